Source: an optimization exercise on an open RTL-to-GDS flow (aim: small area). Production flows keep margins and buffers that such runs may drop. RTL that was checked went through simulation tests only; none was proved equivalent to the original. The runs stand in the order in which they began. Some may have run side by side, so a run need not build on the results above it, and the first need not be the original design. The series may have gaps, and a smaller design here may also do less where the tests do not look. Function not checked in runs 3 to 7: the RTL went through the layout flow alone. Power figures rest on the tool's default switching activity, not on a simulated workload.

<file path="flow/design.v">
module gshare
	#(  parameter GH_WIDTH = 8,
		parameter PC_WIDTH = 32,
		parameter INDEX_W  = 8 
	)
	(
	input clk,ares,sync_reset,
	input [PC_WIDTH-1:0] instr_data,
	input instr_valid,
	input [INDEX_W-1:0] pred_result_idx,
	input pred_result_data,
	input pred_result_valid,
	output [INDEX_W+1-1:0] pred_data,
	output pred_valid
);
	localparam GHIST_W = GH_WIDTH < INDEX_W ? INDEX_W : GH_WIDTH;
	localparam INIT_PRED = 2'b10;  
	reg [1:0] pred_state_table [(1<<INDEX_W)-1:0] ;
	reg [1:0] pred_state_next ;
	reg [GHIST_W-1:0] ghist;
	wire [INDEX_W-1:0] idx ;
	wire [1:0] pred_state; 
	wire [1:0] current_pred;
	reg [1:0] pred_state_table_state_next;
	integer i;
	assign idx = instr_data[INDEX_W-1:0]^ghist[INDEX_W-1:0];
	assign pred_state = pred_state_table [idx];
	assign pred_data = {idx,pred_state[1]};
	assign pred_valid = instr_valid;
	assign current_pred = pred_state_table[pred_result_idx];
	always@* begin
		case({pred_result_data,current_pred})
			3'b0_00 : pred_state_table_state_next = 2'b00;
			3'b0_01 : pred_state_table_state_next = 2'b00;
			3'b0_10 : pred_state_table_state_next = 2'b01;
			3'b0_11 : pred_state_table_state_next = 2'b10;
			3'b1_00 : pred_state_table_state_next = 2'b01;
			3'b1_01 : pred_state_table_state_next = 2'b10;
			3'b1_10 : pred_state_table_state_next = 2'b11;
			3'b1_11 : pred_state_table_state_next = 2'b11;
		endcase
	end
	always@(posedge clk or posedge ares) begin
		if (ares) begin
			for (i=0; i< (1<<INDEX_W) ; i=i+1) pred_state_table[i] <= INIT_PRED;
		end
		else if (sync_reset) begin
			for (i=0; i< (1<<INDEX_W) ; i=i+1) pred_state_table[i] <= INIT_PRED;
		end
		else begin
			if (pred_result_valid) begin
				pred_state_table[pred_result_idx] <= pred_state_table_state_next; 
			end
			end
	end
	always@(posedge clk or posedge ares) begin
		if (ares) ghist <= 'd0;
		else if (sync_reset) ghist <= 'd0;
		else if (pred_result_valid) ghist <= {ghist[GHIST_W-2:0],pred_result_data};
	end
endmodule
</file>
<file path="flow/run.sh">
#!/bin/bash
# synth_recipe.tcl (not shown) runs the flow's synth.tcl, then flattens the netlist and writes it again
# the make line also repeats each setting of config.mk as NAME=value (left out here)
make -C /OpenROAD-flow-scripts/flow DESIGN_CONFIG=/design/flow/config.mk WORK_HOME=/design/flow/orfs CLKGATE_MAP_FILE= SYNTH_SCRIPT=/design/flow/synth_recipe.tcl finish
</file>
<file path="flow/config.mk">
export PLATFORM = sky130hd
export DESIGN_NAME = gshare
export DESIGN_NICKNAME = gshare
export VERILOG_FILES = /design/flow/design.v
export SDC_FILE = /design/flow/constraint.sdc
export NUM_CORES = 4
export LEC_CHECK = 0
export CAP_MARGIN = 20
export CORE_MARGIN = 2
export CORE_UTILIZATION = 30
export PLACE_DENSITY = 0.4
export SLEW_MARGIN = 20
</file>
<file path="flow/constraint.sdc">
create_clock -name core_clock -period 9.0 [get_ports {clk}]
set_input_delay 1.8000 -clock core_clock [delete_from_list [all_inputs] [get_ports {clk}]]
set_output_delay 1.8000 -clock core_clock [all_outputs]
set_load 0.01 [all_outputs]
</file>
==> summary.txt, run 1 <==
Synth Instances = 3787
PD cells = 170 nW/µm²
WP buf/inv = 6
worst path required time = 7.20 ns
Critical Path Slowest Stage Cell = a2111oi_0
cells on worst reg2reg path = 9
worst hold path startpoint = pred_state_table[174][1]
initial antenna violation count = 8
switching power = 0.00217 W
hold path cells = 2
Lkg Pwr = 12.2 nW
combinational share of power = 18.4%
Hold Vio Cnt, Final = 0
synthesized area = 33500 µm²
Hold EP = pred_state_table[174][1]
Syn Nets = 3833
Nets = 3691
Post-synth EDFFs = 0
WL final = 193000 µm
Detailed Routing Iterations Pass 1 = 6
CP arrival = 6.69 ns
TritonCTS clock tree = built
post-synthesis sequential area ratio = 39.8%
CP Capture Type = output pin
clock slew at reported path FFs = 0.05 ns
GRT Total Usage = 32.7%
final setup fails = 0
via count = 34.6k
crit share post-route = 94.4%
detailed placement HPWL = 128000 µm
status = finished clean
CTS Hold Bufs = 0
antenna viol nets, final = 0
relative slew slack = 23.8%
RSZ-0062 raised after global routing = no
initial core utilization = 30.3%
Resize count post-CTS = 0
Die W = 338 µm
most frequent CP cell = buf_4
sw frac = 33.5%
GR Overflow Total = 0
Hold Crit Class = reg -> reg
slowest cell delay on critical path = 0.83 ns
Synth async-reset ratio = 100%
critical path peak fanout = 18
max frequency = 0.118 GHz
vias in the first global route = 32.5k
Final Cell Area = 38100 µm²
P_int = 0.00431 W
first-pass GRT wire length = 271000 µm
total I/O pin count = 56
Seq pwr share = 36.4%
row count = 122
H-tree lvl count = 3
total CTS buffers = 69
Final Wtd Congestion = 0.972
maxcap violations = 0
final core occ = 34.4%
worst skew pair latency = 0.67 ns
crit-path cells = clkdlybuf4s50_1 > xnor2_2 > buf_4 > clkinv_1 > buf_4 > nor4_2 > buf_4 > a22oi_1 > a31oi_1 > a2111oi_0 > nand4_1 > or4_1 > mux2_2 > clkdlybuf4s50_1
final setup TNS = 0 ns
clock skew = 0.0342 ns
P&R area growth vs syn = 13.8%
Setup Buffers After CTS = 0
layout cells sized above 1 = 24.0%
# DRC = 0
Die Ht = 338 µm
DR WL/cell = 37.3 µm
top_reg_cell synth = dfrtp_1
CTS root buf = clkbuf_16
largest net degree at the start of global routing = 177
Syn Area/Cell = 8.84 µm²
Max Slew Vio Count = 0
floorplan core area = 111000 µm²
#FFs+latches synth = 520
Initial DRC Count = 4901
number of vias per cell = 6.67
Setup crit start kind = input port
Die Area = 114000 µm²
reg-to-reg endpoint = pred_state_table[176][1]
Distinct cells, synth = 81
cell area after placement = 35800 µm²
Clock Path Buffers = 3
Final min period = 8.49 ns
clk sink count = 520
Worst-Margin Slew = 1.14 ns
Worst VDD drop = 169 µV
Port Buffers = 29
Setup CP Type = in -> out
fillers = 11.3k
clock power share = 45.2%
Synth Warn # = 2
internal reg-to-reg setup slack = 4.42 ns
Reg-to-Reg Start = pred_state_table[183][0]
critical path's top delay family = buffers and inverters
## metal layers
layer  share of wire (%)  vias to the layer above  global-route usage (%)
met4                 4.5                        8                    13.5
li1                    -                    14200                       -
met2                  42                     2166                    46.4
met3                  10                      428                    8.48
met5               0.027                        -                       0
met1                  43                    17800                    46.6
## power groups by stage
stage / Combinational, W / Sequential, W / Clock [W]
after global routing: 0.00122 / 0.00236 / 0.00305
after CTS: 0.00116 / 0.00236 / 0.00297
after floorplan: 0.000730 / 0.00239 / 0
after detailed placement: 0.00116 / 0.00240 / 0
final: 0.00119 / 0.00236 / 0.00293
after global placement: 0.00117 / 0.00240 / 0
## metrics by stage
step           setup slack (ns)  std cells  power (W)  hold slack [ns]
6_report                  0.507       5190    0.00648            0.560
3_5_place_dp              0.887       5062    0.00356            0.552
2_1_floorplan             0.345       3787    0.00312            0.508
3_3_place_gp              0.799       5060    0.00356            0.544
5_1_grt                   0.449       5185    0.00663            0.578
4_1_cts                   0.868       5185    0.00649            0.556
## synth_stat cells, drive strengths merged, types with 14 or more instances
library cell  count  share of area [%]
a21oi           294                4.4
a221oi           25               0.67
a222oi           15               0.45
a22o             32               0.84
a22oi           184                4.1
a311oi          262                 11
a31oi            29               0.54
a32oi            22               0.58
and2             30               0.56
and3             16               0.30
buf             189                3.1
clkbuf          259                3.0
dfrtp           264                 20
dfstp           256                 20
mux2             23               0.77
mux2i            19               0.57
nand2           370                4.1
nand3           166                2.5
nand4            55                1.0
nor2            573                6.4
nor2b            18               0.34
nor3             27               0.40
nor3b            14               0.31
nor4             63                1.2
o211ai           16               0.36
o21ai            53               0.80
o22ai            47               0.88
o31ai           261                5.9
## layout by cell type (no fill, tap or decap), types with 47 or more instances in the layout
cell type | netlist | routed
a22oi_1 | 183 | 183
nand3_1 | 166 | 166
a311oi_2 | 208 | 208
buf_4 | 37 | 195
nand2_1 | 370 | 368
a21oi_1 | 294 | 294
o31ai_1 | 261 | 261
o21ai_0 | 52 | 52
o22ai_1 | 47 | 47
nand4_1 | 55 | 55
a311oi_1 | 54 | 54
nor2_1 | 573 | 570
dfstp_2 | 256 | 256
clkbuf_16 | 0 | 72
dfrtp_1 | 264 | 264
## worst register-to-register path, cell delays in order, from the launching register on
cell and delay (ns):
dfrtp_1 0.40, a22oi_1 0.23, o21ai_0 0.31, a2111oi_1 0.96, nand3_1 0.27, nor4_4 0.36
a31oi_1 0.27, a221oi_4 0.84, buf_4 0.63, o31ai_1 0.21
## final cells by class
class                           count  area [µm²]  share of cell area, %
Inverter                           15        60.1                  0.158
Tap cell                         1488        1860                   4.88
Sequential cell                   520       13300                   35.0
Clock inverter                     23         299                  0.785
Antenna cell                        5        12.5                 0.0328
Clock buffer                      100        2010                   5.27
Multi-Input combinational cell   2804       18500                   48.6
Timing Repair Buffer              235        2010                   5.27
## state kept, by name, summed over array words and instances (netlist names)
signal / count
ghist: 8
pred_state_table: 512
## kinds of logic (layout without fill, tap and decap cells)
group                    Yosys count  after routing  share of synthesized area, %
AO/OA/AOI/OAI                   1316           1316                          32.2
XOR/XNOR                           9              9                         0.235
adder cells (fa/ha/maj)            2              2                        0.0598
buffers and inverters            463            373                          6.35
flip-flops                       520            520                          39.8
multiplexers                      42             42                          1.34
other                              0              5                             0
AND/OR/NAND/NOR                 1435           1435                          20.0
## worst max-delay path by stage
| stage | startpoint | to | slack, ns | cells after the start |
|---|---|---|---|---|
| after floorplan | ares | ghist[0] | 0.34 | 1 |
| after CTS | instr_data[7] | pred_data[0] | 0.87 | 14 |
| after global placement | instr_data[6] | pred_data[0] | 0.80 | 12 |
| after global routing | instr_data[6] | pred_data[0] | 0.45 | 12 |
| final | instr_data[7] | pred_data[0] | 0.51 | 14 |
| after detailed placement | instr_data[7] | pred_data[0] | 0.89 | 14 |
==> inputs of run 2 (changes only) <==
==> flow/design.v (replaced) <==
module gshare
	#(  parameter GH_WIDTH = 8,
		parameter PC_WIDTH = 32,
		parameter INDEX_W  = 8
	)
	(
	input clk,ares,sync_reset,
	input [PC_WIDTH-1:0] instr_data,
	input instr_valid,
	input [INDEX_W-1:0] pred_result_idx,
	input pred_result_data,
	input pred_result_valid,
	output [INDEX_W+1-1:0] pred_data,
	output pred_valid
);
	localparam N = 1<<INDEX_W;
	reg [N-1:0] dir_n;
	reg [N-1:0] str;
	reg [INDEX_W-1:0] ghist;
	wire [INDEX_W-1:0] idx = instr_data[INDEX_W-1:0] ^ ghist;
	assign pred_data = {idx, ~dir_n[idx]};
	assign pred_valid = instr_valid;
	wire cur_dir = ~dir_n[pred_result_idx];
	wire cur_str = str[pred_result_idx];
	wire new_dir_n = sync_reset ? 1'b0 : ~(cur_str ? cur_dir : pred_result_data);
	wire new_str   = sync_reset ? 1'b0 : (cur_dir == pred_result_data);
	wire [N-1:0] we = {N{sync_reset}} | ({{(N-1){1'b0}}, pred_result_valid} << pred_result_idx);
	integer i;
	always @(posedge clk or posedge ares) begin
		if (ares) begin
			dir_n <= {N{1'b0}};
			str <= {N{1'b0}};
		end else begin
			for (i = 0; i < N; i = i + 1)
				if (we[i]) begin
					dir_n[i] <= new_dir_n;
					str[i] <= new_str;
				end
		end
	end
	always @(posedge clk or posedge ares) begin
		if (ares) ghist <= {INDEX_W{1'b0}};
		else if (sync_reset) ghist <= {INDEX_W{1'b0}};
		else if (pred_result_valid) ghist <= {ghist[INDEX_W-2:0], pred_result_data};
	end
endmodule
--- a/flow/config.mk
+++ b/flow/config.mk
@@ -9,4 +9,5 @@
 export CORE_MARGIN = 2
-export CORE_UTILIZATION = 30
-export PLACE_DENSITY = 0.4
+export CORE_UTILIZATION = 50
+export CTS_BUF_LIST = sky130_fd_sc_hd__clkbuf_4 sky130_fd_sc_hd__clkbuf_8
+export PLACE_DENSITY = 0.6
 export SLEW_MARGIN = 20
==> summary.txt, run 2 <==
Syn Area/Cell = 10.7 µm² (+21%)
relative slew slack = 17.2% (-6.6 points)
Detailed Routing Iterations Pass 1 = 5 (-1)
Worst-Margin Slew = 1.24 ns (+0.0946 ns)
vias in the first global route = 21.8k (-33%)
Die Ht = 239 µm (-29%)
RSZ-0062 raised after global routing = no
Final min period = 7.72 ns (-0.769 ns)
Setup CP Type = in -> out
Synth area leader = dfrtp_1
main combinational cell family by area after synthesis = multiplexers
largest net degree at the start of global routing = 194 (+9.6%)
Largest regs = dir_n x256, str x256, ghist x8
clock slew at reported path FFs = 0.05 ns (about the same)
Worst VDD drop = 103 µV (-39%)
top_reg_cell synth = dfrtp_1
Syn Nets = 2631 (-31%)
Die Area = 57300 µm² (-50%)
PD cells = 172 nW/µm² (+1.2%)
# DRC = 0 (unchanged)
Synth Warn # = 1 (-1)
Hold Crit Class = reg -> reg
post-synthesis sequential area ratio = 47.0% (+7.2 points)
Post-Synth Simple-Gate Area = 13.9% (-6.1 points)
Distinct cells, synth = 49 (-40%)
total I/O pin count = 56 (unchanged)
layout cells sized above 1 = 16.1% (-7.9 points)
final setup fails = 0 (unchanged)
mux cell area share after synthesis = 17.8% (+16 points)
Post-Synth XOR/XNOR Area = 0.285% (+0.049 points)
number of vias per cell = 6.57 (-1.4%)
Lkg Pwr = 11.5 nW (-5.9%)
worst path required time = 7.20 ns (about the same)
Critical Path Slowest Stage Cell = xor2_4
DR WL/cell = 26.7 µm (-28%)
WL final = 88900 µm (-54%)
Setup Buffers After CTS = 0 (unchanged)
Max Slew Vio Count = 0 (unchanged)
WP buf/inv = 3 (-3)
Synth Instances = 2585 (-32%)
Synth async-reset ratio = 100% (unchanged)
most frequent CP cell = mux4_2
commonest non-fill, non-tap cell in the layout = nor2_1
row count = 86 (-30%)
GRT Total Usage = 31.7% (-1.0 points)
critical path peak fanout = 14 (-4)
synthesized area = 27700 µm² (-17%)
CTS root buf = clkbuf_8
first-pass GRT wire length = 136000 µm (-50%)
synth cell count leaders = 798 x nor2_1, 520 x dfrtp_1, 509 x a211oi_1, 183 x mux4_2, 110 x clkbuf_1
post-synth top area share = 47.0% (+27 points)
Post-synth EDFFs = 0 (unchanged)
H-tree lvl count = 3 (unchanged)
CP Capture Type = output pin
TritonCTS clock tree = built
CP arrival = 5.92 ns (-0.77 ns)
Resize count post-CTS = 0 (unchanged)
count leader, synth = nor2_1
max frequency = 0.129 GHz (+10%)
total CTS buffers = 91 (+32%)
GR Overflow Total = 0 (unchanged)
Port Buffers = 29 (unchanged)
status = finished clean
post-synthesis compound-gate area fraction = 16.4% (-16 points)
antenna viol nets, final = 0 (unchanged)
most frequent cells in the layout = 796 x nor2_1, 520 x dfrtp_1, 509 x a211oi_1
P&R area growth vs syn = 8.89%
Initial DRC Count = 2295 (-53%)
CTS Hold Bufs = 0 (unchanged)
Post-Synth Adder-Cell Area = 0% (-0.060 points)
Die W = 239 µm (-29%)
Final Wtd Congestion = 0.919 (-5.5%)
crit share post-route = 85.8% (-8.5 points)
floorplan core area = 54900 µm² (-50%)
slowest cell delay on critical path = 0.76 ns (-0.07 ns)
Clock Path Buffers = 3 (unchanged)
maxcap violations = 0 (unchanged)
Hold Vio Cnt, Final = 0 (unchanged)
Tot Pwr = 0.00519 W (-20%)
#FFs+latches synth = 520 (unchanged)
initial antenna violation count = 1 (-7)
DP Worst Slack = 1.28 ns (+0.395 ns)
final worst setup slack = 1.28 ns (+0.769 ns)
crit-path cells = clkdlybuf4s50_1 > xor2_4 > buf_12 > mux4_2 > mux4_2 > a22o_1 > a221oi_1 > mux4_2 > clkdlybuf4s50_1
clk sink count = 520 (unchanged)
final setup TNS = 0 ns (unchanged)
Nets = 2595 (-30%)
initial core utilization = 50.5% (+20 points)
via count = 21.9k (-37%)
critical path's top delay family = multiplexers
detailed placement HPWL = 57500 µm (-55%)
Setup crit start kind = input port
top cells by area, synth = dfrtp_1 47%, mux4_2 15%, a211oi_1 14%
worst skew pair latency = 0.71 ns (+0.04 ns)
clock skew = 0.0405 ns (+0.00632 ns)
## run 2: changes by cell type after synthesis, moves of 159 or more
cell / change
dfrtp_1: +256
nor2_1: +225
a211oi_1: +500
dfstp_2: -256
a22oi_1: -159
a311oi_2: -208
a21oi_1: -284
mux4_2: +183
o31ai_1: -260
nand2_1: -285
## run 2: metal layers
layer	share of wire, %	GRT usage (%)
met2	46	48.3
met4	4.9	14.8
met5	0	0
met1	41	43.6
met3	8.5	6.77
## run 2: area by class of cell
type | count | area (µm²)
diodes | 2 | 5.00
clock buffers | 148 | 1820
clock inverters | 17 | 109
fillers | 4748 | 24700
inverters | 8 | 33.8
multi-input cells | 1849 | 13500
flip-flops and latches | 520 | 13000
well taps | 704 | 881
repair buffers | 79 | 816
## run 2: power by group
group | internal [W] | switching [W] | leakage, nW
combinational | 0.000130 | 0.000419 | 3.18
sequential | 0.00234 | 0.00000442 | 7.26
clock | 0.00128 | 0.00102 | 1.02
## run 2: path summary, 6_finish.rpt
path                          startpoint            to  slack [ns]  depth (start not counted)
setup / recovery           instr_data[0]  pred_data[0]        1.28                          9
hold / removal                   str[95]       str[95]        0.56                          2
setup reg to reg                str[235]     dir_n[34]        4.76                          9
hold reg to reg                  str[95]       str[95]        0.56                          2
max in group asynchronous           ares       str[36]        5.45                          4
min in group asynchronous           ares     dir_n[26]        1.60                          2
## run 2: worst register-to-register path, stage by stage, from the launching register on
cell and delay, ns:
dfrtp_1 0.38, mux4_2 0.51, a32o_1 0.36, a311oi_1 0.43, a31oi_1 0.14, or4_1 0.52, a32oi_1 0.42, mux2i_4 0.39
buf_12 0.54, a211oi_1 0.36
## run 2: cells by family after synthesis
logic type | after synthesis
compound gates | 604
xor+xnor | 9
buf+inv | 216
flops | 520
mux | 262
simple gates | 974
## run 2: stage by stage
step	hold WS, ns	area, µm²	util, %	cells
floorplan	0.507	27700	-	2585
global placement	0.532	28200	51.4	3159
detailed placement	0.554	28200	51.4	3159
CTS	0.562	30100	54.9	3324
global route	0.577	30100	54.9	3327
finish	0.558	30100	54.9	3327
==> inputs of run 3 (changes only) <==
--- a/flow/design.v
+++ b/flow/design.v
@@ -22,7 +22,6 @@
 	assign pred_valid = instr_valid;
+	wire [N-1:0] sel = {{(N-1){1'b0}}, pred_result_valid} << pred_result_idx;
 	wire cur_dir = ~dir_n[pred_result_idx];
-	wire cur_str = str[pred_result_idx];
-	wire new_dir_n = sync_reset ? 1'b0 : ~(cur_str ? cur_dir : pred_result_data);
-	wire new_str   = sync_reset ? 1'b0 : (cur_dir == pred_result_data);
-	wire [N-1:0] we = {N{sync_reset}} | ({{(N-1){1'b0}}, pred_result_valid} << pred_result_idx);
+	wire new_str = ~sync_reset & (cur_dir == pred_result_data);
+	wire new_dir_n = ~sync_reset & ~pred_result_data;
 	integer i;
@@ -33,7 +32,6 @@
 		end else begin
-			for (i = 0; i < N; i = i + 1)
-				if (we[i]) begin
-					dir_n[i] <= new_dir_n;
-					str[i] <= new_str;
-				end
+			for (i = 0; i < N; i = i + 1) begin
+				if (sel[i] | sync_reset) str[i] <= new_str;
+				if ((sel[i] & ~str[i]) | sync_reset) dir_n[i] <= new_dir_n;
+			end
 		end
==> flow/flow/run.sh (new file) <==
#!/bin/bash
set -euo pipefail
W=$(pwd)
# synthesis script: synth_recipe.tcl, sourcing a copy of ORFS synth.tcl whose
# abc call uses our script
sed "s#log_cmd abc {\*}\$abc_args#log_cmd abc -script $W/flow/abc.script {*}[lrange \$abc_args 2 end]#" \
  "$FLOW_HOME/scripts/synth.tcl" > "$W/area_synth_main.tcl"
grep -q "flow/abc.script" "$W/area_synth_main.tcl"
sed "s#\$::env(SCRIPTS_DIR)/synth.tcl#$W/area_synth_main.tcl#" "$W/synth_recipe.tcl" > "$W/area_synth.tcl"
grep -q "area_synth_main.tcl" "$W/area_synth.tcl"
sed "s#SYNTH_SCRIPT=[^ ]*#SYNTH_SCRIPT=$W/area_synth.tcl#" "$W/standard.sh" > "$W/area_standard.sh"
grep -q "area_synth.tcl" "$W/area_standard.sh"
bash "$W/area_standard.sh" finish > "$W/flow_make.log" 2>&1
==> flow/flow/abc.script (new file) <==
strash
&get -n
&st
&synch2
&nf -a -R 1000
&st
&synch2
&nf -a -R 1000
&put
==> flow/standard.sh (new file) <==
#!/bin/bash
# synth_recipe.tcl (not shown) runs the flow's synth.tcl, then flattens the netlist and writes it again
# the make line also repeats each setting of config.mk as NAME=value (left out here)
make -C /OpenROAD-flow-scripts/flow DESIGN_CONFIG=/design/flow/config.mk WORK_HOME=/design/flow/orfs CLKGATE_MAP_FILE= SYNTH_SCRIPT=/design/flow/synth_recipe.tcl "${@:-finish}"
removed: flow/run.sh
==> summary.txt, run 3 <==
Port Buffers = 29 (unchanged)
Setup CP Type = in -> out
Die Area = 53100 µm² (-7.3%)
CTS root buf = clkbuf_8
first-pass GRT wire length = 121000 µm (-11%)
#FFs+latches synth = 520 (unchanged)
Final Cell Area = 29300 µm² (-2.9%)
largest net degree at the start of global routing = 168 (-13%)
Die W = 230 µm (-3.7%)
most frequent cells in the layout = 520 x dfrtp_1, 510 x o21ai_0, 263 x nand2_1
worst skew pair latency = 0.70 ns (about the same)
PD cells = 171 nW/µm² (-0.71%)
synth cell count leaders = 520 x dfrtp_1, 510 x o21ai_0, 263 x nand2_1, 261 x a21oi_1, 256 x nand3b_1
Final min period = 7.89 ns (+0.162 ns)
Synth area leader = dfrtp_1
Largest regs = dir_n x256, str x256, ghist x8
Clock Path Buffers = 3 (unchanged)
crit share post-route = 87.6% (+1.8 points)
top cells by area, synth = dfrtp_1 51%, mux4_2 13%, o21ai_0 10%
synthesized area = 25600 µm² (-7.4%)
critical path peak fanout = 14 (unchanged)
final setup TNS = 0 ns (unchanged)
max frequency = 0.127 GHz (-2.1%)
Post-synth EDFFs = 0 (unchanged)
Final Wtd Congestion = 0.807 (-12%)
row count = 82 (-4.7%)
Setup crit end = pred_data[0]
Max Slew Vio Count = 0 (unchanged)
Nets = 2572 (-0.89%)
H-tree lvl count = 3 (unchanged)
clock skew = 0.0369 ns (-0.00358 ns)
Setup Buffers After CTS = 0 (unchanged)
relative slew slack = 22.7% (+5.6 points)
internal reg-to-reg setup slack = 4.70 ns (-0.06 ns)
P_int = 0.00377 W (+0.49%)
CP Capture Type = output pin
worst path required time = 7.20 ns (about the same)
layout cells sized above 1 = 14.4% (-1.7 points)
detailed placement HPWL = 44000 µm (-23%)
Tot Pwr = 0.00500 W (-3.6%)
GRT Total Usage = 29.3% (-2.3 points)
final setup fails = 0 (unchanged)
status = finished clean
RSZ-0062 raised after global routing = no
WL final = 76400 µm (-14%)
maxcap violations = 0 (unchanged)
Synth Warn # = 1 (unchanged)
Setup crit start kind = input port
Crit. Startpoint = instr_data[0]
P&R area growth vs syn = 14.1%
TritonCTS clock tree = built
final core occ = 58.1% (+3.2 points)
vias in the first global route = 21.4k (-2.0%)
Lkg Pwr = 11.3 nW (-1.6%)
Die Ht = 230 µm (-3.7%)
count leader, synth = dfrtp_1
commonest non-fill, non-tap cell in the layout = dfrtp_1
reg-to-reg endpoint = str[165]
Distinct cells, synth = 25 (-49%)
Syn Nets = 2412 (-8.3%)
via count = 21.4k (-2.2%)
initial core utilization = 50.9% (+0.46 points)
Initial DRC Count = 1852 (-19%)
initial antenna violation count = 1 (unchanged)
Reg-to-Reg Start = dir_n[237]
Hold Vio Cnt, Final = 0 (unchanged)
CP arrival = 6.09 ns (+0.17 ns)
Worst-Margin Slew = 1.16 ns (-0.0816 ns)
hold path cells = 2 (unchanged)
Detailed Routing Iterations Pass 1 = 6 (+1)
Worst VDD drop = 112 µV (+8.4%)
fillers = 4272 (-10%)
cell area after placement = 27300 µm² (-3.2%)
cells on worst reg2reg path = 11 (+2)
clock slew at reported path FFs = 0.05 ns (about the same)
Seq pwr share = 46.9% (+1.7 points)
floorplan core area = 50400 µm² (-8.2%)
total CTS buffers = 90 (-1.1%)
number of vias per cell = 6.54 (-0.46%)
total I/O pin count = 56 (unchanged)
DR WL/cell = 23.4 µm (-12%)
switching power = 0.00123 W (-14%)
top_reg_cell synth = dfrtp_1
post-synth top area share = 50.7% (+3.7 points)
post-synthesis sequential area ratio = 50.7% (+3.7 points)
GR Overflow Total = 0 (unchanged)
clock power share = 46.3% (+2.1 points)
antenna viol nets, final = 0 (unchanged)
Synth Instances = 2366 (-8.5%)
# DRC = 0 (unchanged)
Hold Crit Class = reg -> reg
Resize count post-CTS = 0 (unchanged)
Syn Area/Cell = 10.8 µm² (+1.2%)
CTS Hold Bufs = 0 (unchanged)
sw frac = 24.7% (-3.1 points)
clk sink count = 520 (unchanged)
Synth async-reset ratio = 100% (unchanged)
combinational share of power = 6.9% (-3.7 points)
run 3: through the flow:
| stage | setup slack [ns] | hold WS (ns) | cells |
|---|---|---|---|
| final | 1.11 | 0.526 | 3269 |
| after global routing | 0.922 | 0.553 | 3269 |
| after global placement | 1.09 | 0.497 | 3105 |
| after floorplan | 0.0444 | 0.482 | 2366 |
| after CTS | 1.09 | 0.525 | 3267 |
| after detailed placement | 1.09 | 0.510 | 3105 |
run 3: cell families (layout without fill, tap and decap cells):
group                     after synthesis  count (layout)  synth area share, %
DFF                                   520             520                 50.7
AOI/OAI and AO/OA                     812             812                 16.3
other                                   0               1                    0
buffers and inverters                   5             235               0.0878
xor gates and xnor gates                9               9                0.307
and+or+nand+nor                       862             862                 19.2
muxes                                 158             158                 13.4
run 3: layout make-up:
cell class,count,area [µm²],area share [%]
diodes,1,2.50,0.00855
flip-flops and latches,520,13000,44.5
inverters,4,31.3,0.107
well taps,672,841,2.87
clock inverters,5,27.5,0.0940
clock buffers,157,1930,6.59
multi-input cells,1841,12800,43.6
repair buffers,69,664,2.27
run 3: worst min-delay path by stage:
stage               slack [ns]       end      from
global placement          0.50  str[255]  str[255]
global route              0.55    str[5]    str[5]
finish                    0.53  str[253]  str[253]
floorplan                 0.48  str[253]  str[253]
CTS                       0.53  str[253]  str[253]
detailed placement        0.51  str[253]  str[253]
run 3: metal layers:
layer  global-route usage, %  up-vias  part of all wire (%)
met4                    11.3        0                   3.7
li1                        -     9466                     -
met2                    47.5      745                    48
met5                       0        -                     0
met1                    39.3    11000                    42
met3                    5.79      178                   6.7
run 3: power groups by stage:
| stage | combinational (W) | clock [W] | sequential (W) |
|---|---|---|---|
| 6_report | 0.000343 | 0.00232 | 0.00235 |
| 5_1_grt | 0.000367 | 0.00247 | 0.00234 |
| 4_1_cts | 0.000346 | 0.00236 | 0.00235 |
| 3_5_place_dp | 0.000346 | 0 | 0.00239 |
| 3_3_place_gp | 0.000343 | 0 | 0.00239 |
| 2_1_floorplan | 0.000157 | 0 | 0.00239 |
run 3: critical path: stages:
cell and delay, ns:
clkdlybuf4s50_1 0.57, xor2_4 0.56, buf_4 0.41, mux4_2 0.54
mux4_2 0.52, mux4_2 0.52, mux2_1 0.30, o21ai_0 0.23
clkdlybuf4s50_1 0.61
==> inputs of run 4 (changes only) <==
==> flow/design.v (replaced) <==
module gshare
	#(  parameter GH_WIDTH = 8,
		parameter PC_WIDTH = 32,
		parameter INDEX_W  = 8
	)
	(
	input clk,ares,sync_reset,
	input [PC_WIDTH-1:0] instr_data,
	input instr_valid,
	input [INDEX_W-1:0] pred_result_idx,
	input pred_result_data,
	input pred_result_valid,
	output [INDEX_W+1-1:0] pred_data,
	output pred_valid
);
	localparam N = 256;
	reg [N-1:0] dir_n;
	reg [N-1:0] str;
	reg [7:0] ghist;
	wire [7:0] idx = instr_data[7:0] ^ ghist;
	wire [7:0] lo_sel = 8'd1 << idx[2:0];
	wire [31:0] grp;
	genvar g, k;
	generate for (g = 0; g < 32; g = g + 1) begin : prd
		assign grp[g] = |(lo_sel & dir_n[g*8 +: 8]);
	end endgenerate
	assign pred_data = {idx, ~grp[idx[7:3]]};
	assign pred_valid = instr_valid;
	wire [15:0] row = {15'd0, pred_result_valid} << pred_result_idx[7:4];
	wire [15:0] col = 16'd1 << pred_result_idx[3:0];
	wire [15:0] row_s = row | {16{sync_reset}};
	wire [15:0] col_s = col | {16{sync_reset}};
	wire [N-1:0] we;
	generate for (g = 0; g < 16; g = g + 1) begin : r
		for (k = 0; k < 16; k = k + 1) begin : c
			assign we[g*16+k] = row_s[g] & col_s[k];
		end
	end endgenerate
	wire cur_dir = |(we & ~dir_n);
	wire new_str = ~sync_reset & (cur_dir ~^ pred_result_data);
	wire new_dir_n = ~sync_reset & ~pred_result_data;
	integer i;
	always @(posedge clk or posedge ares) begin
		if (ares) begin
			dir_n <= {N{1'b0}};
			str <= {N{1'b0}};
		end else begin
			for (i = 0; i < N; i = i + 1) begin
				if (we[i]) str[i] <= new_str;
				if (we[i] & ~(str[i] & ~sync_reset)) dir_n[i] <= new_dir_n;
			end
		end
	end
	always @(posedge clk or posedge ares) begin
		if (ares) ghist <= 8'd0;
		else if (sync_reset) ghist <= 8'd0;
		else if (pred_result_valid) ghist <= {ghist[6:0], pred_result_data};
	end
endmodule
--- a/flow/config.mk
+++ b/flow/config.mk
@@ -10,3 +10,5 @@
 export CORE_UTILIZATION = 50
-export CTS_BUF_LIST = sky130_fd_sc_hd__clkbuf_4 sky130_fd_sc_hd__clkbuf_8
+export CTS_BUF_LIST = sky130_fd_sc_hd__clkbuf_8
+export CTS_CLUSTER_DIAMETER = 60
+export CTS_CLUSTER_SIZE = 14
 export PLACE_DENSITY = 0.6
==> summary.txt, run 4 <==
clk sink count = 520 (unchanged)
final setup TNS = 0 ns (unchanged)
CTS root buf = clkbuf_8
Hold Crit Class = reg -> reg
CP arrival = 6.55 ns (+0.46 ns)
post-synthesis sequential area ratio = 53.3% (+2.5 points)
Port Buffers = 29 (unchanged)
WL final = 85700 µm (+12%)
RSZ-0062 raised after global routing = no
post-synth top area share = 53.3% (+2.5 points)
GR Overflow Total = 0 (unchanged)
n_diodes = 0 (-1)
total CTS buffers = 46 (-49%)
DR WL/cell = 25.3 µm (+8.1%)
worst skew pair latency = 0.68 ns (-0.02 ns)
Final Wtd Congestion = 0.925 (+15%)
vias in the first global route = 21.0k (-1.5%)
Resize count post-CTS = 0 (unchanged)
count leader, synth = nand2_1
fillers = 4400 (+3.0%)
#FFs+latches synth = 520 (unchanged)
Synth Warn # = 1 (unchanged)
P&R area growth vs syn = 11.4%
Post-synth EDFFs = 0 (unchanged)
Setup Buffers After CTS = 0 (unchanged)
clock slew at reported path FFs = 0.10 ns (+0.05 ns)
TritonCTS clock tree = built
final core occ = 56.1% (-2.0 points)
initial core utilization = 50.3% (-0.58 points)
status = finished clean
Hold Vio Cnt, Final = 0 (unchanged)
maxcap violations = 0 (unchanged)
PD cells = 196 nW/µm² (+15%)
Detailed Routing Iterations Pass 1 = 8 (+2)
detailed placement HPWL = 53600 µm (+22%)
Die Area = 50700 µm² (-4.6%)
Final min period = 8.35 ns (+0.467 ns)
Die W = 225 µm (-2.3%)
Synth async-reset ratio = 100% (unchanged)
Final Cell Area = 27200 µm² (-7.0%)
Worst-Margin Slew = 1.20 ns (+0.0437 ns)
Distinct cells, synth = 37 (+48%)
clock skew = 0.0322 ns (-0.00466 ns)
Synth Instances = 2604 (+10%)
Clock Path Buffers = 3 (unchanged)
Setup CP Type = in -> out
worst path required time = 7.20 ns (about the same)
top cells by area, synth = dfrtp_1 53%, o21ai_0 11%, nand2_1 8.6%
relative slew slack = 20.0% (-2.7 points)
total I/O pin count = 56 (unchanged)
row count = 81 (-1.2%)
Worst VDD drop = 134 µV (+20%)
Lkg Pwr = 11.4 nW (+1.4%)
cell area after placement = 26300 µm² (-3.6%)
Syn Area/Cell = 9.38 µm² (-13%)
H-tree lvl count = 2 (-1)
top_reg_cell synth = dfrtp_1
floorplan core area = 48500 µm² (-3.6%)
Largest regs = dir_n x256, str x256, ghist x8
synth cell count leaders = 559 x nand2_1, 555 x o21ai_0, 520 x dfrtp_1, 224 x o31ai_1, 222 x nor2b_1
Setup crit start kind = input port
max frequency = 0.120 GHz (-5.6%)
largest net degree at the start of global routing = 164 (-2.4%)
crit share post-route = 92.8% (+5.2 points)
storage element area = 13000 µm² (unchanged)
commonest non-fill, non-tap cell in the layout = nand2_1
CTS Hold Bufs = 0 (unchanged)
Initial DRC Count = 2883 (+56%)
first-pass GRT wire length = 130000 µm (+7.9%)
critical path peak fanout = 17 (+3)
layout cells sized above 1 = 5.77% (-8.6 points)
most frequent cells in the layout = 559 x nand2_1, 555 x o21ai_0, 520 x dfrtp_1
Die Ht = 225 µm (-2.3%)
GRT Total Usage = 34.1% (+4.8 points)
initial antenna violation count = 0 (-1)
# DRC = 0 (unchanged)
synthesized area = 24400 µm² (-4.7%)
antenna viol nets, final = 0 (unchanged)
Syn Nets = 2650 (+9.9%)
Synth area leader = dfrtp_1
Nets = 2798 (+8.8%)
Multi-input gate area = 11500 µm² (-9.7%)
via count = 22.3k (+4.1%)
Max Slew Vio Count = 0 (unchanged)
CP Capture Type = output pin
number of vias per cell = 6.56 (+0.25%)
final setup fails = 0 (unchanged)
-- run 4: layer usage --
| metal | up-vias | wire, µm | part of all wire, % | global-route usage, % |
|---|---|---|---|---|
| met1 | 10900 | 37800 | 44 | 50.8 |
| met3 | 189 | 8350 | 9.7 | 7.05 |
| met4 | 0 | 3070 | 3.6 | 12.3 |
| met2 | 1080 | 36500 | 43 | 49.2 |
| li1 | 10100 | - | - | - |
| met5 | - | 0 | 0 | 0 |
-- run 4: cell families (layout without fill, tap and decap cells) --
logic type	after synthesis	in the layout	share of synthesized area (%)
xor+xnor	9	9	0.323
flops	520	520	53.3
buf+inv	7	175	0.123
mux	11	11	0.604
simple gates	914	914	17.0
compound gates	1143	1143	28.7
-- run 4: area by class of cell --
class | count | area share [%]
clock buffers | 55 | 2.78
clock inverters | 13 | 0.529
inverters | 6 | 0.143
multi-input cells | 2077 | 42.4
flip-flops and latches | 520 | 47.8
well taps | 622 | 2.86
repair buffers | 101 | 3.51
-- run 4: worst paths after layout --
check | slack, ns | start | cells after the start | endpoint
worst max-delay path | 0.65 | instr_data[1] | 11 | pred_data[0]
max in group asynchronous | 5.76 | ares | 3 | str[248]
min in group asynchronous | 1.74 | ares | 2 | str[130]
worst min-delay path | 0.46 | str[242] | 1 | dir_n[242]
worst min register to register | 0.46 | str[242] | 1 | dir_n[242]
worst max register to register | 4.88 | dir_n[87] | 10 | str[27]
-- run 4: critical path: stages --
cell             delay (ns)
clkdlybuf4s50_1        0.42
xnor2_1                0.84
clkinv_1               0.61
nor2_4                 0.51
buf_12                 0.24
a221oi_1               0.09
a31oi_1                0.33
a21oi_1                0.15
mux4_2                 0.48
mux4_2                 0.53
clkdlybuf4s50_1        0.52
-- run 4: metrics by stage --
| step | worst slack (ns) | hold slack [ns] | total power (W) | instances |
|---|---|---|---|---|
| after global routing | 0.582 | 0.470 | 0.00558 | 3394 |
| after floorplan | 0.506 | 0.445 | 0.00343 | 2604 |
| after global placement | 0.839 | 0.450 | 0.00382 | 3326 |
| final | 0.646 | 0.458 | 0.00534 | 3394 |
| after CTS | 0.754 | 0.453 | 0.00534 | 3394 |
| after detailed placement | 0.789 | 0.457 | 0.00387 | 3326 |
-- run 4: where the power goes --
group          internal (W)  total [W]  switching (W)
Clock              0.000638    0.00148       0.000841
Combinational      0.000329   0.000946       0.000617
Sequential          0.00263    0.00291       0.000286
==> inputs of run 5 (changes only) <==
--- a/flow/config.mk
+++ b/flow/config.mk
@@ -10,5 +10,5 @@
 export CORE_UTILIZATION = 50
-export CTS_BUF_LIST = sky130_fd_sc_hd__clkbuf_8
-export CTS_CLUSTER_DIAMETER = 60
-export CTS_CLUSTER_SIZE = 14
+export CTS_BUF_LIST = sky130_fd_sc_hd__clkbuf_16
+export CTS_CLUSTER_DIAMETER = 80
+export CTS_CLUSTER_SIZE = 28
 export PLACE_DENSITY = 0.6
==> summary.txt, run 5 <==
number of vias per cell = 6.60 (+0.69%)
P&R area growth vs syn = 12.2%
Syn Area/Cell = 9.38 µm² (unchanged)
Synth area leader = dfrtp_1
maxcap violations = 0 (unchanged)
TritonCTS clock tree = built
crit share post-route = 92.8% (about the same)
Setup crit start kind = input port
Post-synth EDFFs = 0 (unchanged)
final setup fails = 0 (unchanged)
count leader, synth = nand2_1
initial antenna violation count = 1 (+1)
floorplan core area = 48500 µm² (unchanged)
total CTS buffers = 30 (-35%)
clock slew at reported path FFs = 0.10 ns (about the same)
synthesized area = 24400 µm² (unchanged)
largest net degree at the start of global routing = 164 (unchanged)
n_diodes = 0 (unchanged)
GR Overflow Total = 0 (unchanged)
row count = 81 (unchanged)
CTS root buf = clkbuf_16
total I/O pin count = 56 (unchanged)
synth cell count leaders = 559 x nand2_1, 555 x o21ai_0, 520 x dfrtp_1, 224 x o31ai_1, 222 x nor2b_1
critical path peak fanout = 19 (+2)
worst skew pair latency = 0.64 ns (-0.04 ns)
Final Wtd Congestion = 0.925 (unchanged)
status = finished clean
GRT Total Usage = 33.7% (-0.46 points)
CTS Hold Bufs = 0 (unchanged)
RSZ-0062 raised after global routing = no
clk sink count = 520 (unchanged)
Nets = 2782 (-0.57%)
Synth Instances = 2604 (unchanged)
Worst VDD drop = 141 µV (+5.0%)
Largest regs = dir_n x256, str x256, ghist x8
layout cells sized above 1 = 5.44% (-0.33 points)
Synth Warn # = 1 (unchanged)
Clock Path Buffers = 3 (unchanged)
top_reg_cell synth = dfrtp_1
# DRC = 0 (unchanged)
clock skew = 0.0352 ns (+0.00291 ns)
Hold Crit Class = reg -> reg
Die W = 225 µm (unchanged)
final setup TNS = 0 ns (unchanged)
Synth async-reset ratio = 100% (unchanged)
DR WL/cell = 25.1 µm (-0.48%)
Initial DRC Count = 2659 (-7.8%)
Die Ht = 225 µm (unchanged)
Detailed Routing Iterations Pass 1 = 6 (-2)
worst path required time = 7.20 ns (about the same)
commonest non-fill, non-tap cell in the layout = nand2_1
hold slack = 0.470 ns (+0.0114 ns)
Lkg Pwr = 11.5 nW (+0.56%)
initial core utilization = 50.3% (unchanged)
first-pass GRT wire length = 130000 µm (-0.43%)
Die Area = 50700 µm² (unchanged)
CP Capture Type = output pin
antenna viol nets, final = 0 (unchanged)
most frequent cells in the layout = 559 x nand2_1, 555 x o21ai_0, 520 x dfrtp_1
Syn Nets = 2650 (unchanged)
relative slew slack = 19.8% (-0.23 points)
post-synth top area share = 53.3% (unchanged)
Hold Vio Cnt, Final = 0 (unchanged)
WL final = 85000 µm (-0.89%)
Worst-Margin Slew = 1.20 ns (+0.00340 ns)
Setup Buffers After CTS = 0 (unchanged)
DP Worst Slack = 0.789 ns (unchanged)
Port Buffers = 29 (unchanged)
max frequency = 0.120 GHz (about the same)
H-tree lvl count = 1 (-1)
#FFs+latches synth = 520 (unchanged)
Setup CP Type = in -> out
top cells by area, synth = dfrtp_1 53%, o21ai_0 11%, nand2_1 8.6%
Distinct cells, synth = 37 (unchanged)
Final min period = 8.35 ns (-0.000479 ns)
detailed placement HPWL = 53600 µm (unchanged)
Resize count post-CTS = 0 (unchanged)
via count = 22.3k (+0.28%)
Max Slew Vio Count = 0 (unchanged)
final worst setup slack = 0.647 ns (+0.000479 ns)
post-synthesis sequential area ratio = 53.3% (unchanged)
PD cells = 202 nW/µm² (+3.2%)
CP arrival = 6.55 ns (about the same)
vias in the first global route = 20.9k (-0.62%)
-- run 5: cell counts after synthesis --
No cell type changed its count.
-- run 5: metrics by stage --
stage	power [W]	util [%]	instances	area (µm²)
2_1_floorplan	0.00343	-	2604	24400
3_3_place_gp	0.00382	54.2	3326	26300
3_5_place_dp	0.00387	54.2	3326	26300
4_1_cts	0.00554	56.5	3380	27400
5_1_grt	0.00578	56.5	3380	27400
6_report	0.00555	56.5	3380	27400
-- run 5: where the power goes --
part	leakage, nW	switching, W	internal [W]
clock	0.545	0.000948	0.000746
combinational	4.13	0.000617	0.000329
sequential	6.82	0.000285	0.00263
-- run 5: kinds of logic after synthesis --
kind of cell	count (synthesis)	share of synthesized area, %
AOI/OAI and AO/OA	1143	28.7
xor gates and xnor gates	9	0.323
buffers and inverters	7	0.123
DFF	520	53.3
muxes	11	0.604
and+or+nand+nor	914	17.0
-- run 5: worst paths after layout --
check | from | end | slack [ns] | depth (start not counted)
max in group asynchronous | ares | dir_n[121] | 5.74 | 3
min in group asynchronous | ares | str[130] | 1.78 | 2
hold / removal | str[242] | dir_n[242] | 0.47 | 1
hold reg to reg | str[242] | dir_n[242] | 0.47 | 1
setup reg to reg | dir_n[87] | str[182] | 4.86 | 10
setup / recovery | instr_data[1] | pred_data[0] | 0.65 | 12
-- run 5: final cells by class --
cell class                      instances  area, µm²
Sequential cell                       520      13000
Timing Repair Buffer                  101        956
Inverter                                6       38.8
Clock inverter                         23        339
Multi-Input combinational cell       2077      11500
Tap cell                              622        778
Fill cell                            4371      21100
Clock buffer                           31        776
-- run 5: per-layer routing --
metal / part of all wire [%] / up-vias / track usage, % / wire, µm
li1: - / 10100 / - / -
met1: 45 / 11000 / 51.6 / 38400
met2: 43 / 1011 / 48.9 / 36300
met3: 8.8 / 189 / 5.07 / 7470
met4: 3.3 / 2 / 11.2 / 2820
met5: 0.020 / - / 0 / 17
-- run 5: worst max-delay path: stages --
cell and delay (ns):
clkdlybuf4s50_1 0.42, xnor2_1 0.84, clkinv_1 0.61, nor2_4 0.50
buf_12 0.25, a22o_1 0.17, a221oi_1 0.05, nand3_1 0.20
a21oi_1 0.13, mux4_2 0.49, mux4_2 0.54, clkdlybuf4s50_1 0.52
==> inputs of run 6 (changes only) <==
--- a/flow/design.v
+++ b/flow/design.v
@@ -39,4 +39,5 @@
 	wire cur_dir = |(we & ~dir_n);
+	wire cur_str = |(we & str);
 	wire new_str = ~sync_reset & (cur_dir ~^ pred_result_data);
-	wire new_dir_n = ~sync_reset & ~pred_result_data;
+	wire new_dir_n = ~sync_reset & ~(cur_str ? cur_dir : pred_result_data);
 	integer i;
@@ -48,4 +49,6 @@
 			for (i = 0; i < N; i = i + 1) begin
-				if (we[i]) str[i] <= new_str;
-				if (we[i] & ~(str[i] & ~sync_reset)) dir_n[i] <= new_dir_n;
+				if (we[i]) begin
+					str[i] <= new_str;
+					dir_n[i] <= new_dir_n;
+				end
 			end
--- a/flow/config.mk
+++ b/flow/config.mk
@@ -10,5 +10,5 @@
 export CORE_UTILIZATION = 50
-export CTS_BUF_LIST = sky130_fd_sc_hd__clkbuf_16
-export CTS_CLUSTER_DIAMETER = 80
-export CTS_CLUSTER_SIZE = 28
+export CTS_BUF_LIST = sky130_fd_sc_hd__clkbuf_8
+export CTS_CLUSTER_DIAMETER = 60
+export CTS_CLUSTER_SIZE = 16
 export PLACE_DENSITY = 0.6
==> summary.txt, run 6 <==
synthesized area = 24000 µm² (-1.7%)
CP Capture Type = output pin
CTS root buf = clkbuf_8
Tot Pwr = 0.00489 W (-12%)
final worst setup slack = 1.15 ns (+0.499 ns)
Hold EP = str[123]
Reg-to-Reg Start = dir_n[91]
hold slack = 0.484 ns (+0.0147 ns)
Synth area leader = dfrtp_1
top_reg_cell synth = dfrtp_1
Worst VDD drop = 122 µV (-14%)
Setup CP Type = in -> out
Final Wtd Congestion = 1.01 (+9.1%)
GRT Total Usage = 39.2% (+5.5 points)
RSZ-0062 raised after global routing = no
Syn Nets = 2567 (-3.1%)
row count = 80 (-1.2%)
Die W = 223 µm (-0.83%)
synth cell count leaders = 777 x nand2_1, 520 x dfrtp_1, 298 x o21ai_0, 261 x o31ai_1, 165 x a22oi_1
Syn Area/Cell = 9.53 µm² (+1.6%)
WL met2 = 42500 µm (+17%)
Seq pwr share = 51.9% (-0.6 points)
crit share post-route = 87.3% (-5.5 points)
Clock Path Buffers = 3 (unchanged)
total I/O pin count = 56 (unchanged)
number of vias per cell = 6.91 (+4.6%)
top cells by area, synth = dfrtp_1 54%, nand2_1 12%, o31ai_1 8.2%
Setup crit start kind = input port
# DRC = 0 (unchanged)
reg-to-reg endpoint = dir_n[182]
maxcap violations = 0 (unchanged)
P&R area growth vs syn = 12.5%
Final min period = 7.85 ns (-0.499 ns)
Port Buffers = 29 (unchanged)
Post-synth EDFFs = 0 (unchanged)
storage element area = 13000 µm² (unchanged)
final setup fails = 0 (unchanged)
first-pass GRT wire length = 145000 µm (+11%)
Distinct cells, synth = 38 (+2.7%)
clk sink count = 520 (unchanged)
floorplan core area = 47500 µm² (-2.1%)
Die Area = 49800 µm² (-1.7%)
Met3 Wirelength = 8760 µm (+17%)
count leader, synth = nand2_1
Hold Vio Cnt, Final = 0 (unchanged)
relative slew slack = 19.8% (about the same)
PD cells = 181 nW/µm² (-11%)
CTS Hold Bufs = 0 (unchanged)
Detailed Routing Iterations Pass 1 = 6 (unchanged)
Max Slew Vio Count = 0 (unchanged)
hold path cells = 2 (+1)
Synth Warn # = 1 (unchanged)
post-synthesis sequential area ratio = 54.2% (+0.91 points)
largest net degree at the start of global routing = 173 (+5.5%)
most frequent cells in the layout = 777 x nand2_1, 520 x dfrtp_1, 298 x o21ai_0
max frequency = 0.127 GHz (+6.4%)
DR WL/cell = 29.2 µm (+16%)
detailed placement HPWL = 62100 µm (+16%)
clock power share = 31.6% (+1.1 points)
Hold Crit Class = reg -> reg
internal reg-to-reg setup slack = 3.91 ns (-0.95 ns)
worst hold path startpoint = str[123]
antenna viol nets, final = 0 (unchanged)
total CTS buffers = 45 (+50%)
Multi-input gate area = 11200 µm² (-3.0%)
worst path required time = 7.20 ns (about the same)
Lkg Pwr = 11.4 nW (-0.81%)
metal1 wirelength = 38800 µm (+1.1%)
worst skew pair latency = 0.70 ns (+0.06 ns)
P_int = 0.00334 W (-9.8%)
H-tree lvl count = 2 (+1)
post-synth top area share = 54.2% (+0.91 points)
#FFs+latches synth = 520 (unchanged)
Setup Buffers After CTS = 0 (unchanged)
DP Worst Slack = 1.27 ns (+0.482 ns)
Initial DRC Count = 3099 (+17%)
Largest regs = dir_n x256, str x256, ghist x8
Die Ht = 223 µm (-0.83%)
cells on worst reg2reg path = 12 (+2)
Synth async-reset ratio = 100% (unchanged)
clock skew = 0.0336 ns (-0.00159 ns)
WL final = 97000 µm (+14%)
Top Layer Used = met5
clock slew at reported path FFs = 0.09 ns (about the same)
initial core utilization = 50.5% (+0.19 points)
status = finished clean
Synth Instances = 2521 (-3.2%)
final setup TNS = 0 ns (unchanged)
vias in the first global route = 21.8k (+4.3%)
Nets = 2731 (-1.8%)
switching power = 0.00155 W (-16%)
commonest non-fill, non-tap cell in the layout = nand2_1
Resize count post-CTS = 0 (unchanged)
GR Overflow Total = 0 (unchanged)
initial antenna violation count = 1 (unchanged)
TritonCTS clock tree = built
CP arrival = 6.05 ns (-0.50 ns)
critical path peak fanout = 24 (+5)
combinational share of power = 16.5% (-0.5 points)
Worst-Margin Slew = 1.20 ns (+0.0000941 ns)
layout cells sized above 1 = 7.08% (+1.6 points)
via count = 23.0k (+3.0%)
sw frac = 31.7% (-1.6 points)
n_diodes = 0 (unchanged)
fillers = 4291 (-1.8%)
-- run 6: cell types whose count changed after synthesis, moves of 12 or more --
cell / delta
nor3_1: -32
a22oi_1: +95
nor2b_1: -216
a21oi_1: -21
nand2_1: +218
nand4_1: +12
o31ai_1: +37
nand3_1: +19
o22ai_1: +20
o21ai_0: -257
-- run 6: kinds of logic after synthesis --
logic type / count (synthesis) / synth area share [%]
AOI/OAI and AO/OA: 1057 / 29.5
DFF: 520 / 54.2
xor gates and xnor gates: 9 / 0.328
and+or+nand+nor: 917 / 15.2
muxes: 13 / 0.698
buffers and inverters: 5 / 0.0937
-- run 6: how the worst max path moves through the flow --
| stage | end | slack [ns] | startpoint | cells past startpoint |
|---|---|---|---|---|
| floorplan | str[0] | 1.09 | pred_result_idx[0] | 11 |
| global placement | dir_n[249] | 1.36 | pred_result_idx[2] | 16 |
| detailed placement | dir_n[192] | 1.27 | pred_result_idx[3] | 16 |
| CTS | pred_data[0] | 1.36 | instr_data[2] | 12 |
| global route | pred_data[0] | 1.12 | instr_data[2] | 12 |
| finish | pred_data[0] | 1.15 | instr_data[2] | 12 |
-- run 6: final cells by class --
| cell class | instances | share of cell area, % |
|---|---|---|
| Inverter | 4 | 0.116 |
| Multi-Input combinational cell | 1996 | 41.4 |
| Clock buffer | 51 | 2.60 |
| Timing Repair Buffer | 118 | 3.98 |
| Clock inverter | 23 | 0.930 |
| Sequential cell | 520 | 48.1 |
| Tap cell | 615 | 2.85 |
-- run 6: critical path, stage by stage --
cell and delay (ns):
clkdlybuf4s50_1 0.48, xor2_1 0.31, nand2_1 0.22, nor2_4 0.84, buf_4 0.38, a22oi_1 0.11
nand4_1 0.18, o21ai_0 0.20, mux4_2 0.54, o211ai_1 0.18, o21ai_0 0.23, clkdlybuf4s50_1 0.55
-- run 6: per-stage QoR --
step,cell area (µm²),utilization [%],std cells
5_1_grt,27000,56.9,3327
4_1_cts,27000,56.8,3327
3_3_place_gp,26100,54.8,3253
6_report,27000,56.9,3327
2_1_floorplan,24000,-,2521
3_5_place_dp,26100,54.8,3253
-- run 6: layer usage --
layer / up-vias / global-route usage, %
met5: - / 0
met4: 2 / 24.6
met3: 329 / 7.01
met2: 1320 / 59.1
met1: 11300 / 52.8
li1: 10100 / -
-- run 6: power groups by stage --
stage	clock network, W	registers [W]	logic (W)
after floorplan	0	0.00256	0.000435
after global placement	0	0.00258	0.000773
after detailed placement	0	0.00258	0.000786
after CTS	0.00155	0.00253	0.000786
after global routing	0.00164	0.00255	0.000859
final	0.00154	0.00254	0.000808
==> inputs of run 7 (changes only) <==
--- a/flow/flow/run.sh
+++ b/flow/flow/run.sh
@@ -12,2 +12,3 @@
 grep -q "area_synth.tcl" "$W/area_standard.sh"
+export BUFFER_PORTS_ARGS="-buffer_cell sky130_fd_sc_hd__buf_1"
 bash "$W/area_standard.sh" finish > "$W/flow_make.log" 2>&1
--- a/flow/config.mk
+++ b/flow/config.mk
@@ -7,3 +7,3 @@
 export LEC_CHECK = 0
-export CAP_MARGIN = 20
+export CAP_MARGIN = 10
 export CORE_MARGIN = 2
@@ -14,2 +14,2 @@
 export PLACE_DENSITY = 0.6
-export SLEW_MARGIN = 20
+export SLEW_MARGIN = 10
==> summary.txt, run 7 <==
final setup TNS = 0 ns (unchanged)
synth cell count leaders = 777 x nand2_1, 520 x dfrtp_1, 298 x o21ai_0, 261 x o31ai_1, 165 x a22oi_1
largest net degree at the start of global routing = 173 (unchanged)
worst path required time = 7.20 ns (about the same)
Synth Instances = 2521 (unchanged)
clock power share = 32.6% (+1.0 points)
Critical Path Slowest Stage Cell = xnor2_1
H-tree lvl count = 2 (unchanged)
critical path peak fanout = 21 (-13%)
CP Capture Type = output pin
initial core utilization = 50.5% (unchanged)
DR WL/cell = 29.0 µm (-0.58%)
Tot Pwr = 0.00495 W (+1.3%)
detailed placement HPWL = 61400 µm (-1.0%)
Port Buffers = 29 (unchanged)
most frequent cells in the layout = 777 x nand2_1, 520 x dfrtp_1, 298 x o21ai_0
row count = 80 (unchanged)
PD cells = 185 nW/µm² (+2.0%)
floorplan core area = 47500 µm² (unchanged)
WL final = 96400 µm (-0.61%)
post-synthesis sequential area ratio = 54.2% (unchanged)
total CTS buffers = 47 (+4.4%)
Setup Buffers After CTS = 0 (unchanged)
initial antenna violation count = 2 (+1)
WP buf/inv = 4 (+1)
CTS root buf = clkbuf_8
Hold Crit Class = reg -> reg
#FFs+latches synth = 520 (unchanged)
Die Area = 49800 µm² (unchanged)
Die Ht = 223 µm (unchanged)
# DRC = 0 (unchanged)
top_reg_cell synth = dfrtp_1
number of vias per cell = 6.87 (-0.53%)
Detailed Routing Iterations Pass 1 = 6 (unchanged)
top cells by area, synth = dfrtp_1 54%, nand2_1 12%, o31ai_1 8.2%
synthesized area = 24000 µm² (unchanged)
crit share post-route = 85.3% (-2.0 points)
Clock Path Buffers = 3 (unchanged)
Final min period = 7.68 ns (-0.176 ns)
Synth async-reset ratio = 100% (unchanged)
clock skew = 0.0228 ns (-0.0107 ns)
Resize count post-CTS = 0 (unchanged)
crit-path cells = buf_1 > xnor2_1 > clkinv_1 > nor2_4 > buf_4 > a22o_1 > a221oi_1 > nand4_1 > o21ai_0 > mux4_2 > o211ai_1 > o21ai_0 > buf_1
layout cells sized above 1 = 6.90% (-0.18 points)
worst skew pair latency = 0.69 ns (about the same)
Seq pwr share = 51.3% (-0.6 points)
max frequency = 0.130 GHz (+2.3%)
clock slew at reported path FFs = 0.08 ns (about the same)
post-synth top area share = 54.2% (unchanged)
CP arrival = 5.88 ns (-0.17 ns)
Nets = 2725 (-0.22%)
Hold Vio Cnt, Final = 0 (unchanged)
count leader, synth = nand2_1
total I/O pin count = 56 (unchanged)
critical path's top delay family = buffers and inverters
sw frac = 31.8% (+0.054 points)
Setup CP Type = in -> out
Lkg Pwr = 11.3 nW (-1.1%)
TritonCTS clock tree = built
RSZ-0062 raised after global routing = no
Distinct cells, synth = 38 (unchanged)
Initial DRC Count = 2967 (-4.3%)
antenna viol nets, final = 0 (unchanged)
slowest cell delay on critical path = 0.74 ns (-0.10 ns)
CTS Hold Bufs = 0 (unchanged)
first-pass GRT wire length = 143000 µm (-1.4%)
status = finished clean
Post-synth EDFFs = 0 (unchanged)
GRT Total Usage = 38.7% (-0.50 points)
Non-Filler Instances = 3326 (-0.030%)
Synth Warn # = 1 (unchanged)
switching power = 0.00157 W (+1.4%)
via count = 22.9k (-0.56%)
Synth area leader = dfrtp_1
final setup fails = 0 (unchanged)
Max Slew Vio Count = 0 (unchanged)
dpl cells = 3245 (-0.25%)
relative slew slack = 14.0% (-5.8 points)
combinational share of power = 16.1% (-0.4 points)
Syn Area/Cell = 9.53 µm² (unchanged)
maxcap violations = 0 (unchanged)
Largest regs = dir_n x256, str x256, ghist x8
Setup crit start kind = input port
fillers = 4292 (+0.023%)
P_int = 0.00338 W (+1.2%)
P&R area growth vs syn = 11.7%
Worst VDD drop = 132 µV (+8.0%)
Final Wtd Congestion = 1.02 (+0.53%)
Syn Nets = 2567 (unchanged)
vias in the first global route = 21.9k (+0.46%)
Die W = 223 µm (unchanged)
GR Overflow Total = 0 (unchanged)
commonest non-fill, non-tap cell in the layout = nand2_1
Worst-Margin Slew = 1.27 ns (+0.0706 ns)
clk sink count = 520 (unchanged)
run 7: cell count changes in the layout (fill, tap and decap cells not counted), moves of 3 or more:
cell	previous run	this run
clkinv_4	3	6
buf_1	0	28
clkdlybuf4s50_1	28	0
clkinvlp_4	2	9
buf_4	80	73
clkinv_2	6	2
run 7: cell families after synthesis:
logic type / count (synthesis) / synth area share, %
compound gates: 1057 / 29.5
flops: 520 / 54.2
simple gates: 917 / 15.2
buf+inv: 5 / 0.0937
mux: 13 / 0.698
xor+xnor: 9 / 0.328
run 7: worst paths after layout:
check | start | to | slack (ns) | cells after the start
max | instr_data[0] | pred_data[0] | 1.32 | 13
min | str[57] | str[57] | 0.48 | 2
max reg2reg | dir_n[89] | dir_n[217] | 4.02 | 11
min reg2reg | str[57] | str[57] | 0.48 | 2
max in group asynchronous | ares | dir_n[152] | 6.31 | 3
min in group asynchronous | ares | str[254] | 1.23 | 2
run 7: through the flow:
stage	setup WS [ns]	area (µm²)	hold slack, ns	utilization [%]
3_5_place_dp	1.39	25800	0.459	54.2
2_1_floorplan	1.09	24000	0.440	-
3_3_place_gp	1.44	25800	0.453	54.2
6_report	1.32	26800	0.482	56.4
4_1_cts	1.35	26800	0.482	56.4
5_1_grt	1.15	26800	0.501	56.4
run 7: metal layers:
layer | vias up | share of wire, % | track usage [%]
li1 | 10100 | - | -
met1 | 11100 | 38 | 50.5
met2 | 1310 | 44 | 58.9
met3 | 361 | 9.4 | 7.92
met4 | 2 | 7.7 | 25.6
met5 | - | 0.019 | 0
run 7: final cells by class:
cell class / count / area (µm²) / share of cell area, %
sequential: 520 / 13000 / 48.5
antenna: 1 / 2.50 / 0.00933
multi-input combinational: 1996 / 11200 / 41.6
timing repair buffer: 110 / 821 / 3.06
tap: 615 / 769 / 2.87
inverter: 4 / 31.3 / 0.117
clock inverter: 31 / 365 / 1.36
clock buffer: 49 / 674 / 2.51
run 7: worst register-to-register path: stages, from the launching register on:
cell and delay [ns]:
dfrtp_1 0.41, o22ai_1 0.12, o41ai_1 0.74, o221ai_1 0.36, nor4_1 0.64, o2111ai_1 0.28, nor3_1 0.39, nand4_1 0.42
mux2i_1 0.37, nand2b_4 0.37, buf_4 0.50, o21ai_0 0.30
run 7: power groups by stage:
stage	clock [W]	combinational [W]	sequential (W)
detailed placement	0	0.000778	0.00258
finish	0.00161	0.000799	0.00254
global placement	0	0.000765	0.00258
CTS	0.00163	0.000779	0.00253
floorplan	0	0.000435	0.00256
global route	0.00170	0.000849	0.00255
==> inputs of run 8 (changes only) <==
==> flow/design.v (replaced) <==
module gshare
	#(  parameter GH_WIDTH = 8,
		parameter PC_WIDTH = 32,
		parameter INDEX_W  = 8
	)
	(
	input clk,ares,sync_reset,
	input [PC_WIDTH-1:0] instr_data,
	input instr_valid,
	input [INDEX_W-1:0] pred_result_idx,
	input pred_result_data,
	input pred_result_valid,
	output [INDEX_W+1-1:0] pred_data,
	output pred_valid
);
	localparam N = 256;
	reg [N-1:0] dir_n;      
	reg [N-1:0] str;        
	reg [7:0] ghist;
	reg clr_pend;           
	reg wb_valid;           
	reg [7:0] wb_idx;
	reg wb_dir, wb_str;
	genvar g, k;
	wire [7:0] idx = instr_data[7:0] ^ ghist;
	wire [7:0] lo_sel = 8'd1 << idx[2:0];
	wire [31:0] grp;
	generate for (g = 0; g < 32; g = g + 1) begin : prd
		assign grp[g] = |(lo_sel & dir_n[g*8 +: 8]);
	end endgenerate
	wire tbl_dir_n = grp[idx[7:3]];
	wire p_hit = wb_valid & (wb_idx == idx);
	assign pred_data = {idx, p_hit ? wb_dir : (clr_pend | ~tbl_dir_n)};
	assign pred_valid = instr_valid;
	wire [15:0] u_row = 16'd1 << pred_result_idx[7:4];
	wire [15:0] u_col = 16'd1 << pred_result_idx[3:0];
	wire [15:0] row_dir, row_str;
	generate for (g = 0; g < 16; g = g + 1) begin : rd
		assign row_dir[g] = |(u_col & ~dir_n[g*16 +: 16]);
		assign row_str[g] = |(u_col & str[g*16 +: 16]);
	end endgenerate
	wire u_hit = wb_valid & (wb_idx == pred_result_idx);
	wire cur_dir = u_hit ? wb_dir : (clr_pend | (|(u_row & row_dir)));
	wire cur_str = u_hit ? wb_str : (~clr_pend & (|(u_row & row_str)));
	wire new_dir = cur_str ? cur_dir : pred_result_data;
	wire new_str = cur_dir ~^ pred_result_data;
	wire clear = clr_pend | sync_reset;
	wire [15:0] w_row = ({15'd0, wb_valid} << wb_idx[7:4]) | {16{clear}};
	wire [15:0] w_col = (16'd1 << wb_idx[3:0]) | {16{clear}};
	wire w_dir_n = ~clear & ~wb_dir;
	wire w_str = ~clear & wb_str;
	wire [N-1:0] we_n;    
	generate for (g = 0; g < 16; g = g + 1) begin : r
		for (k = 0; k < 16; k = k + 1) begin : c
			assign we_n[g*16+k] = ~(w_row[g] & w_col[k]);
		end
	end endgenerate
	wire [N-1:0] dir_n_d = ~(({N{~w_dir_n}} | we_n) & ~(dir_n & we_n));
	wire [N-1:0] str_d = ~(({N{~w_str}} | we_n) & ~(str & we_n));
	always @(posedge clk) begin
		dir_n <= dir_n_d;
		str <= str_d;
	end
	always @(posedge clk or posedge ares) begin
		if (ares) begin
			clr_pend <= 1'b1;
			wb_valid <= 1'b0;
		end else begin
			clr_pend <= 1'b0;
			wb_valid <= pred_result_valid & ~sync_reset;
		end
	end
	always @(posedge clk) begin
		wb_idx <= pred_result_idx;
		wb_dir <= new_dir;
		wb_str <= new_str;
	end
	always @(posedge clk or posedge ares) begin
		if (ares) ghist <= 8'd0;
		else if (sync_reset) ghist <= 8'd0;
		else if (pred_result_valid) ghist <= {ghist[6:0], pred_result_data};
	end
endmodule
==> flow/run.sh (new file) <==
#!/bin/bash
# synth_recipe.tcl (not shown) runs the flow's synth.tcl, then flattens the netlist and writes it again
# the make line also repeats each setting of config.mk as NAME=value (left out here)
make -C /OpenROAD-flow-scripts/flow DESIGN_CONFIG=/design/flow/config.mk WORK_HOME=/design/flow/orfs CLKGATE_MAP_FILE= SYNTH_SCRIPT=/design/flow/synth_recipe.tcl finish
removed: flow/flow/run.sh
removed: flow/flow/abc.script
removed: flow/standard.sh
==> summary.txt, run 8 <==
clock skew = 0.0319 ns (+0.00905 ns)
CTS Hold Bufs = 0 (unchanged)
Die Ht = 223 µm (about the same)
Setup CP Type = in -> out
Non-Filler Instances = 2507 (-25%)
top_reg_cell synth = edfxtp_1
worst skew pair latency = 0.70 ns (about the same)
P_int = 0.00375 W (+11%)
SO Faults = slew limit
total CTS buffers = 44 (-6.4%)
dpl cells = 2438 (-25%)
antenna viol nets, final = 0 (unchanged)
combinational share of power = 14.3% (-1.8 points)
P&R area growth vs syn = 8.51%
post-synth top area share = 63.9% (+9.7 points)
Max Slew Vio Count = 87 (+87)
switching power = 0.00152 W (-3.2%)
top cells by area, synth = edfxtp_1 64%, nor2_1 5.3%, o22ai_1 3.1%
# DRC = 0 (unchanged)
floorplan core area = 47600 µm² (+0.21%)
Distinct cells, synth = 90 (+140%)
via count = 18.7k (-18%)
clock slew at reported path FFs = 0.10 ns (+0.02 ns)
Lkg Pwr = 9.12 nW (-19%)
Syn Area/Cell = 13.0 µm² (+36%)
GR Overflow Total = 0 (unchanged)
Synth async-reset ratio = 1.88% (-98 points)
clk sink count = 532 (+2.3%)
final worst setup slack = 0.997 ns (-0.325 ns)
detailed placement HPWL = 63900 µm (+4.1%)
most frequent CP cell = clkdlybuf4s50_1
worst path required time = 7.20 ns (about the same)
PD cells = 202 nW/µm² (+9.4%)
vias in the first global route = 17.9k (-18%)
H-tree lvl count = 2 (unchanged)
sw frac = 28.9% (-2.9 points)
layout cells sized above 1 = 12.9% (+6.0 points)
WL final = 101000 µm (+4.5%)
Port Buffers = 29 (unchanged)
cell area after placement = 25300 µm² (-2.0%)
relative slew slack = -8.83% (-23 points)
post-synthesis sequential area ratio = 65.8% (+12 points)
Hold Crit Class = reg -> reg
Worst-Margin Slew = 1.63 ns (+0.358 ns)
Critical Path Slowest Stage Cell = nor2_1
GRT Total Usage = 40.3% (+1.5 points)
number of vias per cell = 7.46 (+8.6%)
DP Worst Slack = 1.28 ns (-0.103 ns)
final setup fails = 0 (unchanged)
Setup crit start kind = input port
initial antenna violation count = 4 (+2)
initial core utilization = 50.5% (about the same)
synthesized area = 24100 µm² (+0.14%)
crit share post-route = 88.9% (+3.6 points)
Tot Pwr = 0.00527 W (+6.4%)
synth cell count leaders = 512 x edfxtp_1, 338 x nor2_1, 118 x o22ai_1, 71 x nand2_1, 70 x clkbuf_1
final setup TNS = 0 ns (unchanged)
Synth Warn # = 1 (unchanged)
first-pass GRT wire length = 138000 µm (-3.1%)
Clock Path Buffers = 3 (unchanged)
maxcap violations = 0 (unchanged)
Syn Nets = 1903 (-26%)
commonest non-fill, non-tap cell in the layout = edfxtp_1
Final min period = 8.00 ns (+0.325 ns)
clock power share = 26.2% (-6.4 points)
count leader, synth = edfxtp_1
#FFs+latches synth = 532 (+2.3%)
CTS root buf = clkbuf_8
max frequency = 0.125 GHz (-4.1%)
crit-path cells = clkdlybuf4s50_1 > xnor2_4 > clkinv_2 > buf_12 > nor2_1 > o2bb2ai_1 > nand2_1 > a41oi_1 > a211o_1 > nor4bb_1 > nor3_1 > clkdlybuf4s50_1
Worst VDD drop = 143 µV (+8.4%)
Hold Vio Cnt, Final = 0 (unchanged)
Synth area leader = edfxtp_1
DR WL/cell = 40.2 µm (+39%)
Initial DRC Count = 3404 (+15%)
CP arrival = 6.20 ns (+0.32 ns)
Post-synth EDFFs = 512 (+512)
critical path peak fanout = 66 (+210%)
internal reg-to-reg setup slack = 5.67 ns (+1.65 ns)
TritonCTS clock tree = built
Setup Buffers After CTS = 0 (unchanged)
CP Capture Type = output pin
Detailed Routing Iterations Pass 1 = 7 (+1)
status = failed layout checks
Nets = 1915 (-30%)
most frequent cells in the layout = 512 x edfxtp_1, 335 x nor2_1, 118 x o22ai_1
Die W = 223 µm (about the same)
total I/O pin count = 56 (unchanged)
Die Area = 49900 µm² (+0.14%)
Final Wtd Congestion = 1.06 (+4.0%)
Resize count post-CTS = 0 (unchanged)
Seq pwr share = 59.5% (+8.2 points)
Final Cell Area = 26100 µm² (-2.7%)
row count = 80 (unchanged)
slowest cell delay on critical path = 0.95 ns (+0.21 ns)
RSZ-0062 raised after global routing = no
largest net degree at the start of global routing = 257 (+49%)
Synth Instances = 1857 (-26%)
==> run 8: area by class of cell <==
type / count / area, µm²
Inverter: 13 / 52.6
Tap cell: 615 / 769
Fill cell: 4021 / 21500
Sequential cell: 532 / 15800
Clock inverter: 21 / 173
Antenna cell: 1 / 2.50
Multi-Input combinational cell: 1166 / 7710
Clock buffer: 47 / 647
Timing Repair Buffer: 112 / 926
==> run 8: through the flow <==
| step | util (%) | hold WS, ns |
|---|---|---|
| floorplan | - | 0.507 |
| detailed placement | 53.1 | 0.577 |
| global placement | 53.1 | 0.565 |
| CTS | 54.8 | 0.600 |
| global route | 54.8 | 0.648 |
| finish | 54.8 | 0.587 |
==> run 8: cell families after synthesis <==
logic type | synth area share [%]
mux | 4.64
other cells | 0.0156
buf+inv | 3.24
xor+xnor | 1.05
flops | 65.8
compound gates | 14.1
simple gates | 11.1
==> run 8: metal layers <==
layer / part of all wire (%) / global-route usage (%) / up-vias
met5: 0.026 / 0 / -
met1: 36 / 54.2 / 9255
li1: - / - / 7338
met3: 14 / 12.2 / 429
met4: 7.2 / 22.2 / 4
met2: 42 / 58.6 / 1670
==> run 8: critical path: cells and delay by family <==
family	cells	cell delay (ns)
compound gates	3	0.73
buf+inv	4	1.47
xor+xnor	1	0.61
simple gates	4	1.46
==> run 8: final timing paths <==
kind	to	cells after the start	startpoint
worst max-delay path	pred_data[0]	12	instr_data[1]
worst min-delay path	ghist[7]	2	ghist[7]
worst max register to register	wb_dir	8	flop
worst min register to register	ghist[7]	2	ghist[7]
max in group asynchronous	clr_pend	2	ares
min in group asynchronous	ghist[0]	2	ares
==> run 8: power by group through the flow <==
stage	Sequential, W	Combinational (W)	Clock, W
after floorplan	0.00313	0.000427	0
after global placement	0.00318	0.000713	0
after detailed placement	0.00318	0.000719	0
after CTS	0.00313	0.000721	0.00138
after global routing	0.00315	0.000773	0.00146
final	0.00313	0.000754	0.00138
==> inputs of run 9 (changes only) <==
--- a/flow/design.v
+++ b/flow/design.v
@@ -57,7 +57,9 @@
 	end endgenerate
-	wire [N-1:0] dir_n_d = ~(({N{~w_dir_n}} | we_n) & ~(dir_n & we_n));
-	wire [N-1:0] str_d = ~(({N{~w_str}} | we_n) & ~(str & we_n));
+	integer i;
 	always @(posedge clk) begin
-		dir_n <= dir_n_d;
-		str <= str_d;
+		for (i = 0; i < N; i = i + 1)
+			if (~we_n[i]) begin
+				dir_n[i] <= w_dir_n;
+				str[i] <= w_str;
+			end
 	end
==> flow/flow/run.sh (new file) <==
#!/bin/bash
set -euo pipefail
W=$(pwd)
# synthesis script: synth_recipe.tcl, sourcing a copy of ORFS synth.tcl whose
# abc call uses our script
sed "s#log_cmd abc {\*}\$abc_args#log_cmd abc -script $W/flow/abc.script {*}[lrange \$abc_args 2 end]#" \
  "$FLOW_HOME/scripts/synth.tcl" > "$W/area_synth_main.tcl"
grep -q "flow/abc.script" "$W/area_synth_main.tcl"
sed "s#\$::env(SCRIPTS_DIR)/synth.tcl#$W/area_synth_main.tcl#" "$W/synth_recipe.tcl" > "$W/area_synth.tcl"
grep -q "area_synth_main.tcl" "$W/area_synth.tcl"
sed "s#SYNTH_SCRIPT=[^ ]*#SYNTH_SCRIPT=$W/area_synth.tcl#" "$W/standard.sh" > "$W/area_standard.sh"
grep -q "area_synth.tcl" "$W/area_standard.sh"
export BUFFER_PORTS_ARGS="-buffer_cell sky130_fd_sc_hd__buf_1"
bash "$W/area_standard.sh" finish > "$W/flow_make.log" 2>&1
==> flow/flow/abc.script (new file) <==
strash
&get -n
&st
&synch2
&nf -a -R 1000
&st
&synch2
&nf -a -R 1000
&put
==> flow/standard.sh (new file) <==
#!/bin/bash
# synth_recipe.tcl (not shown) runs the flow's synth.tcl, then flattens the netlist and writes it again
# the make line also repeats each setting of config.mk as NAME=value (left out here)
make -C /OpenROAD-flow-scripts/flow DESIGN_CONFIG=/design/flow/config.mk WORK_HOME=/design/flow/orfs CLKGATE_MAP_FILE= SYNTH_SCRIPT=/design/flow/synth_recipe.tcl "${@:-finish}"
--- a/flow/config.mk
+++ b/flow/config.mk
@@ -7,3 +7,3 @@
 export LEC_CHECK = 0
-export CAP_MARGIN = 10
+export CAP_MARGIN = 20
 export CORE_MARGIN = 2
@@ -14,2 +14,2 @@
 export PLACE_DENSITY = 0.6
-export SLEW_MARGIN = 10
+export SLEW_MARGIN = 20
removed: flow/run.sh
==> summary.txt, run 9 <==
H-tree lvl count = 2 (unchanged)
critical path peak fanout = 15 (-77%)
WL final = 82900 µm (-18%)
worst path required time = 7.20 ns (about the same)
GRT Total Usage = 36.8% (-3.5 points)
Detailed Routing Iterations Pass 1 = 6 (-1)
Setup CP Type = in -> out
relative slew slack = 25.9% (+35 points)
CTS Hold Bufs = 0 (unchanged)
Setup crit start kind = input port
final worst setup slack = 1.30 ns (+0.302 ns)
Lkg Pwr = 8.34 nW (-8.5%)
Multi-input gate area = 6270 µm² (-19%)
post-synth top area share = 70.2% (+6.3 points)
clock slew at reported path FFs = 0.09 ns (about the same)
Synth Warn # = 1 (unchanged)
largest net degree at the start of global routing = 110 (-57%)
layout cells sized above 1 = 10.3% (-2.6 points)
status = finished clean
Hold Crit Class = reg -> reg
clock power share = 27.0% (+0.8 points)
slowest cell delay on critical path = 0.96 ns (about the same)
detailed placement HPWL = 50100 µm (-22%)
vias in the first global route = 15.8k (-12%)
Initial DRC Count = 2873 (-16%)
total CTS buffers = 43 (-2.3%)
Synth Instances = 1578 (-15%)
most frequent cells in the layout = 512 x edfxtp_1, 309 x nor2_1, 122 x o22ai_1
total I/O pin count = 56 (unchanged)
PD cells = 208 nW/µm² (+2.9%)
first-pass GRT wire length = 114000 µm (-17%)
Clock Path Buffers = 3 (unchanged)
Critical Path Slowest Stage Cell = o311ai_0
Setup Buffers After CTS = 0 (unchanged)
Tot Pwr = 0.00506 W (-3.9%)
Distinct cells, synth = 42 (-53%)
Synth async-reset ratio = 1.88% (unchanged)
Die Area = 45500 µm² (-8.8%)
Synth area leader = edfxtp_1
Max Slew Vio Count = 0 (-100%)
Die W = 213 µm (-4.5%)
#FFs+latches synth = 532 (unchanged)
cell area after placement = 23600 µm² (-6.8%)
Post-synth EDFFs = 512 (unchanged)
CP Capture Type = output pin
Nets = 1776 (-7.3%)
number of vias per cell = 7.19 (-3.5%)
crit share post-route = 85.6% (-3.4 points)
final setup TNS = 0 ns (unchanged)
Worst VDD drop = 96.2 µV (-33%)
Port Buffers = 29 (unchanged)
DP Worst Slack = 1.56 ns (+0.276 ns)
Hold Vio Cnt, Final = 0 (unchanged)
synthesized area = 21900 µm² (-9.0%)
top cells by area, synth = edfxtp_1 70%, nor2_1 5.6%, a22oi_1 3.8%
worst skew pair latency = 0.67 ns (-0.03 ns)
count leader, synth = edfxtp_1
Die Ht = 213 µm (-4.5%)
Non-Filler Instances = 2337 (-6.8%)
row count = 76 (-5.0%)
Largest regs = dir_n x256, str x256
CTS root buf = clkbuf_8
P_int = 0.00370 W (-1.1%)
Final Cell Area = 24400 µm² (-6.6%)
Seq pwr share = 61.6% (+2.1 points)
floorplan core area = 43200 µm² (-9.4%)
maxcap violations = 0 (unchanged)
most frequent CP cell = buf_1
commonest non-fill, non-tap cell in the layout = edfxtp_1
DR WL/cell = 35.5 µm (-12%)
fillers = 3616 (-10%)
CP arrival = 5.90 ns (-0.30 ns)
Syn Nets = 1624 (-15%)
clock skew = 0.0333 ns (+0.00147 ns)
synth cell count leaders = 512 x edfxtp_1, 327 x nor2_1, 122 x o22ai_1, 111 x a22oi_1, 73 x a22o_1
crit-path cells = buf_1 > xnor2_1 > clkinv_1 > nor2_4 > a22o_1 > a221oi_1 > nand4_1 > o21ai_0 > o311ai_0 > o211ai_1 > a211oi_1 > a21oi_1 > buf_1
initial antenna violation count = 4 (unchanged)
switching power = 0.00136 W (-11%)
# DRC = 0 (unchanged)
final setup fails = 0 (unchanged)
Final Wtd Congestion = 0.986 (-6.6%)
RSZ-0062 raised after global routing = no
TritonCTS clock tree = built
initial core utilization = 50.7% (+0.23 points)
Resize count post-CTS = 0 (unchanged)
P&R area growth vs syn = 11.3%
dpl cells = 2270 (-6.9%)
top_reg_cell synth = edfxtp_1
GR Overflow Total = 0 (unchanged)
antenna viol nets, final = 0 (unchanged)
Final min period = 7.70 ns (-0.302 ns)
clk sink count = 532 (unchanged)
combinational share of power = 11.3% (-3.0 points)
Syn Area/Cell = 13.9 µm² (+7.1%)
storage element area = 15800 µm² (unchanged)
max frequency = 0.130 GHz (+3.9%)
via count = 16.8k (-10%)
post-synthesis sequential area ratio = 72.3% (+6.5 points)
sw frac = 26.9% (-2.1 points)
Worst-Margin Slew = 1.11 ns (-0.525 ns)
-- run 9: changes by cell type in the layout (fill, tap and decap cells not counted), moves of 13 or more --
cell / before / now
a22oi_1: 66 / 111
mux2_2: 33 / 0
mux2i_1: 44 / 8
nor2_1: 335 / 309
a221oi_1: 40 / 60
buf_1: 0 / 29
a222oi_1: 16 / 0
nand4_1: 10 / 36
a22o_1: 15 / 73
nand2_1: 71 / 48
nand3_1: 30 / 45
a32oi_1: 13 / 0
clkdlybuf4s50_1: 25 / 0
-- run 9: metrics by stage --
stage / hold slack, ns / utilization, %
finish: 0.587 / 56.5
global route: 0.625 / 56.4
CTS: 0.588 / 56.4
detailed placement: 0.566 / 54.6
global placement: 0.536 / 54.6
floorplan: 0.506 / -
-- run 9: final cells by class --
type / count / share of cell area (%)
well taps: 585 / 3.00
inverters: 6 / 0.0924
multi-input cells: 1039 / 25.7
clock buffers: 45 / 2.54
repair buffers: 108 / 2.88
flip-flops and latches: 532 / 64.9
diodes: 3 / 0.0308
clock inverters: 19 / 0.780
-- run 9: kinds of logic (layout without fill, tap and decap cells) --
| logic type | Yosys count | count (layout) | share of synthesized area [%] |
|---|---|---|---|
| muxes | 9 | 9 | 0.417 |
| and+or+nand+nor | 521 | 521 | 10.2 |
| buffers and inverters | 7 | 178 | 0.137 |
| DFF | 532 | 532 | 72.3 |
| other | 1 | 4 | 0.0171 |
| AOI/OAI and AO/OA | 483 | 483 | 15.9 |
| xor gates and xnor gates | 25 | 25 | 1.00 |
-- run 9: power groups by stage --
| stage | Clock [W] | Combinational, W | Sequential (W) |
|---|---|---|---|
| floorplan | 0 | 0.000301 | 0.00313 |
| global placement | 0 | 0.000539 | 0.00317 |
| detailed placement | 0 | 0.000548 | 0.00317 |
| CTS | 0.00138 | 0.000549 | 0.00312 |
| global route | 0.00146 | 0.000597 | 0.00314 |
| finish | 0.00137 | 0.000574 | 0.00312 |
-- run 9: worst paths after layout --
kind / from / to / slack [ns] / cells after the start
min in group asynchronous: ares / wb_valid / 1.04 / 2
setup / recovery: instr_data[1] / pred_data[0] / 1.30 / 13
setup reg to reg: str[50] / wb_dir / 5.53 / 10
hold reg to reg: ghist[2] / ghist[2] / 0.59 / 2
hold / removal: ghist[2] / ghist[2] / 0.59 / 2
max in group asynchronous: ares / clr_pend / 7.69 / 2
-- run 9: worst max-delay path: cells and delay by family --
kind	cells	cell delay, ns
buffers and inverters	3	0.71
xor gates and xnor gates	1	0.65
and+or+nand+nor	2	0.76
AOI/OAI and AO/OA	7	1.97
-- run 9: per-layer routing --
metal,up-vias,global-route usage [%],part of all wire [%],wire length (µm)
li1,6773,-,-,-
met1,8269,50.5,37,30500
met2,1427,51.0,41,33800
met3,338,12.9,16,13000
met4,6,20.6,6.9,5710
met5,-,0,0.048,40
==> inputs of run 10 (changes only) <==
--- a/flow/config.mk
+++ b/flow/config.mk
@@ -10,5 +10,5 @@
 export CORE_UTILIZATION = 50
-export CTS_BUF_LIST = sky130_fd_sc_hd__clkbuf_8
-export CTS_CLUSTER_DIAMETER = 60
-export CTS_CLUSTER_SIZE = 16
+export CTS_BUF_LIST = sky130_fd_sc_hd__clkbuf_4
+export CTS_CLUSTER_DIAMETER = 40
+export CTS_CLUSTER_SIZE = 8
 export PLACE_DENSITY = 0.6
==> summary.txt, run 10 <==
Setup CP Type = in -> out
Synth Warn # = 1 (unchanged)
Non-Filler Instances = 2395 (+2.5%)
Hold Crit Class = reg -> reg
Post-Synth Simple-Gate Area = 10.2% (unchanged)
critical path peak fanout = 15 (unchanged)
WL final = 83500 µm (+0.65%)
Crit. Startpoint = instr_data[1]
GR Overflow Total = 0 (unchanged)
worst hold path startpoint = ghist[7]
CP Capture Type = output pin
CTS root buf = clkbuf_4
Die Area = 45500 µm² (unchanged)
Final Wtd Congestion = 0.986 (unchanged)
P&R area growth vs syn = 11.8%
antenna viol nets, final = 0 (unchanged)
H-tree lvl count = 3 (+1)
max frequency = 0.130 GHz (+0.19%)
worst path required time = 7.20 ns (about the same)
top_reg_cell synth = edfxtp_1
clk sink count = 532 (unchanged)
Post-synth EDFFs = 512 (unchanged)
total CTS buffers = 84 (+95%)
layout cells sized above 1 = 13.4% (+3.1 points)
mux cell area share after synthesis = 0.417% (unchanged)
total I/O pin count = 56 (unchanged)
Port Buffers = 29 (unchanged)
crit-path cells = buf_1 > xnor2_1 > clkinv_1 > nor2_4 > a22o_1 > a221oi_1 > nand4_1 > o21ai_0 > o311ai_0 > o211ai_1 > a211oi_1 > a21oi_1 > buf_1
via count = 17.1k (+1.5%)
most frequent cells in the layout = 512 x edfxtp_1, 309 x nor2_1, 122 x o22ai_1
Setup Buffers After CTS = 0 (unchanged)
Max Slew Vio Count = 0 (unchanged)
final core occ = 56.7% (+0.26 points)
PD cells = 209 nW/µm² (+0.80%)
Clock Path Buffers = 3 (unchanged)
Worst VDD drop = 90.0 µV (-6.4%)
Top Layer Used = met5
worst skew pair latency = 0.81 ns (+0.14 ns)
Initial DRC Count = 3181 (+11%)
top cells by area, synth = edfxtp_1 70%, nor2_1 5.6%, a22oi_1 3.8%
synthesized area = 21900 µm² (unchanged)
synth cell count leaders = 512 x edfxtp_1, 327 x nor2_1, 122 x o22ai_1, 111 x a22oi_1, 73 x a22o_1
slowest cell delay on critical path = 0.93 ns (-0.03 ns)
Setup crit start kind = input port
status = finished clean
Post-Synth Adder-Cell Area = 0% (unchanged)
CTS Hold Bufs = 0 (unchanged)
Worst-Margin Slew = 1.12 ns (+0.0154 ns)
Final min period = 7.69 ns (-0.0146 ns)
Reg-to-Reg Start = str[50]
#FFs+latches synth = 532 (unchanged)
final setup fails = 0 (unchanged)
WL met2 = 33900 µm (+0.42%)
crit share post-route = 85.4% (-0.16 points)
Hold Vio Cnt, Final = 0 (unchanged)
Met3 Wirelength = 12900 µm (-0.32%)
number of vias per cell = 7.12 (-0.99%)
Die W = 213 µm (unchanged)
main combinational cell family by area after synthesis = compound AO/OA/AOI/OAI gates
metal1 wirelength = 31000 µm (+1.6%)
GRT Total Usage = 37.1% (+0.26 points)
row count = 76 (unchanged)
hold slack = 0.582 ns (-0.00472 ns)
initial core utilization = 50.7% (unchanged)
detailed placement HPWL = 50100 µm (unchanged)
Largest regs = dir_n x256, str x256
fillers = 3655 (+1.1%)
# DRC = 0 (unchanged)
relative slew slack = 25.1% (-0.79 points)
storage element area = 15800 µm² (unchanged)
TritonCTS clock tree = built
first-pass GRT wire length = 115000 µm (+0.72%)
Synth async-reset ratio = 1.88% (unchanged)
Critical Path Slowest Stage Cell = o311ai_0
Synth area leader = edfxtp_1
Die Ht = 213 µm (unchanged)
Synth Instances = 1578 (unchanged)
Resize count post-CTS = 0 (unchanged)
post-synth top area share = 70.2% (unchanged)
Detailed Routing Iterations Pass 1 = 6 (unchanged)
Nets = 1817 (+2.3%)
Lkg Pwr = 8.46 nW (+1.5%)
Multi-input gate area = 6270 µm² (unchanged)
Distinct cells, synth = 42 (unchanged)
clock slew at reported path FFs = 0.08 ns (about the same)
post-synthesis sequential area ratio = 72.3% (unchanged)
DR WL/cell = 34.9 µm (-1.8%)
clock skew = 0.0498 ns (+0.0165 ns)
CP arrival = 5.89 ns (about the same)
count leader, synth = edfxtp_1
initial antenna violation count = 4 (unchanged)
most frequent CP cell = buf_1
maxcap violations = 0 (unchanged)
Syn Area/Cell = 13.9 µm² (unchanged)
Post-Synth XOR/XNOR Area = 1.00% (unchanged)
Syn Nets = 1624 (unchanged)
vias in the first global route = 16.2k (+2.6%)
post-synthesis compound-gate area fraction = 15.9% (unchanged)
RSZ-0062 raised after global routing = no
largest net degree at the start of global routing = 110 (unchanged)
floorplan core area = 43200 µm² (unchanged)
dpl cells = 2270 (unchanged)
commonest non-fill, non-tap cell in the layout = edfxtp_1
==> run 10: cell count changes in the layout (fill, tap and decap cells not counted), sizes merged <==
cell / before / now
inv: 9 / 0
bufinv: 3 / 1
clkbuf: 45 / 108
clkinvlp: 3 / 2
clkinv: 10 / 17
==> run 10: cells by family (layout without fill, tap and decap cells) <==
kind of cell / after synthesis / after routing
other cells: 1 / 4
flops: 532 / 532
mux: 9 / 9
buf+inv: 7 / 236
xor+xnor: 25 / 25
compound gates: 483 / 483
simple gates: 521 / 521
==> run 10: layout make-up <==
type	instances	area share, %
clock inverters	14	0.455
repair buffers	108	2.87
diodes	3	0.0307
multi-input cells	1039	25.6
clock buffers	108	3.31
flip-flops and latches	532	64.6
well taps	585	2.99
inverters	6	0.0920
==> run 10: layer usage <==
layer,track usage [%],vias to the layer above
met3,12.7,329
li1,-,6908
met1,50.7,8308
met5,0.779,-
met4,23.1,6
met2,50.7,1509
==> run 10: power breakdown <==
| part | leakage [nW] | internal (W) | total [W] | switching [W] |
|---|---|---|---|---|
| Combinational | 2.35 | 0.000146 | 0.000575 | 0.000429 |
| Clock | 0.548 | 0.000586 | 0.00143 | 0.000847 |
| Sequential | 5.56 | 0.00300 | 0.00312 | 0.000120 |
==> run 10: per-stage QoR <==
step | cell area [µm²] | setup slack [ns] | TNS (ns) | power, W
2_1_floorplan | 21900 | -0.920 | -470.86 | 0.00343
3_3_place_gp | 23600 | 1.55 | 0 | 0.00371
3_5_place_dp | 23600 | 1.56 | 0 | 0.00372
4_1_cts | 24500 | 1.55 | 0 | 0.00511
5_1_grt | 24500 | 1.25 | 0 | 0.00528
6_report | 24500 | 1.31 | 0 | 0.00513
==> run 10: worst max-delay path, delay by kind of cell <==
| kind | cells | cell delay [ns] |
|---|---|---|
| AO/OA/AOI/OAI | 7 | 1.97 |
| XOR/XNOR | 1 | 0.65 |
| buffers and inverters | 3 | 0.70 |
| AND/OR/NAND/NOR | 2 | 0.76 |
==> run 10: worst paths after layout <==
check                                to  slack [ns]  cells past startpoint
setup / recovery           pred_data[0]        1.31                     13
min in group asynchronous      ghist[4]        0.89                      2
max in group asynchronous      clr_pend        7.83                      2
hold reg to reg                ghist[7]        0.58                      2
setup reg to reg                 wb_dir        5.62                     10
hold / removal                 ghist[7]        0.58                      2
==> inputs of run 11 (changes only) <==
==> flow/design.v (replaced) <==
module gshare
	#(  parameter GH_WIDTH = 8,
		parameter PC_WIDTH = 32,
		parameter INDEX_W  = 8
	)
	(
	input clk,ares,sync_reset,
	input [PC_WIDTH-1:0] instr_data,
	input instr_valid,
	input [INDEX_W-1:0] pred_result_idx,
	input pred_result_data,
	input pred_result_valid,
	output [INDEX_W+1-1:0] pred_data,
	output pred_valid
);
	localparam N = 256;
	reg [N-1:0] dir_n;      
	reg [N-1:0] str;        
	reg [7:0] ghist;
	reg clr_pend;           
	reg wb_valid;           
	reg [7:0] wb_idx;
	reg wb_taken;
	genvar g, k;
	wire clear = clr_pend | sync_reset;
	wire [15:0] b_row = 16'd1 << wb_idx[7:4];
	wire [15:0] b_col = 16'd1 << wb_idx[3:0];
	wire [15:0] row_dir, row_str;
	generate for (g = 0; g < 16; g = g + 1) begin : rd
		assign row_dir[g] = |(b_col & ~dir_n[g*16 +: 16]);
		assign row_str[g] = |(b_col & str[g*16 +: 16]);
	end endgenerate
	wire cur_dir = |(b_row & row_dir);
	wire cur_str = |(b_row & row_str);
	wire new_dir = cur_str ? cur_dir : wb_taken;
	wire new_str = cur_dir ~^ wb_taken;
	wire [7:0] idx = instr_data[7:0] ^ ghist;
	wire [7:0] lo_sel = 8'd1 << idx[2:0];
	wire [31:0] grp;
	generate for (g = 0; g < 32; g = g + 1) begin : prd
		assign grp[g] = |(lo_sel & dir_n[g*8 +: 8]);
	end endgenerate
	wire tbl_dir_n = grp[idx[7:3]];
	wire p_hit = wb_valid & (wb_idx == idx);
	assign pred_data = {idx, p_hit ? new_dir : (clr_pend | ~tbl_dir_n)};
	assign pred_valid = instr_valid;
	wire [15:0] w_row = (b_row & {16{wb_valid}}) | {16{clear}};
	wire [15:0] w_col = b_col | {16{clear}};
	wire w_dir_n = ~clear & ~new_dir;
	wire w_str = ~clear & new_str;
	integer i;
	always @(posedge clk) begin
		for (i = 0; i < N; i = i + 1)
			if (w_row[i/16] & w_col[i%16]) begin
				dir_n[i] <= w_dir_n;
				str[i] <= w_str;
			end
	end
	always @(posedge clk or posedge ares) begin
		if (ares) begin
			clr_pend <= 1'b1;
			wb_valid <= 1'b0;
		end else begin
			clr_pend <= 1'b0;
			wb_valid <= pred_result_valid & ~sync_reset;
		end
	end
	always @(posedge clk) begin
		wb_idx <= pred_result_idx;
		wb_taken <= pred_result_data;
	end
	always @(posedge clk or posedge ares) begin
		if (ares) ghist <= 8'd0;
		else if (sync_reset) ghist <= 8'd0;
		else if (pred_result_valid) ghist <= {ghist[6:0], pred_result_data};
	end
endmodule
--- a/flow/config.mk
+++ b/flow/config.mk
@@ -10,5 +10,5 @@
 export CORE_UTILIZATION = 50
-export CTS_BUF_LIST = sky130_fd_sc_hd__clkbuf_4
-export CTS_CLUSTER_DIAMETER = 40
-export CTS_CLUSTER_SIZE = 8
+export CTS_BUF_LIST = sky130_fd_sc_hd__clkbuf_8
+export CTS_CLUSTER_DIAMETER = 60
+export CTS_CLUSTER_SIZE = 16
 export PLACE_DENSITY = 0.6
==> summary.txt, run 11 <==
floorplan core area = 44200 µm² (+2.4%)
Hold Vio Cnt, Final = 0 (unchanged)
largest net degree at the start of global routing = 257 (+130%)
n_diodes = 0 (-3)
DR WL/cell = 33.4 µm (-4.2%)
antenna viol nets, final = 0 (unchanged)
row count = 77 (+1.3%)
critical path's top delay family = simple AND/OR/NAND/NOR gates
initial antenna violation count = 0 (-4)
Syn Area/Cell = 13.5 µm² (-2.7%)
number of vias per cell = 6.93 (-2.8%)
Max Slew Vio Count = 0 (unchanged)
dpl cells = 2342 (+3.2%)
top cells by area, synth = edfxtp_1 69%, nor2_1 5.4%, mux2i_1 4.4%
WL final = 80900 µm (-3.1%)
clock slew at reported path FFs = 0.09 ns (about the same)
TritonCTS clock tree = built
relative slew slack = 18.0% (-7.1 points)
P&R area growth vs syn = 11.0%
CTS Hold Bufs = 0 (unchanged)
Crit. Startpoint = instr_data[2]
Resize count post-CTS = 0 (unchanged)
Port Buffers = 29 (unchanged)
fillers = 3733 (+2.1%)
Clock Path Buffers = 3 (unchanged)
CP arrival = 5.74 ns (-0.15 ns)
Final min period = 7.54 ns (-0.147 ns)
Synth area leader = edfxtp_1
Setup crit start kind = input port
GRT Total Usage = 34.6% (-2.4 points)
PD cells = 213 nW/µm² (+1.8%)
Hold Crit Class = reg -> reg
worst hold path startpoint = ghist[6]
Distinct cells, synth = 38 (-9.5%)
via count = 16.8k (-1.7%)
status = finished clean
Die W = 216 µm (+1.2%)
Reg-to-Reg Start = wb_idx[1]
H-tree lvl count = 2 (-1)
# DRC = 0 (unchanged)
Syn Nets = 1706 (+5.0%)
Largest regs = dir_n x256, str x256
Setup CP Type = in -> out
#FFs+latches synth = 531 (-0.19%)
critical path peak fanout = 14 (-1)
Nets = 1843 (+1.4%)
crit share post-route = 83.8% (-1.6 points)
Worst-Margin Slew = 1.23 ns (+0.104 ns)
crit-path cells = buf_1 > xor2_1 > nand2b_1 > buf_4 > a21oi_1 > nor4_1 > nor4_1 > o21ai_0 > mux2i_1 > a21oi_1 > nor2_1 > a21oi_1 > buf_1
CTS root buf = clkbuf_8
maxcap violations = 0 (unchanged)
Die Area = 46600 µm² (+2.3%)
Initial DRC Count = 2821 (-11%)
synth cell count leaders = 512 x edfxtp_1, 324 x nor2_1, 158 x nand2_1, 105 x o22ai_1, 99 x mux2i_1
total I/O pin count = 56 (unchanged)
Die Ht = 216 µm (+1.2%)
Synth Instances = 1660 (+5.2%)
total CTS buffers = 45 (-46%)
top_reg_cell synth = edfxtp_1
Detailed Routing Iterations Pass 1 = 6 (unchanged)
post-synth top area share = 68.6% (-1.6 points)
most frequent CP cell = a21oi_1
Setup Buffers After CTS = 0 (unchanged)
worst path required time = 7.20 ns (about the same)
first-pass GRT wire length = 114000 µm (-1.2%)
Post-synth EDFFs = 512 (unchanged)
worst skew pair latency = 0.69 ns (-0.12 ns)
clock skew = 0.0429 ns (-0.00693 ns)
final setup TNS = 0 ns (unchanged)
Synth Warn # = 1 (unchanged)
layout cells sized above 1 = 9.40% (-4.0 points)
synthesized area = 22400 µm² (+2.4%)
max frequency = 0.133 GHz (+1.9%)
final setup fails = 0 (unchanged)
initial core utilization = 50.7% (about the same)
commonest non-fill, non-tap cell in the layout = edfxtp_1
Final Wtd Congestion = 0.920 (-6.6%)
vias in the first global route = 16.0k (-1.0%)
Synth async-reset ratio = 1.88% (+0.0035 points)
Worst VDD drop = 136 µV (+51%)
WP buf/inv = 3 (unchanged)
Critical Path Slowest Stage Cell = nand2b_1
Non-Filler Instances = 2422 (+1.1%)
Lkg Pwr = 8.81 nW (+4.0%)
count leader, synth = edfxtp_1
most frequent cells in the layout = 512 x edfxtp_1, 297 x nor2_1, 156 x nand2_1
clk sink count = 531 (-0.19%)
CP Capture Type = output pin
detailed placement HPWL = 48500 µm (-3.2%)
hold slack = 0.596 ns (+0.0140 ns)
slowest cell delay on critical path = 0.87 ns (-0.06 ns)
GR Overflow Total = 0 (unchanged)
RSZ-0062 raised after global routing = no
post-synthesis sequential area ratio = 70.5% (-1.8 points)
-- run 11: cell types whose count changed after synthesis, moves of 17 or more --
| cell | change |
|---|---|
| a31oi_1 | -20 |
| o22ai_1 | -17 |
| nor4_1 | +32 |
| nand2_1 | +110 |
| a21oi_1 | +31 |
| nand3_1 | -39 |
| a22oi_1 | -68 |
| mux2i_1 | +91 |
-- run 11: through the flow --
stage | power [W] | instance area, µm² | setup WS, ns | util, %
after CTS | 0.00529 | 24900 | 1.69 | 56.3
after global placement | 0.00387 | 24000 | 1.73 | 54.2
after detailed placement | 0.00389 | 24000 | 1.71 | 54.2
final | 0.00531 | 24900 | 1.46 | 56.3
after global routing | 0.00546 | 24900 | 1.34 | 56.3
after floorplan | 0.00359 | 22400 | -1.58 | -
-- run 11: area by class of cell --
type / instances / area, µm² / share of cell area (%)
Tap cell: 592 / 741 / 2.98
Inverter: 5 / 23.8 / 0.0955
Clock inverter: 30 / 234 / 0.940
Sequential cell: 531 / 15800 / 63.5
Multi-Input combinational cell: 1123 / 6790 / 27.3
Clock buffer: 50 / 688 / 2.76
Timing Repair Buffer: 91 / 603 / 2.42
-- run 11: cell families after synthesis --
kind of cell / synth area share (%)
compound gates: 12.0
simple gates: 11.5
mux: 5.22
flops: 70.5
xor+xnor: 0.664
other cells: 0.0167
buf+inv: 0.117
-- run 11: path summary, 6_finish.rpt --
path / to / slack (ns) / depth (start not counted)
min: ghist[6] / 0.60 / 2
min in group asynchronous: ghist[5] / 1.02 / 2
max: pred_data[0] / 1.46 / 13
min reg2reg: ghist[6] / 0.60 / 2
max reg2reg: str[40] / 4.12 / 12
max in group asynchronous: clr_pend / 7.71 / 2
-- run 11: worst min-delay path, stage by stage (launching register included) --
cell and delay (ns):
dfrtp_1 0.39, mux2i_1 0.09, nor2_1 0.08
-- run 11: metal layers --
| metal | up-vias | wire length, µm | global-route usage (%) |
|---|---|---|---|
| met1 | 8360 | 30800 | 48.5 |
| li1 | 6906 | - | - |
| met4 | 0 | 4260 | 16.0 |
| met2 | 1263 | 35600 | 51.5 |
| met3 | 247 | 10200 | 8.27 |
| met5 | - | 0 | 0 |
-- run 11: where the power goes --
part           internal, W  switching, W
registers          0.00306      0.000138
clock network     0.000590      0.000857
logic             0.000183      0.000483
==> inputs of run 12 (changes only) <==
--- a/flow/config.mk
+++ b/flow/config.mk
@@ -7,5 +7,5 @@
 export LEC_CHECK = 0
-export CAP_MARGIN = 20
+export CAP_MARGIN = 10
 export CORE_MARGIN = 2
-export CORE_UTILIZATION = 50
+export CORE_UTILIZATION = 65
 export CTS_BUF_LIST = sky130_fd_sc_hd__clkbuf_8
@@ -13,3 +13,3 @@
 export CTS_CLUSTER_SIZE = 16
-export PLACE_DENSITY = 0.6
-export SLEW_MARGIN = 20
+export PLACE_DENSITY = 0.75
+export SLEW_MARGIN = 10
==> summary.txt, run 12 <==
status = finished clean
Setup crit end = pred_data[0]
maxcap violations = 0 (unchanged)
top_reg_cell synth = edfxtp_1
clock power share = 24.2% (-3.1 points)
Lkg Pwr = 8.76 nW (-0.48%)
Multi-input gate area = 6780 µm² (-0.20%)
Initial DRC Count = 3181 (+13%)
Worst VDD drop = 194 µV (+43%)
CTS root buf = clkbuf_8
most frequent cells in the layout = 512 x edfxtp_1, 297 x nor2_1, 158 x nand2_1
Hold Crit Class = reg -> reg
Port Buffers = 29 (unchanged)
number of vias per cell = 7.48 (+8.0%)
Crit. Startpoint = instr_data[1]
initial antenna violation count = 2 (+2)
commonest non-fill, non-tap cell in the layout = edfxtp_1
clk sink count = 531 (unchanged)
Synth async-reset ratio = 1.88% (unchanged)
DP Worst Slack = 1.82 ns (+0.112 ns)
synthesized area = 22400 µm² (unchanged)
switching power = 0.00138 W (-6.7%)
internal reg-to-reg setup slack = 2.76 ns (-1.36 ns)
relative slew slack = 5.35% (-13 points)
Synth area leader = edfxtp_1
TritonCTS clock tree = built
Resize count post-CTS = 0 (unchanged)
Critical Path Slowest Stage Cell = nor4_1
#FFs+latches synth = 531 (unchanged)
Setup CP Type = in -> out
Synth Warn # = 1 (unchanged)
WP buf/inv = 3 (unchanged)
worst path required time = 7.20 ns (about the same)
CP arrival = 5.67 ns (-0.07 ns)
clock slew at reported path FFs = 0.09 ns (about the same)
initial core utilization = 65.4% (+15 points)
final setup fails = 0 (unchanged)
Clock Path Buffers = 3 (unchanged)
Die Area = 36000 µm² (-23%)
sw frac = 27.2% (-0.66 points)
hold slack = 0.585 ns (-0.0108 ns)
Reg-to-Reg Start = wb_idx[0]
Setup Buffers After CTS = 0 (unchanged)
GRT Total Usage = 42.0% (+7.4 points)
Syn Nets = 1706 (unchanged)
Final min period = 7.47 ns (-0.0650 ns)
cells on worst reg2reg path = 13 (+1)
P&R area growth vs syn = 9.21%
first-pass GRT wire length = 106000 µm (-6.4%)
total I/O pin count = 56 (unchanged)
Synth Instances = 1660 (unchanged)
P_int = 0.00369 W (-3.6%)
detailed placement HPWL = 45000 µm (-7.2%)
reg-to-reg endpoint = str[27]
Crit path depth = 13 (unchanged)
Post-synth EDFFs = 512 (unchanged)
fillers = 2433 (-35%)
clock skew = 0.0406 ns (-0.00223 ns)
worst skew pair latency = 0.64 ns (-0.05 ns)
Die W = 190 µm (-12%)
Tot Pwr = 0.00507 W (-4.5%)
Syn Area/Cell = 13.5 µm² (unchanged)
antenna viol nets, final = 0 (unchanged)
total CTS buffers = 39 (-13%)
Seq pwr share = 62.8% (+2.6 points)
H-tree lvl count = 2 (unchanged)
Largest regs = dir_n x256, str x256
Setup crit start kind = input port
CTS Hold Bufs = 0 (unchanged)
layout cells sized above 1 = 8.12% (-1.3 points)
max frequency = 0.134 GHz (+0.87%)
floorplan core area = 34300 µm² (-22%)
DR WL/cell = 33.0 µm (-1.2%)
CP Capture Type = output pin
GR Overflow Total = 0 (unchanged)
combinational share of power = 13.0% (+0.4 points)
Nets = 1838 (-0.27%)
via count = 17.0k (+1.6%)
RSZ-0062 raised after global routing = no
critical path peak fanout = 13 (-1)
Die Ht = 190 µm (-12%)
largest net degree at the start of global routing = 149 (-42%)
Final Wtd Congestion = 0.981 (+6.6%)
Distinct cells, synth = 38 (unchanged)
# DRC = 0 (unchanged)
synth cell count leaders = 512 x edfxtp_1, 324 x nor2_1, 158 x nand2_1, 105 x o22ai_1, 99 x mux2i_1
storage element area = 15800 µm² (about the same)
Hold Vio Cnt, Final = 0 (unchanged)
WL final = 75200 µm (-7.0%)
critical path's top delay family = simple AND/OR/NAND/NOR gates
vias in the first global route = 16.4k (+2.2%)
Detailed Routing Iterations Pass 1 = 7 (+1)
PD cells = 207 nW/µm² (-2.9%)
Worst-Margin Slew = 1.42 ns (+0.189 ns)
slowest cell delay on critical path = 0.68 ns (-0.19 ns)
crit share post-route = 83.1% (-0.72 points)
post-synthesis sequential area ratio = 70.5% (unchanged)
count leader, synth = edfxtp_1
post-synth top area share = 68.6% (unchanged)
final worst setup slack = 1.53 ns (+0.0650 ns)
Max Slew Vio Count = 0 (unchanged)
crit-path cells = buf_1 > xor2_1 > nand2b_1 > buf_4 > o22ai_1 > nor4_1 > o41ai_1 > o21ai_0 > mux2i_1 > a21oi_1 > nor2_1 > a21oi_1 > buf_1
top cells by area, synth = edfxtp_1 69%, nor2_1 5.4%, mux2i_1 4.4%
row count = 68 (-12%)
## run 12: changes by cell type in the layout (fill, tap and decap cells not counted), sizes merged
cell      previous run  this run
diode                0         2
buf                 91        92
clkinv              10         5
inv                 19        29
clkbuf              50        41
clkinvlp             4         0
bufinv               2         1
## run 12: cells by family after synthesis
family          after synthesis  synth area share (%)
simple gates                610                  11.5
other cells                   1                0.0167
flops                       531                  70.5
xor+xnor                     17                 0.664
buf+inv                       6                 0.117
compound gates              380                  12.0
mux                         115                  5.22
## run 12: stage by stage
stage / setup TNS [ns] / instances / area, µm² / util (%)
2_1_floorplan: -1.58 / 1660 / 22400 / -
3_3_place_gp: 0 / 2205 / 23700 / 69.3
3_5_place_dp: 0 / 2206 / 23800 / 69.3
4_1_cts: 0 / 2277 / 24500 / 71.4
5_1_grt: 0 / 2277 / 24500 / 71.4
6_report: 0 / 2279 / 24500 / 71.4
## run 12: area by class of cell
type                            instances  share of cell area [%]
Antenna cell                            2                  0.0204
Clock buffer                           41                    2.30
Clock inverter                         30                   0.572
Inverter                                5                  0.0971
Multi-Input combinational cell       1123                    27.7
Sequential cell                       531                    64.6
Tap cell                              455                    2.32
Timing Repair Buffer                   92                    2.44
## run 12: worst min-delay path by stage
stage                     slack [ns]       end      from  depth (start not counted)
after floorplan                 0.51  ghist[7]  ghist[7]                          2
after global placement          0.54  ghist[7]  ghist[7]                          2
after detailed placement        0.58  ghist[7]  ghist[7]                          2
after CTS                       0.60  ghist[7]  ghist[7]                          2
after global routing            0.62  ghist[7]  ghist[7]                          2
final                           0.59  ghist[7]  ghist[7]                          2
## run 12: power groups by stage
| stage | combinational, W | clock (W) | sequential (W) |
|---|---|---|---|
| after floorplan | 0.000389 | 0 | 0.00320 |
| after global placement | 0.000611 | 0 | 0.00322 |
| after detailed placement | 0.000628 | 0 | 0.00323 |
| after CTS | 0.000630 | 0.00121 | 0.00318 |
| after global routing | 0.000684 | 0.00130 | 0.00320 |
| final | 0.000659 | 0.00123 | 0.00318 |
## run 12: per-layer routing
metal	vias to the layer above	share of wire, %	GRT usage, %
li1	6905	-	-
met1	8124	33	56.8
met2	1610	43	61.7
met3	403	16	12.0
met4	0	7.2	24.3
met5	-	0	0
## run 12: worst register-to-register path, cell delays in order (launching register included)
cell     delay (ns)
dfxtp_2        0.93
buf_4          0.50
nor2b_1        0.19
nand2_1        1.06
o22ai_1        0.25
nor2_1         0.22
nand4_1        0.20
a22oi_1        0.33
nand4_1        0.25
nor2_1         0.26
xnor2_1        0.15
nor2_4         0.11
buf_4          0.66
buf_4          0.78
==> inputs of run 13 (changes only) <==
==> flow/flow/abc.script (replaced) <==
strash
&get -n
&st
&dch -f
&nf -a -R 1000
&put
strash
&get -n
&st
&dch -f
&nf -a -R 1000
&put
strash
&get -n
&st
&dch -f
&nf -a -R 1000
&put
==> summary.txt, run 13 <==
P_int = 0.00367 W (-0.57%)
Hold EP = ghist[7]
fillers = 2145 (-12%)
cells on worst reg2reg path = 15 (+2)
CTS root buf = clkbuf_8
layout cells sized above 1 = 10.7% (+2.6 points)
Non-Filler Instances = 2051 (-10%)
synthesized area = 21200 µm² (-5.6%)
#FFs+latches synth = 531 (unchanged)
WL final = 76800 µm (+2.1%)
Clock Path Buffers = 3 (unchanged)
Max Slew Vio Count = 0 (unchanged)
Resize count post-CTS = 0 (unchanged)
internal reg-to-reg setup slack = 2.67 ns (-0.09 ns)
main combinational cell family by area after synthesis = compound AO/OA/AOI/OAI gates
Hold Vio Cnt, Final = 0 (unchanged)
hold slack = 0.552 ns (-0.0335 ns)
CTS Hold Bufs = 0 (unchanged)
post-synth top area share = 72.6% (+4.1 points)
max frequency = 0.128 GHz (-4.0%)
Die W = 184 µm (-2.8%)
PD cells = 214 nW/µm² (+3.3%)
Die Area = 34000 µm² (-5.5%)
crit-path cells = buf_1 > xnor2_1 > buf_4 > clkinv_1 > nor2_4 > buf_4 > a222oi_1 > nand3_1 > nand2_1 > a31oi_1 > a311oi_1 > a311o_1 > a311oi_1 > o21ai_0 > buf_1
clock slew at reported path FFs = 0.09 ns (about the same)
Final min period = 7.79 ns (+0.312 ns)
P&R area growth vs syn = 10.3%
critical path peak fanout = 21 (+8)
top_reg_cell synth = edfxtp_1
initial core utilization = 65.5% (+0.15 points)
total CTS buffers = 40 (+2.6%)
antenna viol nets, final = 0 (unchanged)
via count = 16.9k (-1.1%)
Post-Synth XOR/XNOR Area = 0.538% (-0.13 points)
post-synthesis compound-gate area fraction = 15.0% (+3.1 points)
worst skew pair latency = 0.60 ns (-0.04 ns)
Initial DRC Count = 4427 (+39%)
GR Overflow Total = 0 (unchanged)
switching power = 0.00132 W (-4.2%)
Detailed Routing Iterations Pass 1 = 14 (+7)
Largest regs = dir_n x256, str x256
Seq pwr share = 63.9% (+1.1 points)
number of vias per cell = 8.22 (+9.9%)
sw frac = 26.4% (-0.73 points)
Post-Synth Adder-Cell Area = 0% (unchanged)
DR WL/cell = 37.4 µm (+13%)
slowest cell delay on critical path = 0.86 ns (+0.18 ns)
CP arrival = 5.99 ns (+0.32 ns)
Final Wtd Congestion = 1.01 (+2.8%)
Synth area leader = edfxtp_1
Post-synth EDFFs = 512 (unchanged)
first-pass GRT wire length = 108000 µm (+1.2%)
Nets = 1632 (-11%)
Worst VDD drop = 146 µV (-25%)
initial antenna violation count = 5 (+3)
CP Capture Type = output pin
hold path cells = 1 (-1)
crit share post-route = 86.5% (+3.5 points)
floorplan core area = 32300 µm² (-5.8%)
Synth Instances = 1439 (-13%)
Reg-to-Reg Start = wb_idx[1]
Setup crit start kind = input port
Lkg Pwr = 8.04 nW (-8.3%)
reg-to-reg endpoint = str[23]
Port Buffers = 29 (unchanged)
synth cell count leaders = 512 x edfxtp_1, 311 x nor2_1, 121 x a222oi_1, 117 x o22ai_1, 50 x nand2_1
mux cell area share after synthesis = 0.0532% (-5.2 points)
final setup fails = 0 (unchanged)
Final Cell Area = 23300 µm² (-4.7%)
clock skew = 0.0180 ns (-0.0227 ns)
TritonCTS clock tree = built
vias in the first global route = 16.2k (-1.4%)
Synth Warn # = 1 (unchanged)
Setup Buffers After CTS = 0 (unchanged)
RSZ-0062 raised after global routing = no
# DRC = 0 (unchanged)
dpl cells = 1986 (-10%)
most frequent cells in the layout = 512 x edfxtp_1, 276 x nor2_1, 121 x a222oi_1
Worst-Margin Slew = 1.32 ns (-0.0961 ns)
final core occ = 72.3% (+0.87 points)
row count = 66 (-2.9%)
Post-Synth Simple-Gate Area = 9.51% (-2.0 points)
cell area after placement = 22600 µm² (-4.8%)
count leader, synth = edfxtp_1
maxcap violations = 0 (unchanged)
Distinct cells, synth = 39 (+2.6%)
worst hold path startpoint = ghist[7]
commonest non-fill, non-tap cell in the layout = edfxtp_1
largest net degree at the start of global routing = 165 (+11%)
status = finished clean
Die Ht = 184 µm (-2.8%)
Synth async-reset ratio = 1.88% (unchanged)
relative slew slack = 11.9% (+6.5 points)
H-tree lvl count = 2 (unchanged)
total I/O pin count = 56 (unchanged)
Critical Path Slowest Stage Cell = nor2_4
Hold Crit Class = reg -> reg
combinational share of power = 11.1% (-1.9 points)
Setup CP Type = in -> out
final setup TNS = 0 ns (unchanged)
post-synthesis sequential area ratio = 74.7% (+4.2 points)
clk sink count = 531 (unchanged)
GRT Total Usage = 45.6% (+3.6 points)
detailed placement HPWL = 45000 µm (about the same)
Syn Nets = 1485 (-13%)
top cells by area, synth = edfxtp_1 73%, a222oi_1 5.7%, nor2_1 5.5%
clock power share = 25.0% (+0.8 points)
Syn Area/Cell = 14.7 µm² (+8.9%)
worst path required time = 7.20 ns (about the same)
## run 13: changes by cell type after synthesis, moves of 16 or more
cell and delta:
a22oi_1 -22, a221oi_1 -18, a31oi_1 +16, a21oi_1 -54, nand2_1 -108, mux2i_1 -99, a22o_1 -44, nand3_1 +37
a222oi_1 +121
## run 13: layer usage
layer | up-vias | share of wire [%] | track usage, %
li1 | 6403 | - | -
met5 | - | 0.029 | 1.04
met2 | 1943 | 41 | 62.8
met1 | 7932 | 31 | 57.9
met3 | 580 | 20 | 22.7
met4 | 4 | 8.4 | 27.6
## run 13: stage by stage
step | setup WS (ns) | power (W)
floorplan | 1.53 | 0.00348
global placement | 1.94 | 0.00372
finish | 1.21 | 0.00499
CTS | 1.83 | 0.00493
global route | 1.28 | 0.00509
detailed placement | 1.87 | 0.00375
## run 13: how the worst max path moves through the flow
stage                        startpoint  cells past startpoint  slack (ns)      endpoint
after floorplan               wb_idx[0]                     11        1.53      dir_n[0]
after global placement    instr_data[2]                     15        1.94  pred_data[0]
after detailed placement  instr_data[2]                     15        1.87  pred_data[0]
after CTS                 instr_data[2]                     15        1.83  pred_data[0]
after global routing          wb_idx[1]                     14        1.28  pred_data[0]
final                     instr_data[2]                     15        1.21  pred_data[0]
## run 13: cells by family after synthesis
group,Yosys count
flops,531
xor+xnor,13
buf+inv,8
compound gates,407
other cells,1
simple gates,478
mux,1
## run 13: power groups by stage
stage / clock (W) / sequential, W / combinational (W)
floorplan: 0 / 0.00319 / 0.000295
global placement: 0 / 0.00322 / 0.000500
detailed placement: 0 / 0.00323 / 0.000516
CTS: 0.00123 / 0.00318 / 0.000517
global route: 0.00132 / 0.00321 / 0.000570
finish: 0.00125 / 0.00319 / 0.000554
## run 13: cell type report
type	instances	area, µm²	share of cell area [%]
Clock inverter	19	138	0.590
Sequential cell	531	15800	67.7
Tap cell	442	553	2.37
Inverter	7	26.3	0.113
Antenna cell	5	12.5	0.0536
Timing Repair Buffer	106	712	3.05
Clock buffer	41	564	2.42
Multi-Input combinational cell	900	5530	23.7
## run 13: critical path, delay by kind of cell
kind / cells / cell delay, ns
AOI/OAI and AO/OA: 6 / 1.81
xor gates and xnor gates: 1 / 0.14
buffers and inverters: 5 / 1.17
and+or+nand+nor: 3 / 1.05
==> inputs of run 14 (changes only) <==
--- a/flow/config.mk
+++ b/flow/config.mk
@@ -7,5 +7,5 @@
 export LEC_CHECK = 0
-export CAP_MARGIN = 10
+export CAP_MARGIN = 5
 export CORE_MARGIN = 2
-export CORE_UTILIZATION = 65
+export CORE_UTILIZATION = 72
 export CTS_BUF_LIST = sky130_fd_sc_hd__clkbuf_8
@@ -13,3 +13,3 @@
 export CTS_CLUSTER_SIZE = 16
-export PLACE_DENSITY = 0.75
-export SLEW_MARGIN = 10
+export PLACE_DENSITY = 0.82
+export SLEW_MARGIN = 5
==> summary.txt, run 14 <==
hold path cells = 1 (unchanged)
top cells by area, synth = edfxtp_1 73%, a222oi_1 5.7%, nor2_1 5.5%
top_reg_cell synth = edfxtp_1
detailed placement HPWL = 45000 µm (-0.14%)
total I/O pin count = 56 (unchanged)
count leader, synth = edfxtp_1
Setup Buffers After CTS = 0 (unchanged)
Die Ht = 175 µm (-4.9%)
initial core utilization = 73.3% (+7.8 points)
Initial DRC Count = 5942 (+34%)
Port Buffers = 29 (unchanged)
fillers = 1582 (-26%)
# DRC = 0 (unchanged)
P&R area growth vs syn = 9.72%
crit share post-route = 85.4% (-1.1 points)
max frequency = 0.130 GHz (+1.3%)
CTS root buf = clkbuf_8
worst skew pair latency = 0.63 ns (+0.03 ns)
post-synth top area share = 72.6% (unchanged)
Synth Instances = 1439 (unchanged)
Final Cell Area = 23200 µm² (-0.51%)
Largest regs = dir_n x256, str x256
Hold Vio Cnt, Final = 0 (unchanged)
Syn Area/Cell = 14.7 µm² (unchanged)
via count = 17.1k (+1.2%)
Nets = 1635 (+0.18%)
Reg-to-Reg Start = wb_idx[1]
initial antenna violation count = 3 (-2)
Die Area = 30800 µm² (-9.5%)
relative slew slack = 13.3% (+1.4 points)
number of vias per cell = 8.60 (+4.6%)
Hold Crit Class = reg -> reg
Final Wtd Congestion = 1.02 (+1.5%)
Syn Nets = 1485 (unchanged)
status = finished clean
Max Slew Vio Count = 0 (unchanged)
CP Capture Type = output pin
maxcap violations = 0 (unchanged)
Detailed Routing Iterations Pass 1 = 13 (-1)
Final min period = 7.69 ns (-0.0974 ns)
final setup TNS = 0 ns (unchanged)
Worst-Margin Slew = 1.30 ns (-0.0199 ns)
worst hold path startpoint = ghist[7]
Post-synth EDFFs = 512 (unchanged)
total CTS buffers = 39 (-2.5%)
vias in the first global route = 16.6k (+2.7%)
PD cells = 213 nW/µm² (-0.43%)
WL final = 75700 µm (-1.4%)
floorplan core area = 28900 µm² (-11%)
RSZ-0062 raised after global routing = no
Setup CP Type = reg -> out
worst path required time = 7.20 ns (about the same)
H-tree lvl count = 2 (unchanged)
Clock Path Buffers = 3 (unchanged)
#FFs+latches synth = 531 (unchanged)
layout cells sized above 1 = 10.8% (+0.027 points)
CTS Hold Bufs = 0 (unchanged)
most frequent cells in the layout = 512 x edfxtp_1, 276 x nor2_1, 121 x a222oi_1
Synth async-reset ratio = 1.88% (unchanged)
final setup fails = 0 (unchanged)
largest net degree at the start of global routing = 167 (+1.2%)
Lkg Pwr = 8.00 nW (-0.42%)
row count = 62 (-6.1%)
first-pass GRT wire length = 107000 µm (-0.59%)
GR Overflow Total = 0 (unchanged)
critical path peak fanout = 16 (-24%)
clock slew at reported path FFs = 0.11 ns (+0.02 ns)
DR WL/cell = 38.1 µm (+1.9%)
CP arrival = 5.89 ns (-0.10 ns)
Die W = 175 µm (-4.9%)
post-synthesis sequential area ratio = 74.7% (unchanged)
Resize count post-CTS = 0 (unchanged)
Synth Warn # = 1 (unchanged)
clk sink count = 531 (unchanged)
cell area after placement = 22600 µm² (-0.25%)
clock skew = 0.0487 ns (+0.0308 ns)
Worst VDD drop = 178 µV (+22%)
commonest non-fill, non-tap cell in the layout = edfxtp_1
Crit. Startpoint = wb_idx[1]
GRT Total Usage = 49.3% (+3.7 points)
synth cell count leaders = 512 x edfxtp_1, 311 x nor2_1, 121 x a222oi_1, 117 x o22ai_1, 50 x nand2_1
Setup crit start kind = flop
antenna viol nets, final = 0 (unchanged)
TritonCTS clock tree = built
Distinct cells, synth = 39 (unchanged)
cells on worst reg2reg path = 15 (unchanged)
Synth area leader = edfxtp_1
synthesized area = 21200 µm² (unchanged)
-- run 14: cell counts after synthesis --
Identical to the previous run, type by type.
-- run 14: worst max-delay path, cell delays in order (launching register included) --
cell       delay [ns]
dfxtp_1          0.75
nor2b_1          0.21
nand2_1          0.67
buf_4            0.34
o22ai_1          0.12
nor3_1           0.20
o221ai_1         0.14
nor4_1           0.30
o221ai_1         0.22
a31oi_1          0.30
nand3_1          0.10
a2111oi_0        0.79
nand4_1          0.30
mux2_1           0.46
nand2_1          0.08
o21ai_0          0.11
buf_1            0.16
-- run 14: stage by stage --
stage	power, W	cells	util [%]	hold slack (ns)	worst slack (ns)
final	0.00495	1985	80.5	0.545	1.31
after detailed placement	0.00375	1931	78.2	0.515	1.92
after global routing	0.00502	1984	80.5	0.566	1.49
after CTS	0.00486	1983	80.4	0.543	1.76
after global placement	0.00372	1931	78.2	0.516	2.01
after floorplan	0.00348	1439	-	0.494	1.53
-- run 14: cell type report --
class / count / area, µm² / share of cell area [%]
flip-flops and latches: 531 / 15800 / 68.1
multi-input cells: 900 / 5530 / 23.8
repair buffers: 110 / 742 / 3.20
clock buffers: 41 / 564 / 2.43
well taps: 384 / 480 / 2.07
clock inverters: 11 / 68.8 / 0.296
inverters: 7 / 26.3 / 0.113
diodes: 1 / 2.50 / 0.0108
-- run 14: layer usage --
layer,wire (µm),share of wire [%],global-route usage [%],vias up
met5,67,0.088,0.641,-
met4,7920,10,35.1,6
met3,16200,21,22.9,702
met2,30000,40,67.3,2258
met1,21500,28,62.6,7702
li1,-,-,-,6396
-- run 14: report_power, final --
part	total, W	switching (W)	internal [W]
combinational	0.000561	0.000419	0.000142
sequential	0.00319	0.000138	0.00305
clock	0.00120	0.000753	0.000445
total	0.00495	0.00131	0.00364
-- run 14: path summary, 6_finish.rpt --
kind | end | slack (ns)
min in group asynchronous | ghist[6] | 1.07
max | pred_data[0] | 1.31
min reg2reg | ghist[7] | 0.54
min | ghist[7] | 0.54
max reg2reg | str[29] | 2.25
max in group asynchronous | clr_pend | 7.65
-- run 14: logic make-up after synthesis --
kind of cell	count (synthesis)	synth area share (%)
and+or+nand+nor	478	9.51
xor gates and xnor gates	13	0.538
muxes	1	0.0532
DFF	531	74.7
other	1	0.0177
AOI/OAI and AO/OA	407	15.0
buffers and inverters	8	0.160
==> inputs of run 15 (changes only) <==
--- a/flow/design.v
+++ b/flow/design.v
@@ -16,3 +16,3 @@
 	localparam N = 256;
-	reg [N-1:0] dir_n;      
+	reg [N-1:0] dir;        
 	reg [N-1:0] str;        
@@ -29,3 +29,3 @@
 	generate for (g = 0; g < 16; g = g + 1) begin : rd
-		assign row_dir[g] = |(b_col & ~dir_n[g*16 +: 16]);
+		assign row_dir[g] = |(b_col & dir[g*16 +: 16]);
 		assign row_str[g] = |(b_col & str[g*16 +: 16]);
@@ -40,7 +40,7 @@
 	generate for (g = 0; g < 32; g = g + 1) begin : prd
-		assign grp[g] = |(lo_sel & dir_n[g*8 +: 8]);
+		assign grp[g] = |(lo_sel & dir[g*8 +: 8]);
 	end endgenerate
-	wire tbl_dir_n = grp[idx[7:3]];
+	wire tbl_dir = grp[idx[7:3]];
 	wire p_hit = wb_valid & (wb_idx == idx);
-	assign pred_data = {idx, p_hit ? new_dir : (clr_pend | ~tbl_dir_n)};
+	assign pred_data = {idx, p_hit ? new_dir : (clr_pend | tbl_dir)};
 	assign pred_valid = instr_valid;
@@ -48,3 +48,3 @@
 	wire [15:0] w_col = b_col | {16{clear}};
-	wire w_dir_n = ~clear & ~new_dir;
+	wire w_dir = clear | new_dir;
 	wire w_str = ~clear & new_str;
@@ -54,3 +54,3 @@
 			if (w_row[i/16] & w_col[i%16]) begin
-				dir_n[i] <= w_dir_n;
+				dir[i] <= w_dir;
 				str[i] <= w_str;
--- a/flow/flow/run.sh
+++ b/flow/flow/run.sh
@@ -13,2 +13,3 @@
 export BUFFER_PORTS_ARGS="-buffer_cell sky130_fd_sc_hd__buf_1"
+export CTS_ARGS="-sink_clustering_enable -repair_clock_nets -dont_use_dummy_load -buf_list sky130_fd_sc_hd__clkbuf_8 -sink_clustering_size 16 -sink_clustering_max_diameter 60"
 bash "$W/area_standard.sh" finish > "$W/flow_make.log" 2>&1
==> flow/config.mk (replaced) <==
export PLATFORM = sky130hd
export DESIGN_NAME = gshare
export DESIGN_NICKNAME = gshare
export VERILOG_FILES = /design/flow/design.v
export SDC_FILE = /design/flow/constraint.sdc
export NUM_CORES = 4
export LEC_CHECK = 0
export CAP_MARGIN = 10
export CORE_MARGIN = 2
export CORE_UTILIZATION = 72
export PLACE_DENSITY = 0.82
export SLEW_MARGIN = 10
==> summary.txt, run 15 <==
status = finished clean
CP arrival = 5.55 ns (-0.34 ns)
Final min period = 7.35 ns (-0.343 ns)
Syn Area/Cell = 15.3 µm² (+3.8%)
cell area after placement = 22300 µm² (-1.2%)
Post-synth EDFFs = 512 (unchanged)
Critical Path Slowest Stage Cell = nor2_4
vias in the first global route = 15.8k (-4.9%)
RSZ-0062 raised after global routing = no
GRT Total Usage = 44.8% (-4.6 points)
WL final = 68100 µm (-10%)
P&R area growth vs syn = 8.62%
Top Layer Used = met4
most frequent cells in the layout = 512 x edfxtp_1, 268 x nor2_1, 188 x a222oi_1
# DRC = 0 (unchanged)
Worst VDD drop = 158 µV (-11%)
via count = 16.1k (-5.6%)
Setup crit end = pred_data[0]
final worst setup slack = 1.65 ns (+0.343 ns)
Final Wtd Congestion = 0.971 (-5.2%)
total CTS buffers = 39 (unchanged)
Clock Path Buffers = 3 (unchanged)
cells on worst reg2reg path = 14 (-1)
Setup Buffers After CTS = 0 (unchanged)
Detailed Routing Iterations Pass 1 = 11 (-2)
slowest cell delay on critical path = 0.90 ns (+0.11 ns)
Die Ht = 175 µm (-0.28%)
Setup crit start kind = input port
Die Area = 30600 µm² (-0.56%)
post-synthesis sequential area ratio = 75.1% (+0.43 points)
CTS root buf = clkbuf_8
maxcap violations = 0 (unchanged)
Worst-Margin Slew = 1.33 ns (+0.0263 ns)
top cells by area, synth = edfxtp_1 73%, a222oi_1 8.9%, nor2_1 5.4%
floorplan core area = 28700 µm² (-0.54%)
TritonCTS clock tree = built
fillers = 1595 (+0.82%)
antenna viol nets, final = 0 (unchanged)
worst path required time = 7.20 ns (about the same)
Synth Instances = 1379 (-4.2%)
Resize count post-CTS = 0 (unchanged)
row count = 62 (unchanged)
clock slew at reported path FFs = 0.10 ns (about the same)
Syn Nets = 1425 (-4.0%)
synth cell count leaders = 512 x edfxtp_1, 302 x nor2_1, 188 x a222oi_1, 68 x nand3_1, 52 x a221oi_1
total I/O pin count = 56 (unchanged)
Die W = 175 µm (-0.28%)
DR WL/cell = 36.0 µm (-5.5%)
Met3 Wirelength = 13000 µm (-20%)
layout cells sized above 1 = 9.77% (-0.98 points)
crit-path cells = buf_1 > xnor2_1 > clkinv_1 > or2_0 > nor2_4 > buf_4 > a222oi_1 > a31oi_1 > o21ai_0 > nand3_1 > a31o_1 > a221oi_1 > mux2i_1 > buf_1
metal1 wirelength = 20400 µm (-5.1%)
Distinct cells, synth = 32 (-18%)
CTS Hold Bufs = 0 (unchanged)
synthesized area = 21000 µm² (-0.57%)
worst skew pair latency = 0.59 ns (-0.04 ns)
Setup CP Type = in -> out
final setup TNS = 0 ns (unchanged)
DP Worst Slack = 1.93 ns (+0.0174 ns)
detailed placement HPWL = 38400 µm (-15%)
Lkg Pwr = 7.31 nW (-8.7%)
Synth area leader = edfxtp_1
clock skew = 0.0315 ns (-0.0173 ns)
Final Cell Area = 22900 µm² (-1.6%)
most frequent CP cell = buf_1
reg-to-reg endpoint = dir[168]
Reg-to-Reg Start = wb_idx[3]
Crit. Startpoint = instr_data[1]
H-tree lvl count = 2 (unchanged)
WL met2 = 28900 µm (-3.6%)
initial core utilization = 73.3% (about the same)
Hold Vio Cnt, Final = 0 (unchanged)
crit share post-route = 81.6% (-3.8 points)
critical path peak fanout = 25 (+9)
Max Slew Vio Count = 0 (unchanged)
hold path cells = 1 (unchanged)
number of vias per cell = 8.52 (-0.89%)
Port Buffers = 29 (unchanged)
Nets = 1553 (-5.0%)
first-pass GRT wire length = 98200 µm (-8.2%)
CP Capture Type = output pin
clk sink count = 531 (unchanged)
max frequency = 0.136 GHz (+4.7%)
internal reg-to-reg setup slack = 3.08 ns (+0.83 ns)
Hold Crit Class = reg -> reg
Initial DRC Count = 4494 (-24%)
post-synth top area share = 73.1% (+0.41 points)
relative slew slack = 11.6% (-1.8 points)
count leader, synth = edfxtp_1
Synth Warn # = 1 (unchanged)
Synth async-reset ratio = 1.88% (unchanged)
commonest non-fill, non-tap cell in the layout = edfxtp_1
top_reg_cell synth = edfxtp_1
Largest regs = dir x256, str x256
largest net degree at the start of global routing = 109 (-35%)
initial antenna violation count = 0 (-3)
#FFs+latches synth = 531 (unchanged)
GR Overflow Total = 0 (unchanged)
final setup fails = 0 (unchanged)
PD cells = 207 nW/µm² (-2.7%)
## run 15: changes by cell type after synthesis, moves of 4 or more
cell / change
a222oi_1: +67
nor3_1: -4
a31oi_1: -5
nor2_1: -9
a22oi_1: +20
o221ai_1: -12
nor4_1: -20
o22ai_1: -115
a221oi_1: +12
nand3_1: +25
nor2b_1: -5
## run 15: worst min path at each step
stage                to  slack (ns)      from
2_1_floorplan  ghist[7]        0.50  ghist[7]
4_1_cts        ghist[7]        0.54  ghist[7]
6_report       ghist[7]        0.54  ghist[7]
3_3_place_gp   ghist[7]        0.51  ghist[7]
5_1_grt        ghist[7]        0.59  ghist[7]
3_5_place_dp   ghist[7]        0.52  ghist[7]
## run 15: per-layer routing
layer | vias to the layer above | GRT usage [%]
met5 | - | 0
met4 | 0 | 28.7
met3 | 491 | 15.7
met2 | 1931 | 65.0
met1 | 7502 | 58.4
li1 | 6178 | -
## run 15: cells by family after synthesis
logic type | Yosys count | share of synthesized area [%]
other | 1 | 0.0178
AO/OA/AOI/OAI | 361 | 15.0
XOR/XNOR | 11 | 0.458
buffers and inverters | 9 | 0.178
AND/OR/NAND/NOR | 464 | 9.16
multiplexers | 2 | 0.0951
flip-flops | 531 | 75.1
## run 15: power breakdown
part / switching, W / leakage, nW / internal [W] / total, W
sequential: 0.0000981 / 5.00 / 0.00299 / 0.00309
clock: 0.000707 / 0.280 / 0.000391 / 0.00110
combinational: 0.000402 / 2.02 / 0.000144 / 0.000546
## run 15: stage by stage
stage                     hold slack [ns]  total power (W)  instances  util (%)
final                               0.543          0.00474       1890      79.6
after CTS                           0.540          0.00468       1889      79.6
after detailed placement            0.517          0.00365       1850      77.7
after global placement              0.510          0.00362       1850      77.7
after floorplan                     0.495          0.00342       1379         -
after global routing                0.586          0.00484       1889      79.6
## run 15: layout make-up
class	instances	area [µm²]	area share, %
Tap cell	384	480	2.10
Sequential cell	531	15800	69.2
Antenna cell	1	2.50	0.0109
Timing Repair Buffer	88	552	2.41
Inverter	8	30.0	0.131
Multi-Input combinational cell	839	5450	23.8
Clock buffer	39	537	2.35
## run 15: worst max-delay path: cells and delay by family
| family | cells | cell delay (ns) |
|---|---|---|
| buffers and inverters | 4 | 0.82 |
| XOR/XNOR | 1 | 0.34 |
| AND/OR/NAND/NOR | 3 | 1.48 |
| multiplexers | 1 | 0.19 |
| AO/OA/AOI/OAI | 5 | 0.89 |
==> inputs of run 16 (changes only) <==
--- a/flow/design.v
+++ b/flow/design.v
@@ -16,3 +16,3 @@
 	localparam N = 256;
-	reg [N-1:0] dir;        
+	reg [N-1:0] dir_n;      
 	reg [N-1:0] str;        
@@ -29,3 +29,3 @@
 	generate for (g = 0; g < 16; g = g + 1) begin : rd
-		assign row_dir[g] = |(b_col & dir[g*16 +: 16]);
+		assign row_dir[g] = |(b_col & ~dir_n[g*16 +: 16]);
 		assign row_str[g] = |(b_col & str[g*16 +: 16]);
@@ -40,7 +40,7 @@
 	generate for (g = 0; g < 32; g = g + 1) begin : prd
-		assign grp[g] = |(lo_sel & dir[g*8 +: 8]);
+		assign grp[g] = |(lo_sel & dir_n[g*8 +: 8]);
 	end endgenerate
-	wire tbl_dir = grp[idx[7:3]];
+	wire tbl_dir_n = grp[idx[7:3]];
 	wire p_hit = wb_valid & (wb_idx == idx);
-	assign pred_data = {idx, p_hit ? new_dir : (clr_pend | tbl_dir)};
+	assign pred_data = {idx, p_hit ? new_dir : (clr_pend | ~tbl_dir_n)};
 	assign pred_valid = instr_valid;
@@ -48,3 +48,3 @@
 	wire [15:0] w_col = b_col | {16{clear}};
-	wire w_dir = clear | new_dir;
+	wire w_dir_n = ~clear & ~new_dir;
 	wire w_str = ~clear & new_str;
@@ -54,3 +54,3 @@
 			if (w_row[i/16] & w_col[i%16]) begin
-				dir[i] <= w_dir;
+				dir_n[i] <= w_dir_n;
 				str[i] <= w_str;
==> summary.txt, run 16 <==
status = finished clean
main combinational cell family by area after synthesis = compound AO/OA/AOI/OAI gates
first-pass GRT wire length = 107000 µm (+8.5%)
Nets = 1634 (+5.2%)
Multi-input gate area = 5540 µm² (+1.6%)
P_int = 0.00358 W (+1.5%)
internal reg-to-reg setup slack = 2.26 ns (-0.82 ns)
Hold Crit Class = reg -> reg
maxcap violations = 0 (unchanged)
Setup CP Type = reg -> out
most frequent cells in the layout = 512 x edfxtp_1, 276 x nor2_1, 121 x a222oi_1
Clock Path Buffers = 3 (unchanged)
GRT Total Usage = 49.1% (+4.3 points)
total I/O pin count = 56 (unchanged)
max frequency = 0.131 GHz (-4.1%)
sw frac = 26.4% (+0.91 points)
synthesized area = 21200 µm² (+0.57%)
Die Area = 30800 µm² (+0.56%)
Max Slew Vio Count = 0 (unchanged)
P&R area growth vs syn = 9.26%
clock skew = 0.0582 ns (+0.0267 ns)
Lkg Pwr = 7.92 nW (+8.4%)
DP Worst Slack = 1.92 ns (-0.0174 ns)
Syn Area/Cell = 14.7 µm² (-3.6%)
CP arrival = 5.86 ns (+0.31 ns)
Setup crit start kind = flop
mux cell area share after synthesis = 0.0532% (-0.042 points)
Syn Nets = 1485 (+4.2%)
count leader, synth = edfxtp_1
via count = 17.1k (+6.0%)
clock power share = 23.0% (-0.2 points)
WL final = 75500 µm (+11%)
DR WL/cell = 38.3 µm (+6.2%)
RSZ-0062 raised after global routing = no
Worst VDD drop = 175 µV (+11%)
Post-Synth Simple-Gate Area = 9.51% (+0.36 points)
post-synthesis sequential area ratio = 74.7% (-0.43 points)
synth cell count leaders = 512 x edfxtp_1, 311 x nor2_1, 121 x a222oi_1, 117 x o22ai_1, 50 x nand2_1
commonest non-fill, non-tap cell in the layout = edfxtp_1
Synth Instances = 1439 (+4.4%)
clock slew at reported path FFs = 0.10 ns (about the same)
GR Overflow Total = 0 (unchanged)
final worst setup slack = 1.34 ns (-0.312 ns)
Post-Synth Adder-Cell Area = 0% (unchanged)
initial core utilization = 73.3% (about the same)
Distinct cells, synth = 39 (+22%)
CP Capture Type = output pin
Final Cell Area = 23100 µm² (+1.2%)
Worst-Margin Slew = 1.20 ns (-0.124 ns)
# DRC = 0 (unchanged)
post-synthesis compound-gate area fraction = 15.0% (+0.051 points)
final setup TNS = 0 ns (unchanged)
fillers = 1594 (-0.063%)
initial antenna violation count = 1 (+1)
Hold Vio Cnt, Final = 0 (unchanged)
Synth Warn # = 1 (unchanged)
worst skew pair latency = 0.61 ns (+0.02 ns)
CTS Hold Bufs = 0 (unchanged)
antenna viol nets, final = 0 (unchanged)
Port Buffers = 29 (unchanged)
crit share post-route = 85.1% (+3.5 points)
final core occ = 80.1% (+0.50 points)
critical path peak fanout = 16 (-36%)
Post-Synth XOR/XNOR Area = 0.538% (+0.080 points)
Die Ht = 175 µm (+0.28%)
Synth async-reset ratio = 1.88% (unchanged)
row count = 62 (unchanged)
final setup fails = 0 (unchanged)
Resize count post-CTS = 0 (unchanged)
Setup Buffers After CTS = 0 (unchanged)
CTS root buf = clkbuf_8
Largest regs = dir_n x256, str x256
cell area after placement = 22600 µm² (+1.2%)
top_reg_cell synth = edfxtp_1
detailed placement HPWL = 45000 µm (+17%)
post-synth top area share = 72.6% (-0.41 points)
switching power = 0.00128 W (+6.4%)
largest net degree at the start of global routing = 167 (+53%)
Synth area leader = edfxtp_1
number of vias per cell = 8.66 (+1.7%)
Tot Pwr = 0.00487 W (+2.7%)
clk sink count = 531 (unchanged)
TritonCTS clock tree = built
Initial DRC Count = 5720 (+27%)
Final min period = 7.66 ns (+0.312 ns)
#FFs+latches synth = 531 (unchanged)
worst path required time = 7.20 ns (about the same)
top cells by area, synth = edfxtp_1 73%, a222oi_1 5.7%, nor2_1 5.5%
total CTS buffers = 39 (unchanged)
Seq pwr share = 65.5% (+0.2 points)
storage element area = 15800 µm² (unchanged)
H-tree lvl count = 2 (unchanged)
relative slew slack = 19.6% (+8.1 points)
floorplan core area = 28900 µm² (+0.54%)
Detailed Routing Iterations Pass 1 = 13 (+2)
vias in the first global route = 16.5k (+4.7%)
PD cells = 210 nW/µm² (+1.6%)
Post-synth EDFFs = 512 (unchanged)
combinational share of power = 11.5% (about the same)
layout cells sized above 1 = 10.7% (+0.89 points)
Die W = 175 µm (+0.28%)
Final Wtd Congestion = 1.02 (+5.5%)
run 16: changes by cell type in the layout (fill, tap and decap cells not counted), sizes merged, moves of 5 or more:
cell	previous run	this run
o22ai	2	117
a222oi	188	121
nand3	68	43
buf	88	109
a22oi	41	21
nor4	3	23
a221oi	52	40
o221ai	0	12
nor2	302	311
a31oi	11	16
nor2b	1	6
run 16: per-stage QoR:
stage               hold WS, ns  cells
floorplan                 0.494   1439
global placement          0.516   1931
detailed placement        0.515   1931
CTS                       0.541   1970
global route              0.564   1970
finish                    0.540   1971
run 16: cell type report:
class | instances | share of cell area, %
Tap cell | 384 | 2.08
Sequential cell | 531 | 68.4
Timing Repair Buffer | 109 | 3.18
Multi-Input combinational cell | 900 | 23.9
Antenna cell | 1 | 0.0108
Inverter | 7 | 0.114
Clock buffer | 39 | 2.32
run 16: power by group through the flow:
stage	Sequential [W]	Combinational, W	Clock [W]
3_5_place_dp	0.00323	0.000517	0
2_1_floorplan	0.00319	0.000295	0
4_1_cts	0.00317	0.000519	0.00109
5_1_grt	0.00320	0.000567	0.00118
6_report	0.00319	0.000560	0.00112
3_3_place_gp	0.00322	0.000498	0
run 16: path summary, 6_finish.rpt:
kind	start	to	cells after the start
max	wb_idx[1]	pred_data[0]	16
min	ghist[7]	ghist[7]	1
max reg2reg	wb_idx[1]	str[29]	15
min reg2reg	ghist[7]	ghist[7]	1
max in group asynchronous	ares	clr_pend	2
min in group asynchronous	ares	ghist[4]	2
run 16: kinds of logic after synthesis:
logic type | after synthesis
buf+inv | 8
mux | 1
other cells | 1
xor+xnor | 13
flops | 531
simple gates | 478
compound gates | 407
run 16: critical path: stages, from the launching register on:
cell and delay, ns:
dfxtp_1 0.74, nor2b_1 0.20, nand2_1 0.67, buf_4 0.34
o22ai_1 0.12, nor3_1 0.20, o221ai_1 0.14, nor4_1 0.29
o221ai_1 0.23, a31oi_1 0.30, nand3_1 0.10, a2111oi_0 0.79
nand4_1 0.32, mux2_1 0.47, nand2_1 0.08, o21ai_0 0.11
buf_1 0.16
run 16: routing by layer:
layer / track usage (%) / part of all wire (%) / vias to the layer above
met5: 0.641 / 0 / -
met4: 36.5 / 11 / 0
met3: 22.6 / 21 / 740
met2: 66.5 / 40 / 2258
met1: 62.2 / 28 / 7696
li1: - / - / 6381

## re-timing with driven ports
The flow's constraints put no driver on any port. The routed layouts listed below were extracted and timed again, unchanged, in two steps.
Step 1 assumes that a clkbuf_16 drives the clock port and a buf_2 every other input.
Step 2 moves the port delays by t, midway between the first and last clock arrival at a register: inputs arrive t later, outputs are due t later. That takes back most of the time a late clock gives input paths.
Three values: ideal, step 1, step 2; two values: the first two.
run | shift t [ns] | setup slack, ns | hold WS [ns] | slew at the worst register clock pin (ns)
run 1 | 0.733 | 0.507 / 0.466 / 0.466 | 0.560 / 0.560 / 0.560 | 0.07 / 0.07
run 2 | 0.743 | 1.276 / 1.244 / 1.244 | 0.558 / 0.558 / 0.558 | 0.07 / 0.07
run 3 | 0.734 | 1.113 / 1.075 / 1.075 | 0.526 / 0.526 / 0.526 | 0.07 / 0.07
run 4 | 0.718 | 0.646 / 0.622 / 0.622 | 0.458 / 0.458 / 0.458 | 0.11 / 0.11
run 5 | 0.686 | 0.647 / 0.622 / 0.622 | 0.470 / 0.470 / 0.470 | 0.11 / 0.11
run 6 | 0.740 | 1.146 / 1.121 / 0.844 | 0.484 / 0.484 / 0.484 | 0.11 / 0.11
run 7 | 0.736 | 1.322 / 1.293 / 1.227 | 0.482 / 0.482 / 0.482 | 0.11 / 0.11
run 8 | 0.744 | 0.997 / 0.968 / 0.968 | 0.587 / 0.587 / 0.587 | 0.12 / 0.12
run 9 | 0.703 | 1.299 / 1.277 / 1.277 | 0.587 / 0.587 / 0.587 | 0.10 / 0.10
run 10 | 0.845 | 1.313 / 1.291 / 1.291 | 0.582 / 0.582 / 0.582 | 0.10 / 0.10
run 11 | 0.720 | 1.460 / 1.430 / 1.430 | 0.596 / 0.596 / 0.596 | 0.11 / 0.11
run 12 | 0.670 | 1.525 / 1.501 / 1.501 | 0.585 / 0.585 / 0.585 | 0.11 / 0.11
run 13 | 0.639 | 1.213 / 1.190 / 1.190 | 0.552 / 0.552 / 0.552 | 0.11 / 0.11
run 14 | 0.653 | 1.311 / 1.258 / 1.517 | 0.545 / 0.545 / 0.545 | 0.11 / 0.11
run 15 | 0.625 | 1.654 / 1.627 / 1.627 | 0.543 / 0.543 / 0.543 | 0.11 / 0.11
run 16 | 0.636 | 1.342 / 1.291 / 1.540 | 0.540 / 0.540 / 0.540 | 0.11 / 0.11
For run 6, which loses most, drivers alone change the setup slack by -0.025 ns; drivers and shift together by -0.302 ns.
